Background: an optimization exercise with open tools, aiming at small area. Do not read the settings as production practice.
Where RTL was checked, it was by simulation tests only, not by an equivalence proof against the original.
Order is by start time. A run may have started before the one above it ended, and the first run may already hold edits.
The series may have gaps, and a smaller design here may also do less where the tests do not look.
Only the layout flow was run in run 6; the RTL was not checked for function there.
Power and IR drop assume default switching activity.

--- flow/design.v ---
module SEG_HEX
	(
		iDIG,							
		oHEX_D		
	);
input	  [3:0]   iDIG;				
output	  [6:0]	  oHEX_D;   
reg	  [6:0]	  oHEX_D;	
always @(iDIG) 
    begin
			case(iDIG)
			4'h0: oHEX_D <= 7'b1000000;  
			4'h1: oHEX_D <= 7'b1111001;  
			4'h2: oHEX_D <= 7'b0100100;  
			4'h3: oHEX_D <= 7'b0110000;  
			4'h4: oHEX_D <= 7'b0011001;  
			4'h5: oHEX_D <= 7'b0010010;  
			4'h6: oHEX_D <= 7'b0000010;  
			4'h7: oHEX_D <= 7'b1111000;  
			4'h8: oHEX_D <= 7'b0000000;  
			4'h9: oHEX_D <= 7'b0011000;  
			4'ha: oHEX_D <= 7'b0001000;  
			4'hb: oHEX_D <= 7'b0000011;  
			4'hc: oHEX_D <= 7'b1000110;  
			4'hd: oHEX_D <= 7'b0100001;  
			4'he: oHEX_D <= 7'b0000110;  
			4'hf: oHEX_D <= 7'b0001110;  
	     default: oHEX_D <= 7'b1000000;  
			endcase
		end
endmodule
module ir_edge
(
    input       CLOCK_50,
    input       rst_n,
    input       IRDA_RXD,
    output      ir_pos_O,
    output      ir_neg_O    
);
reg     ir_1d;
reg     ir_2d;
reg     ir_3d;
reg     ir_pos;
reg     ir_neg;
assign      ir_pos_O = ir_pos;
assign      ir_neg_O = ir_neg;
always @(posedge CLOCK_50 or negedge rst_n)begin     
    if(!rst_n)begin
        ir_1d <= 1'b0;
    end
    else begin
        ir_1d <= IRDA_RXD;
    end
end
always @(posedge CLOCK_50 or negedge rst_n)begin     
    if(!rst_n)begin
        ir_2d <= 1'b0;
    end
    else begin
        ir_2d <= ir_1d;
    end
end
always @(posedge CLOCK_50 or negedge rst_n)begin     
    if(!rst_n)begin
        ir_3d <= 1'b0;
    end
    else begin
        ir_3d <= ir_2d;
    end
end
always @(posedge CLOCK_50 or negedge rst_n)begin     
    if(!rst_n)begin
        ir_pos <= 1'b0;
    end
    else begin
        ir_pos <= ir_2d & !ir_3d;
    end
end
always @(posedge CLOCK_50 or negedge rst_n)begin     
    if(!rst_n)begin
        ir_neg <= 1'b0;
    end
    else begin
        ir_neg <= !ir_2d & ir_3d;
    end
end
endmodule 
module us_50_cnt
(
    input       CLOCK_50,
    input       rst_n,
    input       IRDA_RXD,
    output      pos_check_0_O,
    output      pos_check_1_O,
    output      neg_check_O,
    output      vaild_sig_0_O,
    output      vaild_sig_1_O
);
wire    ir_pos_50;
wire    ir_neg_50;
ir_edge ir_edge_inst_I
(
    .CLOCK_50(CLOCK_50),
    .rst_n(rst_n),
    .IRDA_RXD(IRDA_RXD),
    .ir_pos_O(ir_pos_50),
    .ir_neg_O(ir_neg_50)
);
reg     pos_check_0;
reg     pos_check_1;
reg     neg_check;
reg     vaild_sig_0;
reg     vaild_sig_1;
reg     [5:0]parity_np;
reg     [5:0]order_50us_p;
reg     [5:0]order_50us_n;
reg     [11:0]covert_50us_p;
reg     [11:0]covert_50us_n;
assign  pos_check_0_O = pos_check_0;
assign  pos_check_1_O = pos_check_1;
assign  neg_check_O   = neg_check;
assign  vaild_sig_0_O = vaild_sig_0;
assign  vaild_sig_1_O = vaild_sig_1;
always @(posedge CLOCK_50 or negedge rst_n)begin
    if(!rst_n)begin
        covert_50us_n <= 12'd0;
        order_50us_n <= 6'd0;
    end
    else begin
        casez({ir_neg_50, covert_50us_n})
            13'b1_????_????_????:begin
                covert_50us_n <= 12'd0;
                order_50us_n  <= 6'd0;
            end
            13'b0_1001_1100_0011:begin
                covert_50us_n  <= 12'd0;
                order_50us_n   <= order_50us_n + 6'd1;
            end
            13'b0_????_????_????:begin
                covert_50us_n <= covert_50us_n + 12'd1;
            end
            default:begin
                covert_50us_n <= covert_50us_n;
            end
        endcase
    end
end
always @(posedge CLOCK_50 or negedge rst_n)begin
    if(!rst_n)begin
        covert_50us_p <= 12'h0;
        order_50us_p <= 6'h0;
    end
    else begin
        casez({ir_neg_50, ir_pos_50, covert_50us_p})
            14'b1?_????_????_????:begin
                covert_50us_p <= 12'd0;
                order_50us_p  <= 6'd0;
            end
            14'b?1_????_????_????:begin
                covert_50us_p <= 12'd0;
                order_50us_p <= 6'd0;
            end
            14'b00_1001_1100_0011:begin
                covert_50us_p  <= 12'd0;
                order_50us_p   <= order_50us_p + 6'd1;
            end
            14'b00_????_????_????:begin
                covert_50us_p <= covert_50us_p + 12'd1;
            end
            default:begin
                covert_50us_p <= covert_50us_p;
            end
        endcase
    end
end
always @(posedge CLOCK_50 or negedge rst_n)begin
    if(!rst_n)begin
        parity_np <= 6'd0;
    end
    else begin
        if(ir_neg_50)begin
            parity_np <= 6'd0;
        end
        else begin    
            if(order_50us_n < order_50us_p)begin
                parity_np <= ~(order_50us_n - order_50us_p) + 6'd1;
            end
            else begin
                parity_np <= order_50us_n - order_50us_p;
            end
        end
    end
end
always @(posedge CLOCK_50 or negedge rst_n)begin  
    if(!rst_n)begin
        pos_check_0 <= 1'b0;
    end
    else begin
        if(order_50us_p > 6'h7 && order_50us_p < 6'hf)begin
            pos_check_0 <= 1'b1;
        end
        else begin
            pos_check_0 <= 1'b0;
        end
    end
end
always @(posedge CLOCK_50 or negedge rst_n)begin
    if(!rst_n)begin
        pos_check_1 <= 1'b0;
    end
    else begin
        if(order_50us_p > 6'h1d && order_50us_p < 6'h25)begin  
            pos_check_1 <= 1'b1;
        end
        else begin
            pos_check_1 <= 1'b0;
        end
    end
end
always @(posedge CLOCK_50 or negedge rst_n)begin  
    if(!rst_n)begin
        neg_check <= 1'b0;
    end
    else begin
        if(parity_np > 6'h7 && parity_np < 6'hf)begin
            neg_check <= 1'b1;
        end
        else begin
            neg_check <= 1'b0;
        end
    end
end
always @(posedge CLOCK_50 or negedge rst_n)begin
    if(!rst_n)begin
        vaild_sig_0 <= 1'b0;
    end
    else begin
        if(pos_check_0 && neg_check && ir_neg_50)begin
            vaild_sig_0 <= 1'b1;
        end
        else begin
            vaild_sig_0 <= 1'b0;
        end
    end
end
always @(posedge CLOCK_50 or negedge rst_n)begin
    if(!rst_n)begin
        vaild_sig_1 <= 1'b0;
    end
    else begin
        if(pos_check_1 && neg_check && ir_neg_50)begin
            vaild_sig_1 <= 1'b1;
        end
        else begin
            vaild_sig_1 <= 1'b0;
        end
    end
end
endmodule 
module us_500_cnt
(
    input       CLOCK_50,
    input       rst_n,
    input       IRDA_RXD,
    output      pos_check_O,
    output      neg_check_O,
    output      ir_neg_500_O
);
wire    ir_pos_500;
wire    ir_neg_500;
ir_edge ir_edge_inst_I
(
    .CLOCK_50(CLOCK_50),
    .rst_n(rst_n),
    .IRDA_RXD(IRDA_RXD),
    .ir_pos_O(ir_pos_500),
    .ir_neg_O(ir_neg_500)
);
reg     pos_check;
reg     neg_check;
reg     [4:0]parity_np;
reg     [4:0]order_500us_p;
reg     [4:0]order_500us_n;
reg     [15:0]covert_500us_p;
reg     [15:0]covert_500us_n;
assign  pos_check_O  = pos_check;
assign  neg_check_O  = neg_check;
assign  ir_neg_500_O = ir_neg_500;
always @(posedge CLOCK_50 or negedge rst_n)begin
    if (!rst_n) begin
       covert_500us_n   <= 16'd0;
       order_500us_n    <= 5'd0;
    end
    else begin
        casez({ir_neg_500, covert_500us_n})  
            17'b1_????_????_????_????:begin
                covert_500us_n <= 16'd0;
                order_500us_n  <= 5'd0;
            end
            17'b0_0110_0001_1010_0111:begin
                covert_500us_n  <= 16'd0;
                order_500us_n   <= order_500us_n + 5'd1;
            end
            17'b0_????_????_????_????:begin
                covert_500us_n <= covert_500us_n + 16'd1;
            end
            default:begin
                covert_500us_n <= covert_500us_n;
            end
        endcase
    end
end
always @(posedge CLOCK_50 or negedge rst_n)begin
    if (!rst_n) begin
       covert_500us_p   <= 16'd0;
       order_500us_p    <= 5'd0;
    end
    else begin
        casez({ir_neg_500, ir_pos_500, covert_500us_p})  
            18'b1?_????_????_????_????:begin    
                covert_500us_p <= 16'd0;
                order_500us_p  <= 5'd0;
            end
            18'b?1_????_????_????_????:begin 
                covert_500us_p <= 16'd0;
                order_500us_p  <= 5'd0;
            end
            18'b00_0110_0001_1010_0111:begin
                covert_500us_p  <= 16'd0;
                order_500us_p   <= order_500us_p + 5'd1;
            end
            18'b00_????_????_????_????:begin
                covert_500us_p <= covert_500us_p + 16'd1;
            end
            default:begin
                covert_500us_p <= covert_500us_p;
            end
        endcase
    end
end
always @(posedge CLOCK_50 or negedge rst_n)begin
    if(!rst_n)begin
        parity_np <= 5'd0;
    end
    else begin
        if(ir_neg_500)begin
            parity_np <= 5'd0;
        end
        else begin    
            if(order_500us_n < order_500us_p)begin
                parity_np <= ~(order_500us_n - order_500us_p) + 5'd1;
            end
            else begin
                parity_np <= order_500us_n - order_500us_p;
            end
        end
    end
end
always @(posedge CLOCK_50 or negedge rst_n)begin  
    if(!rst_n)begin
        neg_check <= 1'b0;
    end
    else begin
        if(parity_np > 5'h10 && parity_np < 5'h14)begin
            neg_check <= 1'b1;
        end
        else begin
            neg_check <= 1'b0;
        end
    end
end
always @(posedge CLOCK_50 or negedge rst_n)begin
    if(!rst_n)begin
        pos_check <= 1'b0;
    end
    else begin
        if(order_500us_p > 5'h6 && order_500us_p < 5'ha)begin  
            pos_check <= 1'b1;
        end
        else begin
            pos_check <= 1'b0;
        end
    end
end
endmodule 
module ir_leader_check
(
    input       CLOCK_50,
    input       rst_n,
    input       IRDA_RXD,
    output      ir_leader_check_O,
    output      ir_neg_ldr_O
);
wire    pos_check_ldr;
wire    neg_check_ldr;
wire    ir_neg_500_ldr;
us_500_cnt us_500_cnt_inst_I
(
    .CLOCK_50(CLOCK_50),
    .rst_n(rst_n),
    .IRDA_RXD(IRDA_RXD),
    .pos_check_O(pos_check_ldr),
    .neg_check_O(neg_check_ldr),
    .ir_neg_500_O(ir_neg_500_ldr)
);
reg     ir_leader_check;
assign  ir_leader_check_O = ir_leader_check;
assign  ir_neg_ldr_O      = ir_neg_500_ldr;
always @(posedge CLOCK_50 or negedge rst_n)begin
    if(!rst_n)begin
        ir_leader_check <= 1'b0;
    end
    else begin
        if(pos_check_ldr && neg_check_ldr && ir_neg_500_ldr)begin
            ir_leader_check <= 1'b1;
        end
        else begin
            ir_leader_check <= 1'b0;
        end
    end
end
endmodule 
module ir_rx
(
    input       CLOCK_50,
    input       rst_n,
    input       IRDA_RXD,
    output      [3:0]clu_O,
    output      [3:0]cll_O,
    output      [3:0]cru_O,
    output      [3:0]crl_O,
    output      [3:0]ku_O,
    output      [3:0]kl_O,
    output      [3:0]iku_O,
    output      [3:0]ikl_O,
    output      lead_flag_O,
    output      [5:0]vaild_cnt_O
);
wire    ir_leader_check_rx;
wire    ir_neg_rx;
wire    pos_check_0_rx;
wire    pos_check_1_rx;
wire    neg_check_rx;
wire    vaild_sig_0_rx;
wire    vaild_sig_1_rx;
ir_leader_check ir_leader_check_inst_I
(
    .CLOCK_50(CLOCK_50),
    .rst_n(rst_n),
    .IRDA_RXD(IRDA_RXD),
    .ir_leader_check_O(ir_leader_check_rx),
    .ir_neg_ldr_O(ir_neg_rx)
);
us_50_cnt us_50_cnt_inst_I
(
    .CLOCK_50(CLOCK_50),
    .rst_n(rst_n),
    .IRDA_RXD(IRDA_RXD),
    .pos_check_0_O(pos_check_0_rx),
    .pos_check_1_O(pos_check_1_rx),
    .neg_check_O(neg_check_rx),
    .vaild_sig_0_O(vaild_sig_0_rx),
    .vaild_sig_1_O(vaild_sig_1_rx)
);
reg     lead_flag;
reg     [24:0]lead_cnt;
reg     time_out;
reg     [7:0]vaild_cnt;
reg     end_sig;
reg     [7:0]custom_l;
reg     [7:0]custom_r;
reg     [7:0]key;
reg     [7:0]inv_key;
assign  cll_O = {custom_l[7], custom_l[6], custom_l[5], custom_l[4]};
assign  clu_O = {custom_l[3], custom_l[2], custom_l[1], custom_l[0]};
assign  crl_O = {custom_r[7], custom_r[6], custom_r[5], custom_r[4]};
assign  cru_O = {custom_r[3], custom_r[2], custom_r[1], custom_r[0]};
assign  kl_O  = {key[7], key[6], key[5], key[4]};
assign  ku_O  = {key[3], key[2], key[1], key[0]};
assign  ikl_O = {inv_key[7], inv_key[6], inv_key[5], inv_key[4]};
assign  iku_O = {inv_key[3], inv_key[2], inv_key[1], inv_key[0]};
assign  lead_flag_O = lead_flag;
assign  vaild_cnt_O = vaild_cnt;
always @(posedge CLOCK_50 or negedge rst_n)begin
    if(!rst_n)begin
        lead_flag <= 1'b0;
    end
    else begin
        case({ir_leader_check_rx, end_sig})
            2'b00:begin
                lead_flag <= lead_flag;
            end
            2'b10:begin
                lead_flag <= 1'b1;
            end
            2'b01:begin
                lead_flag <= 1'b0;
            end
            2'b11:begin
                lead_flag <= 1'b0;
            end
            default:begin
                lead_flag <= lead_flag;
            end
        endcase
    end
end
always @(posedge CLOCK_50 or negedge rst_n)begin
    if(!rst_n)begin
        vaild_cnt <= 8'h0;
    end
    else begin
        if(end_sig)begin
            vaild_cnt <= 8'h0;
        end
        else begin
            case({lead_flag, vaild_sig_0_rx, vaild_sig_1_rx})
                3'b101:begin
                    vaild_cnt <= vaild_cnt + 8'h1;
                end
                3'b110:begin
                    vaild_cnt <= vaild_cnt + 8'h1;
                end 
                3'b111:begin
                    vaild_cnt <= vaild_cnt + 8'h1;
                end
                default:begin
                    vaild_cnt <= vaild_cnt;
                end
            endcase
        end
    end
end
always @(posedge CLOCK_50 or negedge rst_n)begin
    if(!rst_n)begin
        end_sig <= 1'b0;
    end
    else begin
        if(time_out)begin
            end_sig <= 1'b1;
        end
        else begin
            case(vaild_cnt)
                6'h00:begin
                    end_sig <= 1'b0;
                end
                6'h20:begin
                    end_sig <= 1'b1;
                end
                default:begin
                    end_sig <= end_sig;
                end
            endcase 
        end
    end
end
always @(posedge CLOCK_50 or negedge rst_n)begin
    if(!rst_n)begin
        custom_l <= 8'd0;
        custom_r <= 8'd0;
        key <= 8'd0;
        inv_key <= 8'd0;
    end
    else begin
        if(ir_leader_check_rx)begin
            custom_l <= 8'd0;
            custom_r <= 8'd0;
            key <= 8'd0;
            inv_key <= 8'd0;     
        end
        else begin
            case(vaild_cnt)
                32'd0, 32'd1, 32'd2, 32'd3, 32'd4, 32'd5, 32'd6, 32'd7:begin
                    if(vaild_sig_1_rx)begin
                        custom_l[vaild_cnt] <= 1'b1;
                    end
                    else begin
                        custom_l[vaild_cnt] <= 1'b0;
                    end
                end
                32'd8, 32'd9, 32'd10, 32'd11, 32'd12, 32'd13, 32'd14, 32'd15:begin
                    if(vaild_sig_1_rx)begin
                        custom_r[vaild_cnt-8'd8] <= 1'b1;
                    end
                    else begin
                        custom_r[vaild_cnt-8'd8] <= custom_r[vaild_cnt-6'd8];
                    end
                end
                32'd16, 32'd17, 32'd18, 32'd19, 32'd20, 32'd21, 32'd22, 32'd23:begin
                    if(vaild_sig_1_rx)begin
                        key[vaild_cnt-8'd16] <= 1'b1;
                    end
                    else begin
                        key[vaild_cnt-8'd16] <= key[vaild_cnt-6'd16];
                    end
                end
                32'd24, 32'd25, 32'd26, 32'd27, 32'd28, 32'd29, 32'd30, 32'd31:begin
                    if(vaild_sig_1_rx)begin
                        inv_key[vaild_cnt-8'd24] <= 1'b1;
                    end
                    else begin
                        inv_key[vaild_cnt-8'd24] <= inv_key[vaild_cnt-6'd24];
                    end
                end
                default:begin
                    custom_l <= custom_l;
                    custom_r <= custom_r;
                    key <= key;
                    inv_key <= inv_key;
                end
            endcase
        end
    end
end
always @(posedge CLOCK_50 or negedge rst_n)begin
    if(!rst_n)begin
        lead_cnt <= 24'h0;
    end
    else begin
        if(lead_flag)begin
            lead_cnt <= lead_cnt + 24'h1;
        end
        else begin
            lead_cnt <= 24'h0;
        end
    end
end
always @(posedge CLOCK_50 or negedge rst_n)begin
    if(!rst_n)begin
        time_out <= 1'b0;       
    end
    else begin
        if(lead_cnt == 25'h2dc6c0)begin
            time_out <= 1'b1;
        end
        else begin
            time_out <= 1'b0;
        end
    end
end
endmodule 
module LCM_controller
(
    input       CLOCK_50,
    input       rst_n,
    input       IRDA_RXD,
    output reg  LCD_RS,
    output reg  LCD_RW,
    output reg  LCD_EN,
    output reg  [7:0]LCD_DATA,    
    output reg  LCD_ON,
    output reg  LCD_BLON,
    output      lead_flag_O,
    output      [5:0]vaild_cnt_O,
    output      [3:0]clu_O,
    output      [3:0]cll_O,
    output      [3:0]cru_O,
    output      [3:0]crl_O,
    output      [3:0]ku_O,
    output      [3:0]kl_O,
    output      [3:0]iku_O,
    output      [3:0]ikl_O,
    output      clear_sig_O
);
wire    [3:0]clu_lcm;
wire    [3:0]cll_lcm;
wire    [3:0]cru_lcm;
wire    [3:0]crl_lcm;
wire    [3:0]ku_lcm;
wire    [3:0]kl_lcm;
wire    [3:0]iku_lcm;
wire    [3:0]ikl_lcm;
wire    lead_flag_lcm;
wire    vaild_cnt_lcm;
ir_rx ir_rx_I
(
    .CLOCK_50(CLOCK_50),
    .rst_n(rst_n),
    .IRDA_RXD(IRDA_RXD),
    .clu_O(clu_lcm),
    .cll_O(cll_lcm),
    .cru_O(cru_lcm),
    .crl_O(crl_lcm),
    .ku_O(ku_lcm),
    .kl_O(kl_lcm),
    .iku_O(iku_lcm),
    .ikl_O(ikl_lcm),
    .lead_flag_O(lead_flag_lcm),
    .vaild_cnt_O(vaild_cnt_lcm)
);
reg     init_stage;
reg     ms_pos;
reg     [7:0]ms_cnt;
reg     [4:0]ns_cnt;
reg     [16:0]covert_ns2ms;
reg     clear_sig;
assign  lead_flag_O = lead_flag_lcm;
assign  vaild_cnt_O = vaild_cnt_lcm;
assign  clu_O = clu_lcm;
assign  cll_O = cll_lcm;
assign  cru_O = cru_lcm;
assign  crl_O = crl_lcm;
assign  ku_O  = ku_lcm;
assign  kl_O  = kl_lcm;
assign  iku_O = iku_lcm;
assign  ikl_O = ikl_lcm;
assign  clear_sig_O = clear_sig;
always @(posedge CLOCK_50 or negedge rst_n)begin
    if(!rst_n)begin
        LCD_RS      <= 1'b1;
        LCD_RW      <= 1'b0;
        LCD_EN      <= 1'b0;
        LCD_DATA    <= 8'd0;
        LCD_ON      <= 1'b1;
        LCD_BLON    <= 1'b1;
        ns_cnt      <= 5'd0;
    end
    else begin
        case(init_stage)
            1'b0:begin
                case(ms_cnt)
                    8'h11:begin
                        case(ns_cnt)                        
                            5'd0:begin                       
                                LCD_RS  <= 1'b0;
                                LCD_EN  <= 1'b0;
                                ns_cnt  <= ns_cnt + 5'd1;
                            end
                            5'd3:begin                       
                                LCD_EN  <= 1'b1;             
                                ns_cnt  <= ns_cnt + 5'd1;
                            end
                            5'd8:begin                       
                                LCD_DATA[7] <= 1'b0;
                                LCD_DATA[6] <= 1'b0;
                                LCD_DATA[5] <= 1'b1;
                                LCD_DATA[4] <= 1'b1;
                                LCD_DATA[3] <= 1'b0;
                                LCD_DATA[2] <= 1'b0;
                                LCD_DATA[1] <= 1'b0;
                                LCD_DATA[0] <= 1'b0;  
                                ns_cnt <= ns_cnt + 5'd1;
                            end
                            5'd16:begin                      
                                LCD_EN <= 1'b0;              
                                ns_cnt <= ns_cnt + 5'd1;     
                            end
                            5'd18:begin                      
                                LCD_RS          <= 1'b1;
                                ns_cnt <= ns_cnt + 5'd1;
                            end
                            5'd30:begin                     
                                ns_cnt <= ns_cnt;
                            end
                            default:begin
                                ns_cnt <= ns_cnt + 5'd1;
                            end
                        endcase
                    end
                    8'h1a:begin                            
                        case(ns_cnt)       
                            5'd0:begin                       
                                LCD_RS  <= 1'b0;
                                LCD_EN  <= 1'b0;
                                ns_cnt  <= ns_cnt + 5'd1;
                            end
                            5'd3:begin                       
                                LCD_EN  <= 1'b1;             
                                ns_cnt  <= ns_cnt + 5'd1;
                            end
                            5'd8:begin                       
                                LCD_DATA[7] <= 1'b0;
                                LCD_DATA[6] <= 1'b0;
                                LCD_DATA[5] <= 1'b1;
                                LCD_DATA[4] <= 1'b1;
                                LCD_DATA[3] <= 1'b0;
                                LCD_DATA[2] <= 1'b0;
                                LCD_DATA[1] <= 1'b0;
                                LCD_DATA[0] <= 1'b0;  
                                ns_cnt <= ns_cnt + 5'd1;
                            end
                            5'd16:begin                      
                                LCD_EN <= 1'b0;              
                                ns_cnt <= ns_cnt + 5'd1;
                            end
                            5'd18:begin                      
                                LCD_RS          <= 1'b1;
                                ns_cnt <= ns_cnt + 5'd1;
                            end
                            5'd30:begin                     
                                ns_cnt <= ns_cnt;
                            end
                            default:begin
                                ns_cnt <= ns_cnt + 5'd1;
                            end
                        endcase
                    end
                    8'h1c:begin
                        case(ns_cnt)                        
                            5'd0:begin                       
                                LCD_RS  <= 1'b0;
                                LCD_EN  <= 1'b0;
                                ns_cnt  <= ns_cnt + 5'd1;
                            end
                            5'd3:begin                       
                                LCD_EN  <= 1'b1;             
                                ns_cnt  <= ns_cnt + 5'd1;
                            end
                            5'd8:begin                       
                                LCD_DATA[7] <= 1'b0;
                                LCD_DATA[6] <= 1'b0;
                                LCD_DATA[5] <= 1'b1;
                                LCD_DATA[4] <= 1'b1;
                                LCD_DATA[3] <= 1'b0;
                                LCD_DATA[2] <= 1'b0;
                                LCD_DATA[1] <= 1'b0;
                                LCD_DATA[0] <= 1'b0;  
                                ns_cnt <= ns_cnt + 5'd1;
                            end
                            5'd16:begin                      
                                LCD_EN <= 1'b0;              
                                ns_cnt <= ns_cnt + 5'd1;
                            end
                            5'd18:begin                      
                                LCD_RS          <= 1'b1;
                                ns_cnt <= ns_cnt + 5'd1;
                            end
                            5'd30:begin                     
                                ns_cnt <= ns_cnt;
                            end
                            default:begin
                                ns_cnt <= ns_cnt + 5'd1;
                            end
                        endcase
                    end
                    8'h1e:begin
                       case(ns_cnt)                        
                            5'd0:begin                      
                                LCD_RS  <= 1'b0;
                                LCD_EN  <= 1'b0;
                                ns_cnt  <= ns_cnt + 5'd1;
                            end
                            5'd3:begin                       
                                LCD_EN  <= 1'b1;             
                                ns_cnt  <= ns_cnt + 5'd1;
                            end
                            5'd8:begin                       
                                LCD_DATA[7] <= 1'b0;
                                LCD_DATA[6] <= 1'b0;
                                LCD_DATA[5] <= 1'b1;
                                LCD_DATA[4] <= 1'b1;
                                LCD_DATA[3] <= 1'b1;
                                LCD_DATA[2] <= 1'b0;
                                LCD_DATA[1] <= 1'b0;
                                LCD_DATA[0] <= 1'b0;  
                                ns_cnt <= ns_cnt + 5'd1;
                            end
                            5'd16:begin                      
                                LCD_EN <= 1'b0;              
                                ns_cnt <= ns_cnt + 5'd1;
                            end
                            5'd18:begin                      
                                LCD_RS          <= 1'b1;
                                ns_cnt <= ns_cnt + 5'd1;
                            end
                            5'd30:begin                     
                                ns_cnt <= ns_cnt;
                            end
                            default:begin
                                ns_cnt <= ns_cnt + 5'd1;
                            end
                        endcase     
                    end
                    8'h20:begin
                        case(ns_cnt)                        
                            5'd0:begin                       
                                LCD_RS  <= 1'b0;
                                LCD_EN  <= 1'b0;
                                ns_cnt  <= ns_cnt + 5'd1;
                            end
                            5'd3:begin                       
                                LCD_EN  <= 1'b1;             
                                ns_cnt  <= ns_cnt + 5'd1;    
                            end
                            5'd8:begin                       
                                LCD_DATA[7] <= 1'b0;
                                LCD_DATA[6] <= 1'b0;
                                LCD_DATA[5] <= 1'b0;
                                LCD_DATA[4] <= 1'b0;
                                LCD_DATA[3] <= 1'b1;
                                LCD_DATA[2] <= 1'b0;
                                LCD_DATA[1] <= 1'b0;
                                LCD_DATA[0] <= 1'b0;  
                                ns_cnt <= ns_cnt + 5'd1;
                            end
                            5'd16:begin                      
                                LCD_EN <= 1'b0;              
                                ns_cnt <= ns_cnt + 5'd1;
                            end
                            5'd18:begin                      
                                LCD_RS          <= 1'b1;
                                ns_cnt <= ns_cnt + 5'd1;
                            end
                            5'd30:begin                     
                                ns_cnt <= ns_cnt;
                            end
                            default:begin
                                ns_cnt <= ns_cnt + 5'd1;
                            end
                        endcase   
                    end
                    8'h22:begin
                        case(ns_cnt)                       
                            5'd0:begin                       
                                LCD_RS  <= 1'b0;
                                LCD_EN  <= 1'b0;
                                ns_cnt  <= ns_cnt + 5'd1;
                            end
                            5'd3:begin                       
                                LCD_EN  <= 1'b1;             
                                ns_cnt  <= ns_cnt + 5'd1;    
                            end
                            5'd8:begin                       
                                LCD_DATA[7] <= 1'b0;
                                LCD_DATA[6] <= 1'b0;
                                LCD_DATA[5] <= 1'b0;
                                LCD_DATA[4] <= 1'b0;
                                LCD_DATA[3] <= 1'b0;
                                LCD_DATA[2] <= 1'b0;
                                LCD_DATA[1] <= 1'b0;
                                LCD_DATA[0] <= 1'b1;  
                                ns_cnt <= ns_cnt + 5'd1;
                            end
                            5'd16:begin                      
                                LCD_EN <= 1'b0;              
                                ns_cnt <= ns_cnt + 5'd1;
                            end
                            5'd18:begin                      
                                LCD_RS          <= 1'b1;
                                ns_cnt <= ns_cnt + 5'd1;
                            end
                            5'd30:begin                      
                                ns_cnt <= ns_cnt;
                            end
                            default:begin
                                ns_cnt <= ns_cnt + 5'd1;
                            end
                        endcase   
                    end
                    8'h24:begin
                        case(ns_cnt)                       
                            5'd0:begin                       
                                LCD_RS  <= 1'b0;
                                LCD_EN  <= 1'b0;
                                ns_cnt  <= ns_cnt + 5'd1;
                            end
                            5'd3:begin                       
                                LCD_EN  <= 1'b1;             
                                ns_cnt  <= ns_cnt + 5'd1;    
                            end
                            5'd8:begin                       
                                LCD_DATA[7] <= 1'b0;
                                LCD_DATA[6] <= 1'b0;
                                LCD_DATA[5] <= 1'b0;
                                LCD_DATA[4] <= 1'b0;
                                LCD_DATA[3] <= 1'b0;
                                LCD_DATA[2] <= 1'b1;
                                LCD_DATA[1] <= 1'b1;
                                LCD_DATA[0] <= 1'b0;  
                                ns_cnt <= ns_cnt + 5'd1;
                            end
                            5'd16:begin                      
                                LCD_EN <= 1'b0;              
                                ns_cnt <= ns_cnt + 5'd1;
                            end
                            5'd18:begin                      
                                LCD_RS          <= 1'b1;
                                ns_cnt <= ns_cnt + 5'd1;
                            end
                            5'd30:begin                      
                                ns_cnt <= ns_cnt;
                            end
                            default:begin
                                ns_cnt <= ns_cnt + 5'd1;
                            end
                        endcase   
                    end
                    default:begin
                        ns_cnt <= 5'd0;
                    end
                endcase    
            end
            1'b1:begin   
                case(ms_cnt)
                    8'h00:begin      
                        case(ns_cnt)                       
                            5'd0:begin                       
                                LCD_RS  <= 1'b0;
                                LCD_EN  <= 1'b0;
                                ns_cnt  <= ns_cnt + 5'd1;
                            end
                            5'd3:begin                       
                                LCD_EN  <= 1'b1;             
                                ns_cnt  <= ns_cnt + 5'd1;    
                            end
                            5'd8:begin                       
                                LCD_DATA[7] <= 1'b0;
                                LCD_DATA[6] <= 1'b0;
                                LCD_DATA[5] <= 1'b0;
                                LCD_DATA[4] <= 1'b0;
                                LCD_DATA[3] <= 1'b1;
                                LCD_DATA[2] <= 1'b1;
                                LCD_DATA[1] <= 1'b0;
                                LCD_DATA[0] <= 1'b0;  
                                ns_cnt <= ns_cnt + 5'd1;
                            end
                            5'd16:begin                      
                                LCD_EN <= 1'b0;              
                                ns_cnt <= ns_cnt + 5'd1;
                            end
                            5'd18:begin                      
                                LCD_RS          <= 1'b1;
                                ns_cnt <= ns_cnt + 5'd1;
                            end
                            5'd30:begin                      
                                ns_cnt <= ns_cnt;
                            end
                            default:begin
                                ns_cnt <= ns_cnt + 5'd1;
                            end
                        endcase
                    end
                    8'h02:begin      
                        case(ns_cnt)                       
                            5'd0:begin                       
                                LCD_RS  <= 1'b0;
                                LCD_EN  <= 1'b0;
                                ns_cnt  <= ns_cnt + 5'd1;
                            end
                            5'd3:begin                       
                                LCD_EN  <= 1'b1;             
                                ns_cnt  <= ns_cnt + 5'd1;    
                            end
                            5'd8:begin                       
                                LCD_DATA[7] <= 1'b1;
                                LCD_DATA[6] <= 1'b0;
                                LCD_DATA[5] <= 1'b0;
                                LCD_DATA[4] <= 1'b0;
                                LCD_DATA[3] <= 1'b0;
                                LCD_DATA[2] <= 1'b0;
                                LCD_DATA[1] <= 1'b1;
                                LCD_DATA[0] <= 1'b1;  
                                ns_cnt <= ns_cnt + 5'd1;
                            end
                            5'd16:begin                      
                                LCD_EN <= 1'b0;              
                                ns_cnt <= ns_cnt + 5'd1;
                            end
                            5'd18:begin                      
                                LCD_RS          <= 1'b1;
                                ns_cnt <= ns_cnt + 5'd1;
                            end
                            5'd30:begin                      
                                ns_cnt <= ns_cnt;
                            end
                            default:begin
                                ns_cnt <= ns_cnt + 5'd1;
                            end
                        endcase
                    end
                    8'h04:begin      
                        case(ns_cnt)                       
                            5'd0:begin                       
                                LCD_RS  <= 1'b1;
                                LCD_EN  <= 1'b0;
                                ns_cnt  <= ns_cnt + 5'd1;
                            end
                            5'd3:begin                       
                                LCD_EN  <= 1'b1;             
                                ns_cnt  <= ns_cnt + 5'd1;    
                            end
                            5'd8:begin                       
                                LCD_DATA <= 8'h49; 
                                ns_cnt <= ns_cnt + 5'd1;
                            end
                            5'd16:begin                      
                                LCD_EN <= 1'b0;              
                                ns_cnt <= ns_cnt + 5'd1;
                            end
                            5'd18:begin                      
                                LCD_RS          <= 1'b1;
                                ns_cnt <= ns_cnt + 5'd1;
                            end
                            5'd30:begin                      
                                ns_cnt <= ns_cnt;
                            end
                            default:begin
                                ns_cnt <= ns_cnt + 5'd1;
                            end
                        endcase
                    end
                    8'h06:begin      
                        case(ns_cnt)                       
                            5'd0:begin                       
                                LCD_RS  <= 1'b1;
                                LCD_EN  <= 1'b0;
                                ns_cnt  <= ns_cnt + 5'd1;
                            end
                            5'd3:begin                       
                                LCD_EN  <= 1'b1;             
                                ns_cnt  <= ns_cnt + 5'd1;    
                            end
                            5'd8:begin                       
                                LCD_DATA <= 8'h52; 
                                ns_cnt <= ns_cnt + 5'd1;
                            end
                            5'd16:begin                      
                                LCD_EN <= 1'b0;              
                                ns_cnt <= ns_cnt + 5'd1;
                            end
                            5'd18:begin                      
                                LCD_RS          <= 1'b1;
                                ns_cnt <= ns_cnt + 5'd1;
                            end
                            5'd30:begin                      
                                ns_cnt <= ns_cnt;
                            end
                            default:begin
                                ns_cnt <= ns_cnt + 5'd1;
                            end
                        endcase
                    end
                    8'h08:begin      
                        case(ns_cnt)                       
                            5'd0:begin                       
                                LCD_RS  <= 1'b1;
                                LCD_EN  <= 1'b0;
                                ns_cnt  <= ns_cnt + 5'd1;
                            end
                            5'd3:begin                       
                                LCD_EN  <= 1'b1;             
                                ns_cnt  <= ns_cnt + 5'd1;    
                            end
                            5'd8:begin                       
                                LCD_DATA <= 8'h20; 
                                ns_cnt <= ns_cnt + 5'd1;
                            end
                            5'd16:begin                      
                                LCD_EN <= 1'b0;              
                                ns_cnt <= ns_cnt + 5'd1;
                            end
                            5'd18:begin                      
                                LCD_RS          <= 1'b1;
                                ns_cnt <= ns_cnt + 5'd1;
                            end
                            5'd30:begin                      
                                ns_cnt <= ns_cnt;
                            end
                            default:begin
                                ns_cnt <= ns_cnt + 5'd1;
                            end
                        endcase
                    end
                    8'h0a:begin      
                        case(ns_cnt)                       
                            5'd0:begin                       
                                LCD_RS  <= 1'b1;
                                LCD_EN  <= 1'b0;
                                ns_cnt  <= ns_cnt + 5'd1;
                            end
                            5'd3:begin                       
                                LCD_EN  <= 1'b1;             
                                ns_cnt  <= ns_cnt + 5'd1;    
                            end
                            5'd8:begin                       
                                LCD_DATA <= 8'h44; 
                                ns_cnt <= ns_cnt + 5'd1;
                            end
                            5'd16:begin                      
                                LCD_EN <= 1'b0;              
                                ns_cnt <= ns_cnt + 5'd1;
                            end
                            5'd18:begin                      
                                LCD_RS          <= 1'b1;
                                ns_cnt <= ns_cnt + 5'd1;
                            end
                            5'd30:begin                      
                                ns_cnt <= ns_cnt;
                            end
                            default:begin
                                ns_cnt <= ns_cnt + 5'd1;
                            end
                        endcase
                    end
                    8'h0c:begin      
                        case(ns_cnt)                       
                            5'd0:begin                       
                                LCD_RS  <= 1'b1;
                                LCD_EN  <= 1'b0;
                                ns_cnt  <= ns_cnt + 5'd1;
                            end
                            5'd3:begin                       
                                LCD_EN  <= 1'b1;             
                                ns_cnt  <= ns_cnt + 5'd1;    
                            end
                            5'd8:begin                       
                                LCD_DATA <= 8'h45; 
                                ns_cnt <= ns_cnt + 5'd1;
                            end
                            5'd16:begin                      
                                LCD_EN <= 1'b0;              
                                ns_cnt <= ns_cnt + 5'd1;
                            end
                            5'd18:begin                      
                                LCD_RS          <= 1'b1;
                                ns_cnt <= ns_cnt + 5'd1;
                            end
                            5'd30:begin                      
                                ns_cnt <= ns_cnt;
                            end
                            default:begin
                                ns_cnt <= ns_cnt + 5'd1;
                            end
                        endcase
                    end
                    8'h0e:begin      
                        case(ns_cnt)                       
                            5'd0:begin                       
                                LCD_RS  <= 1'b1;
                                LCD_EN  <= 1'b0;
                                ns_cnt  <= ns_cnt + 5'd1;
                            end
                            5'd3:begin                       
                                LCD_EN  <= 1'b1;             
                                ns_cnt  <= ns_cnt + 5'd1;    
                            end
                            5'd8:begin                       
                                LCD_DATA <= 8'h43;  
                                ns_cnt <= ns_cnt + 5'd1;
                            end
                            5'd16:begin                      
                                LCD_EN <= 1'b0;              
                                ns_cnt <= ns_cnt + 5'd1;
                            end
                            5'd18:begin                      
                                LCD_RS          <= 1'b1;
                                ns_cnt <= ns_cnt + 5'd1;
                            end
                            5'd30:begin                      
                                ns_cnt <= ns_cnt;
                            end
                            default:begin
                                ns_cnt <= ns_cnt + 5'd1;
                            end
                        endcase
                    end
                    8'h10:begin      
                        case(ns_cnt)                       
                            5'd0:begin                       
                                LCD_RS  <= 1'b1;
                                LCD_EN  <= 1'b0;
                                ns_cnt  <= ns_cnt + 5'd1;
                            end
                            5'd3:begin                       
                                LCD_EN  <= 1'b1;             
                                ns_cnt  <= ns_cnt + 5'd1;    
                            end
                            5'd8:begin                       
                                LCD_DATA <= 8'h4F;  
                                ns_cnt <= ns_cnt + 5'd1;
                            end
                            5'd16:begin                      
                                LCD_EN <= 1'b0;              
                                ns_cnt <= ns_cnt + 5'd1;
                            end
                            5'd18:begin                      
                                LCD_RS          <= 1'b1;
                                ns_cnt <= ns_cnt + 5'd1;
                            end
                            5'd30:begin                      
                                ns_cnt <= ns_cnt;
                            end
                            default:begin
                                ns_cnt <= ns_cnt + 5'd1;
                            end
                        endcase
                    end
                    8'h12:begin      
                        case(ns_cnt)                       
                            5'd0:begin                       
                                LCD_RS  <= 1'b1;
                                LCD_EN  <= 1'b0;
                                ns_cnt  <= ns_cnt + 5'd1;
                            end
                            5'd3:begin                       
                                LCD_EN  <= 1'b1;             
                                ns_cnt  <= ns_cnt + 5'd1;    
                            end
                            5'd8:begin                       
                                LCD_DATA <= 8'h44; 
                                ns_cnt <= ns_cnt + 5'd1;
                            end
                            5'd16:begin                      
                                LCD_EN <= 1'b0;              
                                ns_cnt <= ns_cnt + 5'd1;
                            end
                            5'd18:begin                      
                                LCD_RS          <= 1'b1;
                                ns_cnt <= ns_cnt + 5'd1;
                            end
                            5'd30:begin                      
                                ns_cnt <= ns_cnt;
                            end
                            default:begin
                                ns_cnt <= ns_cnt + 5'd1;
                            end
                        endcase
                    end
                    8'h14:begin      
                        case(ns_cnt)                       
                            5'd0:begin                       
                                LCD_RS  <= 1'b1;
                                LCD_EN  <= 1'b0;
                                ns_cnt  <= ns_cnt + 5'd1;
                            end
                            5'd3:begin                       
                                LCD_EN  <= 1'b1;             
                                ns_cnt  <= ns_cnt + 5'd1;    
                            end
                            5'd8:begin                       
                                LCD_DATA <= 8'h45;  
                                ns_cnt <= ns_cnt + 5'd1;
                            end
                            5'd16:begin                      
                                LCD_EN <= 1'b0;              
                                ns_cnt <= ns_cnt + 5'd1;
                            end
                            5'd18:begin                      
                                LCD_RS          <= 1'b1;
                                ns_cnt <= ns_cnt + 5'd1;
                            end
                            5'd30:begin                      
                                ns_cnt <= ns_cnt;
                            end
                            default:begin
                                ns_cnt <= ns_cnt + 5'd1;
                            end
                        endcase
                    end
                    8'h16:begin      
                        case(ns_cnt)                       
                            5'd0:begin                       
                                LCD_RS  <= 1'b1;
                                LCD_EN  <= 1'b0;
                                ns_cnt  <= ns_cnt + 5'd1;
                            end
                            5'd3:begin                       
                                LCD_EN  <= 1'b1;             
                                ns_cnt  <= ns_cnt + 5'd1;    
                            end
                            5'd8:begin                       
                                LCD_DATA <= 8'h52;
                                ns_cnt <= ns_cnt + 5'd1;
                            end
                            5'd16:begin                      
                                LCD_EN <= 1'b0;              
                                ns_cnt <= ns_cnt + 5'd1;
                            end
                            5'd18:begin                      
                                LCD_RS          <= 1'b1;
                                ns_cnt <= ns_cnt + 5'd1;
                            end
                            5'd30:begin                      
                                ns_cnt <= ns_cnt;
                            end
                            default:begin
                                ns_cnt <= ns_cnt + 5'd1;
                            end
                        endcase
                    end
                    8'h18:begin      
                        case(ns_cnt)                       
                            5'd0:begin                       
                                LCD_RS  <= 1'b0;
                                LCD_EN  <= 1'b0;
                                ns_cnt  <= ns_cnt + 5'd1;
                            end
                            5'd3:begin                       
                                LCD_EN  <= 1'b1;             
                                ns_cnt  <= ns_cnt + 5'd1;    
                            end
                            5'd8:begin                       
                                LCD_DATA[7] <= 1'b1;
                                LCD_DATA[6] <= 1'b1;
                                LCD_DATA[5] <= 1'b0;
                                LCD_DATA[4] <= 1'b0;
                                LCD_DATA[3] <= 1'b0;
                                LCD_DATA[2] <= 1'b0;
                                LCD_DATA[1] <= 1'b1;
                                LCD_DATA[0] <= 1'b1;  
                                ns_cnt <= ns_cnt + 5'd1;
                            end
                            5'd16:begin                      
                                LCD_EN <= 1'b0;              
                                ns_cnt <= ns_cnt + 5'd1;
                            end
                            5'd18:begin                      
                                LCD_RS          <= 1'b1;
                                ns_cnt <= ns_cnt + 5'd1;
                            end
                            5'd30:begin                      
                                ns_cnt <= ns_cnt;
                            end
                            default:begin
                                ns_cnt <= ns_cnt + 5'd1;
                            end
                        endcase
                    end
                    8'h1a:begin      
                        case(ns_cnt)                       
                            5'd0:begin                       
                                LCD_RS  <= 1'b1;
                                LCD_EN  <= 1'b0;
                                ns_cnt  <= ns_cnt + 5'd1;
                            end
                            5'd3:begin                       
                                LCD_EN  <= 1'b1;             
                                ns_cnt  <= ns_cnt + 5'd1;    
                            end
                            5'd8:begin                       
                                case(clu_lcm)
                                    4'h0:begin
                                        LCD_DATA <= 8'h30;
                                        ns_cnt <= ns_cnt + 5'd1;
                                    end
                                    4'h1:begin
                                        LCD_DATA <= 8'h31;
                                        ns_cnt <= ns_cnt + 5'd1;
                                    end
                                    4'h2:begin
                                        LCD_DATA <= 8'h32;
                                        ns_cnt <= ns_cnt + 5'd1;
                                    end
                                    4'h3:begin
                                        LCD_DATA <= 8'h33;
                                        ns_cnt <= ns_cnt + 5'd1;
                                    end
                                    4'h4:begin
                                        LCD_DATA <= 8'h34;
                                        ns_cnt <= ns_cnt + 5'd1;
                                    end
                                    4'h5:begin
                                        LCD_DATA <= 8'h35;
                                        ns_cnt <= ns_cnt + 5'd1;
                                    end
                                    4'h6:begin
                                        LCD_DATA <= 8'h36;
                                        ns_cnt <= ns_cnt + 5'd1;
                                    end
                                    4'h7:begin
                                        LCD_DATA <= 8'h37;
                                        ns_cnt <= ns_cnt + 5'd1;
                                    end
                                    4'h8:begin
                                        LCD_DATA <= 8'h38;
                                        ns_cnt <= ns_cnt + 5'd1;
                                    end
                                    4'h9:begin
                                        LCD_DATA <= 8'h39;
                                        ns_cnt <= ns_cnt + 5'd1;
                                    end
                                    4'ha:begin
                                        LCD_DATA <= 8'h41;
                                        ns_cnt <= ns_cnt + 5'd1;
                                    end
                                    4'hb:begin
                                        LCD_DATA <= 8'h42;
                                        ns_cnt <= ns_cnt + 5'd1;
                                    end
                                    4'hc:begin
                                        LCD_DATA <= 8'h43;
                                        ns_cnt <= ns_cnt + 5'd1;
                                    end
                                    4'hd:begin
                                        LCD_DATA <= 8'h44;
                                        ns_cnt <= ns_cnt + 5'd1;
                                    end
                                    4'he:begin
                                        LCD_DATA <= 8'h45;
                                        ns_cnt <= ns_cnt + 5'd1;
                                    end
                                    4'hf:begin
                                        LCD_DATA <= 8'h46;
                                        ns_cnt <= ns_cnt + 5'd1;
                                    end
                                    default:begin
                                        LCD_DATA <= 8'h30;
                                        ns_cnt <= ns_cnt + 5'd1;
                                    end
                                endcase
                            end
                            5'd16:begin                      
                                LCD_EN <= 1'b0;              
                                ns_cnt <= ns_cnt + 5'd1;
                            end
                            5'd18:begin                      
                                LCD_RS          <= 1'b1;
                                ns_cnt <= ns_cnt + 5'd1;
                            end
                            5'd30:begin                      
                                ns_cnt <= ns_cnt;
                            end
                            default:begin
                                ns_cnt <= ns_cnt + 5'd1;
                            end
                        endcase
                    end
                    8'h1c:begin      
                        case(ns_cnt)                       
                            5'd0:begin                       
                                LCD_RS  <= 1'b1;
                                LCD_EN  <= 1'b0;
                                ns_cnt  <= ns_cnt + 5'd1;
                            end
                            5'd3:begin                       
                                LCD_EN  <= 1'b1;             
                                ns_cnt  <= ns_cnt + 5'd1;    
                            end
                            5'd8:begin                       
                                case(cll_lcm)
                                    4'h0:begin
                                        LCD_DATA <= 8'h30;
                                        ns_cnt <= ns_cnt + 5'd1;
                                    end
                                    4'h1:begin
                                        LCD_DATA <= 8'h31;
                                        ns_cnt <= ns_cnt + 5'd1;
                                    end
                                    4'h2:begin
                                        LCD_DATA <= 8'h32;
                                        ns_cnt <= ns_cnt + 5'd1;
                                    end
                                    4'h3:begin
                                        LCD_DATA <= 8'h33;
                                        ns_cnt <= ns_cnt + 5'd1;
                                    end
                                    4'h4:begin
                                        LCD_DATA <= 8'h34;
                                        ns_cnt <= ns_cnt + 5'd1;
                                    end
                                    4'h5:begin
                                        LCD_DATA <= 8'h35;
                                        ns_cnt <= ns_cnt + 5'd1;
                                    end
                                    4'h6:begin
                                        LCD_DATA <= 8'h36;
                                        ns_cnt <= ns_cnt + 5'd1;
                                    end
                                    4'h7:begin
                                        LCD_DATA <= 8'h37;
                                        ns_cnt <= ns_cnt + 5'd1;
                                    end
                                    4'h8:begin
                                        LCD_DATA <= 8'h38;
                                        ns_cnt <= ns_cnt + 5'd1;
                                    end
                                    4'h9:begin
                                        LCD_DATA <= 8'h39;
                                        ns_cnt <= ns_cnt + 5'd1;
                                    end
                                    4'ha:begin
                                        LCD_DATA <= 8'h41;
                                        ns_cnt <= ns_cnt + 5'd1;
                                    end
                                    4'hb:begin
                                        LCD_DATA <= 8'h42;
                                        ns_cnt <= ns_cnt + 5'd1;
                                    end
                                    4'hc:begin
                                        LCD_DATA <= 8'h43;
                                        ns_cnt <= ns_cnt + 5'd1;
                                    end
                                    4'hd:begin
                                        LCD_DATA <= 8'h44;
                                        ns_cnt <= ns_cnt + 5'd1;
                                    end
                                    4'he:begin
                                        LCD_DATA <= 8'h45;
                                        ns_cnt <= ns_cnt + 5'd1;
                                    end
                                    4'hf:begin
                                        LCD_DATA <= 8'h46;
                                        ns_cnt <= ns_cnt + 5'd1;
                                    end
                                    default:begin
                                        LCD_DATA <= 8'h30;
                                        ns_cnt <= ns_cnt + 5'd1;
                                    end
                                endcase
                            end
                            5'd16:begin                      
                                LCD_EN <= 1'b0;              
                                ns_cnt <= ns_cnt + 5'd1;
                            end
                            5'd18:begin                      
                                LCD_RS          <= 1'b1;
                                ns_cnt <= ns_cnt + 5'd1;
                            end
                            5'd30:begin                      
                                ns_cnt <= ns_cnt;
                            end
                            default:begin
                                ns_cnt <= ns_cnt + 5'd1;
                            end
                        endcase
                    end
                    8'h1e:begin      
                        case(ns_cnt)                       
                            5'd0:begin                       
                                LCD_RS  <= 1'b1;
                                LCD_EN  <= 1'b0;
                                ns_cnt  <= ns_cnt + 5'd1;
                            end
                            5'd3:begin                       
                                LCD_EN  <= 1'b1;             
                                ns_cnt  <= ns_cnt + 5'd1;    
                            end
                            5'd8:begin                       
                                LCD_DATA <= 8'h2d;
                                ns_cnt <= ns_cnt + 5'd1;
                            end
                            5'd16:begin                      
                                LCD_EN <= 1'b0;              
                                ns_cnt <= ns_cnt + 5'd1;
                            end
                            5'd18:begin                      
                                LCD_RS          <= 1'b1;
                                ns_cnt <= ns_cnt + 5'd1;
                            end
                            5'd30:begin                      
                                ns_cnt <= ns_cnt;
                            end
                            default:begin
                                ns_cnt <= ns_cnt + 5'd1;
                            end
                        endcase
                    end
                    8'h20:begin      
                        case(ns_cnt)                       
                            5'd0:begin                       
                                LCD_RS  <= 1'b1;
                                LCD_EN  <= 1'b0;
                                ns_cnt  <= ns_cnt + 5'd1;
                            end
                            5'd3:begin                       
                                LCD_EN  <= 1'b1;             
                                ns_cnt  <= ns_cnt + 5'd1;    
                            end
                            5'd8:begin                       
                                case(cru_lcm)
                                    4'h0:begin
                                        LCD_DATA <= 8'h30;
                                        ns_cnt <= ns_cnt + 5'd1;
                                    end
                                    4'h1:begin
                                        LCD_DATA <= 8'h31;
                                        ns_cnt <= ns_cnt + 5'd1;
                                    end
                                    4'h2:begin
                                        LCD_DATA <= 8'h32;
                                        ns_cnt <= ns_cnt + 5'd1;
                                    end
                                    4'h3:begin
                                        LCD_DATA <= 8'h33;
                                        ns_cnt <= ns_cnt + 5'd1;
                                    end
                                    4'h4:begin
                                        LCD_DATA <= 8'h34;
                                        ns_cnt <= ns_cnt + 5'd1;
                                    end
                                    4'h5:begin
                                        LCD_DATA <= 8'h35;
                                        ns_cnt <= ns_cnt + 5'd1;
                                    end
                                    4'h6:begin
                                        LCD_DATA <= 8'h36;
                                        ns_cnt <= ns_cnt + 5'd1;
                                    end
                                    4'h7:begin
                                        LCD_DATA <= 8'h37;
                                        ns_cnt <= ns_cnt + 5'd1;
                                    end
                                    4'h8:begin
                                        LCD_DATA <= 8'h38;
                                        ns_cnt <= ns_cnt + 5'd1;
                                    end
                                    4'h9:begin
                                        LCD_DATA <= 8'h39;
                                        ns_cnt <= ns_cnt + 5'd1;
                                    end
                                    4'ha:begin
                                        LCD_DATA <= 8'h41;
                                        ns_cnt <= ns_cnt + 5'd1;
                                    end
                                    4'hb:begin
                                        LCD_DATA <= 8'h42;
                                        ns_cnt <= ns_cnt + 5'd1;
                                    end
                                    4'hc:begin
                                        LCD_DATA <= 8'h43;
                                        ns_cnt <= ns_cnt + 5'd1;
                                    end
                                    4'hd:begin
                                        LCD_DATA <= 8'h44;
                                        ns_cnt <= ns_cnt + 5'd1;
                                    end
                                    4'he:begin
                                        LCD_DATA <= 8'h45;
                                        ns_cnt <= ns_cnt + 5'd1;
                                    end
                                    4'hf:begin
                                        LCD_DATA <= 8'h46;
                                        ns_cnt <= ns_cnt + 5'd1;
                                    end
                                    default:begin
                                        LCD_DATA <= 8'h30;
                                        ns_cnt <= ns_cnt + 5'd1;
                                    end
                                endcase
                            end
                            5'd16:begin                      
                                LCD_EN <= 1'b0;              
                                ns_cnt <= ns_cnt + 5'd1;
                            end
                            5'd18:begin                      
                                LCD_RS          <= 1'b1;
                                ns_cnt <= ns_cnt + 5'd1;
                            end
                            5'd30:begin                      
                                ns_cnt <= ns_cnt;
                            end
                            default:begin
                                ns_cnt <= ns_cnt + 5'd1;
                            end
                        endcase
                    end
                    8'h22:begin      
                        case(ns_cnt)                       
                            5'd0:begin                       
                                LCD_RS  <= 1'b1;
                                LCD_EN  <= 1'b0;
                                ns_cnt  <= ns_cnt + 5'd1;
                            end
                            5'd3:begin                       
                                LCD_EN  <= 1'b1;             
                                ns_cnt  <= ns_cnt + 5'd1;    
                            end
                            5'd8:begin                       
                                case(crl_lcm)
                                    4'h0:begin
                                        LCD_DATA <= 8'h30;
                                        ns_cnt <= ns_cnt + 5'd1;
                                    end
                                    4'h1:begin
                                        LCD_DATA <= 8'h31;
                                        ns_cnt <= ns_cnt + 5'd1;
                                    end
                                    4'h2:begin
                                        LCD_DATA <= 8'h32;
                                        ns_cnt <= ns_cnt + 5'd1;
                                    end
                                    4'h3:begin
                                        LCD_DATA <= 8'h33;
                                        ns_cnt <= ns_cnt + 5'd1;
                                    end
                                    4'h4:begin
                                        LCD_DATA <= 8'h34;
                                        ns_cnt <= ns_cnt + 5'd1;
                                    end
                                    4'h5:begin
                                        LCD_DATA <= 8'h35;
                                        ns_cnt <= ns_cnt + 5'd1;
                                    end
                                    4'h6:begin
                                        LCD_DATA <= 8'h36;
                                        ns_cnt <= ns_cnt + 5'd1;
                                    end
                                    4'h7:begin
                                        LCD_DATA <= 8'h37;
                                        ns_cnt <= ns_cnt + 5'd1;
                                    end
                                    4'h8:begin
                                        LCD_DATA <= 8'h38;
                                        ns_cnt <= ns_cnt + 5'd1;
                                    end
                                    4'h9:begin
                                        LCD_DATA <= 8'h39;
                                        ns_cnt <= ns_cnt + 5'd1;
                                    end
                                    4'ha:begin
                                        LCD_DATA <= 8'h41;
                                        ns_cnt <= ns_cnt + 5'd1;
                                    end
                                    4'hb:begin
                                        LCD_DATA <= 8'h42;
                                        ns_cnt <= ns_cnt + 5'd1;
                                    end
                                    4'hc:begin
                                        LCD_DATA <= 8'h43;
                                        ns_cnt <= ns_cnt + 5'd1;
                                    end
                                    4'hd:begin
                                        LCD_DATA <= 8'h44;
                                        ns_cnt <= ns_cnt + 5'd1;
                                    end
                                    4'he:begin
                                        LCD_DATA <= 8'h45;
                                        ns_cnt <= ns_cnt + 5'd1;
                                    end
                                    4'hf:begin
                                        LCD_DATA <= 8'h46;
                                        ns_cnt <= ns_cnt + 5'd1;
                                    end
                                    default:begin
                                        LCD_DATA <= 8'h30;
                                        ns_cnt <= ns_cnt + 5'd1;
                                    end
                                endcase
                            end
                            5'd16:begin                      
                                LCD_EN <= 1'b0;              
                                ns_cnt <= ns_cnt + 5'd1;
                            end
                            5'd18:begin                      
                                LCD_RS          <= 1'b1;
                                ns_cnt <= ns_cnt + 5'd1;
                            end
                            5'd30:begin                      
                                ns_cnt <= ns_cnt;
                            end
                            default:begin
                                ns_cnt <= ns_cnt + 5'd1;
                            end
								endcase
                    end
                    8'h24:begin      
                        case(ns_cnt)                       
                            5'd0:begin                       
                                LCD_RS  <= 1'b1;
                                LCD_EN  <= 1'b0;
                                ns_cnt  <= ns_cnt + 5'd1;
                            end
                            5'd3:begin                       
                                LCD_EN  <= 1'b1;             
                                ns_cnt  <= ns_cnt + 5'd1;    
                            end
                            5'd8:begin                       
                                LCD_DATA <= 8'h2d;
                                ns_cnt <= ns_cnt + 5'd1;
                            end
                            5'd16:begin                      
                                LCD_EN <= 1'b0;              
                                ns_cnt <= ns_cnt + 5'd1;
                            end
                            5'd18:begin                      
                                LCD_RS          <= 1'b1;
                                ns_cnt <= ns_cnt + 5'd1;
                            end
                            5'd30:begin                      
                                ns_cnt <= ns_cnt;
                            end
                            default:begin
                                ns_cnt <= ns_cnt + 5'd1;
                            end
                        endcase
                    end
                    8'h26:begin      
                        case(ns_cnt)                       
                            5'd0:begin                       
                                LCD_RS  <= 1'b1;
                                LCD_EN  <= 1'b0;
                                ns_cnt  <= ns_cnt + 5'd1;
                            end
                            5'd3:begin                       
                                LCD_EN  <= 1'b1;             
                                ns_cnt  <= ns_cnt + 5'd1;    
                            end
                            5'd8:begin                       
                                case(ku_lcm)
                                    4'h0:begin
                                        LCD_DATA <= 8'h30;
                                        ns_cnt <= ns_cnt + 5'd1;
                                    end
                                    4'h1:begin
                                        LCD_DATA <= 8'h31;
                                        ns_cnt <= ns_cnt + 5'd1;
                                    end
                                    4'h2:begin
                                        LCD_DATA <= 8'h32;
                                        ns_cnt <= ns_cnt + 5'd1;
                                    end
                                    4'h3:begin
                                        LCD_DATA <= 8'h33;
                                        ns_cnt <= ns_cnt + 5'd1;
                                    end
                                    4'h4:begin
                                        LCD_DATA <= 8'h34;
                                        ns_cnt <= ns_cnt + 5'd1;
                                    end
                                    4'h5:begin
                                        LCD_DATA <= 8'h35;
                                        ns_cnt <= ns_cnt + 5'd1;
                                    end
                                    4'h6:begin
                                        LCD_DATA <= 8'h36;
                                        ns_cnt <= ns_cnt + 5'd1;
                                    end
                                    4'h7:begin
                                        LCD_DATA <= 8'h37;
                                        ns_cnt <= ns_cnt + 5'd1;
                                    end
                                    4'h8:begin
                                        LCD_DATA <= 8'h38;
                                        ns_cnt <= ns_cnt + 5'd1;
                                    end
                                    4'h9:begin
                                        LCD_DATA <= 8'h39;
                                        ns_cnt <= ns_cnt + 5'd1;
                                    end
                                    4'ha:begin
                                        LCD_DATA <= 8'h41;
                                        ns_cnt <= ns_cnt + 5'd1;
                                    end
                                    4'hb:begin
                                        LCD_DATA <= 8'h42;
                                        ns_cnt <= ns_cnt + 5'd1;
                                    end
                                    4'hc:begin
                                        LCD_DATA <= 8'h43;
                                        ns_cnt <= ns_cnt + 5'd1;
                                    end
                                    4'hd:begin
                                        LCD_DATA <= 8'h44;
                                        ns_cnt <= ns_cnt + 5'd1;
                                    end
                                    4'he:begin
                                        LCD_DATA <= 8'h45;
                                        ns_cnt <= ns_cnt + 5'd1;
                                    end
                                    4'hf:begin
                                        LCD_DATA <= 8'h46;
                                        ns_cnt <= ns_cnt + 5'd1;
                                    end
                                    default:begin
                                        LCD_DATA <= 8'h30;
                                        ns_cnt <= ns_cnt + 5'd1;
                                    end
                                endcase
                            end
                            5'd16:begin                      
                                LCD_EN <= 1'b0;              
                                ns_cnt <= ns_cnt + 5'd1;
                            end
                            5'd18:begin                      
                                LCD_RS          <= 1'b1;
                                ns_cnt <= ns_cnt + 5'd1;
                            end
                            5'd30:begin                      
                                ns_cnt <= ns_cnt;
                            end
                            default:begin
                                ns_cnt <= ns_cnt + 5'd1;
                            end
                        endcase
                    end
                    8'h28:begin      
                        case(ns_cnt)                       
                            5'd0:begin                       
                                LCD_RS  <= 1'b1;
                                LCD_EN  <= 1'b0;
                                ns_cnt  <= ns_cnt + 5'd1;
                            end
                            5'd3:begin                       
                                LCD_EN  <= 1'b1;             
                                ns_cnt  <= ns_cnt + 5'd1;    
                            end
                            5'd8:begin                       
                                case(kl_lcm)
                                    4'h0:begin
                                        LCD_DATA <= 8'h30;
                                        ns_cnt <= ns_cnt + 5'd1;
                                    end
                                    4'h1:begin
                                        LCD_DATA <= 8'h31;
                                        ns_cnt <= ns_cnt + 5'd1;
                                    end
                                    4'h2:begin
                                        LCD_DATA <= 8'h32;
                                        ns_cnt <= ns_cnt + 5'd1;
                                    end
                                    4'h3:begin
                                        LCD_DATA <= 8'h33;
                                        ns_cnt <= ns_cnt + 5'd1;
                                    end
                                    4'h4:begin
                                        LCD_DATA <= 8'h34;
                                        ns_cnt <= ns_cnt + 5'd1;
                                    end
                                    4'h5:begin
                                        LCD_DATA <= 8'h35;
                                        ns_cnt <= ns_cnt + 5'd1;
                                    end
                                    4'h6:begin
                                        LCD_DATA <= 8'h36;
                                        ns_cnt <= ns_cnt + 5'd1;
                                    end
                                    4'h7:begin
                                        LCD_DATA <= 8'h37;
                                        ns_cnt <= ns_cnt + 5'd1;
                                    end
                                    4'h8:begin
                                        LCD_DATA <= 8'h38;
                                        ns_cnt <= ns_cnt + 5'd1;
                                    end
                                    4'h9:begin
                                        LCD_DATA <= 8'h39;
                                        ns_cnt <= ns_cnt + 5'd1;
                                    end
                                    4'ha:begin
                                        LCD_DATA <= 8'h41;
                                        ns_cnt <= ns_cnt + 5'd1;
                                    end
                                    4'hb:begin
                                        LCD_DATA <= 8'h42;
                                        ns_cnt <= ns_cnt + 5'd1;
                                    end
                                    4'hc:begin
                                        LCD_DATA <= 8'h43;
                                        ns_cnt <= ns_cnt + 5'd1;
                                    end
                                    4'hd:begin
                                        LCD_DATA <= 8'h44;
                                        ns_cnt <= ns_cnt + 5'd1;
                                    end
                                    4'he:begin
                                        LCD_DATA <= 8'h45;
                                        ns_cnt <= ns_cnt + 5'd1;
                                    end
                                    4'hf:begin
                                        LCD_DATA <= 8'h46;
                                        ns_cnt <= ns_cnt + 5'd1;
                                    end
                                    default:begin
                                        LCD_DATA <= 8'h30;
                                        ns_cnt <= ns_cnt + 5'd1;
                                    end
                                endcase
                            end
                            5'd16:begin                      
                                LCD_EN <= 1'b0;              
                                ns_cnt <= ns_cnt + 5'd1;
                            end
                            5'd18:begin                      
                                LCD_RS          <= 1'b1;
                                ns_cnt <= ns_cnt + 5'd1;
                            end
                            5'd30:begin                      
                                ns_cnt <= ns_cnt;
                            end
                            default:begin
                                ns_cnt <= ns_cnt + 5'd1;
                            end
                        endcase
                    end
                    8'h2a:begin      
                        case(ns_cnt)                       
                            5'd0:begin                       
                                LCD_RS  <= 1'b1;
                                LCD_EN  <= 1'b0;
                                ns_cnt  <= ns_cnt + 5'd1;
                            end
                            5'd3:begin                       
                                LCD_EN  <= 1'b1;             
                                ns_cnt  <= ns_cnt + 5'd1;    
                            end
                            5'd8:begin                       
                                LCD_DATA <= 8'h2d;
                                ns_cnt <= ns_cnt + 5'd1;
                            end
                            5'd16:begin                      
                                LCD_EN <= 1'b0;              
                                ns_cnt <= ns_cnt + 5'd1;
                            end
                            5'd18:begin                      
                                LCD_RS          <= 1'b1;
                                ns_cnt <= ns_cnt + 5'd1;
                            end
                            5'd30:begin                      
                                ns_cnt <= ns_cnt;
                            end
                            default:begin
                                ns_cnt <= ns_cnt + 5'd1;
                            end
                        endcase
                    end
                    8'h2c:begin      
                        case(ns_cnt)                       
                            5'd0:begin                       
                                LCD_RS  <= 1'b1;
                                LCD_EN  <= 1'b0;
                                ns_cnt  <= ns_cnt + 5'd1;
                            end
                            5'd3:begin                       
                                LCD_EN  <= 1'b1;             
                                ns_cnt  <= ns_cnt + 5'd1;    
                            end
                            5'd8:begin                       
                                case(iku_lcm)
                                    4'h0:begin
                                        LCD_DATA <= 8'h30;
                                        ns_cnt <= ns_cnt + 5'd1;
                                    end
                                    4'h1:begin
                                        LCD_DATA <= 8'h31;
                                        ns_cnt <= ns_cnt + 5'd1;
                                    end
                                    4'h2:begin
                                        LCD_DATA <= 8'h32;
                                        ns_cnt <= ns_cnt + 5'd1;
                                    end
                                    4'h3:begin
                                        LCD_DATA <= 8'h33;
                                        ns_cnt <= ns_cnt + 5'd1;
                                    end
                                    4'h4:begin
                                        LCD_DATA <= 8'h34;
                                        ns_cnt <= ns_cnt + 5'd1;
                                    end
                                    4'h5:begin
                                        LCD_DATA <= 8'h35;
                                        ns_cnt <= ns_cnt + 5'd1;
                                    end
                                    4'h6:begin
                                        LCD_DATA <= 8'h36;
                                        ns_cnt <= ns_cnt + 5'd1;
                                    end
                                    4'h7:begin
                                        LCD_DATA <= 8'h37;
                                        ns_cnt <= ns_cnt + 5'd1;
                                    end
                                    4'h8:begin
                                        LCD_DATA <= 8'h38;
                                        ns_cnt <= ns_cnt + 5'd1;
                                    end
                                    4'h9:begin
                                        LCD_DATA <= 8'h39;
                                        ns_cnt <= ns_cnt + 5'd1;
                                    end
                                    4'ha:begin
                                        LCD_DATA <= 8'h41;
                                        ns_cnt <= ns_cnt + 5'd1;
                                    end
                                    4'hb:begin
                                        LCD_DATA <= 8'h42;
                                        ns_cnt <= ns_cnt + 5'd1;
                                    end
                                    4'hc:begin
                                        LCD_DATA <= 8'h43;
                                        ns_cnt <= ns_cnt + 5'd1;
                                    end
                                    4'hd:begin
                                        LCD_DATA <= 8'h44;
                                        ns_cnt <= ns_cnt + 5'd1;
                                    end
                                    4'he:begin
                                        LCD_DATA <= 8'h45;
                                        ns_cnt <= ns_cnt + 5'd1;
                                    end
                                    4'hf:begin
                                        LCD_DATA <= 8'h46;
                                        ns_cnt <= ns_cnt + 5'd1;
                                    end
                                    default:begin
                                        LCD_DATA <= 8'h30;
                                        ns_cnt <= ns_cnt + 5'd1;
                                    end
                                endcase
                            end
                            5'd16:begin                      
                                LCD_EN <= 1'b0;              
                                ns_cnt <= ns_cnt + 5'd1;
                            end
                            5'd18:begin                      
                                LCD_RS          <= 1'b1;
                                ns_cnt <= ns_cnt + 5'd1;
                            end
                            5'd30:begin                      
                                ns_cnt <= ns_cnt;
                            end
                            default:begin
                                ns_cnt <= ns_cnt + 5'd1;
                            end
                        endcase
                    end
                    8'h2e:begin      
                        case(ns_cnt)                       
                            5'd0:begin                       
                                LCD_RS  <= 1'b1;
                                LCD_EN  <= 1'b0;
                                ns_cnt  <= ns_cnt + 5'd1;
                            end
                            5'd3:begin                       
                                LCD_EN  <= 1'b1;             
                                ns_cnt  <= ns_cnt + 5'd1;    
                            end
                            5'd8:begin                       
                                case(ikl_lcm)
                                    4'h0:begin
                                        LCD_DATA <= 8'h30;
                                        ns_cnt <= ns_cnt + 5'd1;
                                    end
                                    4'h1:begin
                                        LCD_DATA <= 8'h31;
                                        ns_cnt <= ns_cnt + 5'd1;
                                    end
                                    4'h2:begin
                                        LCD_DATA <= 8'h32;
                                        ns_cnt <= ns_cnt + 5'd1;
                                    end
                                    4'h3:begin
                                        LCD_DATA <= 8'h33;
                                        ns_cnt <= ns_cnt + 5'd1;
                                    end
                                    4'h4:begin
                                        LCD_DATA <= 8'h34;
                                        ns_cnt <= ns_cnt + 5'd1;
                                    end
                                    4'h5:begin
                                        LCD_DATA <= 8'h35;
                                        ns_cnt <= ns_cnt + 5'd1;
                                    end
                                    4'h6:begin
                                        LCD_DATA <= 8'h36;
                                        ns_cnt <= ns_cnt + 5'd1;
                                    end
                                    4'h7:begin
                                        LCD_DATA <= 8'h37;
                                        ns_cnt <= ns_cnt + 5'd1;
                                    end
                                    4'h8:begin
                                        LCD_DATA <= 8'h38;
                                        ns_cnt <= ns_cnt + 5'd1;
                                    end
                                    4'h9:begin
                                        LCD_DATA <= 8'h39;
                                        ns_cnt <= ns_cnt + 5'd1;
                                    end
                                    4'ha:begin
                                        LCD_DATA <= 8'h41;
                                        ns_cnt <= ns_cnt + 5'd1;
                                    end
                                    4'hb:begin
                                        LCD_DATA <= 8'h42;
                                        ns_cnt <= ns_cnt + 5'd1;
                                    end
                                    4'hc:begin
                                        LCD_DATA <= 8'h43;
                                        ns_cnt <= ns_cnt + 5'd1;
                                    end
                                    4'hd:begin
                                        LCD_DATA <= 8'h44;
                                        ns_cnt <= ns_cnt + 5'd1;
                                    end
                                    4'he:begin
                                        LCD_DATA <= 8'h45;
                                        ns_cnt <= ns_cnt + 5'd1;
                                    end
                                    4'hf:begin
                                        LCD_DATA <= 8'h46;
                                        ns_cnt <= ns_cnt + 5'd1;
                                    end
                                    default:begin
                                        LCD_DATA <= 8'h30;
                                        ns_cnt <= ns_cnt + 5'd1;
                                    end
                                endcase
                            end
                            5'd16:begin                      
                                LCD_EN <= 1'b0;              
                                ns_cnt <= ns_cnt + 5'd1;
                            end
                            5'd18:begin                      
                                LCD_RS          <= 1'b1;
                                ns_cnt <= ns_cnt + 5'd1;
                            end
                            5'd30:begin                      
                                ns_cnt <= ns_cnt;
                            end
                            default:begin
                                ns_cnt <= ns_cnt + 5'd1;
                            end
                        endcase
                    end
                    default:begin
                        ns_cnt <= 5'd0;
                    end
                endcase
            end
        endcase
    end
end
always @(posedge CLOCK_50 or negedge rst_n)begin
    if(!rst_n)begin
        covert_ns2ms <= 17'd0;
    end
    else begin
        if(covert_ns2ms == 17'd50_000)begin
            covert_ns2ms <= 17'd0;
        end
        else begin
            covert_ns2ms <= covert_ns2ms + 17'd1;
        end
    end
end
always @(posedge CLOCK_50 or negedge rst_n)begin
    if(!rst_n)begin
        ms_pos <= 1'b0;
    end
    else begin
        if(covert_ns2ms == 17'd50_000)begin
            ms_pos <= 1'b1;
        end
        else begin
            ms_pos <= 1'b0;
        end
    end
end
always @(posedge CLOCK_50 or negedge rst_n)begin
    if(!rst_n)begin
        init_stage  <= 1'b0;
        ms_cnt <= 5'd0;
    end
    else begin
        if(ms_pos)begin
            ms_cnt <= ms_cnt + 5'd1;
        end
        else begin
            if(init_stage)begin
                case(ms_cnt)
                    8'hff:begin
                        ms_cnt <= 8'h0;
                    end
                    default:begin
                        ms_cnt <= ms_cnt;
                    end
                endcase
            end
            else begin
                case(ms_cnt)
                    8'h26:begin
                        ms_cnt <= 8'h0;
                        init_stage  <= 1'b1;
                    end
                    default:begin
                        ms_cnt <= ms_cnt;
                    end
                endcase
            end 
        end
    end
end
always @(posedge CLOCK_50 or negedge rst_n)begin
    if(!rst_n)begin
        clear_sig <= 1'b0;
    end
    else begin
        if(ms_cnt > 8'h2e && ms_cnt < 8'hff)begin
            clear_sig <= 1'b1;
        end
        else begin
            clear_sig <= 1'b0;
        end
    end
end
endmodule 
module lab3
(
    input       CLOCK_50,
    input       rst_n,
    input       IRDA_RXD,
    output      LCD_RS,
    output      LCD_RW,
    output      LCD_EN,
    output      [7:0]LCD_DATA,    
    output      LCD_ON,
    output      LCD_BLON,
    output      [7:0]LEDG,
    output      [6:0]HEX0,
    output      [6:0]HEX1,
    output      [6:0]HEX2,
    output      [6:0]HEX3,
    output      [6:0]HEX4,
    output      [6:0]HEX5,
    output      [6:0]HEX6,
    output      [6:0]HEX7,
    output      [3:0]KEY
);
wire    lead_flag_top;
wire    [5:0]vaild_cnt_top;
wire    [3:0]clu_top;
wire    [3:0]cll_top;
wire    [3:0]cru_top;
wire    [3:0]crl_top;
wire    [3:0]ku_top;
wire    [3:0]kl_top;
wire    [3:0]iku_top;
wire    [3:0]ikl_top;
wire    clear_sig_top;
LCM_controller LCM_controller_inst_I
(
    .CLOCK_50(CLOCK_50),
    .rst_n(rst_n),
    .IRDA_RXD(IRDA_RXD),
    .LCD_RS(LCD_RS),
    .LCD_RW(LCD_RW),
    .LCD_EN(LCD_EN),
    .LCD_DATA(LCD_DATA),    
    .LCD_ON(LCD_ON),
    .LCD_BLON(LCD_BLON),
    .lead_flag_O(lead_flag_top),
    .vaild_cnt_O(vaild_cnt_top),
    .clu_O(clu_top),
    .cll_O(cll_top),
    .cru_O(cru_top),
    .crl_O(crl_top),
    .ku_O(ku_top),
    .kl_O(kl_top),
    .iku_O(iku_top),
    .ikl_O(ikl_top),
    .clear_sig_O(clear_sig_top)
);
assign  LEDG[0] = lead_flag_top;
assign  LEDG[1] = clear_sig_top;
assign  KEY[0]  = rst_n;
assign  LEDG[7:2] = 6'b0;
assign  KEY[3:1]  = 3'b0;
SEG_HEX l0  (clu_top, HEX7);
SEG_HEX l1  (cll_top, HEX6);
SEG_HEX l2  (cru_top, HEX5);
SEG_HEX l3  (crl_top, HEX4);
SEG_HEX l4  (ku_top, HEX3);
SEG_HEX l5  (kl_top, HEX2);
SEG_HEX l6  (iku_top, HEX1);
SEG_HEX l7  (ikl_top, HEX0);
endmodule 
--- flow/run.sh ---
#!/bin/bash
# synth_recipe.tcl (not shown) runs the flow's synth.tcl, then flattens the netlist and writes it again
# the make line also repeats each setting of config.mk as NAME=value (left out here)
make -C /OpenROAD-flow-scripts/flow DESIGN_CONFIG=/design/flow/config.mk WORK_HOME=/design/flow/orfs CLKGATE_MAP_FILE= SYNTH_SCRIPT=/design/flow/synth_recipe.tcl finish
--- flow/config.mk ---
export PLATFORM = sky130hd
export DESIGN_NAME = lab3
export DESIGN_NICKNAME = lab3
export VERILOG_FILES = /design/flow/design.v
export SDC_FILE = /design/flow/constraint.sdc
export NUM_CORES = 4
export LEC_CHECK = 0
export CAP_MARGIN = 20
export CORE_MARGIN = 2
export CORE_UTILIZATION = 40
export SLEW_MARGIN = 20
--- flow/constraint.sdc ---
create_clock -name core_clock -period 20.0 [get_ports {CLOCK_50}]
set_input_delay 4.0000 -clock core_clock [delete_from_list [all_inputs] [get_ports {CLOCK_50}]]
set_output_delay 4.0000 -clock core_clock [all_outputs]
set_load 0.01 [all_outputs]
==> summary.md, run 1 <==
| Metric | Value |
|---|---|
| Final setup violating endpoints | `0` |
| Average size of a mapped cell | `~8.5 µm²` |
| Clk pin slew, worst setup/hold paths | `approximately 60 ps` |
| WP buf/inv | `2` |
| Dpl hpwl | `~26000 µm` |
| Clk latency of the worst-skew pair | `570 ps` |
| Clk_skew | `~13 ps` |
| Fin crit share | `between 40 and 50%` |
| Distinct cells, synth | `86` |
| Leakage | `slightly below 7 nW` |
| Hold-fix buffers at CTS | `0` |
| CP max-delay cell | `clkdlybuf4s50_1` |
| Worst Tran Pin Value | `approximately 1000 ps` |
| CTS sink count | `about 210` |
| Gr ovfl total | `0` |
| Post-synth top area cell | `dfrtp_1` |
| Final hold vios | `0` |
| WP data required | `approximately 16000 ps` |
| WP data arrival | `just under 5000 ps` |
| Worst path cell trace | `buf_8 > clkdlybuf4s50_1` |
| Initial DRC Count | `slightly above 900` |
| Maximum VDD drop | `0.0000536 V` |
| Global-route wire length before repair | `between 60000 and 70000 µm` |
| Hold WC Path Type | `flip-flop to flip-flop` |
| Die W | `~200 µm` |
| Setup crit end kind | `output port` |
| Synthesis Warnings | `8` |
| Routed wire length | `36600 µm` |
| Most frequent cells in the layout | `dfrtp_1 (212), nor2_1 (203), nand2_1 (157)` |
| Startpoint types | `input pin` |
| Top cell type's share of synthesized area | `35.4%` |
| Yosys reg bits | `~210` |
| Overall routing resource usage | `roughly a fifth` |
| Synth-to-layout area growth | `12.2%` |
| CTS tree | `built` |
| TNS Setup | `0 ps` |
| Layout Nets | `1870` |
| Commonest non-fill, non-tap cell in the layout | `dfrtp_1` |
| Sequential fraction of the synthesis area | `35.5%` |
| Slew Limit Fails | `0` |
| CP max FO | `48` |
| Ports | `84` |
| Worst path top cell family by delay | `buffers and inverters` |
| Ranking of synthesized cells by area | `dfrtp_1 (35%), ha_1 (8.1%), nor2_1 (5.1%)` |
| Core Region | `between 0.03 and 0.04 mm²` |
| Ys async rst share | `between 90% and 100%` |
| Layout cells sized above 1 | `around 5.3%` |
| Vias in the first global route | `~12000` |
| Post-layout min period | `about 9000 ps` |
| Rows | `70` |
| Largest net degree at the start of global routing | `168` |
| Starting density of the core | `between 40 and 50%` |
| First-pass DRT Iterations | `5` |
| Netlist Area Pre-Place | `approximately 0.015 mm²` |
| Post-CTS resize count | `0` |
| Max Cap Viol | `0` |
| Initial antenna violation count | `0` |
| Routability Congestion | `~0.90` |
| PortBufs | `a little over 70` |
| CTS buffer count | `26` |
| Run status | `timing/DRC/antenna clean` |
| H-tree depth | `1` |
| RSZ-0062 raised after global routing | `no` |
| Vias per cell | `around 5.6` |
| Drt drc | `0` |
| Setup bufs post-CTS | `0` |
| ANT nets after route | `0` |
| Post-synth EDFFs | `0` |
| Util after Layout | `a little under half` |
| Ys flop type | `dfrtp_1` |
| Critical path type | `input pin to output port` |
| Routed via count | `between 10000 and 15000` |
| Rel. slew slack | `31.5%` |
| ANT cells | `0` |
| Power Dens Cells | `a little under 60 mW/mm²` |
| Critical Path Max Stage Delay | `~620 ps` |
| Clock Tree Root | `clkbuf_16` |
| Synth Instances | `1759` |
| Fillers | `about 3600` |
| Fmax | `roughly 0.11 GHz` |
| Die footprint | `roughly 0.039 mm²` |
| Die height | `roughly 200 µm` |
| Clock tree buffer depth | `3` |
| DR WL/cell | `~16 µm` |
[final timing paths]
check / from / endpoint / slack (ps) / depth (start not counted)
min in group asynchronous: rst_n / LCM_controller_inst_I.ir_rx_I.lead_cnt[7] / 3330 / 1
worst max-delay path: rst_n / KEY[0] / 11030 / 2
worst min-delay path: flip-flop / flip-flop / 350 / 0
worst min register to register: flip-flop / flip-flop / 350 / 0
max in group asynchronous: rst_n / LCM_controller_inst_I.clear_sig / 15410 / 2
worst max register to register: LCM_controller_inst_I.ir_rx_I.vaild_cnt[1] / LCM_controller_inst_I.ir_rx_I.key[6] / 16550 / 9
[metrics by stage]
step	std cells	instance area, µm²	power, mW	setup WS [ps]	hold slack [ps]
2_1_floorplan	1769	15000	0.475	11880	331
6_report	2256	16800	0.983	11030	348
4_1_cts	2256	16800	0.998	11000	351
3_3_place_gp	2208	15900	0.488	10990	332
5_1_grt	2256	16800	1.02	10940	371
3_5_place_dp	2208	15900	0.488	10990	337
[routing by layer]
layer | wire length [µm] | up-vias | global-route usage, %
met5 | 0 | - | 0
met1 | 17300 | 6036 | 26.2
li1 | - | 6208 | -
met4 | 714 | 0 | 4.18
met2 | 17000 | 268 | 31.0
met3 | 1570 | 43 | 2.27
[Yosys cell counts, drive strengths merged, types with 28 or more instances]
| master | instances |
|---|---|
| nor2 | 203 |
| mux2i | 42 |
| nor3 | 36 |
| a21oi | 84 |
| inv | 80 |
| nand3 | 92 |
| ha | 97 |
| xnor2 | 71 |
| buf | 42 |
| xor2 | 56 |
| dfrtp | 212 |
| and3 | 28 |
| o21ai | 112 |
| nand2 | 158 |
| clkbuf | 64 |
[kinds of logic (layout without fill, tap and decap cells)]
logic type,count (synthesis),in the layout,share of synthesized area [%]
xor gates and xnor gates,127,127,7.41
and+or+nand+nor,698,698,23.1
AOI/OAI and AO/OA,381,381,16.3
other,2,12,0.0500
buffers and inverters,189,208,5.42
muxes,50,50,3.85
adders and majority gates,99,99,8.35
DFF,213,213,35.5
[area by class of cell]
class,instances,area (µm²),area share [%]
multi-input cells,1367,8900,52.8
clock inverters,11,141,0.839
well taps,468,586,3.48
inverters,83,312,1.85
flip-flops and latches,213,5330,31.6
repair buffers,77,773,4.59
clock buffers,37,802,4.76
[report_power, final]
group          switching (mW)  internal [mW]
Clock                   0.197          0.306
Sequential            0.00866          0.440
Combinational          0.0211         0.0105
==> run 2: changes to the inputs <==
==> flow/design.v (replaced) <==
module SEG_HEX
	(
		iDIG,							
		oHEX_D		
	);
input	  [3:0]   iDIG;				
output	  [6:0]	  oHEX_D;   
reg	  [6:0]	  oHEX_D;	
always @(iDIG) 
    begin
			case(iDIG)
			4'h0: oHEX_D <= 7'b1000000;  
			4'h1: oHEX_D <= 7'b1111001;  
			4'h2: oHEX_D <= 7'b0100100;  
			4'h3: oHEX_D <= 7'b0110000;  
			4'h4: oHEX_D <= 7'b0011001;  
			4'h5: oHEX_D <= 7'b0010010;  
			4'h6: oHEX_D <= 7'b0000010;  
			4'h7: oHEX_D <= 7'b1111000;  
			4'h8: oHEX_D <= 7'b0000000;  
			4'h9: oHEX_D <= 7'b0011000;  
			4'ha: oHEX_D <= 7'b0001000;  
			4'hb: oHEX_D <= 7'b0000011;  
			4'hc: oHEX_D <= 7'b1000110;  
			4'hd: oHEX_D <= 7'b0100001;  
			4'he: oHEX_D <= 7'b0000110;  
			4'hf: oHEX_D <= 7'b0001110;  
	     default: oHEX_D <= 7'b1000000;  
			endcase
		end
endmodule
module ir_edge
(
    input       CLOCK_50,
    input       rst_n,
    input       IRDA_RXD,
    output      ir_pos_O,
    output      ir_neg_O
);
reg     ir_1d, ir_2d, ir_3d, ir_4d;
always @(posedge CLOCK_50 or negedge rst_n)begin
    if(!rst_n)begin
        ir_1d <= 1'b0;
        ir_2d <= 1'b0;
        ir_3d <= 1'b0;
        ir_4d <= 1'b0;
    end
    else begin
        ir_1d <= IRDA_RXD;
        ir_2d <= ir_1d;
        ir_3d <= ir_2d;
        ir_4d <= ir_3d;
    end
end
assign  ir_pos_O =  ir_3d & ~ir_4d;
assign  ir_neg_O = ~ir_3d &  ir_4d;
endmodule
module us_50_cnt
(
    input       CLOCK_50,
    input       rst_n,
    input       clr,
    output      [5:0]o50_O,
    output      [4:0]o500_O
);
reg     [11:0]fine;
reg     [3:0]dec;
reg     [4:0]o500;
wire    fine_end = (fine == 12'h206);    
wire    dec_end  = (dec == 4'd9);
always @(posedge CLOCK_50 or negedge rst_n)begin
    if(!rst_n)begin
        fine <= 12'd0;
        dec  <= 4'd0;
        o500 <= 5'd0;
    end
    else begin
        if(clr || fine_end)
            fine <= 12'd0;
        else
            fine <= {fine[10:0], ~(fine[11] ^ fine[5] ^ fine[3] ^ fine[0])};
        if(clr)begin
            dec  <= 4'd0;
            o500 <= 5'd0;
        end
        else if(fine_end)begin
            dec  <= dec_end ? 4'd0 : dec + 4'd1;
            if(dec_end)
                o500 <= o500 + 5'd1;
        end
    end
end
assign  o50_O  = {o500, 3'b000} + {o500, 1'b0} + {2'b00, dec};
assign  o500_O = o500;
endmodule
module us_500_cnt #(parameter W = 6)
(
    input       [W-1:0]a,
    input       [W-1:0]b,
    output      [W-1:0]d
);
assign  d = (a < b) ? (b - a) : (a - b);
endmodule
module ir_leader_check
(
    input       CLOCK_50,
    input       rst_n,
    input       IRDA_RXD,
    output reg  ldr_O,
    output      vs0_O,
    output reg  vs1_O
);
wire    pos, neg;
ir_edge ir_edge_inst_I
(
    .CLOCK_50(CLOCK_50),
    .rst_n(rst_n),
    .IRDA_RXD(IRDA_RXD),
    .ir_pos_O(pos),
    .ir_neg_O(neg)
);
wire    [5:0]on50, op50;
wire    [4:0]on500, op500;
us_50_cnt cnt_n
(
    .CLOCK_50(CLOCK_50),
    .rst_n(rst_n),
    .clr(neg),
    .o50_O(on50),
    .o500_O(on500)
);
us_50_cnt cnt_p
(
    .CLOCK_50(CLOCK_50),
    .rst_n(rst_n),
    .clr(neg | pos),
    .o50_O(op50),
    .o500_O(op500)
);
wire    [6:0]s50  = {1'b0, on50} - {1'b0, op50};
wire    [5:0]s500 = {1'b0, on500} - {1'b0, op500};
reg     r50, r500, p0, p1, p500;
always @(*)begin
    case(s50)        
        7'd8, 7'd9, 7'd10, 7'd11, 7'd12, 7'd13, 7'd14,
        7'd114, 7'd115, 7'd116, 7'd117, 7'd118, 7'd119, 7'd120: r50 = 1'b1;
        default: r50 = 1'b0;
    endcase
    case(s500)       
        6'd17, 6'd18, 6'd19, 6'd45, 6'd46, 6'd47: r500 = 1'b1;
        default: r500 = 1'b0;
    endcase
    case(op50)
        6'd8, 6'd9, 6'd10, 6'd11, 6'd12, 6'd13, 6'd14: p0 = 1'b1;
        default: p0 = 1'b0;
    endcase
    case(op50)
        6'd30, 6'd31, 6'd32, 6'd33, 6'd34, 6'd35, 6'd36: p1 = 1'b1;
        default: p1 = 1'b0;
    endcase
    case(op500)
        5'd7, 5'd8, 5'd9: p500 = 1'b1;
        default: p500 = 1'b0;
    endcase
end
reg     pr50, w0, w1, pr500, w500, vs0;
always @(posedge CLOCK_50)begin
    pr50  <= ~neg & r50;
    w0    <= pr50 & p0;
    w1    <= pr50 & p1;
    pr500 <= ~neg & r500;
    w500  <= pr500 & p500;
    vs0   <= w0 & neg;
end
assign  vs0_O = vs0;
always @(posedge CLOCK_50 or negedge rst_n)begin
    if(!rst_n)begin
        ldr_O <= 1'b0;
        vs1_O <= 1'b0;
    end
    else begin
        ldr_O <= w500 & neg;
        vs1_O <= w1 & neg;
    end
end
endmodule
module ir_rx
(
    input       CLOCK_50,
    input       rst_n,
    input       IRDA_RXD,
    output      [31:0]data_O,
    output      lead_flag_O
);
wire    ldr, vs0, vs1;
ir_leader_check ir_leader_check_inst_I
(
    .CLOCK_50(CLOCK_50),
    .rst_n(rst_n),
    .IRDA_RXD(IRDA_RXD),
    .ldr_O(ldr),
    .vs0_O(vs0),
    .vs1_O(vs1)
);
reg     lead_flag;
reg     [5:0]vaild_cnt;      
reg     [31:0]data;          
reg     [21:0]lead_cnt;
reg     time_out;
reg     end_sig;
assign  data_O = data;
assign  lead_flag_O = lead_flag;
always @(posedge CLOCK_50)begin
    lead_cnt <= lead_flag ? {lead_cnt[20:0], ~(lead_cnt[21] ^ lead_cnt[20])} : 22'd0;
    time_out <= (lead_cnt == 22'h1341a8);
    if(time_out || vaild_cnt == 6'h20)
        end_sig <= 1'b1;
    else if(vaild_cnt == 6'h00)
        end_sig <= 1'b0;
end
always @(posedge CLOCK_50 or negedge rst_n)begin
    if(!rst_n)begin
        lead_flag <= 1'b0;
        vaild_cnt <= 6'd0;
    end
    else begin
        if(end_sig)
            lead_flag <= 1'b0;
        else if(ldr)
            lead_flag <= 1'b1;
        if(end_sig)
            vaild_cnt <= 6'd0;
        else if(lead_flag && (vs0 || vs1))
            vaild_cnt <= vaild_cnt + 6'd1;
    end
end
integer i;
always @(posedge CLOCK_50 or negedge rst_n)begin
    if(!rst_n)begin
        data <= 32'd0;
    end
    else begin
        for(i = 0; i < 32; i = i + 1)begin
            if(ldr)
                data[i] <= 1'b0;
            else if(vaild_cnt == i)begin
                if(i < 8)
                    data[i] <= vs1;
                else if(vs1)
                    data[i] <= 1'b1;
            end
        end
    end
end
endmodule
module LCM_controller
(
    input       CLOCK_50,
    input       rst_n,
    input       [31:0]data_I,
    output      LCD_RS,
    output      LCD_RW,
    output      LCD_EN,
    output reg  [7:0]LCD_DATA,
    output      LCD_ON,
    output      LCD_BLON,
    output      clear_sig_O
);
reg     init_stage;
reg     [7:0]ms_cnt;
reg     [16:0]covert_ns2ms;
wire    ms_end = (covert_ns2ms == 17'd50_000);
wire    lo = (covert_ns2ms[16:5] == 12'd0);
wire    [4:0]t = covert_ns2ms[4:0];
wire    c01 = lo & (t[4:1] == 4'd0);         
wire    c1 = c01 & t[0];
always @(posedge CLOCK_50 or negedge rst_n)begin
    if(!rst_n)begin
        covert_ns2ms <= 17'd0;
        init_stage <= 1'b0;
        ms_cnt <= 8'd0;
    end
    else begin
        covert_ns2ms <= ms_end ? 17'd0 : covert_ns2ms + 17'd1;
        if(ms_end)
            ms_cnt <= ms_cnt + 8'd1;
        else if(c1)begin
            if(init_stage)begin
                if(ms_cnt == 8'hff)
                    ms_cnt <= 8'h0;
            end
            else if(ms_cnt == 8'h26)begin
                ms_cnt <= 8'h0;
                init_stage <= 1'b1;
            end
        end
    end
end
wire    s0 = init_stage & (ms_cnt == 8'h00);
reg     active, cmd;
always @(*)begin
    if(init_stage)begin
        active = ~ms_cnt[0] & (ms_cnt[7:6] == 2'b00) & ~(ms_cnt[5] & ms_cnt[4]);
        cmd    = (ms_cnt == 8'h00) | (ms_cnt == 8'h02) | (ms_cnt == 8'h18);
    end
    else begin
        case(ms_cnt)
            8'h11, 8'h1a, 8'h1c, 8'h1e, 8'h20, 8'h22, 8'h24: active = 1'b1;
            default: active = 1'b0;
        endcase
        cmd = 1'b1;
    end
end
reg     rs_win, en_win;
always @(*)begin
    case({s0, t})
        6'd2, 6'd3, 6'd4, 6'd5, 6'd6, 6'd7, 6'd8, 6'd9, 6'd10,
        6'd11, 6'd12, 6'd13, 6'd14, 6'd15, 6'd16, 6'd17, 6'd18, 6'd19,
        6'd35, 6'd36, 6'd37, 6'd38, 6'd39, 6'd40, 6'd41, 6'd42, 6'd43,
        6'd44, 6'd45, 6'd46, 6'd47, 6'd48, 6'd49, 6'd50, 6'd51, 6'd52: rs_win = 1'b1;
        default: rs_win = 1'b0;
    endcase
    case({s0, t})
        6'd5, 6'd6, 6'd7, 6'd8, 6'd9, 6'd10, 6'd11, 6'd12, 6'd13,
        6'd14, 6'd15, 6'd16, 6'd17,
        6'd38, 6'd39, 6'd40, 6'd41, 6'd42, 6'd43, 6'd44, 6'd45, 6'd46,
        6'd47, 6'd48, 6'd49, 6'd50: en_win = 1'b1;
        default: en_win = 1'b0;
    endcase
end
wire    wr     = active & lo & (s0 ? (t == 5'd10) : (t == 5'd9));
assign  LCD_RS = ~(active & cmd & lo & rs_win);
assign  LCD_EN = active & lo & en_win;
assign  LCD_RW = 1'b0;
assign  LCD_ON = 1'b1;
assign  LCD_BLON = 1'b1;
wire    ge30 = (ms_cnt[7:6] != 2'b00) | (ms_cnt[5] & ms_cnt[4]);
assign  clear_sig_O = c01 ? ge30
                          : ((ge30 | (ms_cnt == 8'h2f)) & (ms_cnt != 8'hff));
reg     [3:0]nib;
always @(*)begin
    case(ms_cnt[4:1])
        4'hd: nib = data_I[3:0];
        4'he: nib = data_I[7:4];
        4'h0: nib = data_I[11:8];
        4'h1: nib = data_I[15:12];
        4'h3: nib = data_I[19:16];
        4'h4: nib = data_I[23:20];
        4'h6: nib = data_I[27:24];
        4'h7: nib = data_I[31:28];
        default: nib = 4'h0;
    endcase
end
reg     [7:0]hex;
always @(*)begin
    case(nib)
        4'ha: hex = 8'h41;
        4'hb: hex = 8'h42;
        4'hc: hex = 8'h43;
        4'hd: hex = 8'h44;
        4'he: hex = 8'h45;
        4'hf: hex = 8'h46;
        default: hex = {4'h3, nib};
    endcase
end
reg     [7:0]val;
always @(*)begin
    if(!init_stage)begin
        case(ms_cnt[3:0])
            4'he:    val = 8'h38;    
            4'h0:    val = 8'h08;    
            4'h2:    val = 8'h01;    
            4'h4:    val = 8'h06;    
            default: val = 8'h30;    
        endcase
    end
    else begin
        case(ms_cnt[5:1])
            5'd0:  val = 8'h0c;
            5'd1:  val = 8'h83;
            5'd2:  val = 8'h49;
            5'd3:  val = 8'h52;
            5'd4:  val = 8'h20;
            5'd5:  val = 8'h44;
            5'd6:  val = 8'h45;
            5'd7:  val = 8'h43;
            5'd8:  val = 8'h4f;
            5'd9:  val = 8'h44;
            5'd10: val = 8'h45;
            5'd11: val = 8'h52;
            5'd12: val = 8'hc3;
            5'd15, 5'd18, 5'd21: val = 8'h2d;
            default: val = hex;
        endcase
    end
end
always @(posedge CLOCK_50 or negedge rst_n)begin
    if(!rst_n)
        LCD_DATA <= 8'd0;
    else if(wr)
        LCD_DATA <= val;
end
endmodule
module lab3
(
    input       CLOCK_50,
    input       rst_n,
    input       IRDA_RXD,
    output      LCD_RS,
    output      LCD_RW,
    output      LCD_EN,
    output      [7:0]LCD_DATA,    
    output      LCD_ON,
    output      LCD_BLON,
    output      [7:0]LEDG,
    output      [6:0]HEX0,
    output      [6:0]HEX1,
    output      [6:0]HEX2,
    output      [6:0]HEX3,
    output      [6:0]HEX4,
    output      [6:0]HEX5,
    output      [6:0]HEX6,
    output      [6:0]HEX7,
    output      [3:0]KEY
);
wire    [31:0]data;
wire    lead_flag;
wire    clear_sig;
ir_rx ir_rx_I
(
    .CLOCK_50(CLOCK_50),
    .rst_n(rst_n),
    .IRDA_RXD(IRDA_RXD),
    .data_O(data),
    .lead_flag_O(lead_flag)
);
LCM_controller LCM_controller_inst_I
(
    .CLOCK_50(CLOCK_50),
    .rst_n(rst_n),
    .data_I(data),
    .LCD_RS(LCD_RS),
    .LCD_RW(LCD_RW),
    .LCD_EN(LCD_EN),
    .LCD_DATA(LCD_DATA),
    .LCD_ON(LCD_ON),
    .LCD_BLON(LCD_BLON),
    .clear_sig_O(clear_sig)
);
assign  LEDG[0] = lead_flag;
assign  LEDG[1] = clear_sig;
assign  KEY[0]  = rst_n;
assign  LEDG[7:2] = 6'b0;
assign  KEY[3:1]  = 3'b0;
SEG_HEX l0  (data[3:0],   HEX7);
SEG_HEX l1  (data[7:4],   HEX6);
SEG_HEX l2  (data[11:8],  HEX5);
SEG_HEX l3  (data[15:12], HEX4);
SEG_HEX l4  (data[19:16], HEX3);
SEG_HEX l5  (data[23:20], HEX2);
SEG_HEX l6  (data[27:24], HEX1);
SEG_HEX l7  (data[31:28], HEX0);
endmodule
==> summary.md, run 2 <==
| Metric | Value |
|---|---|
| Gr ovfl total | `0 (unchanged)` |
| Distinct cells, synth | `75 (-13%)` |
| WP data arrival | `4950 ps (-20 ps)` |
| RSZ-0062 raised after global routing | `no` |
| CP max-delay cell | `clkdlybuf4s50_1` |
| Final setup violating endpoints | `0 (unchanged)` |
| Ys flop type | `dfrtp_1` |
| Commonest non-fill, non-tap cell in the layout | `dfrtp_1` |
| Initial antenna violation count | `1 (+1)` |
| H-tree depth | `4 (+3)` |
| Global-route wire length before repair | `37900 µm (-38%)` |
| Clk latency of the worst-skew pair | `430 ps (-140 ps)` |
| Clock tree buffer depth | `2 (-1)` |
| R2R Path End | `ir_rx_I.ir_leader_check_inst_I.pr50` |
| Top cell type's share of synthesized area | `30.4% (-5.0 points)` |
| Post-CTS resize count | `0 (unchanged)` |
| Starting density of the core | `40.9% (+0.099 points)` |
| Worst path cell trace | `buf_4 > clkdlybuf4s50_1` |
| Largest reg by FF count | `ir_rx_I.data` |
| Area after DPL | `0.0108 mm² (-32%)` |
| Synthesis Warnings | `6 (-2)` |
| Power Dens Cells | `64.4 mW/mm² (+10%)` |
| Post-Layout Cell Count | `1502 (-33%)` |
| Routed wire length | `22600 µm (-38%)` |
| Largest register FFs | `32` |
| Worst Tran Pin Value | `891 ps (-110 ps)` |
| Final WS setup | `11050 ps (+28.4 ps)` |
| First-pass DRT Iterations | `6 (+1)` |
| Rel. slew slack | `40.1% (+8.5 points)` |
| Clk pin slew, worst setup/hold paths | `70 ps (about the same)` |
| Core Region | `0.0244 mm² (-34%)` |
| Ranking of synthesized cells by area | `dfrtp_1 (30%), ha_1 (11%), dfxtp_1 (6.0%)` |
| Drt drc | `0 (unchanged)` |
| Yosys reg bits | `151 (-29%)` |
| Fin crit share | `44.7% (-0.14 points)` |
| P_sw | `205 µW (-9.8%)` |
| Pre-CTS WS | `11020 ps (+32.5 ps)` |
| Cells on Worst Hold Path | `0 (unchanged)` |
| Average size of a mapped cell | `8.81 µm² (+3.3%)` |
| Hold-fix buffers at CTS | `0 (unchanged)` |
| ANT nets after route | `0 (unchanged)` |
| Clock Tree Root | `clkbuf_16` |
| Leakage | `4.89 nW (-29%)` |
| Largest net degree at the start of global routing | `61 (-64%)` |
| Top flop regs | `ir_rx_I.data: 32 flops, ir_rx_I.lead_cnt: 22 flops, LCM_controller_inst_I.covert_ns2ms: 17 flops` |
| R2r setup slk | `16300 ps (-250 ps)` |
| Slew Limit Fails | `0 (unchanged)` |
| Critical Path Max Stage Delay | `610 ps (about the same)` |
| TNS Setup | `0 ps (unchanged)` |
| Overall routing resource usage | `17.7% (-0.98 points)` |
| Netlist Area Pre-Place | `0.00997 mm² (-34%)` |
| Sequential power share | `43.7% (-1.9 points)` |
| Layout cells sized above 1 | `5.69% (+0.38 points)` |
| Int Pwr | `532 µW (-30%)` |
| Final Instance Area | `0.0114 mm² (-32%)` |
| Die height | `162 µm (-18%)` |
| Routability Congestion | `0.868 (-3.5%)` |
| Clk_skew | `11.6 ps (-1.72 ps)` |
| Layout Nets | `1257 (-33%)` |
| Rows | `57 (-19%)` |
| R2r startpoint | `ir_rx_I.ir_leader_check_inst_I.cnt_p.o500[0]` |
| Die W | `162 µm (-18%)` |
| Util after Layout | `46.9% (+1.1 points)` |
| Ys async rst share | `80.1% (-20 points)` |
| Synth-to-layout area growth | `14.7%` |
| CTS sink count | `151 (-29%)` |
| Post-layout min period | `8950 ps (-28.4 ps)` |
| Post-synth top area cell | `dfrtp_1` |
| Most frequent cells after synthesis | `dfrtp_1 (121), nor2_1 (99), nand2_1 (98)` |
| Sequential fraction of the synthesis area | `36.4% (+0.85 points)` |
| WP data required | `16000 ps (about the same)` |
| Fmax | `0.112 GHz (+0.32%)` |
| Post-synth EDFFs | `0 (unchanged)` |
| Critical path type | `input pin to output port` |
| Cell count after placement | `1469 (-33%)` |
| Dpl hpwl | `16100 µm (-38%)` |
| Max Cap Viol | `0 (unchanged)` |
| Crit path depth | `2 (unchanged)` |
| Routed via count | `7946 (-37%)` |
| Die footprint | `0.0262 mm² (-33%)` |
| Worst path top cell family by delay | `buffers and inverters` |
| Run status | `timing/DRC/antenna clean` |
| Most frequent cells in the layout | `dfrtp_1 (120), nor2_1 (99), nand2_1 (98)` |
| Setup crit end kind | `output port` |
| Maximum VDD drop | `0.0000617 V (+15%)` |
| Ports | `84 (unchanged)` |
| Vias per cell | `5.29 (-4.9%)` |
| CTS tree | `built` |
| Final hold vios | `0 (unchanged)` |
| Clk network pwr share | `44.8% (-6.4 points)` |
| Startpoint types | `input pin` |
| Hold WC Path Type | `flip-flop to flip-flop` |
| Top-count cell post-synth | `dfrtp_1` |
| CP max FO | `27 (-44%)` |
| Combinational power share | `11.4% (+8.2 points)` |
| Net Sw Frac | `27.8% (+4.7 points)` |
| CTS buffer count | `17 (-35%)` |
| Initial DRC Count | `571 (-38%)` |
| DR WL/cell | `15.0 µm (-7.2%)` |
| Synth Instances | `1132 (-36%)` |
| PortBufs | `71 (unchanged)` |
| Vias in the first global route | `7498 (-36%)` |
| WP buf/inv | `2 (unchanged)` |
| Register-to-Register Path Depth | `9 (unchanged)` |
| Setup bufs post-CTS | `0 (unchanged)` |
[run 2: changes by cell type in the layout (fill, tap and decap cells not counted), sizes merged, moves of 32 or more]
cell / change
a21oi: -36
dfrtp: -91
nand2: -60
nand3: -44
nor2: -103
o21ai: -32
xnor2: -41
xor2: -39
[run 2: area by class of cell]
class | instances | area, µm²
timing repair buffer | 77 | 753
multi-input combinational | 857 | 5810
antenna | 1 | 2.50
clock inverter | 15 | 186
sequential | 151 | 3630
fill | 2337 | 13000
tap | 324 | 405
inverter | 60 | 225
clock buffer | 17 | 425
[run 2: kinds of logic (layout without fill, tap and decap cells)]
logic type / after synthesis / after routing / share of synthesized area [%]
AOI/OAI and AO/OA: 228 / 228 / 14.7
buffers and inverters: 134 / 169 / 5.80
muxes: 37 / 37 / 3.78
other: 2 / 13 / 0.0753
xor gates and xnor gates: 47 / 47 / 4.13
DFF: 151 / 151 / 36.4
and+or+nand+nor: 443 / 443 / 23.4
adders and majority gates: 90 / 90 / 11.7
[run 2: power by group through the flow]
stage / combinational, mW / sequential (mW) / clock [mW]
after floorplan: 0.0671 / 0.325 / 0
after global placement: 0.0820 / 0.328 / 0
after detailed placement: 0.0839 / 0.328 / 0
after CTS: 0.0848 / 0.322 / 0.337
after global routing: 0.0958 / 0.323 / 0.351
final: 0.0843 / 0.322 / 0.330
[run 2: routing by layer]
metal | share of wire (%) | up-vias | track usage (%)
met3 | 4.1 | 25 | 3.24
li1 | - | 3982 | -
met4 | 1.4 | 0 | 5.11
met2 | 46 | 154 | 28.0
met5 | 0 | - | 0
met1 | 49 | 3785 | 24.9
[run 2: how the worst max path moves through the flow]
stage | endpoint | start | slack [ps]
6_report | KEY[0] | rst_n | 11050
5_1_grt | KEY[0] | rst_n | 10960
4_1_cts | KEY[0] | rst_n | 11010
3_5_place_dp | KEY[0] | rst_n | 11020
3_3_place_gp | KEY[0] | rst_n | 11010
2_1_floorplan | KEY[0] | rst_n | 11880
[run 2: stage by stage]
step                power (mW)  hold WS, ps
floorplan                0.392          331
global placement         0.410          334
detailed placement       0.412          342
CTS                      0.744          359
global route             0.770          371
finish                   0.737          356
==> run 3: changes to the inputs <==
--- a/flow/design.v
+++ b/flow/design.v
@@ -67,7 +67,7 @@
 reg     [3:0]dec;
 reg     [4:0]o500;
 wire    fine_end = (fine == 12'h206);    
-wire    dec_end  = (dec == 4'd9);
+wire    dec_end  = dec[3] & dec[0];         
 always @(posedge CLOCK_50 or negedge rst_n)begin
     if(!rst_n)begin
         fine <= 12'd0;
@@ -213,7 +213,7 @@
 always @(posedge CLOCK_50)begin
     lead_cnt <= lead_flag ? {lead_cnt[20:0], ~(lead_cnt[21] ^ lead_cnt[20])} : 22'd0;
     time_out <= (lead_cnt == 22'h1341a8);
-    if(time_out || vaild_cnt == 6'h20)
+    if(time_out || (vaild_cnt[5] & ~vaild_cnt[0]))    
         end_sig <= 1'b1;
     else if(vaild_cnt == 6'h00)
         end_sig <= 1'b0;
@@ -268,15 +268,15 @@
 );
 reg     init_stage;
 reg     [7:0]ms_cnt;
-reg     [16:0]covert_ns2ms;
-wire    ms_end = (covert_ns2ms == 17'd50_000);
-wire    lo = (covert_ns2ms[16:5] == 12'd0);
+reg     [15:0]covert_ns2ms;
+wire    ms_end = &{covert_ns2ms[15:14], covert_ns2ms[9:8], covert_ns2ms[6], covert_ns2ms[4]};
+wire    lo = (covert_ns2ms[15:5] == 11'd0);
 wire    [4:0]t = covert_ns2ms[4:0];
 wire    c01 = lo & (t[4:1] == 4'd0);         
 wire    c1 = c01 & t[0];
 always @(posedge CLOCK_50 or negedge rst_n)begin
     if(!rst_n)begin
-        covert_ns2ms <= 17'd0;
+        covert_ns2ms <= 16'd0;
         init_stage <= 1'b0;
         ms_cnt <= 8'd0;
     end
==> flow/flow/run.sh (new file) <==
#!/bin/bash
# Own layout flow: the standard flow (standard.sh), with two changes to
# synthesis and one to placement:
#  - synthesis skips ORFS's full/half-adder extraction (ADDER_MAP_FILE empty)
#    and maps with an area-oriented ABC script (flow/abc_area.script, used
#    through a copy of ORFS's scripts folder that differs only in that file);
#  - port buffers use sky130_fd_sc_hd__buf_1.
# Every other step is standard.sh unchanged. Each step's output goes to its
# own log file in the work folder.
set -euo pipefail
W=$(pwd)
rm -rf "$W/scripts_area"
cp -rp "$FLOW_HOME/scripts" "$W/scripts_area"
cp "$W/flow/abc_area.script" "$W/scripts_area/abc_area.script"
bash standard.sh SCRIPTS_DIR="$W/scripts_area" ABC_AREA=1 ADDER_MAP_FILE= synth > "$W/synth.log" 2>&1
bash standard.sh "BUFFER_PORTS_ARGS=-buffer_cell sky130_fd_sc_hd__buf_1" finish > "$W/layout.log" 2>&1
==> flow/flow/abc_area.script (new file) <==
strash
&get -n
&st
&deepsyn -T 60
&dch -f
&nf -R 1000 -p
&put
==> flow/standard.sh (new file) <==
#!/bin/bash
# synth_recipe.tcl (not shown) runs the flow's synth.tcl, then flattens the netlist and writes it again
# the make line also repeats each setting of config.mk as NAME=value (left out here)
make -C /OpenROAD-flow-scripts/flow DESIGN_CONFIG=/design/flow/config.mk WORK_HOME=/design/flow/orfs CLKGATE_MAP_FILE= SYNTH_SCRIPT=/design/flow/synth_recipe.tcl "${@:-finish}"
--- a/flow/config.mk
+++ b/flow/config.mk
@@ -8,4 +8,5 @@
 export CAP_MARGIN = 20
 export CORE_MARGIN = 2
 export CORE_UTILIZATION = 40
+export CTS_BUF_LIST = sky130_fd_sc_hd__clkbuf_8
 export SLEW_MARGIN = 20
removed: flow/run.sh
==> summary.md, run 3 <==
| Metric | Value |
|---|---|
| Leakage | `3.66 nW (-25%)` |
| CP max-delay cell | `clkbuf_4` |
| Fmax | `0.115 GHz (+2.7%)` |
| Initial antenna violation count | `0 (-1)` |
| Synth-to-layout area growth | `12.3%` |
| Yosys reg bits | `150 (-0.66%)` |
| Global-route wire length before repair | `30100 µm (-21%)` |
| Post-synth EDFFs | `0 (unchanged)` |
| Routed wire length | `17900 µm (-21%)` |
| Fillers | `1940 (-17%)` |
| Vias in the first global route | `6246 (-17%)` |
| Pre-CTS WS | `11230 ps (+208 ps)` |
| CP max FO | `42 (+56%)` |
| Netlist Area Pre-Place | `0.00784 mm² (-21%)` |
| Vias per cell | `5.35 (+1.2%)` |
| Hold-fix buffers at CTS | `0 (unchanged)` |
| Worst path top cell family by delay | `buffers and inverters` |
| Clk_skew | `9.48 ps (-2.14 ps)` |
| Core Region | `0.0193 mm² (-21%)` |
| ANT nets after route | `0 (unchanged)` |
| Average size of a mapped cell | `8.66 µm² (-1.7%)` |
| Largest reg by FF count | `ir_rx_I.data` |
| Combinational power share | `3.4% (-8.0 points)` |
| Layout Nets | `998 (-21%)` |
| Most frequent cells in the layout | `dfrtp_1 (120), nor2_1 (96), nand2_1 (91)` |
| Max Cap Viol | `0 (unchanged)` |
| Dpl hpwl | `12800 µm (-20%)` |
| P_sw | `134 µW (-34%)` |
| Top-count cell post-synth | `dfrtp_1` |
| Drt drc | `0 (unchanged)` |
| Final WS setup | `11290 ps (+235 ps)` |
| Slew Limit Fails | `0 (unchanged)` |
| CTS buffer count | `17 (unchanged)` |
| Die W | `144 µm (-11%)` |
| Distinct cells, synth | `55 (-27%)` |
| Clock Tree Root | `clkbuf_8` |
| PortBufs | `71 (unchanged)` |
| Post-layout min period | `8710 ps (-235 ps)` |
| TNS Setup | `0 ps (unchanged)` |
| H-tree depth | `4 (unchanged)` |
| Routability Congestion | `0.888 (+2.3%)` |
| WP data required | `16000 ps (about the same)` |
| Worst Tran Pin Value | `1070 ps (+183 ps)` |
| Ys async rst share | `80.0% (-0.13 points)` |
| Gr ovfl total | `0 (unchanged)` |
| First-pass DRT Iterations | `5 (-1)` |
| Ports | `84 (unchanged)` |
| RSZ-0062 raised after global routing | `no` |
| Setup crit end kind | `output port` |
| DR WL/cell | `14.0 µm (-6.7%)` |
| Commonest non-fill, non-tap cell in the layout | `dfrtp_1` |
| R2r startpoint | `ir_rx_I.ir_leader_check_inst_I.cnt_p.o500[1]` |
| Die height | `144 µm (-11%)` |
| Routed via count | `6816 (-14%)` |
| Power Dens Cells | `65.1 mW/mm² (+1.1%)` |
| Critical path type | `input pin to output port` |
| Clock tree buffer depth | `2 (unchanged)` |
| CP startpoint | `rst_n` |
| Clk pin slew, worst setup/hold paths | `80 ps (about the same)` |
| Top cell type's share of synthesized area | `38.3% (+7.9 points)` |
| Post-CTS resize count | `0 (unchanged)` |
| Most frequent cells after synthesis | `dfrtp_1 (120), nor2_1 (96), nand2_1 (91)` |
| Top flop regs | `ir_rx_I.data: 32 flops, ir_rx_I.lead_cnt: 22 flops, LCM_controller_inst_I.covert_ns2ms: 16 flops` |
| Final hold vios | `0 (unchanged)` |
| WP data arrival | `4710 ps (-240 ps)` |
| Largest net degree at the start of global routing | `43 (-30%)` |
| Layout cells sized above 1 | `3.57% (-2.1 points)` |
| CTS tree | `built` |
| Overall routing resource usage | `17.9% (+0.19 points)` |
| Ranking of synthesized cells by area | `dfrtp_1 (38%), dfxtp_1 (7.7%), a21oi_1 (5.5%)` |
| Fin crit share | `43.6% (-1.2 points)` |
| Worst path cell trace | `clkbuf_4 > buf_1` |
| Net Sw Frac | `23.4% (-4.4 points)` |
| Setup bufs post-CTS | `0 (unchanged)` |
| Maximum VDD drop | `0.0000489 V (-21%)` |
| Startpoint types | `input pin` |
| Sequential power share | `54.4% (+11 points)` |
| Die footprint | `0.0207 mm² (-21%)` |
| Hold WC Path Type | `flip-flop to flip-flop` |
| Synthesis Warnings | `6 (unchanged)` |
| Rel. slew slack | `26.6% (-14 points)` |
| Critical Path Max Stage Delay | `480 ps (-130 ps)` |
| Largest register FFs | `32 (unchanged)` |
| ANT cells | `0 (-1)` |
| Run status | `timing/DRC/antenna clean` |
| Post-synth top area cell | `dfrtp_1` |
| WP buf/inv | `2 (unchanged)` |
| Clk network pwr share | `42.2% (-2.6 points)` |
| Initial DRC Count | `520 (-8.9%)` |
| Int Pwr | `439 µW (-17%)` |
| Starting density of the core | `40.6% (-0.33 points)` |
| Synth Instances | `906 (-20%)` |
| R2r setup slk | `16720 ps (+420 ps)` |
| Clk latency of the worst-skew pair | `440 ps (about the same)` |
| Final setup violating endpoints | `0 (unchanged)` |
| CTS sink count | `150 (-0.66%)` |
| Ys flop type | `dfrtp_1` |
| Sequential fraction of the synthesis area | `45.9% (+9.6 points)` |
| Rows | `51 (-11%)` |
[run 3: cell types whose count changed after synthesis, sizes merged, moves of 28 or more]
cell    delta
ha        -84
o21ai     -28
inv       -60
clkbuf    -44
a21oi     +38
mux2i     -28
clkinv    +43
[run 3: per-layer routing]
layer / global-route usage (%) / part of all wire (%)
met5: 0 / 0
met4: 4.59 / 0.89
met3: 3.74 / 4.4
met2: 28.9 / 46
met1: 24.6 / 49
[run 3: kinds of logic after synthesis]
kind of cell	share of synthesized area (%)
simple gates	25.9
compound gates	19.0
flops	45.9
buf+inv	3.49
xor+xnor	5.02
mux	0.510
other cells	0.0957
fa+ha+maj	0.128
[run 3: final timing paths]
path | endpoint | depth (start not counted)
worst max-delay path | KEY[0] | 2
min in group asynchronous | LCM_controller_inst_I.ms_cnt[7] | 1
worst max register to register | ir_rx_I.ir_leader_check_inst_I.pr50 | 15
max in group asynchronous | ir_rx_I.data[9] | 2
worst min-delay path | flip-flop | 0
worst min register to register | flip-flop | 0
[run 3: power by group through the flow]
stage               logic (mW)  registers, mW  clock network [mW]
floorplan               0.0143          0.317                   0
global placement        0.0201          0.318                   0
detailed placement      0.0205          0.318                   0
CTS                     0.0205          0.312               0.250
global route            0.0231          0.313               0.262
finish                  0.0198          0.312               0.242
[run 3: area by class of cell]
cell class	instances	area, µm²	area share (%)
Multi-Input combinational cell	708	4000	45.4
Sequential cell	150	3600	40.9
Tap cell	265	332	3.76
Timing Repair Buffer	75	300	3.41
Clock buffer	17	234	2.66
Clock inverter	15	178	2.02
Inverter	43	161	1.83
[run 3: stage by stage]
| step | total power [mW] | hold WS (ps) | utilization [%] | cell area [µm²] | std cells |
|---|---|---|---|---|---|
| 3_3_place_gp | 0.339 | 333 | 43.4 | 8400 | 1241 |
| 4_1_cts | 0.583 | 367 | 45.6 | 8810 | 1273 |
| 6_report | 0.574 | 364 | 45.6 | 8810 | 1273 |
| 5_1_grt | 0.598 | 374 | 45.6 | 8810 | 1273 |
| 2_1_floorplan | 0.332 | 331 | - | 7880 | 916 |
| 3_5_place_dp | 0.339 | 346 | 43.4 | 8400 | 1241 |
==> run 4: changes to the inputs <==
--- a/flow/design.v
+++ b/flow/design.v
@@ -66,7 +66,7 @@
 reg     [11:0]fine;
 reg     [3:0]dec;
 reg     [4:0]o500;
-wire    fine_end = (fine == 12'h206);    
+wire    fine_end = (fine == 12'h1fd);    
 wire    dec_end  = dec[3] & dec[0];         
 always @(posedge CLOCK_50 or negedge rst_n)begin
     if(!rst_n)begin
@@ -78,7 +78,7 @@
         if(clr || fine_end)
             fine <= 12'd0;
         else
-            fine <= {fine[10:0], ~(fine[11] ^ fine[5] ^ fine[3] ^ fine[0])};
+            fine <= {~fine[10:0], ~(fine[11] ^ fine[5] ^ fine[3] ^ fine[0])};
         if(clr)begin
             dec  <= 4'd0;
             o500 <= 5'd0;
@@ -206,13 +206,12 @@
 reg     [5:0]vaild_cnt;      
 reg     [31:0]data;          
 reg     [21:0]lead_cnt;
-reg     time_out;
+wire    time_out = (lead_cnt == 22'h227ecf);
 reg     end_sig;
 assign  data_O = data;
 assign  lead_flag_O = lead_flag;
 always @(posedge CLOCK_50)begin
-    lead_cnt <= lead_flag ? {lead_cnt[20:0], ~(lead_cnt[21] ^ lead_cnt[20])} : 22'd0;
-    time_out <= (lead_cnt == 22'h1341a8);
+    lead_cnt <= lead_flag ? {~lead_cnt[20:0], ~(lead_cnt[21] ^ lead_cnt[20])} : 22'd0;
     if(time_out || (vaild_cnt[5] & ~vaild_cnt[0]))    
         end_sig <= 1'b1;
     else if(vaild_cnt == 6'h00)
==> flow/flow/run.sh (replaced) <==
#!/bin/bash
# Own layout flow: the standard flow (standard.sh) with these changes.
#  Synthesis: ORFS's full/half-adder extraction is skipped (ADDER_MAP_FILE
#  empty) and ABC maps with an area script. Four area scripts (flow/abc_*.script)
#  are tried, each in its own copy of ORFS's scripts folder that differs
#  only in abc_area.script and its own ORFS work folder; the run with the
#  smallest synthesised cell area becomes the layout's synthesis.
#  Placement: port buffers are sky130_fd_sc_hd__buf_1.
#  CTS: clkbuf_8 buffers (as config.mk), without dummy loads.
# Every step is otherwise standard.sh's. Each tool run logs to its own file
# in the work folder (synth_<x>.log, layout.log).
set -euo pipefail
W=$(pwd)
VARIANTS="a b c d"
for v in $VARIANTS; do
  rm -rf "$W/scripts_$v" "$W/orfs_$v"
  cp -rp "$FLOW_HOME/scripts" "$W/scripts_$v"
  cp "$W/flow/abc_$v.script" "$W/scripts_$v/abc_area.script"
  sed "s#$W/orfs#$W/orfs_$v#g" "$W/standard.sh" > "$W/standard_$v.sh"
  bash "$W/standard_$v.sh" SCRIPTS_DIR="$W/scripts_$v" ABC_AREA=1 ADDER_MAP_FILE= synth > "$W/synth_$v.log" 2>&1 &
done
wait
best=""
best_area=""
for v in $VARIANTS; do
  stat="$W/orfs_$v/reports/sky130hd/lab3/base/synth_stat.txt"
  [[ -f "$stat" && -f "$W/orfs_$v/results/sky130hd/lab3/base/1_synth.odb" ]] || continue
  a=$(grep "Chip area for module" "$stat" | tail -1 | awk '{print $NF}')
  echo "variant $v: synthesised area $a" >> "$W/synth_choice.log"
  if [[ -z "$best" ]] || awk -v a="$a" -v b="$best_area" 'BEGIN{exit !(a < b)}'; then
    best=$v; best_area=$a
  fi
done
echo "chosen: $best ($best_area)" >> "$W/synth_choice.log"
rm -rf "$W/orfs"
mv "$W/orfs_$best" "$W/orfs"
bash standard.sh "BUFFER_PORTS_ARGS=-buffer_cell sky130_fd_sc_hd__buf_1" \
  "CTS_ARGS=-sink_clustering_enable -repair_clock_nets -buf_list sky130_fd_sc_hd__clkbuf_8 -dont_use_dummy_load" \
  finish > "$W/layout.log" 2>&1
==> flow/flow/abc_a.script (new file) <==
strash
&get -n
&st
&deepsyn -T 60
&dch -f
&nf -R 1000 -p
&put
==> flow/flow/abc_b.script (new file) <==
strash
&get -n
&st
&deepsyn -T 60
&put
dch -f
map -a
&get -n
&dch -f
&nf -R 1000 -p
&put
==> flow/flow/abc_c.script (new file) <==
strash
&get -n
&st
&deepsyn -T 120 -S 2
&dch -f
&nf -R 1000 -p
&put
==> flow/flow/abc_d.script (new file) <==
strash
&get -n
&st
&deepsyn -T 60
&dch -f
&nf -R 1000 -p -F 20 -A 8
&put
removed: flow/flow/abc_area.script
==> summary.md, run 4 <==
| Metric | Value |
|---|---|
| Netlist Area Pre-Place | `0.00768 mm² (-2.1%)` |
| Combinational power share | `4.9% (+1.5 points)` |
| Int Pwr | `396 µW (-9.9%)` |
| Clk_skew | `21.7 ps (+12.2 ps)` |
| Die W | `143 µm (-1.0%)` |
| Initial antenna violation count | `0 (unchanged)` |
| Critical Path Max Stage Delay | `160 ps (-320 ps)` |
| WP buf/inv | `2 (unchanged)` |
| CP max-delay cell | `clkbuf_4` |
| CTS tree | `built` |
| Fillers | `1908 (-1.6%)` |
| Adder-cell area share of the yosys netlist | `0% (-0.13 points)` |
| Layout Nets | `972 (-2.6%)` |
| Die footprint | `0.0203 mm² (-2.0%)` |
| Mux cell area share after synthesis | `1.32% (+0.81 points)` |
| Layout cells sized above 1 | `2.38% (-1.2 points)` |
| Most frequent cells in the layout | `dfrtp_1 (120), nor2_1 (119), nand2_1 (91)` |
| CTS buffer count | `17 (unchanged)` |
| Fmax | `0.120 GHz (+4.5%)` |
| Overall routing resource usage | `17.5% (-0.43 points)` |
| Hold-fix buffers at CTS | `0 (unchanged)` |
| Setup crit end kind | `output port` |
| Power Dens Cells | `60.7 mW/mm² (-6.8%)` |
| Clock Tree Root | `clkbuf_8` |
| Run status | `timing/DRC/antenna clean` |
| Sequential fraction of the synthesis area | `46.7% (+0.71 points)` |
| Net Sw Frac | `22.7% (-0.75 points)` |
| Most frequent cells after synthesis | `dfrtp_1 (120), nor2_1 (119), nand2_1 (91)` |
| Worst path cell trace | `clkbuf_4 > buf_1` |
| Final setup violating endpoints | `0 (unchanged)` |
| Gr ovfl total | `0 (unchanged)` |
| Clock tree buffer depth | `2 (unchanged)` |
| P_sw | `116 µW (-14%)` |
| Startpoint types | `input pin` |
| Leakage | `3.58 nW (-2.3%)` |
| Vias in the first global route | `5908 (-5.4%)` |
| Clk latency of the worst-skew pair | `440 ps (about the same)` |
| Worst path top cell family by delay | `buffers and inverters` |
| Hold WC Path Type | `flip-flop to flip-flop` |
| Post-layout min period | `8330 ps (-377 ps)` |
| Compound-Gate Fraction of Synth Area | `18.4% (-0.59 points)` |
| Ranking of synthesized cells by area | `dfrtp_1 (39%), dfxtp_1 (7.6%), nor2_1 (5.8%)` |
| WP data required | `16000 ps (about the same)` |
| Synth-to-layout area growth | `9.87%` |
| Post-CTS resize count | `0 (unchanged)` |
| First-pass DRT Iterations | `5 (unchanged)` |
| FF/Latch Area | `0.00358 mm² (-0.56%)` |
| Critical path type | `input pin to output port` |
| PnR Total Power | `512 µW (-11%)` |
| Clk pin slew, worst setup/hold paths | `60 ps (-20 ps)` |
| Ports | `84 (unchanged)` |
| Min Hold Slack | `351 ps (-12.8 ps)` |
| Synth Instances | `880 (-2.9%)` |
| Ys flop type | `dfrtp_1` |
| Post-synth EDFFs | `0 (unchanged)` |
| Simple logic cell fraction of the synthesized area | `25.2% (-0.63 points)` |
| Worst Tran Pin Value | `937 ps (-137 ps)` |
| Rel. slew slack | `37.3% (+11 points)` |
| Dpl hpwl | `12100 µm (-5.3%)` |
| Setup bufs post-CTS | `0 (unchanged)` |
| Post-synth top area cell | `dfrtp_1` |
| Largest reg by FF count | `ir_rx_I.data` |
| Routed wire length | `17000 µm (-4.6%)` |
| Final hold vios | `0 (unchanged)` |
| Die height | `143 µm (-1.0%)` |
| Synthesis Warnings | `6 (unchanged)` |
| Sequential power share | `62.2% (+7.8 points)` |
| TNS Setup | `0 ps (unchanged)` |
| Commonest non-fill, non-tap cell in the layout | `dfrtp_1` |
| ANT nets after route | `0 (unchanged)` |
| Top flop regs | `ir_rx_I.data: 32 flops, ir_rx_I.lead_cnt: 22 flops, LCM_controller_inst_I.covert_ns2ms: 16 flops` |
| Routed via count | `6583 (-3.4%)` |
| Average size of a mapped cell | `8.73 µm² (+0.82%)` |
| Top-count cell post-synth | `dfrtp_1` |
| CTS sink count | `149 (-0.67%)` |
| DR WL/cell | `14.2 µm (+1.2%)` |
| Routability Congestion | `0.833 (-6.2%)` |
| Multi-input logic area | `0.00389 mm² (-2.9%)` |
| Vias per cell | `5.48 (+2.4%)` |
| CP max FO | `2 (-95%)` |
| Initial DRC Count | `325 (-38%)` |
| H-tree depth | `4 (unchanged)` |
| Largest net degree at the start of global routing | `65 (+51%)` |
| Largest register FFs | `32 (unchanged)` |
| Xor/xnor cell area share of the yosys netlist | `5.02% (-0.0076 points)` |
| Core Region | `0.0188 mm² (-2.9%)` |
| RSZ-0062 raised after global routing | `no` |
| Yosys reg bits | `149 (-0.67%)` |
| Max Cap Viol | `0 (unchanged)` |
| Fin crit share | `41.7% (-1.9 points)` |
| Drt drc | `0 (unchanged)` |
| Starting density of the core | `40.9% (+0.36 points)` |
| Global-route wire length before repair | `28800 µm (-4.1%)` |
| PortBufs | `71 (unchanged)` |
| Largest family of logic cells by synthesized area | `simple AND/OR/NAND/NOR gates` |
| Distinct cells, synth | `55 (unchanged)` |
| Ys async rst share | `80.5% (+0.54 points)` |
| WP data arrival | `4330 ps (-380 ps)` |
| Maximum VDD drop | `0.0000436 V (-11%)` |
| Top cell type's share of synthesized area | `39.1% (+0.81 points)` |
| Slew Limit Fails | `0 (unchanged)` |
| Rows | `50 (-2.0%)` |
| Clk network pwr share | `33.0% (-9.2 points)` |
| ANT cells | `0 (unchanged)` |
-- run 4: cell types whose count changed in the layout (fill, tap and decap cells not counted), moves of 12 or more --
cell | before | now
xor2_1 | 14 | 32
nor2_1 | 96 | 119
a21oi_1 | 86 | 61
and2_0 | 50 | 15
xnor2_1 | 31 | 12
nor3_1 | 28 | 40
nor2b_1 | 28 | 42
-- run 4: power by group through the flow --
stage | Combinational, mW | Sequential [mW] | Clock [mW]
CTS | 0.0257 | 0.318 | 0.176
floorplan | 0.0185 | 0.323 | 0
finish | 0.0248 | 0.318 | 0.169
global route | 0.0292 | 0.320 | 0.188
detailed placement | 0.0255 | 0.324 | 0
global placement | 0.0251 | 0.324 | 0
-- run 4: cell families after synthesis --
| group | after synthesis |
|---|---|
| other cells | 2 |
| compound gates | 221 |
| mux | 10 |
| flops | 149 |
| xor+xnor | 44 |
| buf+inv | 53 |
| simple gates | 401 |
-- run 4: through the flow --
stage               utilization, %  instances  setup slack, ps  cell area (µm²)
floorplan                        -        890            11880             7720
global placement              43.7       1184            11660             8210
detailed placement            43.7       1184            11660             8210
CTS                           45.0       1201            11650             8440
global route                  45.0       1201            11650             8440
finish                        45.0       1201            11670             8440
-- run 4: area by class of cell --
cell class	count	area share, %
clock buffers	17	2.77
inverters	38	1.69
multi-input cells	688	46.0
flip-flops and latches	149	42.5
well taps	234	3.47
repair buffers	75	3.56
-- run 4: routing by layer --
metal	part of all wire, %	GRT usage (%)
met5	0	0
met3	4.0	3.36
met1	50	24.8
met4	0.92	4.85
met2	45	27.4
-- run 4: path summary, 6_finish.rpt --
path	from	to	slack [ps]	depth (start not counted)
worst max-delay path	rst_n	KEY[0]	11670	2
worst min-delay path	flip-flop	flip-flop	350	0
worst max register to register	LCM_controller_inst_I.ms_cnt[4]	LCM_controller_inst_I.LCD_DATA[1]	16310	11
worst min register to register	flip-flop	flip-flop	350	0
max in group asynchronous	rst_n	LCM_controller_inst_I.LCD_DATA[0]	14820	3
min in group asynchronous	rst_n	LCM_controller_inst_I.covert_ns2ms[12]	3810	2
==> run 5: changes to the inputs <==
--- a/flow/flow/run.sh
+++ b/flow/flow/run.sh
@@ -1,7 +1,7 @@
 #!/bin/bash
 # Own layout flow: the standard flow (standard.sh) with these changes.
 #  Synthesis: ORFS's full/half-adder extraction is skipped (ADDER_MAP_FILE
-#  empty) and ABC maps with an area script. Four area scripts (flow/abc_*.script)
+#  empty) and ABC maps with an area script. Four area scripts (flow/abc_*.script: deepsyn with fixed seeds and step limits)
 #  are tried, each in its own copy of ORFS's scripts folder that differs
 #  only in abc_area.script and its own ORFS work folder; the run with the
 #  smallest synthesised cell area becomes the layout's synthesis.
@@ -11,7 +11,7 @@
 # in the work folder (synth_<x>.log, layout.log).
 set -euo pipefail
 W=$(pwd)
-VARIANTS="a b c d"
+VARIANTS="s1 s2 s3 d1"
 for v in $VARIANTS; do
   rm -rf "$W/scripts_$v" "$W/orfs_$v"
   cp -rp "$FLOW_HOME/scripts" "$W/scripts_$v"
==> flow/flow/abc_d1.script (new file) <==
strash
&get -n
&st
&deepsyn -T 900 -J 300 -S 1
&dch -f
&nf -R 1000 -p
&put
==> flow/flow/abc_s1.script (new file) <==
strash
&get -n
&st
&deepsyn -T 900 -J 300 -S 1
&put
dch -f
map -a
&get -n
&dch -f
&nf -R 1000 -p
&put
==> flow/flow/abc_s2.script (new file) <==
strash
&get -n
&st
&deepsyn -T 900 -J 300 -S 2
&put
dch -f
map -a
&get -n
&dch -f
&nf -R 1000 -p
&put
==> flow/flow/abc_s3.script (new file) <==
strash
&get -n
&st
&deepsyn -T 900 -J 300 -S 3
&put
dch -f
map -a
&get -n
&dch -f
&nf -R 1000 -p
&put
removed: flow/flow/abc_a.script
removed: flow/flow/abc_b.script
removed: flow/flow/abc_c.script
removed: flow/flow/abc_d.script
==> summary.md, run 5 <==
| Metric | Value |
|---|---|
| Cells on Worst Hold Path | `0 (unchanged)` |
| Setup bufs post-CTS | `0 (unchanged)` |
| CP max-delay cell | `clkbuf_4` |
| Overall routing resource usage | `17.3% (-0.19 points)` |
| Final hold vios | `0 (unchanged)` |
| Netlist Area Pre-Place | `0.00763 mm² (-0.65%)` |
| Net Sw Frac | `22.8% (+0.16 points)` |
| Synthesis Warnings | `6 (unchanged)` |
| Routability Congestion | `0.827 (-0.73%)` |
| PortBufs | `71 (unchanged)` |
| Worst Tran Pin Value | `1060 ps (+125 ps)` |
| Maximum VDD drop | `0.0000390 V (-10%)` |
| Synth Instances | `895 (+1.7%)` |
| Commonest non-fill, non-tap cell in the layout | `nor2_1` |
| Startpoint types | `input pin` |
| Critical Path Max Stage Delay | `600 ps (+440 ps)` |
| Post-CTS resize count | `0 (unchanged)` |
| Dpl hpwl | `12100 µm (-0.55%)` |
| Most frequent cells after synthesis | `nor2_1 (164), dfrtp_1 (120), a21oi_1 (77)` |
| Ys flop type | `dfrtp_1` |
| DR WL/cell | `13.8 µm (-2.5%)` |
| Fmax | `0.113 GHz (-5.6%)` |
| Run status | `timing/DRC/antenna clean` |
| Initial DRC Count | `302 (-7.1%)` |
| Setup crit end kind | `output port` |
| Clk latency of the worst-skew pair | `440 ps (about the same)` |
| Final setup violating endpoints | `0 (unchanged)` |
| Die height | `142 µm (-0.32%)` |
| Largest net degree at the start of global routing | `69 (+6.2%)` |
| CTS sink count | `149 (unchanged)` |
| Starting density of the core | `40.8% (-0.13 points)` |
| R2r startpoint | `LCM_controller_inst_I.ms_cnt[3]` |
| Clock Tree Root | `clkbuf_8` |
| Clk_skew | `21.1 ps (-0.538 ps)` |
| CTS buffer count | `17 (unchanged)` |
| Final Instance Area | `0.00838 mm² (-0.67%)` |
| Top cell type's share of synthesized area | `39.4% (+0.26 points)` |
| WP buf/inv | `2 (unchanged)` |
| Initial antenna violation count | `0 (unchanged)` |
| Drt drc | `0 (unchanged)` |
| ANT cells | `0 (unchanged)` |
| ANT nets after route | `0 (unchanged)` |
| Routed via count | `6443 (-2.1%)` |
| Die footprint | `0.0202 mm² (-0.64%)` |
| Ys async rst share | `80.5% (unchanged)` |
| Min Hold Slack | `357 ps (+6.47 ps)` |
| Synth-to-layout area growth | `9.85% (about the same)` |
| Sequential power share | `62.1% (about the same)` |
| Largest reg by FF count | `ir_rx_I.data` |
| Worst path top cell family by delay | `buffers and inverters` |
| Yosys reg bits | `149 (unchanged)` |
| Rel. slew slack | `29.0% (-8.3 points)` |
| Max Cap Viol | `0 (unchanged)` |
| Average size of a mapped cell | `8.53 µm² (-2.3%)` |
| Clock tree buffer depth | `2 (unchanged)` |
| Global-route wire length before repair | `28300 µm (-1.7%)` |
| Rows | `50 (unchanged)` |
| First-pass DRT Iterations | `4 (-1)` |
| Vias in the first global route | `5860 (-0.81%)` |
| WP data arrival | `4830 ps (+500 ps)` |
| Distinct cells, synth | `58 (+5.5%)` |
| Vias per cell | `5.30 (-3.3%)` |
| Layout Nets | `987 (+1.5%)` |
| Leakage | `3.54 nW (-0.97%)` |
| Ranking of synthesized cells by area | `dfrtp_1 (39%), nor2_1 (8.1%), dfxtp_1 (7.6%)` |
| Top flop regs | `ir_rx_I.data: 32 flops, ir_rx_I.lead_cnt: 22 flops, LCM_controller_inst_I.covert_ns2ms: 16 flops` |
| CTS tree | `built` |
| Area after DPL | `0.00815 mm² (-0.69%)` |
| Top-count cell post-synth | `nor2_1` |
| Layout cells sized above 1 | `2.24% (-0.14 points)` |
| RSZ-0062 raised after global routing | `no` |
| Gr ovfl total | `0 (unchanged)` |
| Combinational power share | `4.5% (-0.4 points)` |
| R2R Path End | `LCM_controller_inst_I.LCD_DATA[0]` |
| Hold WC Path Type | `flip-flop to flip-flop` |
| Ports | `84 (unchanged)` |
| Routed wire length | `16800 µm (-1.2%)` |
| Post-layout min period | `8830 ps (+497 ps)` |
| Worst path cell trace | `clkbuf_4 > buf_1` |
| TNS Setup | `0 ps (unchanged)` |
| Core Region | `0.0187 mm² (-0.33%)` |
| Post-synth top area cell | `dfrtp_1` |
| Final WS setup | `11170 ps (-497 ps)` |
| Slew Limit Fails | `0 (unchanged)` |
| Most frequent cells in the layout | `nor2_1 (164), dfrtp_1 (120), a21oi_1 (77)` |
| Die W | `142 µm (-0.32%)` |
| P_sw | `117 µW (+0.71%)` |
| Clk network pwr share | `33.4% (+0.4 points)` |
| Register-to-Register Path Depth | `11 (unchanged)` |
| Int Pwr | `395 µW (-0.18%)` |
| WP data required | `16000 ps (about the same)` |
| H-tree depth | `4 (unchanged)` |
| Fin crit share | `44.2% (+2.5 points)` |
| R2r setup slk | `16930 ps (+620 ps)` |
| Pre-CTS WS | `11110 ps (-545 ps)` |
| Post-synth EDFFs | `0 (unchanged)` |
| Hold-fix buffers at CTS | `0 (unchanged)` |
| Largest register FFs | `32 (unchanged)` |
| Power Dens Cells | `61.1 mW/mm² (+0.69%)` |
| Clk pin slew, worst setup/hold paths | `80 ps (+20 ps)` |
| Fillers | `1889 (-1.0%)` |
| CP max FO | `54 (+52)` |
| Sequential fraction of the synthesis area | `47.0% (+0.31 points)` |
| Critical path type | `input pin to output port` |
run 5: changes by cell type in the layout (fill, tap and decap cells not counted), moves of 7 or more:
cell | previous run | this run
nor2_1 | 119 | 164
nand2_1 | 91 | 59
a21oi_1 | 61 | 77
o22ai_1 | 37 | 28
a22oi_1 | 1 | 9
a31oi_1 | 10 | 18
and2_0 | 15 | 23
o32ai_1 | 9 | 2
run 5: through the flow:
stage | utilization, % | cells | total power, mW
floorplan | - | 905 | 0.340
CTS | 44.8 | 1216 | 0.521
detailed placement | 43.6 | 1199 | 0.348
finish | 44.8 | 1216 | 0.512
global route | 44.8 | 1216 | 0.536
global placement | 43.6 | 1199 | 0.348
run 5: final cells by class:
class	count	area [µm²]	area share [%]
timing repair buffer	75	300	3.58
inverter	42	158	1.88
sequential	149	3580	42.7
multi-input combinational	699	3810	45.5
tap	234	293	3.49
clock buffer	17	234	2.79
run 5: power by group through the flow:
stage / Sequential, mW / Combinational, mW / Clock [mW]
after floorplan: 0.323 / 0.0175 / 0
after global placement: 0.324 / 0.0237 / 0
after detailed placement: 0.324 / 0.0240 / 0
after CTS: 0.318 / 0.0242 / 0.179
after global routing: 0.320 / 0.0268 / 0.190
final: 0.318 / 0.0232 / 0.171
run 5: how the worst max path moves through the flow:
stage,start,to,cells after the start
2_1_floorplan,rst_n,KEY[0],1
3_3_place_gp,rst_n,KEY[0],2
3_5_place_dp,rst_n,KEY[0],2
4_1_cts,rst_n,KEY[0],2
5_1_grt,rst_n,KEY[0],2
6_report,rst_n,KEY[0],2
run 5: logic make-up after synthesis:
kind of cell | count (synthesis) | synth area share [%]
and+or+nand+nor | 427 | 27.1
AOI/OAI and AO/OA | 215 | 17.0
muxes | 4 | 0.541
adders and majority gates | 1 | 0.131
other | 2 | 0.0984
buffers and inverters | 57 | 3.54
DFF | 149 | 47.0
xor gates and xnor gates | 40 | 4.59
run 5: layer usage:
layer / track usage, % / vias up / wire length (µm)
met5: 0 / - / 0
met4: 7.21 / 0 / 369
li1: - / 3306 / -
met3: 3.03 / 29 / 532
met1: 23.8 / 2988 / 8270
met2: 27.1 / 120 / 7650
==> run 6: changes to the inputs <==
--- a/flow/design.v
+++ b/flow/design.v
@@ -233,6 +233,9 @@
             vaild_cnt <= vaild_cnt + 6'd1;
     end
 end
+wire    [7:0]lo_sel = 8'd1 << vaild_cnt[2:0];
+wire    [3:0]hi_sel = {4{~vaild_cnt[5]}} & (4'd1 << vaild_cnt[4:3]);
+wire    [3:0]hi_set = {4{vs1}} & hi_sel;
 integer i;
 always @(posedge CLOCK_50 or negedge rst_n)begin
     if(!rst_n)begin
@@ -240,14 +243,10 @@
     end
     else begin
         for(i = 0; i < 32; i = i + 1)begin
-            if(ldr)
-                data[i] <= 1'b0;
-            else if(vaild_cnt == i)begin
-                if(i < 8)
-                    data[i] <= vs1;
-                else if(vs1)
-                    data[i] <= 1'b1;
-            end
+            if(i < 8)
+                data[i] <= ~ldr & ((lo_sel[i] & hi_sel[0]) ? vs1 : data[i]);
+            else
+                data[i] <= ~ldr & (data[i] | (lo_sel[i % 8] & hi_set[i / 8]));
         end
     end
 end
--- a/flow/flow/run.sh
+++ b/flow/flow/run.sh
@@ -1,8 +1,8 @@
 #!/bin/bash
 # Own layout flow: the standard flow (standard.sh) with these changes.
 #  Synthesis: ORFS's full/half-adder extraction is skipped (ADDER_MAP_FILE
-#  empty) and ABC maps with an area script. Four area scripts (flow/abc_*.script: deepsyn with fixed seeds and step limits)
-#  are tried, each in its own copy of ORFS's scripts folder that differs
+#  empty) and ABC maps with an area script. Eight area scripts (flow/abc_*.script: deepsyn with fixed seeds and step
+#  limits) are tried, each in its own copy of ORFS's scripts folder that differs
 #  only in abc_area.script and its own ORFS work folder; the run with the
 #  smallest synthesised cell area becomes the layout's synthesis.
 #  Placement: port buffers are sky130_fd_sc_hd__buf_1.
@@ -11,14 +11,19 @@
 # in the work folder (synth_<x>.log, layout.log).
 set -euo pipefail
 W=$(pwd)
-VARIANTS="s1 s2 s3 d1"
-for v in $VARIANTS; do
+VARIANTS="s1 s2 s3 d1 s4 s5 s6 d2"
+synth_variant() {
+  local v=$1
   rm -rf "$W/scripts_$v" "$W/orfs_$v"
   cp -rp "$FLOW_HOME/scripts" "$W/scripts_$v"
   cp "$W/flow/abc_$v.script" "$W/scripts_$v/abc_area.script"
   sed "s#$W/orfs#$W/orfs_$v#g" "$W/standard.sh" > "$W/standard_$v.sh"
-  bash "$W/standard_$v.sh" SCRIPTS_DIR="$W/scripts_$v" ABC_AREA=1 ADDER_MAP_FILE= synth > "$W/synth_$v.log" 2>&1 &
-done
+  bash "$W/standard_$v.sh" SCRIPTS_DIR="$W/scripts_$v" ABC_AREA=1 ADDER_MAP_FILE= synth > "$W/synth_$v.log" 2>&1 || true
+}
+# two batches of four, one CPU each
+for v in s1 s2 s3 d1; do synth_variant $v & done
+wait
+for v in s4 s5 s6 d2; do synth_variant $v & done
 wait
 best=""
 best_area=""
@@ -34,6 +39,7 @@
 echo "chosen: $best ($best_area)" >> "$W/synth_choice.log"
 rm -rf "$W/orfs"
 mv "$W/orfs_$best" "$W/orfs"
+for v in $VARIANTS; do rm -rf "$W/orfs_$v" "$W/scripts_$v"; done
 bash standard.sh "BUFFER_PORTS_ARGS=-buffer_cell sky130_fd_sc_hd__buf_1" \
   "CTS_ARGS=-sink_clustering_enable -repair_clock_nets -buf_list sky130_fd_sc_hd__clkbuf_8 -dont_use_dummy_load" \
   finish > "$W/layout.log" 2>&1
==> flow/flow/abc_d2.script (new file) <==
strash
&get -n
&st
&deepsyn -T 900 -J 300 -S 2
&dch -f
&nf -R 1000 -p
&put
==> flow/flow/abc_s4.script (new file) <==
strash
&get -n
&st
&deepsyn -T 900 -J 300 -S 4
&put
dch -f
map -a
&get -n
&dch -f
&nf -R 1000 -p
&put
==> flow/flow/abc_s5.script (new file) <==
strash
&get -n
&st
&deepsyn -T 900 -J 300 -S 5
&put
dch -f
map -a
&get -n
&dch -f
&nf -R 1000 -p
&put
==> flow/flow/abc_s6.script (new file) <==
strash
&get -n
&st
&deepsyn -T 900 -J 300 -S 6
&put
dch -f
map -a
&get -n
&dch -f
&nf -R 1000 -p
&put
==> summary.md, run 6 <==
| Metric | Value |
|---|---|
| Clk pin slew, worst setup/hold paths | `80 ps (about the same)` |
| Average size of a mapped cell | `8.54 µm² (+0.15%)` |
| Largest reg by FF count | `ir_rx_I.data` |
| Die footprint | `0.0203 mm² (+0.26%)` |
| Clock tree buffer depth | `2 (unchanged)` |
| Initial DRC Count | `423 (+40%)` |
| R2R Path End | `ir_rx_I.ir_leader_check_inst_I.pr50` |
| Die height | `142 µm (+0.13%)` |
| Ports | `84 (unchanged)` |
| Dpl hpwl | `12400 µm (+2.9%)` |
| Setup bufs post-CTS | `0 (unchanged)` |
| Most frequent cells in the layout | `nor2_1 (162), dfrtp_1 (120), a21oi_1 (75)` |
| Clk_skew | `24.2 ps (+3.11 ps)` |
| Run status | `timing/DRC/antenna clean` |
| H-tree depth | `4 (unchanged)` |
| Synth-to-layout area growth | `9.83% (about the same)` |
| Setup crit end | `KEY[0]` |
| PortBufs | `71 (unchanged)` |
| Core Region | `0.0188 mm² (+0.33%)` |
| Clock Tree Root | `clkbuf_8` |
| Hold-fix buffers at CTS | `0 (unchanged)` |
| Distinct cells, synth | `52 (-10%)` |
| Max Cap Viol | `0 (unchanged)` |
| Top cell type's share of synthesized area | `39.2% (-0.10 points)` |
| Ranking of synthesized cells by area | `dfrtp_1 (39%), nor2_1 (7.9%), dfxtp_1 (7.6%)` |
| Top-count cell post-synth | `nor2_1` |
| Critical Path Max Stage Delay | `690 ps (+90 ps)` |
| WP data required | `16000 ps (about the same)` |
| Layout Nets | `988 (+0.10%)` |
| Worst Tran Pin Value | `977 ps (-84.9 ps)` |
| Post-layout min period | `9030 ps (+197 ps)` |
| Global-route wire length before repair | `29300 µm (+3.6%)` |
| Synth Instances | `896 (+0.11%)` |
| Sequential fraction of the synthesis area | `46.8% (-0.12 points)` |
| ANT cells | `0 (unchanged)` |
| WP buf/inv | `3 (+1)` |
| P_sw | `116 µW (-1.0%)` |
| Gr ovfl total | `0 (unchanged)` |
| First-pass DRT Iterations | `5 (+1)` |
| Rows | `50 (unchanged)` |
| R2r setup slk | `16580 ps (-350 ps)` |
| Ys flop type | `dfrtp_1` |
| TNS Setup | `0 ps (unchanged)` |
| Fin crit share | `45.1% (+0.99 points)` |
| Fillers | `1891 (+0.11%)` |
| Yosys reg bits | `149 (unchanged)` |
| Largest net degree at the start of global routing | `73 (+5.8%)` |
| Maximum VDD drop | `0.0000396 V (+1.4%)` |
| Int Pwr | `396 µW (about the same)` |
| Clk latency of the worst-skew pair | `450 ps (about the same)` |
| Rel. slew slack | `34.6% (+5.6 points)` |
| Vias in the first global route | `5957 (+1.7%)` |
| CP startpoint | `rst_n` |
| Sequential power share | `62.3% (+0.2 points)` |
| ANT nets after route | `0 (unchanged)` |
| Slew Limit Fails | `0 (unchanged)` |
| Die W | `142 µm (+0.13%)` |
| CP max-delay cell | `buf_4` |
| Setup crit end kind | `output port` |
| Critical path type | `input pin to output port` |
| Post-synth EDFFs | `0 (unchanged)` |
| Post-synth top area cell | `dfrtp_1` |
| Routed via count | `6535 (+1.4%)` |
| Synthesis Warnings | `6 (unchanged)` |
| Vias per cell | `5.37 (+1.3%)` |
| Drt drc | `0 (unchanged)` |
| Top flop regs | `ir_rx_I.data: 32 flops, ir_rx_I.lead_cnt: 22 flops, LCM_controller_inst_I.covert_ns2ms: 16 flops` |
| Register-to-Register Path Depth | `15 (+4)` |
| Leakage | `3.53 nW (-0.42%)` |
| Routability Congestion | `0.837 (+1.2%)` |
| Starting density of the core | `40.8% (about the same)` |
| Multi-input logic area | `0.00383 mm² (+0.52%)` |
| R2r startpoint | `ir_rx_I.ir_leader_check_inst_I.cnt_p.o500[1]` |
| Commonest non-fill, non-tap cell in the layout | `nor2_1` |
| Worst path cell trace | `clkbuf_4 > buf_4 > buf_1` |
| CTS tree | `built` |
| Fmax | `0.111 GHz (-2.2%)` |
| Netlist Area Pre-Place | `0.00765 mm² (+0.26%)` |
| Final setup violating endpoints | `0 (unchanged)` |
| Crit path depth | `3 (+1)` |
| RSZ-0062 raised after global routing | `no` |
| Power Dens Cells | `60.8 mW/mm² (-0.42%)` |
| Largest register FFs | `32 (unchanged)` |
| Final hold vios | `0 (unchanged)` |
| Net Sw Frac | `22.6% (-0.19 points)` |
| WP data arrival | `5030 ps (+200 ps)` |
| Hold WC Path Type | `flip-flop to flip-flop` |
| DR WL/cell | `14.2 µm (+2.6%)` |
| Overall routing resource usage | `17.9% (+0.60 points)` |
| Most frequent cells after synthesis | `nor2_1 (162), dfrtp_1 (120), a21oi_1 (75)` |
| CTS sink count | `149 (unchanged)` |
| Clk network pwr share | `33.0% (-0.4 points)` |
| Initial antenna violation count | `0 (unchanged)` |
| Worst path top cell family by delay | `buffers and inverters` |
| Min Hold Slack | `355 ps (-2.83 ps)` |
| Post-CTS resize count | `0 (unchanged)` |
| Combinational power share | `4.7% (+0.2 points)` |
| Layout cells sized above 1 | `2.24% (-0.0023 points)` |
| Routed wire length | `17300 µm (+2.7%)` |
| Ys async rst share | `80.5% (unchanged)` |
| Startpoint types | `input pin` |
| CP max FO | `72 (+33%)` |
| CTS buffer count | `17 (unchanged)` |
| FF/Latch Area | `0.00358 mm² (unchanged)` |
## run 6: cell types whose count changed after synthesis, moves of 5 or more
cell / delta
nor3_1: -14
and3_1: +9
mux2i_1: +7
and2_0: -6
o21ai_0: +6
a31oi_1: +5
xor2_1: -5
## run 6: cell type report
class	count	area share, %
multi-input cells	700	45.6
inverters	42	1.88
repair buffers	75	3.57
clock buffers	17	2.78
flip-flops and latches	149	42.6
well taps	234	3.48
## run 6: power groups by stage
stage	sequential, mW	clock [mW]	combinational (mW)
finish	0.318	0.169	0.0240
global route	0.320	0.190	0.0282
CTS	0.319	0.177	0.0249
detailed placement	0.324	0	0.0247
global placement	0.324	0	0.0241
floorplan	0.323	0	0.0179
## run 6: metrics by stage
stage          power [mW]  utilization, %  worst slack [ps]  cells  area [µm²]
2_1_floorplan       0.340               -             11880    906        7690
3_3_place_gp        0.348            43.5             10910   1200        8170
3_5_place_dp        0.349            43.5             10910   1200        8170
4_1_cts             0.520            44.8             10910   1217        8400
5_1_grt             0.538            44.8             10820   1217        8400
6_report            0.511            44.8             10970   1217        8400
## run 6: worst min path at each step
stage / startpoint / end / depth (start not counted)
after CTS: flip-flop / flip-flop / 0
after detailed placement: flip-flop / flip-flop / 0
final: flip-flop / flip-flop / 0
after global routing: flip-flop / flip-flop / 0
after floorplan: flip-flop / flip-flop / 0
after global placement: flip-flop / flip-flop / 0
## run 6: cell families (layout without fill, tap and decap cells)
| family | after synthesis | after routing | share of synthesized area (%) |
|---|---|---|---|
| muxes | 10 | 10 | 1.31 |
| DFF | 149 | 149 | 46.8 |
| and+or+nand+nor | 410 | 410 | 25.6 |
| other | 2 | 12 | 0.0982 |
| xor gates and xnor gates | 37 | 37 | 4.24 |
| AOI/OAI and AO/OA | 231 | 231 | 18.3 |
| buffers and inverters | 57 | 134 | 3.53 |
## run 6: layer usage
| metal | GRT usage (%) | vias to the layer above | wire length [µm] |
|---|---|---|---|
| met5 | 0 | - | 0 |
| met4 | 5.78 | 0 | 240 |
| li1 | - | 3330 | - |
| met3 | 3.94 | 19 | 658 |
| met2 | 26.9 | 135 | 7580 |
| met1 | 25.7 | 3051 | 8810 |
==> run 7: changes to the inputs <==
--- a/flow/design.v
+++ b/flow/design.v
@@ -138,7 +138,6 @@
     .o500_O(op500)
 );
 wire    [6:0]s50  = {1'b0, on50} - {1'b0, op50};
-wire    [5:0]s500 = {1'b0, on500} - {1'b0, op500};
 reg     r50, r500, p0, p1, p500;
 always @(*)begin
     case(s50)        
@@ -146,8 +145,11 @@
         7'd114, 7'd115, 7'd116, 7'd117, 7'd118, 7'd119, 7'd120: r50 = 1'b1;
         default: r50 = 1'b0;
     endcase
-    case(s500)       
-        6'd17, 6'd18, 6'd19, 6'd45, 6'd46, 6'd47: r500 = 1'b1;
+    case({op500[3], op500[0], on500})
+        7'h17, 7'h18, 7'h19,             
+        7'h38, 7'h39, 7'h3a,             
+        7'h59, 7'h5a, 7'h5b,             
+        7'h7a, 7'h7b, 7'h7c: r500 = 1'b1;    
         default: r500 = 1'b0;
     endcase
     case(op50)
@@ -364,13 +366,13 @@
 reg     [7:0]val;
 always @(*)begin
     if(!init_stage)begin
-        case(ms_cnt[3:0])
-            4'he:    val = 8'h38;    
-            4'h0:    val = 8'h08;    
-            4'h2:    val = 8'h01;    
-            4'h4:    val = 8'h06;    
-            default: val = 8'h30;    
-        endcase
+        val[7:6] = 2'b00;
+        val[5]   = ms_cnt[3] | ms_cnt[0];
+        val[4]   = ms_cnt[3] | ms_cnt[0];
+        val[3]   = ~(ms_cnt[3] ^ ms_cnt[2]) & ~(ms_cnt[2] ^ ms_cnt[1]) & ~ms_cnt[0];
+        val[2]   = ms_cnt[2] & ~ms_cnt[3];
+        val[1]   = ms_cnt[2] & ~ms_cnt[3];
+        val[0]   = ms_cnt[1] & ~ms_cnt[2] & ~ms_cnt[3];
     end
     else begin
         case(ms_cnt[5:1])
==> summary.md, run 7 <==
| Metric | Value |
|---|---|
| Cells on Worst Hold Path | `0 (unchanged)` |
| H-tree depth | `4 (unchanged)` |
| Pre-CTS WS | `11200 ps (+293 ps)` |
| CTS tree | `built` |
| Min Hold Slack | `351 ps (-3.11 ps)` |
| Post-synth top area cell | `dfrtp_1` |
| Yosys reg bits | `149 (unchanged)` |
| Die W | `142 µm (-0.22%)` |
| Worst path top cell family by delay | `buffers and inverters` |
| ANT cells | `0 (unchanged)` |
| Register-to-Register Path Depth | `11 (-4)` |
| Largest net degree at the start of global routing | `76 (+4.1%)` |
| Setup crit end kind | `output port` |
| Core Region | `0.0187 mm² (-0.33%)` |
| Hold-fix buffers at CTS | `0 (unchanged)` |
| Post-synth EDFFs | `0 (unchanged)` |
| Synth-to-layout area growth | `9.89% (about the same)` |
| Commonest non-fill, non-tap cell in the layout | `nor2_1` |
| Vias per cell | `5.43 (+1.1%)` |
| Crit path depth | `2 (-1)` |
| Clock Tree Root | `clkbuf_8` |
| Power Dens Cells | `61.3 mW/mm² (+0.68%)` |
| Post-layout min period | `8750 ps (-274 ps)` |
| Clk latency of the worst-skew pair | `450 ps (about the same)` |
| Ys flop type | `dfrtp_1` |
| R2r setup slk | `16920 ps (+340 ps)` |
| Post-CTS resize count | `0 (unchanged)` |
| Max Cap Viol | `0 (unchanged)` |
| Slew Limit Fails | `0 (unchanged)` |
| Initial antenna violation count | `0 (unchanged)` |
| Starting density of the core | `40.7% (-0.051 points)` |
| Top-count cell post-synth | `nor2_1` |
| Dpl hpwl | `12400 µm (+0.20%)` |
| CP max-delay cell | `clkbuf_4` |
| Drt drc | `0 (unchanged)` |
| Vias in the first global route | `5903 (-0.91%)` |
| Gr ovfl total | `0 (unchanged)` |
| Fin crit share | `43.8% (-1.4 points)` |
| Ranking of synthesized cells by area | `dfrtp_1 (39%), dfxtp_1 (7.6%), nor2_1 (7.0%)` |
| DR WL/cell | `14.6 µm (+2.7%)` |
| Distinct cells, synth | `56 (+7.7%)` |
| Clock tree buffer depth | `2 (unchanged)` |
| Fmax | `0.114 GHz (+3.1%)` |
| Rel. slew slack | `37.5% (+2.9 points)` |
| Net Sw Frac | `22.8% (+0.19 points)` |
| Layout cells sized above 1 | `2.38% (+0.14 points)` |
| PortBufs | `71 (unchanged)` |
| R2R Path End | `ir_rx_I.ir_leader_check_inst_I.pr50` |
| Run status | `timing/DRC/antenna clean` |
| P_sw | `117 µW (+1.1%)` |
| Final hold vios | `0 (unchanged)` |
| Largest reg by FF count | `ir_rx_I.data` |
| Clk pin slew, worst setup/hold paths | `80 ps (about the same)` |
| Startpoint types | `input pin` |
| Initial DRC Count | `520 (+23%)` |
| TNS Setup | `0 ps (unchanged)` |
| Sequential power share | `62.1% (-0.2 points)` |
| Average size of a mapped cell | `8.66 µm² (+1.5%)` |
| CTS sink count | `149 (unchanged)` |
| ANT nets after route | `0 (unchanged)` |
| Fillers | `1886 (-0.26%)` |
| Final WS setup | `11250 ps (+274 ps)` |
| Ys async rst share | `80.5% (unchanged)` |
| Global-route wire length before repair | `29200 µm (-0.38%)` |
| WP buf/inv | `2 (-1)` |
| Combinational power share | `4.6% (about the same)` |
| CP max FO | `47 (-35%)` |
| Util after Layout | `44.7% (about the same)` |
| Final setup violating endpoints | `0 (unchanged)` |
| Die height | `142 µm (-0.22%)` |
| Critical path type | `input pin to output port` |
| Rows | `50 (unchanged)` |
| Top flop regs | `ir_rx_I.data: 32 flops, ir_rx_I.lead_cnt: 22 flops, LCM_controller_inst_I.covert_ns2ms: 16 flops` |
| Layout Nets | `971 (-1.7%)` |
| Netlist Area Pre-Place | `0.00762 mm² (-0.46%)` |
| Ports | `84 (unchanged)` |
| First-pass DRT Iterations | `5 (unchanged)` |
| Setup bufs post-CTS | `0 (unchanged)` |
| Top cell type's share of synthesized area | `39.4% (+0.18 points)` |
| Post-Layout Cell Count | `1200 (-1.4%)` |
| Largest register FFs | `32 (unchanged)` |
| Routed wire length | `17500 µm (+1.3%)` |
| Critical Path Max Stage Delay | `510 ps (-180 ps)` |
| Most frequent cells in the layout | `nor2_1 (142), dfrtp_1 (119), nand2_1 (85)` |
| Most frequent cells after synthesis | `nor2_1 (142), dfrtp_1 (120), nand2_1 (85)` |
| Synthesis Warnings | `6 (unchanged)` |
| WP data arrival | `4750 ps (-280 ps)` |
| Routed via count | `6514 (-0.32%)` |
| Routability Congestion | `0.832 (-0.61%)` |
| CP startpoint | `rst_n` |
| Sequential fraction of the synthesis area | `47.1% (+0.22 points)` |
| Die footprint | `0.0202 mm² (-0.45%)` |
| Leakage | `3.47 nW (-1.7%)` |
| Final Instance Area | `0.00837 mm² (-0.40%)` |
| Cell count after placement | `1183 (-1.4%)` |
| Area after DPL | `0.00813 mm² (-0.43%)` |
| Worst Tran Pin Value | `937 ps (-40.4 ps)` |
| RSZ-0062 raised after global routing | `no` |
| R2r startpoint | `ir_rx_I.ir_leader_check_inst_I.cnt_p.o500[1]` |
| Maximum VDD drop | `0.0000431 V (+8.7%)` |
| Int Pwr | `396 µW (about the same)` |
| PnR Total Power | `513 µW (+0.28%)` |
| Overall routing resource usage | `17.9% (about the same)` |
| Clk_skew | `28.9 ps (+4.65 ps)` |
| Synth Instances | `879 (-1.9%)` |
| CTS buffer count | `17 (unchanged)` |
| Clk network pwr share | `33.3% (+0.3 points)` |
| Worst path cell trace | `clkbuf_4 > buf_1` |
| Hold WC Path Type | `flip-flop to flip-flop` |
| WP data required | `16000 ps (about the same)` |
run 7: cell count changes after synthesis, moves of 9 or more:
cell	delta
a31oi_1	-16
nand2_1	+26
o32ai_1	+9
and3_1	-10
mux2i_1	-9
nor2_1	-20
clkinv_1	-11
a21oi_1	-12
run 7: power groups by stage:
stage                     sequential [mW]  clock, mW  combinational, mW
after floorplan                     0.323          0             0.0179
after global placement              0.324          0             0.0238
after detailed placement            0.324          0             0.0243
after CTS                           0.319      0.175             0.0244
after global routing                0.320      0.188             0.0276
final                               0.318      0.171             0.0235
run 7: metal layers:
layer,GRT usage [%],vias to the layer above,share of wire [%]
met3,3.50,16,3.4
met4,4.84,0,1.3
met2,28.4,120,46
met5,0,-,0
met1,25.1,3087,49
li1,-,3291,-
run 7: how the worst max path moves through the flow:
stage	end	slack [ps]
2_1_floorplan	KEY[0]	11880
3_3_place_gp	KEY[0]	11200
3_5_place_dp	KEY[0]	11200
4_1_cts	KEY[0]	11200
5_1_grt	KEY[0]	11130
6_report	KEY[0]	11250
run 7: layout make-up:
cell class	count	area, µm²	share of cell area (%)
Timing Repair Buffer	75	300	3.59
Tap cell	234	293	3.50
Multi-Input combinational cell	694	3840	45.9
Inverter	31	116	1.39
Clock buffer	17	234	2.80
Sequential cell	149	3580	42.8
run 7: kinds of logic (layout without fill, tap and decap cells):
group	count (synthesis)	in the layout	share of synthesized area, %
compound gates	231	231	19.4
xor+xnor	42	42	4.83
fa+ha+maj	1	1	0.131
buf+inv	46	123	3.01
flops	149	149	47.1
mux	3	3	0.427
other cells	2	12	0.0986
simple gates	405	405	25.0
==> run 8: changes to the inputs <==
--- a/flow/design.v
+++ b/flow/design.v
@@ -366,13 +366,13 @@
 reg     [7:0]val;
 always @(*)begin
     if(!init_stage)begin
-        val[7:6] = 2'b00;
-        val[5]   = ms_cnt[3] | ms_cnt[0];
-        val[4]   = ms_cnt[3] | ms_cnt[0];
-        val[3]   = ~(ms_cnt[3] ^ ms_cnt[2]) & ~(ms_cnt[2] ^ ms_cnt[1]) & ~ms_cnt[0];
-        val[2]   = ms_cnt[2] & ~ms_cnt[3];
-        val[1]   = ms_cnt[2] & ~ms_cnt[3];
-        val[0]   = ms_cnt[1] & ~ms_cnt[2] & ~ms_cnt[3];
+        case(ms_cnt[3:0])
+            4'he:    val = 8'h38;    
+            4'h0:    val = 8'h08;    
+            4'h2:    val = 8'h01;    
+            4'h4:    val = 8'h06;    
+            default: val = 8'h30;    
+        endcase
     end
     else begin
         case(ms_cnt[5:1])
==> summary.md, run 8 <==
| Metric | Value |
|---|---|
| Met3 wire len | `739 µm (+26%)` |
| Dpl hpwl | `12800 µm (+2.6%)` |
| Layout cells sized above 1 | `2.48% (+0.10 points)` |
| Combinational power share | `6.3% (+1.7 points)` |
| CTS sink count | `149 (unchanged)` |
| Overall routing resource usage | `18.2% (+0.28 points)` |
| H-tree depth | `4 (unchanged)` |
| RSZ-0062 raised after global routing | `no` |
| Sequential fraction of the synthesis area | `47.3% (+0.20 points)` |
| Ranking of synthesized cells by area | `dfrtp_1 (40%), dfxtp_1 (7.7%), nor2_1 (5.9%)` |
| WP data required | `16000 ps (about the same)` |
| Synth Instances | `879 (unchanged)` |
| Most frequent cells after synthesis | `dfrtp_1 (120), nor2_1 (120), nand2_1 (101)` |
| Cell count after placement | `1184 (+0.085%)` |
| Die W | `142 µm (-0.21%)` |
| Ys async rst share | `80.5% (unchanged)` |
| PortBufs | `71 (unchanged)` |
| TNS Setup | `0 ps (unchanged)` |
| PnR Total Power | `527 µW (+2.7%)` |
| Rows | `50 (unchanged)` |
| Max layer used | `met4` |
| Distinct cells, synth | `58 (+3.6%)` |
| Netlist Area Pre-Place | `0.00758 mm² (-0.43%)` |
| Most frequent cells in the layout | `nor2_1 (120), dfrtp_1 (119), nand2_1 (101)` |
| DR WL/cell | `14.7 µm (+0.90%)` |
| Run status | `timing/DRC/antenna clean` |
| Global-route wire length before repair | `29600 µm (+1.2%)` |
| Met1 WL | `8510 µm (-1.7%)` |
| Synthesis Warnings | `6 (unchanged)` |
| CTS buffer count | `17 (unchanged)` |
| Setup bufs post-CTS | `0 (unchanged)` |
| Hold WC Path Type | `flip-flop to flip-flop` |
| Vias in the first global route | `5907 (+0.068%)` |
| Startpoint types | `input pin` |
| Starting density of the core | `40.7% (about the same)` |
| Initial antenna violation count | `0 (unchanged)` |
| Routed via count | `6597 (+1.3%)` |
| Critical path type | `input pin to output port` |
| Hold-fix buffers at CTS | `0 (unchanged)` |
| Clk pin slew, worst setup/hold paths | `80 ps (about the same)` |
| Int Pwr | `401 µW (+1.4%)` |
| Net Sw Frac | `23.8% (+0.99 points)` |
| Metal2 WL | `8120 µm (+0.99%)` |
| Layout Nets | `972 (+0.10%)` |
| Ports | `84 (unchanged)` |
| Largest register FFs | `32 (unchanged)` |
| Core Region | `0.0186 mm² (-0.33%)` |
| Synth-to-layout area growth | `10.0%` |
| Largest reg by FF count | `ir_rx_I.data` |
| Vias per cell | `5.49 (+1.2%)` |
| Clk latency of the worst-skew pair | `450 ps (about the same)` |
| Clk network pwr share | `32.6% (-0.7 points)` |
| Min Hold Slack | `341 ps (-10.7 ps)` |
| Final setup violating endpoints | `0 (unchanged)` |
| Clk_skew | `27.8 ps (-1.12 ps)` |
| Post-synth EDFFs | `0 (unchanged)` |
| WP data arrival | `5000 ps (+250 ps)` |
| P_sw | `125 µW (+7.2%)` |
| Routability Congestion | `0.851 (+2.2%)` |
| Slew Limit Fails | `0 (unchanged)` |
| Top cell type's share of synthesized area | `39.6% (+0.17 points)` |
| Post-CTS resize count | `0 (unchanged)` |
| Clock Tree Root | `clkbuf_8` |
| Fmax | `0.111 GHz (-2.8%)` |
| Average size of a mapped cell | `8.63 µm² (-0.43%)` |
| Initial DRC Count | `381 (-27%)` |
| Post-synth top area cell | `dfrtp_1` |
| Fin crit share | `45.0% (+1.2 points)` |
| Sequential power share | `61.2% (-0.9 points)` |
| Post-Layout Cell Count | `1201 (+0.083%)` |
| Ys flop type | `dfrtp_1` |
| Largest net degree at the start of global routing | `70 (-7.9%)` |
| First-pass DRT Iterations | `4 (-1)` |
| Maximum VDD drop | `0.0000392 V (-9.0%)` |
| Commonest non-fill, non-tap cell in the layout | `nor2_1` |
| Leakage | `3.45 nW (-0.54%)` |
| Yosys reg bits | `149 (unchanged)` |
| ANT cells | `0 (unchanged)` |
| Top flop regs | `ir_rx_I.data: 32 flops, ir_rx_I.lead_cnt: 22 flops, LCM_controller_inst_I.covert_ns2ms: 16 flops` |
| CTS tree | `built` |
| Post-layout min period | `9000 ps (+249 ps)` |
| Max Cap Viol | `0 (unchanged)` |
| Worst Tran Pin Value | `905 ps (-32.4 ps)` |
| Routed wire length | `17700 µm (+0.98%)` |
| Clock tree buffer depth | `2 (unchanged)` |
| Die height | `142 µm (-0.21%)` |
| Die footprint | `0.0201 mm² (-0.41%)` |
| Rel. slew slack | `39.7% (+2.2 points)` |
| Setup crit end kind | `output port` |
| Gr ovfl total | `0 (unchanged)` |
| CP max FO | `69 (+47%)` |
| ANT nets after route | `0 (unchanged)` |
| Drt drc | `0 (unchanged)` |
| Power Dens Cells | `63.1 mW/mm² (+3.0%)` |
| Final hold vios | `0 (unchanged)` |
## run 8: changes by cell type in the layout (fill, tap and decap cells not counted), sizes merged, moves of 8 or more
cell / before / now
a21oi: 63 / 76
nand2: 85 / 101
nor2: 142 / 120
o21ai: 42 / 52
o22ai: 38 / 30
xnor2: 19 / 11
## run 8: critical path, stage by stage
cell and delay (ps):
clkbuf_4 100, buf_4 640, buf_1 220
## run 8: logic make-up (layout without fill, tap and decap cells)
kind of cell | after synthesis | after routing | share of synthesized area [%]
and+or+nand+nor | 394 | 394 | 24.7
AOI/OAI and AO/OA | 241 | 241 | 19.9
DFF | 149 | 149 | 47.3
buffers and inverters | 53 | 131 | 3.37
xor gates and xnor gates | 36 | 36 | 4.16
muxes | 4 | 4 | 0.561
other | 2 | 12 | 0.0990
## run 8: metrics by stage
stage | setup WS, ps | instance area [µm²] | util (%)
after floorplan | 11880 | 7620 | -
after global placement | 10930 | 8110 | 43.5
after detailed placement | 10910 | 8110 | 43.5
after CTS | 10920 | 8340 | 44.8
after global routing | 10830 | 8340 | 44.8
final | 11000 | 8340 | 44.8
## run 8: area by class of cell
cell class              instances  area (µm²)
clock buffers                  17         234
fillers                      1890       10300
inverters                      38         143
multi-input cells             687        3780
flip-flops and latches        149        3580
well taps                     234         293
repair buffers                 76         308
## run 8: power groups by stage
stage          combinational (mW)  sequential (mW)  clock [mW]
2_1_floorplan              0.0256            0.326           0
3_3_place_gp               0.0331            0.328           0
3_5_place_dp               0.0337            0.328           0
4_1_cts                    0.0340            0.322       0.180
5_1_grt                    0.0383            0.324       0.190
6_report                   0.0330            0.322       0.172
## run 8: worst paths after layout
path / to / cells past startpoint / slack [ps] / from
max in group asynchronous: ir_rx_I.ir_leader_check_inst_I.cnt_p.dec[1] / 3 / 15000 / rst_n
hold reg to reg: flip-flop / 0 / 340 / flip-flop
min in group asynchronous: LCM_controller_inst_I.LCD_DATA[6] / 2 / 3760 / rst_n
setup reg to reg: LCM_controller_inst_I.ms_cnt[6] / 13 / 16390 / LCM_controller_inst_I.ms_cnt[3]
setup / recovery: KEY[0] / 3 / 11000 / rst_n
hold / removal: flip-flop / 0 / 340 / flip-flop
## run 8: metal layers
layer,GRT usage (%),up-vias
met2,28.1,142
met1,25.6,3119
met4,6.11,0
li1,-,3319
met3,3.68,17
met5,0,-

## static timing again, ports no longer ideal
The results above use ideal ports. As a check the final layouts listed here were re-extracted and re-timed, cells and wires unchanged. Step 1 (the two cells are an assumption about what drives the block):
set clk [get_ports {CLOCK_50}]
set_driving_cell -lib_cell sky130_fd_sc_hd__clkbuf_16 $clk
set_driving_cell -lib_cell sky130_fd_sc_hd__buf_2 [delete_from_list [all_inputs] $clk]
Step 2 adds t to the input delays and takes it off the output delays; t is the mean of the earliest and latest rising clock arrival at the registers after step 1. Input paths then give back, and output paths get back, about the clock's delay inside the block. a / b / c = ideal / step 1 / step 2; a / b = the first two.
| run | t, ns | setup WS [ns] | worst slew at a driven data input, ns |
|---|---|---|---|
| run 1 | 0.609 | 11.026 / 10.962 / 10.962 | 0.06 |
| run 2 | 0.473 | 11.054 / 10.973 / 10.973 | 0.08 |
| run 3 | 0.475 | 11.290 / 11.259 / 11.259 | 0.03 |
| run 4 | 0.463 | 11.667 / 11.642 / 11.642 | 0.03 |
| run 5 | 0.474 | 11.170 / 11.148 / 11.148 | 0.03 |
| run 6 | 0.478 | 10.973 / 10.948 / 10.948 | 0.03 |
| run 7 | 0.472 | 11.247 / 11.225 / 11.225 | 0.03 |
| run 8 | 0.468 | 10.998 / 10.975 / 10.975 | 0.03 |
After both steps every run listed still meets setup and hold. For run 2, which loses most, drivers alone change the setup slack by -0.081 ns; drivers and shift together by -0.081 ns.
